Background: an optimization exercise with open tools, aiming at small area. Do not read the settings as production practice. At most, simulation tests tie the RTL to the original design; equivalence was not proved. Runs are listed by start time; runs that overlapped did not see each other's results, and the first one shown may already differ from the original design. Some runs may be left out. An edit can pass the tests and still lose a function that they never use. The RTL of runs 6 to 11 was laid out without a check of its function. No driver is modelled on the clock port, so clocking that relies on it looks cheaper here than on a real chip.

### run.sh
#!/bin/bash
# synth_recipe.tcl (not shown) runs the flow's synth.tcl, then flattens the netlist and writes it again
# the make line also repeats each setting of config.mk as NAME=value (left out here)
make -C /OpenROAD-flow-scripts/flow DESIGN_CONFIG=/design/flow/config.mk WORK_HOME=/design/flow/orfs CLKGATE_MAP_FILE= SYNTH_SCRIPT=/design/flow/synth_recipe.tcl finish
### constraint.sdc
create_clock -name core_clock -period 10.0 [get_ports {clk}]
set_input_delay 2.0000 -clock core_clock [delete_from_list [all_inputs] [get_ports {clk}]]
set_output_delay 2.0000 -clock core_clock [all_outputs]
set_load 0.01 [all_outputs]
### config.mk
export PLATFORM = sky130hd
export DESIGN_NAME = top
export DESIGN_NICKNAME = top
export VERILOG_FILES = /design/flow/design.v
export SDC_FILE = /design/flow/constraint.sdc
export NUM_CORES = 4
export LEC_CHECK = 0
export CAP_MARGIN = 20
export CORE_MARGIN = 2
export CORE_UTILIZATION = 40
export SLEW_MARGIN = 20
### design.v
module pixel_clk(clk,reset,clkdiv4);
input clk, reset;
output clkdiv4;
reg [1:0] cnt;
assign clkdiv4=(cnt==2'd3);
always@(posedge clk or posedge reset)
begin
    if (reset) cnt<=2'd0;
    else 
     begin
        if (cnt==2'd3) cnt <= 2'd0;   
        else           cnt <= cnt+1;
     end
end
endmodule
module kbd_protocol (reset, clk, en, ps2clk, ps2data, scancode,flag);
  input        reset, clk, en, ps2clk, ps2data;
  output [7:0] scancode;
  output flag;
  reg    [7:0] scancode;
  reg    [7:0] ps2clksamples;  
  reg flag;
  always @(posedge clk or posedge reset)
    if (reset) ps2clksamples <= 8'd0;
      else if (en) ps2clksamples <= {ps2clksamples[7:0], ps2clk};
  wire fall_edge;  
  assign fall_edge = (ps2clksamples[7:4] == 4'hF) & (ps2clksamples[3:0] == 4'h0);
  reg    [9:0] shift;    
  reg    [3:0] cnt;      
  reg          f0;       
  always @(posedge clk or posedge reset)
  begin
    if (reset) 
      begin
        cnt    <= 4'd0;
        scancode <= 8'd0;
        shift    <= 10'd0;
        f0       <= 1'b0;
        flag<=0;
      end  
     else if (en) begin
     flag<=1'd0;
     if (fall_edge)
         begin
           if (cnt == 4'd10)  
             begin
               cnt <= 0;
               if ((shift[0] == 0) && (ps2data == 1) && (^shift[9:1]==1))  
                 begin
                   if (f0)  
                     begin
                       scancode <= shift[8:1];
                       f0 <= 0;
                       flag<=1;
                     end
                    else if (shift[8:1] == 8'hF0) f0 <= 1'b1;
                 end  
             end
            else
             begin
               shift <= {ps2data, shift[9:1]};  
               cnt <= cnt+1;
             end
         end
         end
     end
endmodule
module cnt25 (reset, clk, enable, clkdiv25);
input reset, clk, enable;
output clkdiv25;
reg [5:0] cnt;
assign clkdiv25 =(cnt==5'd24);
always @(posedge reset or posedge clk)
  if (reset) cnt <= 0;
   else if (enable) 
          if (clkdiv25) cnt <= 0;
            else cnt <= cnt + 1;
endmodule
module cnt64 (reset, clk, enable, clkdiv64);
input reset, clk, enable;
output clkdiv64;
reg [5:0] cnt;
assign clkdiv64 = (cnt==8'd63);
always @(posedge reset or posedge clk)
  if (reset) cnt <= 0;
   else if (enable)
       if(clkdiv64) cnt <= 0;
         else cnt <= cnt + 1;
endmodule
module cnt10 (reset, clk, enable, clkdiv10);
input reset, clk, enable;
output clkdiv10;
reg [3:0] cnt;
assign clkdiv10 = (cnt==8'd9);
always @(posedge reset or posedge clk)
  if (reset) cnt <= 0;
   else if (enable) 
        if(clkdiv10)cnt <=0;
           else cnt <= cnt + 1;
endmodule
module TenHertz(reset,clk,tenH_clk);
input clk, reset;
output tenH_clk;
wire clk10Hz;
wire first, second, third, fourth;
cnt25 i0 (reset, clk, 1'b1, first);
cnt25 i1 (reset, clk, first, second);
cnt25 i2 (reset, clk, first & second, third);
cnt10 i3 (reset,clk,first & second & third,fourth);
cnt64 i4 (reset, clk, first & second & third & fourth , clk10Hz);
assign tenH_clk = first & second & third & fourth & clk10Hz;
endmodule
module scancode_decoder(reset,clk,vga_clk,flag,scancode,start_address_out,char_enable,R,G,B);
input [7:0] scancode;
input reset,clk,vga_clk,flag;
output reg char_enable,R,G,B;
output reg [5:0] start_address_out;
always @(posedge clk or posedge reset ) 
begin 
if(reset)
   begin
    char_enable<=0;
     R<=0;
	  G<=0;
	  B<=0;	
   end
else	 begin
   if(vga_clk & flag)
     begin
      case(scancode)
        8'h2B: begin  
					start_address_out<=6'b000000; 
					char_enable<=1; 
					end
        8'h15: begin  
					start_address_out<=6'b010000; 
					char_enable<=1;
					end					
        8'h33: begin  
					start_address_out<=6'b100000; 
					char_enable<=1;
					end
        8'h22: begin  
					start_address_out<=6'b110000 ; 
					char_enable<=1;
					end
			8'h2d:begin
			        R<=1;
					  G<=0;
					  B<=0;
               end	
         8'h34:begin
			        R<=0;
			        G<=1;
					  B<=0;
               end	
	      8'h32:begin
			        R<=0;
					  G<=0;
			        B<=1;
               end	
			8'h44:begin
			        R<=0;
					  G<=0;
					  B<=0;
               end	
			8'h23:begin
			          R<=1;
					  G<=1;
					  B<=1;
               end			
			default : char_enable<=0;
     endcase
  end
  end
end
endmodule
module correct_line(no_line,display_area,starting_address,address_output);
input [5:0]starting_address;
input [3:0]no_line;
input display_area;
output [5:0]address_output;
assign address_output=(display_area) ? starting_address+no_line:0;
endmodule
module myRom(char_enable,address,data_out);
input [5:0] address;
input char_enable;
output [7:0] data_out;
assign data_out= (char_enable) ?(address==6'b000000) ? 8'b11111111 :
								(address==6'b000001) ? 8'b11111111 :		
								(address==6'b000010) ? 8'b11000000 :
								(address==6'b000011) ? 8'b11000000 :
								(address==6'b000100) ? 8'b11000000 :
								(address==6'b000101) ? 8'b11000000 :
					   		(address==6'b000110) ? 8'b11000000 :
								(address==6'b000111) ? 8'b11111111 :
								(address==6'b001000) ? 8'b11111111 :
								(address==6'b001001) ? 8'b11000000 :
								(address==6'b001010) ? 8'b11000000 :
								(address==6'b001011) ? 8'b11000000 :
								(address==6'b001100) ? 8'b11000000 :
								(address==6'b001101) ? 8'b11000000 :
								(address==6'b001110) ? 8'b11000000 :
								(address==6'b001111) ? 8'b11000000 :
								(address==6'b010000) ? 8'b00011000 :		
								(address==6'b010001) ? 8'b01100110 :
								(address==6'b010010) ? 8'b11000011 :
								(address==6'b010011) ? 8'b11000011 :
								(address==6'b010100) ? 8'b11000011 :
								(address==6'b010101) ? 8'b11000011 :
								(address==6'b010110) ? 8'b11000011 :
								(address==6'b010111) ? 8'b11000011 :
								(address==6'b011000) ? 8'b11000011 :
								(address==6'b011001) ? 8'b11000011 :
								(address==6'b011010) ? 8'b11000011 :
								(address==6'b011011) ? 8'b11000011 :
								(address==6'b011100) ? 8'b11000011 :
								(address==6'b011101) ? 8'b11000011 :
								(address==6'b011110) ? 8'b01100110 :
								(address==6'b011111) ? 8'b00011011:
								(address==6'b100000) ? 8'b11000011 :		
								(address==6'b100001) ? 8'b11000011 :
								(address==6'b100010) ? 8'b11000011 :
								(address==6'b100011) ? 8'b11000011 :
								(address==6'b100100) ? 8'b11000011 :
								(address==6'b100101) ? 8'b11000011 :
								(address==6'b100110) ? 8'b11000011 :
								(address==6'b100111) ? 8'b11111111 :
								(address==6'b101000) ? 8'b11111111 :
								(address==6'b101001) ? 8'b11000011 :
								(address==6'b101010) ? 8'b11000011 :
								(address==6'b101011) ? 8'b11000011 :
								(address==6'b101100) ? 8'b11000011 :
								(address==6'b101101) ? 8'b11000011 :
								(address==6'b101110) ? 8'b11000011 :
								(address==6'b101111) ? 8'b11000011 :
								(address==6'b110000) ? 8'b11000011 :		
								(address==6'b110001) ? 8'b11000011 :
								(address==6'b110010) ? 8'b11000011 :
								(address==6'b110011) ? 8'b01100110 :
								(address==6'b110100) ? 8'b01100110 :
								(address==6'b110101) ? 8'b01100110 :
								(address==6'b110110) ? 8'b00111000 :
								(address==6'b110111) ? 8'b00111000 :
								(address==6'b111000) ? 8'b00111000 :
								(address==6'b111001) ? 8'b00111000 :
								(address==6'b111010) ? 8'b01101100 :
								(address==6'b111011) ? 8'b01101100 :
								(address==6'b111100) ? 8'b01100110 :
								(address==6'b111101) ? 8'b11000011 :
								(address==6'b111110) ? 8'b11000011 : 
                             8'b11000011 : 
								8'b00000000; 
endmodule
module piso(reset,parallel_input,clk,vga_clk,display_area,serial_output);
input [7:0] parallel_input;
input clk,vga_clk,display_area,reset;
output reg serial_output;
reg [2:0]cnt;
always @(posedge clk or posedge reset)
begin
 if (reset)
	begin
		cnt<=3'd0;
		serial_output <= 0;
	end
	else if (!vga_clk) ;
	else if (display_area==0) 
    begin
    cnt<=0;
    serial_output <= 0;
    end
	else  
		begin 
          serial_output <= parallel_input[7-cnt];
        if (cnt==3'd7)
		    cnt<=0;
        else
		 cnt<=cnt+1;
		end
end
endmodule
module vgasync(clk,clk25,reset,hsync,vsync,display_area,line);
input clk,clk25,reset;
output hsync,vsync,display_area;
output[3:0] line;
wire hsync,vsync;
reg [9:0] pix_cnt;
reg [8:0] line_cnt;
parameter H_FRONT_PORCH = 16 ;
parameter H_SYNC_PULSE = 96 ;
parameter H_BACK_PORCH = 48 ;
parameter H_VISIBLE_PIXELS = 640 ;
parameter H_END=800;
parameter V_FRONT_PORCH = 12 ;
parameter V_SYNC_PULSE = 2 ;
parameter V_BACK_PORCH = 35 ;   
parameter V_VISIBLE_LINES = 400 ;
parameter V_END=449;
parameter H_LEFT_BORDER=475;
parameter H_RIGHT_BORDER=483;
parameter V_TOP_BORDER=241;
parameter V_BOTTOM_BORDER=256;
always @(posedge clk or posedge reset) 
begin
    if (reset)  
    begin
        pix_cnt<=10'd0;
        line_cnt<=9'd0;	  
    end
    else if (!clk25) ;
    else if (pix_cnt==H_END)  
         begin
          pix_cnt<=10'd0;
             if (line_cnt==V_END)
              line_cnt<=9'd0; 
             else
             line_cnt<=line_cnt+9'd1;  
         end
    else pix_cnt<=pix_cnt+10'd1;  
    end
assign hsync =(pix_cnt>H_FRONT_PORCH-1 && pix_cnt<H_FRONT_PORCH+H_SYNC_PULSE)? 0:1;
assign vsync =(line_cnt>V_FRONT_PORCH-1 && line_cnt<V_FRONT_PORCH+V_SYNC_PULSE)? 1:0; 
assign display_area=(pix_cnt>=H_LEFT_BORDER && pix_cnt<= H_RIGHT_BORDER && line_cnt>=V_TOP_BORDER && line_cnt<=V_BOTTOM_BORDER)? 1:0;
assign line[3:0]=(line_cnt>=V_TOP_BORDER ) ? (line_cnt - V_TOP_BORDER):0;
endmodule
module makeRGB(reset,clk,vga_clk,tenH_clk,display_area,serial_output,Radd,Gadd,Badd,R,G,B);
input reset,clk,vga_clk,tenH_clk,display_area;
input serial_output,Radd,Gadd,Badd;
output reg [2:0]  R,G,B;
reg b1,b2,b3;
always @(posedge clk or posedge reset) begin
 if(reset)
    begin 
     b1 <=0;
	  b2 <=0;
	  b3 <=0;	 
	 end	 
 else if(tenH_clk)
  begin
     b1 <=~b1;
	  b2 <=~b2;
	  b3 <=~b3;
	end  
 end 
always @(posedge clk or posedge reset)  
begin
if (reset)
    begin 
	   R <= 0;
	   G <= 0;
	   B <= 0;
    end
else if (!vga_clk) ;
else if (display_area & serial_output) 
    begin
	   if(Radd & Badd & Gadd)
	      begin 
            R<={b1,b2,b3};
            G<={b1,b2,b3};
            B<={b1,b2,b3};			
          end
		else if(Gadd)	
	     begin  
            R<=3'b000;
            G<=3'b111;
            B<=3'b000;
         end
		else if(Badd)
         begin  
            R<=3'b000;
            G<=3'b000;
            B<=3'b111;
         end
		else if(Radd)
		     begin 
			   R<=3'b111;
            G<=3'b000;
            B<=3'b000;
			  end			
		else
		   begin  
            R<=3'b111;
            G<=3'b111;
            B<=3'b111;
         end
	end
else	
        begin	  
			  R<=3'b000;
           G<=3'b000;
		     B<=3'b000;
			end
end	
endmodule
module make_pwm(reset,clk,clkdiv4,scancode,pwm);
input reset,clk,clkdiv4;
input [7:0] scancode;
output pwm;
reg [9:0]cnt;
reg [6:0]prsinoro;
wire [6:0]sinoro;
wire reset,clkdiv4,first,second,en_nxt;
cnt25 i0 (reset, clk, clkdiv4, first);
cnt25 i1 (reset, clk, clkdiv4 & first, second);
assign en_nxt = clkdiv4 & first & second;
 assign  sinoro = (scancode==8'h2B)?41: 
                  (scancode==8'h15)?51: 
                  (scancode==8'h33)?61: 
                  (scancode==8'h22)?81: 
                   prsinoro;
assign pwm=(cnt<sinoro)?1:0;
  always @(posedge clk or posedge reset) 
   begin
     if(reset) begin cnt <= 9'd0;  end
     else if(en_nxt)
        begin
         if(cnt==10'd800) begin 
            cnt<= 10'd0;
			  end
         else cnt<=cnt+10'd1;
        end
     end 
always @(posedge clk or posedge reset) 
     begin
     if(reset) begin prsinoro <= 41; end
     else if (clkdiv4)
   		prsinoro<=sinoro;	 
     end
endmodule
module top(reset,clk,ps2clk,ps2data,hsync,vsync, Rout, Gout, Bout,pwm);
input reset,clk;
input ps2clk,ps2data;
output hsync,vsync,pwm;
output [2:0]Rout,Gout,Bout;
wire [7:0]scancode,data_out;
wire clkdiv4,display_area,clk,reset,flag,char_enable;
wire [5:0] start_address_out,address_output;
wire serial_output,Radd,Gadd,Badd,tenH_clk;
wire [3:0]no_line;
pixel_clk pix (clk,reset,clkdiv4);
kbd_protocol       kbdp(reset,clk,clkdiv4, ps2clk, ps2data, scancode,flag);
TenHertz th (reset,clk,tenH_clk);
scancode_decoder kbddec(reset,clk,clkdiv4,flag,scancode,start_address_out,char_enable,Radd,Gadd,Badd); 
correct_line cl(no_line,display_area,start_address_out,address_output);
myRom       chr(char_enable,address_output,data_out);
piso         pss(reset,data_out,clk,clkdiv4,display_area,serial_output);
vgasync     syn(clk,clkdiv4,reset,hsync,vsync,display_area,no_line);
makeRGB     clr(reset,clk,clkdiv4,tenH_clk,display_area,serial_output,Radd,Gadd,Badd,Rout,Gout,Bout);
make_pwm   mpwm(reset,clk,clkdiv4,scancode,pwm);
endmodule
==> impl_results.md, run 1 <==
- CTS max path bufs: 2
- RD Place Congestion: 0.908
- Crit path launch type: flop
- Antenna viol nets, final: 0
- CTS H-tree lvls: 4
- Post-CTS sizing: 0
- Clock sinks: roughly 130
- Seq cells post-synth: roughly 130
- Slew Viols, Final: 0
- Vias in the first global route: 5192
- Top Metal Used: met4
- Final setup viols: 0
- Max-slew headroom: 33.2%
- Worst path required time: 8000 ps
- N_diodes: 0
- FF-to-FF End: pss.serial_output$_DFFE_PP0P_
- Syn Area/Cell: ~9.7 um^2
- Fin crit period: 5510 ps
- Remaining DRCs: 0
- Worst Setup SP: kbdp.scancode[1]$_DFFE_PP0P_
- Die ar.: around 19000 um^2
- Chip Height: 137 um
- Number of port buffers: 15
- Die width: 137 um
- Final Hold Fails: 0
- Synth unique cells: 69
- CP max FO: 8
- # rows: 48
- HPWL after DPL: about 9400 um
- Hold Path Class: flop to flop
- Root buffer cell: clkbuf_16
- Nets: approximately 800
- Critical Path AT: 3510 ps
- Final WL: 13700 um
- Remaining Overflow, GRT: 0
- Status: timing/DRC/antenna clean
- Setup Crit Path Kind: flop to output port
- CTS buffer count: 17
- Max Cap Viol: 0
- Fin Setup TNS: 0 ps
- Clk Latency, worst-skew pair: 420 ps
- Reg clk slew, reported paths: around 60 ps
- Core area: 17400 um^2
- Worst Setup End Kind: output port
- GR Util All Layers: 15.6%
- Number of flops mapped to enable cells by yosys: 2
- Critical Path End: pwm
- Global-route wire length before repair: 23800 um
- Yosys Warn Count: 10
- RSZ-0062 raised after global routing: no
- WL met1: 6330 um
- Iteration-0 DRC Markers: 278
- Async S/R FF share, synth: 98.5%
- Seq/Total Area, Yosys: a little under half
- Starting density of the core: 41.1%
- R2R cell count: 9
- Largest net degree at the start of global routing: 71
- Tcrit/Tclk final: 55.1%
- Total number of vias: 5342
- Syn Inst Count: around 730
- WL/cell: about 14 um
- Clock Skew: 9.81 ps
- Via/cell ratio: 5.45
- Top-Level Pins: 16
- Met3 WL: 449 um
- TritonCTS clock tree: yes
- Share of post-route cells with drive strength above 1: 10.9%
- Metal2 WL: between 6000 and 7000 um
- Fmax: 0.182 GHz
- Initial antenna violation count: 0
- Setup slack, reg-to-reg: 6480 ps
- Count of hold-fix buffers inserted at cts: 0
- Worst slew pin tran: 993 ps
- Syn Std Cell Area: 7130 um^2
- Area grow syn2layout: 13.8%
- Filler Cells Inserted: between 1500 and 2000
- R2r startpoint: syn.line_cnt[0]$_DFFE_PP0P_
- TritonRoute pass-1 iters: 5
- Postcts setup bufs: 0
- Post-synth top flop: dfrtp_1
## cell type report
type	instances	area [um^2]	area share, %
multi-input cells	527	3530	43.5
flip-flops and latches	132	3320	40.9
clock buffers	18	429	5.29
well taps	225	282	3.47
clock inverters	14	198	2.44
repair buffers	20	188	2.31
inverters	44	168	2.07
## metrics by stage
stage                     instances  hold slack, ps  setup slack, ps  cell area (um^2)  utilization [%]
after floorplan                 732             403             4540              7130                -
after global placement          948             422             5020              7480             43.1
after detailed placement        948             421             4940              7480             43.1
after CTS                       980             430             4480              8110             46.7
after global routing            980             446             4170              8110             46.7
final                           980             427             4490              8110             46.7
## cells in the mapped netlist (3+ instances only)
cell	number	area, um^2
buf_2	7	35.0
a31oi_1	11	68.8
and2_1	5	31.3
nor2b_1	11	68.8
or4b_1	3	30.0
o2111ai_1	3	26.3
xnor2_1	29	254
a21o_1	5	37.5
and3_1	11	68.8
nand2_1	62	233
dfrtp_1	127	3180
nand4_1	19	119
nor2_1	66	248
mux2i_1	6	60.1
dfstp_2	3	78.8
xor2_1	27	236
clkbuf_1	20	75.1
o21ai_0	47	235
or3_1	7	43.8
and4_1	6	52.6
inv_1	44	165
nand3b_1	3	22.5
mux2_2	25	282
o22ai_1	10	62.6
ha_1	31	388
nor3_1	7	35.0
nor3b_1	6	45.0
a21oi_1	15	75.1
or3b_2	3	26.3
nand3_1	36	180
a2111oi_0	4	35.0
nand4b_1	6	52.6
o211ai_1	5	37.5
o31ai_1	4	30.0
nor4_1	7	43.8
nand2b_1	10	62.6
## worst max-delay path, stage by stage, from the launching register on
cell	delay, ps
dfrtp_1	380
nor2b_1	420
nand3_1	180
nor2_1	230
o21ai_0	110
a21oi_1	140
a31oi_1	70
ha_1	330
a21o_1	160
a21oi_1	140
nor2_1	50
o21ai_0	140
o311a_1	200
clkdlybuf4s50_1	540
## registers in the layout, indices dropped and copies added (netlist names), 2 cells and up
register and count:
kbdp.shift 10, mpwm.cnt 10, syn.pix_cnt 10, syn.line_cnt 9, kbdp.ps2clksamples 8, kbdp.scancode 8
mpwm.prsinoro 7, mpwm.i0.cnt 6, mpwm.i1.cnt 6, th.i0.cnt 6, th.i1.cnt 6, th.i2.cnt 6
th.i4.cnt 6, kbdp.cnt 4, th.i3.cnt 4, clr.B 3, clr.G 3, clr.R 3
pss.cnt 3, kbddec.start_address_out 2, pix.cnt 2
## layout by cell type, fill, tap and decap left out, drive strengths merged, types with 13 or more instances in the layout
cell type        n
clkbuf          18
nand3           37
ha              31
xnor2           29
dfrtp          127
nand4           19
inv             48
clkdlybuf4s50   15
a21oi           15
o21ai           48
nor2            68
nand2           62
and3            13
mux2            25
xor2            27
## worst min path at each step
| stage | start | end | slack [ps] | depth (start not counted) |
|---|---|---|---|---|
| 6_report | pix.cnt[0]$_DFF_PP0_ | pix.cnt[0]$_DFF_PP0_ | 430 | 1 |
| 5_1_grt | pix.cnt[0]$_DFF_PP0_ | pix.cnt[0]$_DFF_PP0_ | 450 | 1 |
| 4_1_cts | pix.cnt[0]$_DFF_PP0_ | pix.cnt[0]$_DFF_PP0_ | 430 | 1 |
| 3_5_place_dp | pix.cnt[0]$_DFF_PP0_ | pix.cnt[0]$_DFF_PP0_ | 420 | 1 |
| 3_3_place_gp | pix.cnt[0]$_DFF_PP0_ | pix.cnt[0]$_DFF_PP0_ | 420 | 1 |
| 2_1_floorplan | pix.cnt[0]$_DFF_PP0_ | pix.cnt[0]$_DFF_PP0_ | 400 | 1 |
## per-layer routing
layer | GRT usage, % | vias to the layer above
met4 | 6.07 | 0
met3 | 3.53 | 16
met1 | 19.8 | 2638
met2 | 25.9 | 79
li1 | - | 2609
met5 | 0 | -
## cell families after synthesis
kind of cell    share of synthesized area, %
xor+xnor                                6.88
simple gates                            21.5
mux                                     4.79
flops                                   46.5
fa+ha+maj                               5.44
compound gates                          10.9
buf+inv                                 3.99
Power of run 1 is not shown: the default activity estimate is doubtful for this run.
==> run 2, diff against run 1 <==
==> design.v (replaced) <==
module top(reset,clk,ps2clk,ps2data,hsync,vsync, Rout, Gout, Bout,pwm);
input reset,clk;
input ps2clk,ps2data;
output hsync,vsync,pwm;
output [2:0] Rout,Gout,Bout;
reg [1:0] q;
wire tick = &q;
always @(posedge clk or posedge reset)
  if (reset) q <= 2'd0;
  else       q <= q + 2'd1;
reg [9:0]  p;
reg [11:0] k;
reg        b;
wire p_end = (p == 10'd624);
wire step  = tick & p_end;
wire k_end = (k == 12'd3999);
always @(posedge clk or posedge reset)
  if (reset) begin
    p <= 10'd0; k <= 12'd0; b <= 1'b0;
  end else if (tick) begin
    p <= p_end ? 10'd0 : p + 10'd1;
    if (p_end) begin
      k <= k_end ? 12'd0 : k + 12'd1;
      if (k_end) b <= ~b;
    end
  end
reg [9:0] h;
reg [8:0] v;
wire h_end = (h == 10'd800);
always @(posedge clk or posedge reset)
  if (reset) begin
    h <= 10'd0; v <= 9'd0;
  end else if (tick) begin
    if (h_end) begin
      h <= 10'd0;
      v <= (v == 9'd449) ? 9'd0 : v + 9'd1;
    end else
      h <= h + 10'd1;
  end
assign hsync = ~(h >= 10'd16 && h <= 10'd111);
assign vsync = (v == 9'd12 || v == 9'd13);
wire display = (h >= 10'd475 && h <= 10'd483 && v >= 9'd241 && v <= 9'd256);
reg [3:0] s;
wire fe = (s == 4'd8);
always @(posedge clk or posedge reset)
  if (reset) s <= 4'd0;
  else if (tick) begin
    if (ps2clk)
      s <= (s < 4'd4) ? s + 4'd1 : (s == 4'd4) ? 4'd4 : 4'd1;
    else
      s <= (s < 4'd4 || s == 4'd8) ? 4'd0 : s + 4'd1;
  end
reg [9:0] shift;    
reg [3:0] cnt;
reg       f0, flag;
reg [1:0] th;       
wire [7:0] d = shift[8:1];
wire stop_edge = tick & fe & (cnt == 4'd10);
wire good = (shift[0] == 1'b0) && ps2data && (^shift[9:1]);
wire key  = stop_edge & good & f0;
always @(posedge clk)
  if (tick & fe & (cnt != 4'd10)) shift <= {ps2data, shift[9:1]};
always @(posedge clk or posedge reset)
  if (reset) begin
    cnt <= 4'd0; f0 <= 1'b0; flag <= 1'b0; th <= 2'd0;
  end else if (tick) begin
    flag <= key;
    if (fe) cnt <= (cnt == 4'd10) ? 4'd0 : cnt + 4'd1;
    if (stop_edge & good) f0 <= ~f0 & (d == 8'hF0);
    if (key)
      case (d)
        8'h2B: th <= 2'd0;
        8'h15: th <= 2'd1;
        8'h33: th <= 2'd2;
        8'h22: th <= 2'd3;
        default: ;
      endcase
  end
reg       ce;
reg [1:0] ca;
reg       dr, dg, db;
always @(posedge clk or posedge reset)
  if (reset) begin
    ce <= 1'b0; ca <= 2'd0; dr <= 1'b0; dg <= 1'b0; db <= 1'b0;
  end else if (tick & flag) begin
    case (d)
      8'h2B: begin ca <= 2'd0; ce <= 1'b1; end
      8'h15: begin ca <= 2'd1; ce <= 1'b1; end
      8'h33: begin ca <= 2'd2; ce <= 1'b1; end
      8'h22: begin ca <= 2'd3; ce <= 1'b1; end
      8'h2D: begin dr <= 1'b1; dg <= 1'b0; db <= 1'b0; end
      8'h34: begin dr <= 1'b0; dg <= 1'b1; db <= 1'b0; end
      8'h32: begin dr <= 1'b0; dg <= 1'b0; db <= 1'b1; end
      8'h44: begin dr <= 1'b0; dg <= 1'b0; db <= 1'b0; end
      8'h23: begin dr <= 1'b1; dg <= 1'b1; db <= 1'b1; end
      default: ce <= 1'b0;
    endcase
  end
wire [3:0] row = v[3:0] - 4'd1;           
wire [2:0] col = h[2:0] - 3'd3;           
reg  [7:0] rd;
always @* begin
  case (ca)
    2'd0: rd = (row == 4'd0 || row == 4'd1 || row == 4'd7 || row == 4'd8) ? 8'hFF : 8'hC0;
    2'd1: case (row)
            4'd0:  rd = 8'h18;
            4'd1:  rd = 8'h66;
            4'd14: rd = 8'h66;
            4'd15: rd = 8'h1B;
            default: rd = 8'hC3;
          endcase
    2'd2: rd = (row == 4'd7 || row == 4'd8) ? 8'hFF : 8'hC3;
    default: case (row)
            4'd3, 4'd4, 4'd5, 4'd12: rd = 8'h66;
            4'd6, 4'd7, 4'd8, 4'd9:  rd = 8'h38;
            4'd10, 4'd11:            rd = 8'h6C;
            default:                 rd = 8'hC3;
          endcase
  endcase
end
wire pix = rd[3'd7 - col];
reg serial;                  
always @(posedge clk)
  if (tick) serial <= display & ce & pix;
reg ro, go, bo;
wire flash = dr & dg;
always @(posedge clk or posedge reset)
  if (reset) begin
    ro <= 1'b0; go <= 1'b0; bo <= 1'b0;
  end else if (tick) begin
    ro <= display & serial & (flash ? b : ~(dg | db));
    go <= display & serial & (flash ? b : ~(dr | db));
    bo <= display & serial & (flash ? b : ~(dr | dg));
  end
assign Rout = {3{ro}};
assign Gout = {3{go}};
assign Bout = {3{bo}};
reg [9:0] c;
always @(posedge clk or posedge reset)
  if (reset) c <= 10'd0;
  else if (step) c <= (c == 10'd800) ? 10'd0 : c + 10'd1;
reg [6:0] thv;
always @* case (th)
  2'd0: thv = 7'd41;
  2'd1: thv = 7'd51;
  2'd2: thv = 7'd61;
  default: thv = 7'd81;
endcase
assign pwm = (c < {3'd0, thv});
endmodule
==> run 2 against run 1 <==
Net effect: area after synthesis fell by 27%; first-iteration DRC count up 16%; highest routed layer unchanged; critical path depth decreased by 3; synthesized cell count down 23%; worst setup slack improved by 800 ps; routed wire length is 27% lower; still clean; critical endpoint unchanged.
==> impl_results.md, run 2 <==
- Status: timing/DRC/antenna clean
- Count of hold-fix buffers inserted at cts: 0 (unchanged)
- Vias in the first global route: 3761 (-28%)
- WL/cell: 13.6 um (-2.9%)
- RSZ-0062 raised after global routing: no
- RD Place Congestion: 0.860 (-5.3%)
- Commonest non-fill, non-tap cell in the layout: dfrtp_1
- Die ar.: 14000 um^2 (-26%)
- Slew Viols, Final: 0 (unchanged)
- Synth top cells by count: dfrtp_1, nand2_1, nor2_1
- Syn Area/Cell: 9.29 um^2 (-4.6%)
- Yosys Warn Count: 1 (-9)
- Largest register FFs: 12
- Nets: 605 (-22%)
- Worst Setup End Kind: output port
- Commonest cells after routing, fill and taps aside: dfrtp_1, nand2_1, nor2_1, ha_1, o21ai_0
- Simple-Gate Fraction of Synth Area: 21.7% (+0.21 points)
- Number of flops mapped to enable cells by yosys: 11 (+9)
- Seq/Total Area, Yosys: 42.3% (-4.3 points)
- Top post-synthesis cells by area: dfrtp_1, ha_1, edfxtp_1, nand2_1, o21ai_0
- Top-Level Pins: 16 (unchanged)
- Area grow syn2layout: 10.8%
- Fin Setup TNS: 0 ps (unchanged)
- # rows: 41 (-15%)
- Postcts setup bufs: 0 (unchanged)
- Final WL: 10100 um (-27%)
- Die width: 118 um (-14%)
- Iteration-0 DRC Markers: 322 (+16%)
- Remaining Overflow, GRT: 0 (unchanged)
- CTS buffer count: 9 (-8)
- TritonRoute pass-1 iters: 5 (unchanged)
- Clock sinks: 86 (-35%)
- Final setup viols: 0 (unchanged)
- Synth Area in Adders: 9.10% (+3.7 points)
- Share of the synthesized area in the top cell type: 35.9% (-8.7 points)
- N_diodes: 0 (unchanged)
- Most numerous cell in the Yosys netlist: dfrtp_1
- Antenna viol nets, final: 0 (unchanged)
- Worst path required time: 8000 ps (about the same)
- Syn Std Cell Area: 5220 um^2 (-27%)
- Max Cap Viol: 0 (unchanged)
- Clock Skew: 6.39 ps (-3.43 ps)
- R2R cell count: 11 (+2)
- Final Hold Fails: 0 (unchanged)
- Number of port buffers: 15 (unchanged)
- Critical Path End: pwm
- Seq cells post-synth: 86 (-35%)
- TritonCTS clock tree: yes
- Fmax: 0.213 GHz (+17%)
- Worst slew pin tran: 1010 ps (+12.5 ps)
- Worst Setup SP: th[1]$_DFFE_PP0P_
- Share of post-route cells with drive strength above 1: 6.16% (-4.7 points)
- Clk Latency, worst-skew pair: 350 ps (-70 ps)
- Tcrit/Tclk final: 47.0% (-8.0 points)
- FF-to-FF End: serial$_DFFE_PP_
- Largest family of logic cells by synthesized area: simple AND/OR/NAND/NOR gates
- Global-route wire length before repair: 17700 um (-26%)
- Starting density of the core: 41.2% (+0.16 points)
- Setup slack, reg-to-reg: 7040 ps (+560 ps)
- Critical Path AT: 2700 ps (-810 ps)
- Crit path launch type: flop
- HPWL after DPL: 7170 um (-24%)
- Largest Register: k
- CP max FO: 5 (-3)
- Post-CTS sizing: 0 (unchanged)
- Root buffer cell: clkbuf_16
- Largest net degree at the start of global routing: 76 (+7.0%)
- Reg clk slew, reported paths: 70 ps (about the same)
- Setup Crit Path Kind: flop to output port
- Synth Area in Compound Gates: 12.5% (+1.6 points)
- Largest area contributor in the netlist: dfrtp_1
- R2r startpoint: v[0]$_DFFE_PP0P_
- Fin crit period: 4700 ps (-802 ps)
- Synth unique cells: 60 (-13%)
- Syn Inst Count: 562 (-23%)
- CTS max path bufs: 2 (unchanged)
- Max-slew headroom: 32.5% (-0.71 points)
- Core area: 12700 um^2 (-27%)
- Total number of vias: 3980 (-25%)
- Xor/xnor share of the synthesized area: 6.35% (-0.53 points)
- Remaining DRCs: 0 (unchanged)
- Async S/R FF share, synth: 87.2% (-11 points)
- Via/cell ratio: 5.38 (-1.3%)
- Hold Path Class: flop to flop
- Post-synth top flop: dfrtp_1
- Chip Height: 118 um (-14%)
- Initial antenna violation count: 0 (unchanged)
- CTS H-tree lvls: 3 (-1)
- Post-synthesis mux area share: 2.85% (-1.9 points)
- GR Util All Layers: 15.3% (-0.34 points)
## run 2: cell count changes in the layout (fill, tap and decap cells not counted), sizes merged, moves of 11 or more
cell | previous run | this run
dfrtp | 127 | 75
inv | 48 | 34
mux2 | 25 | 5
nand3 | 37 | 22
nor2 | 68 | 46
xor2 | 27 | 16
## run 2: worst max-delay path, stage by stage (launching register included)
cell and delay, ps:
dfrtp_1 410, nand2b_1 160, ha_1 270, a21o_1 180, a21o_1 170, a21oi_1 140, nor2b_1 60, o21ai_0 180
nand2b_1 80, a21oi_1 160, clkdlybuf4s50_1 550
## run 2: how the worst min path moves through the flow
| stage | depth (start not counted) | start | endpoint |
|---|---|---|---|
| final | 1 | q[0]$_DFF_PP0_ | q[0]$_DFF_PP0_ |
| after CTS | 1 | q[0]$_DFF_PP0_ | q[0]$_DFF_PP0_ |
| after detailed placement | 1 | q[0]$_DFF_PP0_ | q[0]$_DFF_PP0_ |
| after global placement | 1 | q[0]$_DFF_PP0_ | q[0]$_DFF_PP0_ |
| after floorplan | 1 | q[0]$_DFF_PP0_ | q[0]$_DFF_PP0_ |
| after global routing | 1 | q[0]$_DFF_PP0_ | q[0]$_DFF_PP0_ |
## run 2: cell families (layout without fill, tap and decap cells)
kind of cell,Yosys count,after routing
AND/OR/NAND/NOR,223,223
buffers and inverters,61,67
flip-flops,86,86
AO/OA/AOI/OAI,104,104
multiplexers,13,13
adder cells (fa/ha/maj),38,38
XOR/XNOR,37,37
## run 2: metal layers
layer | track usage (%) | vias up | routed length (um)
li1 | - | 1997 | -
met3 | 3.57 | 14 | 335
met2 | 23.7 | 66 | 4500
met5 | 0 | - | 0
met1 | 21.0 | 1903 | 5080
met4 | 4.89 | 0 | 149
## run 2: final cells by class
cell class / instances / area [um^2]
fill: 1209 / 6890
multi-input combinational: 415 / 2740
sequential: 86 / 2210
clock buffer: 9 / 225
tap: 172 / 215
timing repair buffer: 18 / 173
inverter: 33 / 124
clock inverter: 7 / 97.6
## run 2: through the flow
stage	worst slack [ps]	hold slack (ps)	std cells	utilization [%]	area (um^2)
floorplan	6090	414	562	-	5220
global placement	5710	433	724	43.1	5460
detailed placement	5670	439	724	43.1	5460
CTS	5280	450	740	45.7	5780
global route	5110	469	740	45.7	5780
finish	5300	443	740	45.7	5780
Power of run 2 is not shown: the default activity estimate is doubtful for this run.
==> run 3, diff against run 2 <==
==> design.v (replaced) <==
module top(reset,clk,ps2clk,ps2data,hsync,vsync, Rout, Gout, Bout,pwm);
input reset,clk;
input ps2clk,ps2data;
output hsync,vsync,pwm;
output [2:0] Rout,Gout,Bout;
reg [1:0] q;
wire tick = &q;
always @(posedge clk or posedge reset)
  if (reset) q <= 2'd0;
  else       q <= q + 2'd1;
reg [9:0]  p;
reg [11:0] k;
reg        b;
wire       p_end = p[9] & p[6] & p[5] & p[4];           
wire       step  = tick & p_end;
wire [9:0] pn = p + {9'd0, tick};
wire [12:0] kn = {1'b0, k} + {12'd0, step};
wire       k_wrap = kn[12];
always @(posedge clk or posedge reset)
  if (reset) begin
    p <= 10'd0; k <= 12'd96; b <= 1'b0;
  end else begin
    p <= pn & ~({10{step}} & 10'b1001110001);
    k <= kn[11:0] | {5'd0, k_wrap, k_wrap, 5'd0};
    if (k_wrap) b <= ~b;
  end
reg [9:0] h;
reg [8:0] v;
wire h_end = h[9] & h[8] & h[5];                       
wire v_end = v[8] & v[7] & v[6] & v[0];                
wire hw = tick & h_end;
wire [9:0] hn = h + {9'd0, tick};
wire [8:0] vn = v + {8'd0, hw};
always @(posedge clk or posedge reset)
  if (reset) begin
    h <= 10'd0; v <= 9'd0;
  end else begin
    h <= hn & ~({10{hw}} & 10'b1100100001);
    v <= vn & ~({9{hw & v_end}} & 9'b111000010);
  end
assign hsync = ~(h >= 10'd16 && h <= 10'd111);
assign vsync = (v == 9'd12 || v == 9'd13);
wire display = (h >= 10'd475 && h <= 10'd483 && v >= 9'd241 && v <= 9'd256);
reg [3:0] s;
wire fe = s[3] & (s[2:0] == 3'd4);
always @(posedge clk or posedge reset)
  if (reset) s <= 4'd0;
  else if (tick) begin
    if (ps2clk)
      s <= s[3] ? 4'd1 : (s[2] ? 4'd4 : s + 4'd1);
    else
      s <= s[3] ? (s[2] ? 4'd0 : s + 4'd1) : (s[2] ? 4'b1001 : 4'd0);
  end
reg [8:0] sh;       
reg       par;      
reg [3:0] cnt;
reg       f0, flag;
reg [1:0] th;       
wire [7:0] d = sh[8:1];
wire fe_t   = tick & fe;
wire c10    = cnt[3] & cnt[1];                          
wire c0     = ~(cnt[3] | cnt[2] | cnt[1] | cnt[0]);
wire c_hi   = cnt[3] & (cnt[1] | cnt[0]);               
wire stop_edge = fe_t & c10;
wire good = ~sh[0] & ps2data & par;
wire key  = stop_edge & good & f0;
always @(posedge clk) begin
  if (fe_t & ~c_hi) sh <= {ps2data, sh[8:1]};
  if (fe_t & ~c10)  par <= ps2data ^ (par & ~c0);
end
always @(posedge clk or posedge reset)
  if (reset) begin
    cnt <= 4'd0; f0 <= 1'b0; flag <= 1'b0; th <= 2'd0;
  end else begin
    if (tick) flag <= key;
    if (fe_t) cnt <= c10 ? 4'd0 : cnt + 4'd1;
    if (stop_edge & good) f0 <= ~f0 & (d == 8'hF0);
    if (key)
      case (d)
        8'h2B: th <= 2'd0;
        8'h15: th <= 2'd1;
        8'h33: th <= 2'd2;
        8'h22: th <= 2'd3;
        default: ;
      endcase
  end
reg       ce;
reg [1:0] ca;
reg       dr, dg, db;
always @(posedge clk or posedge reset)
  if (reset) begin
    ce <= 1'b0; ca <= 2'd0; dr <= 1'b0; dg <= 1'b0; db <= 1'b0;
  end else if (tick & flag) begin
    case (d)
      8'h2B: begin ca <= 2'd0; ce <= 1'b1; end
      8'h15: begin ca <= 2'd1; ce <= 1'b1; end
      8'h33: begin ca <= 2'd2; ce <= 1'b1; end
      8'h22: begin ca <= 2'd3; ce <= 1'b1; end
      8'h2D: begin dr <= 1'b1; dg <= 1'b0; db <= 1'b0; end
      8'h34: begin dr <= 1'b0; dg <= 1'b1; db <= 1'b0; end
      8'h32: begin dr <= 1'b0; dg <= 1'b0; db <= 1'b1; end
      8'h44: begin dr <= 1'b0; dg <= 1'b0; db <= 1'b0; end
      8'h23: begin dr <= 1'b1; dg <= 1'b1; db <= 1'b1; end
      default: ce <= 1'b0;
    endcase
  end
reg pix;
always @* begin
  case ({ca, v[3:0], h[2:0]})
    9'd3, 9'd4, 9'd8, 9'd9, 9'd10, 9'd11, 9'd12, 9'd13,
    9'd14, 9'd15, 9'd16, 9'd17, 9'd18, 9'd19, 9'd20, 9'd21,
    9'd22, 9'd23, 9'd27, 9'd28, 9'd35, 9'd36, 9'd43, 9'd44,
    9'd51, 9'd52, 9'd59, 9'd60, 9'd64, 9'd65, 9'd66, 9'd67,
    9'd68, 9'd69, 9'd70, 9'd71, 9'd72, 9'd73, 9'd74, 9'd75,
    9'd76, 9'd77, 9'd78, 9'd79, 9'd83, 9'd84, 9'd91, 9'd92,
    9'd99, 9'd100, 9'd107, 9'd108, 9'd115, 9'd116, 9'd123, 9'd124,
    9'd129, 9'd130, 9'd134, 9'd135, 9'd142, 9'd143, 9'd144, 9'd145,
    9'd148, 9'd149, 9'd153, 9'd154, 9'd155, 9'd156, 9'd161, 9'd162,
    9'd163, 9'd164, 9'd169, 9'd170, 9'd171, 9'd172, 9'd177, 9'd178,
    9'd179, 9'd180, 9'd185, 9'd186, 9'd187, 9'd188, 9'd193, 9'd194,
    9'd195, 9'd196, 9'd201, 9'd202, 9'd203, 9'd204, 9'd209, 9'd210,
    9'd211, 9'd212, 9'd217, 9'd218, 9'd219, 9'd220, 9'd225, 9'd226,
    9'd227, 9'd228, 9'd233, 9'd234, 9'd235, 9'd236, 9'd241, 9'd242,
    9'd243, 9'd244, 9'd248, 9'd249, 9'd252, 9'd253, 9'd257, 9'd258,
    9'd259, 9'd260, 9'd265, 9'd266, 9'd267, 9'd268, 9'd273, 9'd274,
    9'd275, 9'd276, 9'd281, 9'd282, 9'd283, 9'd284, 9'd289, 9'd290,
    9'd291, 9'd292, 9'd297, 9'd298, 9'd299, 9'd300, 9'd305, 9'd306,
    9'd307, 9'd308, 9'd313, 9'd314, 9'd315, 9'd316, 9'd320, 9'd321,
    9'd322, 9'd323, 9'd324, 9'd325, 9'd326, 9'd327, 9'd328, 9'd329,
    9'd330, 9'd331, 9'd332, 9'd333, 9'd334, 9'd335, 9'd337, 9'd338,
    9'd339, 9'd340, 9'd345, 9'd346, 9'd347, 9'd348, 9'd353, 9'd354,
    9'd355, 9'd356, 9'd361, 9'd362, 9'd363, 9'd364, 9'd369, 9'd370,
    9'd371, 9'd372, 9'd377, 9'd378, 9'd379, 9'd380, 9'd385, 9'd386,
    9'd387, 9'd388, 9'd393, 9'd394, 9'd395, 9'd396, 9'd401, 9'd402,
    9'd403, 9'd404, 9'd409, 9'd410, 9'd411, 9'd412, 9'd416, 9'd417,
    9'd420, 9'd421, 9'd424, 9'd425, 9'd428, 9'd429, 9'd432, 9'd433,
    9'd436, 9'd437, 9'd445, 9'd446, 9'd447, 9'd453, 9'd454, 9'd455,
    9'd461, 9'd462, 9'd463, 9'd469, 9'd470, 9'd471, 9'd472, 9'd476,
    9'd477, 9'd479, 9'd480, 9'd484, 9'd485, 9'd487, 9'd488, 9'd489,
    9'd492, 9'd493, 9'd497, 9'd498, 9'd499, 9'd500, 9'd505, 9'd506,
    9'd507, 9'd508: pix = 1'b1;
    default: pix = 1'b0;
  endcase
end
reg serial;                  
always @(posedge clk)
  if (tick) serial <= display & ce & pix;
reg ro, go, bo;
wire flash = dr & dg;
always @(posedge clk or posedge reset)
  if (reset) begin
    ro <= 1'b0; go <= 1'b0; bo <= 1'b0;
  end else if (tick) begin
    ro <= display & serial & (flash ? b : ~(dg | db));
    go <= display & serial & (flash ? b : ~(dr | db));
    bo <= display & serial & (flash ? b : ~(dr | dg));
  end
assign Rout = {3{ro}};
assign Gout = {3{go}};
assign Bout = {3{bo}};
reg [9:0] c;
wire cw = step & c[9] & c[8] & c[5];                   
wire [9:0] cn = c + {9'd0, step};
always @(posedge clk or posedge reset)
  if (reset) c <= 10'd0;
  else c <= cn & ~({10{cw}} & 10'b1100100001);
wire [6:0] cl = c[6:0];
reg lt;
always @* case (th)
  2'd0: lt = cl < 7'd41;
  2'd1: lt = cl < 7'd51;
  2'd2: lt = cl < 7'd61;
  default: lt = cl < 7'd81;
endcase
assign pwm = ~(c[9] | c[8] | c[7]) & lt;
endmodule
==> flow/run.sh (new file) <==
#!/bin/bash
# Standard ORFS flow with smaller port buffers and a smaller clock tree.
set -euo pipefail
bash standard.sh synth > synth.log 2>&1
bash standard.sh \
  REMOVE_ABC_BUFFERS=1 \
  BUFFER_PORTS_ARGS="-buffer_cell sky130_fd_sc_hd__buf_1" \
  CTS_ARGS="-sink_clustering_enable -sink_clustering_size 30 -sink_clustering_max_diameter 100 -buf_list sky130_fd_sc_hd__clkbuf_8 -dont_use_dummy_load -repair_clock_nets" \
  finish > finish.log 2>&1
==> standard.sh (new file) <==
#!/bin/bash
# synth_recipe.tcl (not shown) runs the flow's synth.tcl, then flattens the netlist and writes it again
# the make line also repeats each setting of config.mk as NAME=value (left out here)
make -C /OpenROAD-flow-scripts/flow DESIGN_CONFIG=/design/flow/config.mk WORK_HOME=/design/flow/orfs CLKGATE_MAP_FILE= SYNTH_SCRIPT=/design/flow/synth_recipe.tcl "${@:-finish}"
removed: run.sh
==> run 3 against run 2 <==
Net effect: still clean; design area down 19%; critical path depth down 5; clock skew up 24 ps; maximum frequency up 25%; die area down 14%; via count down 21%; clock-buffer cell count unchanged; critical path type unchanged; largest cell class is now sequential cells.
==> impl_results.md, run 3 <==
- Status: timing/DRC/antenna clean
- Clock Skew: 29.9 ps (+23.5 ps)
- Max Cap Viol: 0 (unchanged)
- CP delay by family, top: compound AO/OA/AOI/OAI gates
- Initial antenna violation count: 0 (unchanged)
- RSZ-0062 raised after global routing: no
- Slowest stage cell, crit path: dfrtp_1
- Die width: 110 um (-7.2%)
- Worst Setup End Kind: output port
- Seq/Total Area, Yosys: 49.4% (+7.1 points)
- Top Metal Used: met4
- Number of cells on the critical path: 5 (-5)
- CP Buf/Inv Count: 1 (unchanged)
- Final setup viols: 0 (unchanged)
- Largest area contributor in the netlist: dfrtp_1
- N_diodes: 0 (unchanged)
- CTS max path bufs: 2 (unchanged)
- Iteration-0 DRC Markers: 106 (-67%)
- Setup slack, reg-to-reg: 7490 ps (+450 ps)
- Dpl cells: 568 (-22%)
- Vias in the first global route: 3001 (-20%)
- Multi-input logic area: 2040 um^2 (-26%)
- Most numerous cell in the Yosys netlist: dfrtp_1
- Share of post-route cells with drive strength above 1: 5.49% (-0.67 points)
- Post-CTS sizing: 0 (unchanged)
- Chip Height: 110 um (-7.2%)
- Largest net degree at the start of global routing: 76 (unchanged)
- Sequential cell area: 2210 um^2 (+0.11%)
- Hold Path Class: flop to flop
- Area grow syn2layout: 5.37%
- TritonRoute pass-1 iters: 4 (-1)
- Number of flops mapped to enable cells by yosys: 11 (unchanged)
- Slew Viols, Final: 0 (unchanged)
- Antenna viol nets, final: 0 (unchanged)
- Postcts setup bufs: 0 (unchanged)
- WL met1: 3880 um (-24%)
- Worst slew pin tran: 932 ps (-73.9 ps)
- Syn Area/Cell: 10.3 um^2 (+10%)
- Clock sinks: 86 (unchanged)
- FF-to-FF End: th[1]$_DFFE_PP0P_
- Async S/R FF share, synth: 87.2% (unchanged)
- R2R cell count: 6 (-5)
- TritonCTS clock tree: yes
- Count of hold-fix buffers inserted at cts: 0 (unchanged)
- Root buffer cell: clkbuf_8
- CTS H-tree lvls: 3 (unchanged)
- Share of the synthesized area in the top cell type: 40.8% (+4.9 points)
- Global-route wire length before repair: 13900 um (-21%)
- WL/cell: 13.9 um (+2.3%)
- Worst path required time: 8000 ps (about the same)
- Clk Latency, worst-skew pair: 350 ps (about the same)
- Fmax: 0.265 GHz (+25%)
- Largest Register: k
- Synth unique cells: 63 (+5.0%)
- Max-slew headroom: 37.9% (+5.4 points)
- Total number of vias: 3140 (-21%)
- Fin crit period: 3770 ps (-936 ps)
- Tcrit/Tclk final: 37.7% (-9.4 points)
- Starting density of the core: 41.1% (-0.13 points)
- Commonest cells after routing, fill and taps aside: dfrtp_1, nand2_1, nand3_1, nor2_1, inv_1
- Largest register FFs: 12 (unchanged)
- Synth top cells by count: dfrtp_1, nand2_1, nand3_1
- CP max stage delay: 460 ps (-90 ps)
- Remaining Overflow, GRT: 0 (unchanged)
- Filler Cells Inserted: 1020 (-16%)
- Syn Inst Count: 436 (-22%)
- HPWL after DPL: 5520 um (-23%)
- Reg clk slew, reported paths: 90 ps (+20 ps)
- Metal2 WL: 3810 um (-15%)
- Final non-filler cell total: 577 (-22%)
- Top post-synthesis cells by area: dfrtp_1, edfxtp_1, ha_1, xnor2_1, xor2_1
- Critical Path AT: 1770 ps (-930 ps)
- Yosys Warn Count: 1 (unchanged)
- Remaining DRCs: 0 (unchanged)
- Nets: 461 (-24%)
- R2r startpoint: q[0]$_DFF_PP0_
- Final Hold Fails: 0 (unchanged)
- # rows: 38 (-7.3%)
- Syn Std Cell Area: 4470 um^2 (-14%)
- Number of port buffers: 15 (unchanged)
- Fin Setup TNS: 0 ps (unchanged)
- CP max FO: 7 (+2)
- Commonest non-fill, non-tap cell in the layout: dfrtp_1
- Worst Setup SP: c[3]$_DFF_PP0_
- Via/cell ratio: 5.44 (+1.2%)
- Critical Path End: pwm
- Top-Level Pins: 16 (unchanged)
- Met3 WL: 263 um (-21%)
- Seq cells post-synth: 86 (unchanged)
- Core area: 10900 um^2 (-14%)
- CTS buffer count: 9 (unchanged)
- Setup Crit Path Kind: flop to output port
- Crit path launch type: flop
- Post-synth top flop: dfrtp_1
- Final WL: 8030 um (-20%)
- Die ar.: 12000 um^2 (-14%)
- Sequence of cells on the critical path: o41ai_1 -> nand4_1 -> o21ai_0 -> o311a_1 -> buf_1
- RD Place Congestion: 0.882 (+2.5%)
- GR Util All Layers: 14.7% (-0.59 points)
==> run 3: cell count changes in the layout (fill, tap and decap cells not counted), sizes merged, moves of 6 or more <==
cell / previous run / this run
ha: 38 / 18
buf: 3 / 17
mux2i: 7 / 1
clkdlybuf4s50: 15 / 0
nor2: 46 / 29
inv: 34 / 24
or3: 9 / 2
nand3: 22 / 29
nand2: 59 / 34
nand4: 25 / 9
and3: 13 / 6
a21oi: 17 / 10
o21ai: 39 / 17
==> run 3: final cells by class <==
| type | count | area share [%] |
|---|---|---|
| Inverter | 24 | 1.91 |
| Timing Repair Buffer | 17 | 1.51 |
| Tap cell | 140 | 3.72 |
| Clock buffer | 9 | 2.63 |
| Multi-Input combinational cell | 301 | 43.4 |
| Sequential cell | 86 | 46.9 |
==> run 3: routing by layer <==
| metal | vias up | track usage, % |
|---|---|---|
| met5 | - | 0 |
| met4 | 0 | 4.97 |
| met3 | 8 | 3.85 |
| met2 | 58 | 24.1 |
| met1 | 1517 | 18.9 |
| li1 | 1557 | - |
==> run 3: kinds of logic after synthesis <==
| group | synth area share (%) |
|---|---|
| xor gates and xnor gates | 8.22 |
| AOI/OAI and AO/OA | 12.1 |
| buffers and inverters | 4.92 |
| DFF | 49.4 |
| and+or+nand+nor | 18.9 |
| muxes | 1.48 |
| adders and majority gates | 5.04 |
==> run 3: worst min-delay path by stage <==
stage | startpoint | to | slack [ps] | cells after the start
after global routing | q[0]$_DFF_PP0_ | q[0]$_DFF_PP0_ | 460 | 1
after floorplan | q[0]$_DFF_PP0_ | q[0]$_DFF_PP0_ | 400 | 1
after global placement | q[0]$_DFF_PP0_ | q[0]$_DFF_PP0_ | 410 | 1
after CTS | q[0]$_DFF_PP0_ | q[0]$_DFF_PP0_ | 440 | 1
after detailed placement | q[0]$_DFF_PP0_ | q[0]$_DFF_PP0_ | 420 | 1
final | q[0]$_DFF_PP0_ | q[0]$_DFF_PP0_ | 430 | 1
==> run 3: through the flow <==
| step | hold WS, ps | utilization [%] | setup WS [ps] | instance area, um^2 |
|---|---|---|---|---|
| finish | 429 | 43.3 | 6230 | 4710 |
| global route | 461 | 43.3 | 6110 | 4710 |
| CTS | 436 | 43.3 | 6240 | 4710 |
| detailed placement | 422 | 42.2 | 6660 | 4590 |
| global placement | 415 | 42.2 | 6670 | 4590 |
| floorplan | 401 | - | 6090 | 4340 |
==> run 3: worst register-to-register path, stage by stage (launching register included) <==
cell,delay (ps)
dfrtp_1,360
ha_1,210
buf_4,280
nand4_1,350
nor4b_1,650
nand3_1,190
mux2_1,340
Power of run 3 is not shown: the default activity estimate is doubtful for this run.
==> run 4, diff against run 3 <==
--- a/flow/run.sh
+++ b/flow/run.sh
@@ -1,7 +1,20 @@
 #!/bin/bash
-# Standard ORFS flow with smaller port buffers and a smaller clock tree.
+# Standard synthesis, then an area re-mapping of its combinational logic
+# (proven equal before use), then the standard ORFS layout with small port
+# buffers and a small clock tree.
 set -euo pipefail
+R=orfs/results/sky130hd/top/base
+LIB=$FLOW_HOME/platforms/sky130hd/lib/sky130_fd_sc_hd__tt_025C_1v80.lib
 bash standard.sh synth > synth.log 2>&1
+cp $R/1_2_yosys.v std.v
+sed "s|@LIB@|$LIB|g" flow/reopt.ys > reopt_run.ys
+sed "s|@LIB@|$LIB|g" flow/equiv.ys > equiv_run.ys
+if yosys -q -l reopt.log reopt_run.ys > reopt_out.log 2>&1 && \
+   yosys -q -l equiv.log equiv_run.ys > equiv_out.log 2>&1; then
+  cp reopt.v $R/1_2_yosys.v
+  rm -f $R/1_synth.odb $R/1_synth.sdc
+  bash standard.sh synth > synth2.log 2>&1
+fi
 bash standard.sh \
   REMOVE_ABC_BUFFERS=1 \
   BUFFER_PORTS_ARGS="-buffer_cell sky130_fd_sc_hd__buf_1" \
==> flow/area.abc (new file) <==
strash
&get -n
&deepsyn -T 30
&dch -f
&nf -a -R 1000
&put
topo
==> flow/equiv.ys (new file) <==
# Prove the re-mapped netlist equal to the standard one, register by register.
read_liberty -ignore_miss_func @LIB@
read_verilog std.v
rename top gold
read_verilog reopt.v
rename top gate
hierarchy -check
rename -hide gold/w:_*_ gold/c:_*_ gate/w:_*_ gate/c:_*_
flatten gold gate
async2sync
opt_clean
equiv_make gold gate eq
hierarchy -top eq
equiv_simple -seq 1
equiv_induct
equiv_status -assert
==> flow/reopt.ys (new file) <==
# Re-map the combinational logic of the standard synthesis for area.
# Registers (and their names and cell types) are kept as they are.
read_liberty -ignore_miss_func @LIB@
read_verilog std.v
hierarchy -top top
blackbox sky130_fd_sc_hd__df* sky130_fd_sc_hd__edf*
flatten
opt -purge
abc -liberty @LIB@ -dont_use sky130_fd_sc_hd__lpflow_bleeder_1 -dont_use sky130_fd_sc_hd__lpflow_clkbufkapwr_1 -dont_use sky130_fd_sc_hd__lpflow_clkbufkapwr_16 -dont_use sky130_fd_sc_hd__lpflow_clkbufkapwr_2 -dont_use sky130_fd_sc_hd__lpflow_clkbufkapwr_4 -dont_use sky130_fd_sc_hd__lpflow_clkbufkapwr_8 -dont_use sky130_fd_sc_hd__lpflow_clkinvkapwr_1 -dont_use sky130_fd_sc_hd__lpflow_clkinvkapwr_16 -dont_use sky130_fd_sc_hd__lpflow_clkinvkapwr_2 -dont_use sky130_fd_sc_hd__lpflow_clkinvkapwr_4 -dont_use sky130_fd_sc_hd__lpflow_clkinvkapwr_8 -dont_use sky130_fd_sc_hd__lpflow_decapkapwr_12 -dont_use sky130_fd_sc_hd__lpflow_decapkapwr_3 -dont_use sky130_fd_sc_hd__lpflow_decapkapwr_4 -dont_use sky130_fd_sc_hd__lpflow_decapkapwr_6 -dont_use sky130_fd_sc_hd__lpflow_decapkapwr_8 -dont_use sky130_fd_sc_hd__lpflow_inputiso0n_1 -dont_use sky130_fd_sc_hd__lpflow_inputiso0p_1 -dont_use sky130_fd_sc_hd__lpflow_inputiso1n_1 -dont_use sky130_fd_sc_hd__lpflow_inputiso1p_1 -dont_use sky130_fd_sc_hd__lpflow_inputisolatch_1 -dont_use sky130_fd_sc_hd__lpflow_isobufsrc_1 -dont_use sky130_fd_sc_hd__lpflow_isobufsrc_16 -dont_use sky130_fd_sc_hd__lpflow_isobufsrc_2 -dont_use sky130_fd_sc_hd__lpflow_isobufsrc_4 -dont_use sky130_fd_sc_hd__lpflow_isobufsrc_8 -dont_use sky130_fd_sc_hd__lpflow_isobufsrckapwr_16 -dont_use sky130_fd_sc_hd__lpflow_lsbuf_lh_hl_isowell_tap_1 -dont_use sky130_fd_sc_hd__lpflow_lsbuf_lh_hl_isowell_tap_2 -dont_use sky130_fd_sc_hd__lpflow_lsbuf_lh_hl_isowell_tap_4 -dont_use sky130_fd_sc_hd__lpflow_lsbuf_lh_isowell_4 -dont_use sky130_fd_sc_hd__lpflow_lsbuf_lh_isowell_tap_1 -dont_use sky130_fd_sc_hd__lpflow_lsbuf_lh_isowell_tap_2 -dont_use sky130_fd_sc_hd__lpflow_lsbuf_lh_isowell_tap_4 -dont_use sky130_fd_sc_hd__probe_p_8 -dont_use sky130_fd_sc_hd__probec_p_8  -script flow/area.abc
opt_clean -purge
setundef -zero
splitnets
opt_clean -purge
hilomap -singleton -hicell sky130_fd_sc_hd__conb_1 HI -locell sky130_fd_sc_hd__conb_1 LO
insbuf -buf sky130_fd_sc_hd__buf_1 A X
opt_clean -purge
check -assert
stat -liberty @LIB@
select top
write_verilog -selected -noattr -nohex -nodec reopt.v
==> run 4 against run 3 <==
Net effect: non-clock buffer count stayed put; maximum frequency did not move; routed wire length unchanged; first-iteration DRC count stayed put; die area unchanged; register-to-register slack barely moved; clock skew stayed put; via count unchanged; synthesized cell count stayed put; hold slack is the same.
==> impl_results.md, run 4 <==
- Starting density of the core: 41.1% (unchanged)
- Tcrit/Tclk final: 37.7% (unchanged)
- N_diodes: 0 (unchanged)
- Iteration-0 DRC Markers: 106 (unchanged)
- CTS H-tree lvls: 3 (unchanged)
- Remaining Overflow, GRT: 0 (unchanged)
- RSZ-0062 raised after global routing: no
- Chip Height: 110 um (unchanged)
- CTS max path bufs: 2 (unchanged)
- Synth Area in Adders: 5.03% (unchanged)
- Top-Level Pins: 16 (unchanged)
- CP delay by family, top: compound AO/OA/AOI/OAI gates
- Final WL: 8030 um (unchanged)
- Finished layout cell area: 4710 um^2 (unchanged)
- Number of port buffers: 15 (unchanged)
- Critical Path AT: 1770 ps (about the same)
- Largest Register: k
- Reg clk slew, reported paths: 90 ps (about the same)
- Syn Std Cell Area: 4470 um^2 (unchanged)
- Fin crit period: 3770 ps (unchanged)
- Most numerous cell in the Yosys netlist: dfrtp_1
- Largest register FFs: 12 (unchanged)
- Worst path required time: 8000 ps (about the same)
- Via/cell ratio: 5.44 (unchanged)
- Clock sinks: 86 (unchanged)
- Synth Area in Compound Gates: 12.1% (unchanged)
- Xor/xnor share of the synthesized area: 8.22% (unchanged)
- CTS buffer count: 9 (unchanged)
- Antenna viol nets, final: 0 (unchanged)
- HPWL after DPL: 5520 um (unchanged)
- GR Util All Layers: 14.7% (unchanged)
- Status: timing/DRC/antenna clean
- Die ar.: 12000 um^2 (unchanged)
- Postcts setup bufs: 0 (unchanged)
- Synth unique cells: 63 (unchanged)
- Post-route setup slack: 6230 ps (unchanged)
- Nets: 461 (unchanged)
- Share of post-route cells with drive strength above 1: 5.49% (unchanged)
- Place WS: 6660 ps (unchanged)
- Initial antenna violation count: 0 (unchanged)
- Yosys Warn Count: 1 (unchanged)
- Remaining DRCs: 0 (unchanged)
- Core area: 10900 um^2 (unchanged)
- Root buffer cell: clkbuf_8
- Cell area after placement: 4590 um^2 (unchanged)
- CP max FO: 7 (unchanged)
- Post-synthesis mux area share: 1.48% (unchanged)
- Final Hold Fails: 0 (unchanged)
- Setup slack, reg-to-reg: 7490 ps (about the same)
- RD Place Congestion: 0.882 (unchanged)
- Syn Inst Count: 436 (unchanged)
- TritonRoute pass-1 iters: 4 (unchanged)
- Fmax: 0.265 GHz (unchanged)
- Area grow syn2layout: 5.37% (unchanged)
- Seq cells post-synth: 86 (unchanged)
- Post-CTS sizing: 0 (unchanged)
- Worst Setup End Kind: output port
- Syn Area/Cell: 10.3 um^2 (unchanged)
- Clk Latency, worst-skew pair: 350 ps (about the same)
- Clock Skew: 29.9 ps (unchanged)
- Largest net degree at the start of global routing: 76 (unchanged)
- Number of flops mapped to enable cells by yosys: 11 (unchanged)
- Share of the synthesized area in the top cell type: 40.8% (unchanged)
- Post-synth top flop: dfrtp_1
- Vias in the first global route: 3001 (unchanged)
- Crit path launch type: flop
- Max-slew headroom: 37.9% (unchanged)
- Sequence of cells on the critical path: o41ai_1 -> nand4_1 -> o21ai_0 -> o311a_1 -> buf_1
- CP max stage delay: 460 ps (about the same)
- Simple-Gate Fraction of Synth Area: 18.9% (unchanged)
- Hold Path Class: flop to flop
- Synth top cells by count: dfrtp_1, nand2_1, nand3_1
- Seq/Total Area, Yosys: 49.4% (unchanged)
- CP Buf/Inv Count: 1 (unchanged)
- Max Cap Viol: 0 (unchanged)
- # rows: 38 (unchanged)
- Total number of vias: 3140 (unchanged)
- Final setup viols: 0 (unchanged)
- Fin Setup TNS: 0 ps (unchanged)
- Commonest cells after routing, fill and taps aside: dfrtp_1, nand2_1, nand3_1, nor2_1, inv_1
- WL/cell: 13.9 um (unchanged)
- Worst slew pin tran: 932 ps (unchanged)
- Setup Crit Path Kind: flop to output port
- Commonest non-fill, non-tap cell in the layout: dfrtp_1
- Slew Viols, Final: 0 (unchanged)
- Global-route wire length before repair: 13900 um (unchanged)
- Largest family of logic cells by synthesized area: simple AND/OR/NAND/NOR gates
- Die width: 110 um (unchanged)
- Count of hold-fix buffers inserted at cts: 0 (unchanged)
- Largest area contributor in the netlist: dfrtp_1
- Top post-synthesis cells by area: dfrtp_1, edfxtp_1, ha_1, xnor2_1, xor2_1
- Async S/R FF share, synth: 87.2% (unchanged)
- Slowest stage cell, crit path: dfrtp_1
- TritonCTS clock tree: yes
run 4: cell counts in the layout (fill, tap and decap cells not counted):
No cell type changed its count.
run 4: cell type report:
cell class,count,area (um^2)
multi-input cells,301,2040
fillers,1020,6170
clock buffers,9,124
repair buffers,17,71.3
flip-flops and latches,86,2210
well taps,140,175
inverters,24,90.1
run 4: cell families (layout without fill, tap and decap cells):
logic type	after synthesis	in the layout
mux	6	6
fa+ha+maj	18	18
flops	86	86
xor+xnor	42	42
simple gates	159	159
compound gates	76	76
buf+inv	49	50
run 4: per-stage QoR:
stage / hold slack [ps] / utilization, % / instances
floorplan: 401 / - / 411
finish: 429 / 43.3 / 577
detailed placement: 422 / 42.2 / 568
CTS: 436 / 43.3 / 577
global placement: 415 / 42.2 / 568
global route: 461 / 43.3 / 577
run 4: worst reg2reg max path, cell delays in order, from the launching register on:
cell,delay (ps)
dfrtp_1,360
ha_1,210
buf_4,280
nand4_1,350
nor4b_1,650
nand3_1,190
mux2_1,340
run 4: worst paths after layout:
check	start	end	cells after the start
hold / removal	q[0]$_DFF_PP0_	q[0]$_DFF_PP0_	1
setup / recovery	c[3]$_DFF_PP0_	pwm	5
min in group asynchronous	reset	k[4]$_DFF_PP0_	3
hold reg to reg	q[0]$_DFF_PP0_	q[0]$_DFF_PP0_	1
max in group asynchronous	reset	s[2]$_DFFE_PP0N_	3
setup reg to reg	q[0]$_DFF_PP0_	th[1]$_DFFE_PP0P_	6
run 4: per-layer routing:
layer,vias up,GRT usage [%],routed length (um)
li1,1557,-,-
met1,1517,18.9,3880
met2,58,24.1,3810
met3,8,3.85,263
met4,0,4.97,81
met5,-,0,0
Power of run 4 is not shown: the default activity estimate is doubtful for this run.
==> run 5, diff against run 4 <==
--- a/flow/equiv.ys
+++ b/flow/equiv.ys
@@ -5,6 +5,7 @@
 read_verilog reopt.v
 rename top gate
 hierarchy -check
+check -assert gate
 rename -hide gold/w:_*_ gold/c:_*_ gate/w:_*_ gate/c:_*_
 flatten gold gate
 async2sync
--- a/flow/reopt.ys
+++ b/flow/reopt.ys
@@ -14,7 +14,6 @@
 hilomap -singleton -hicell sky130_fd_sc_hd__conb_1 HI -locell sky130_fd_sc_hd__conb_1 LO
 insbuf -buf sky130_fd_sc_hd__buf_1 A X
 opt_clean -purge
-check -assert
 stat -liberty @LIB@
 select top
 write_verilog -selected -noattr -nohex -nodec reopt.v
==> run 5 against run 4 <==
Net effect: sequential share of layout area up 6.2 points; worst setup slack better by 33 ps; via count fell by 14%; clock-buffer cell count did not move; synthesized cell count fell by 14%; register-to-register slack got worse by 610 ps; routed wire length decreased by 15%; non-clock buffer count rose by 1; core utilization is 1.5 points higher; first-iteration DRC count is 22% higher; critical path depth increased by 1.
==> impl_results.md, run 5 <==
- Fin Setup TNS: 0 ps (unchanged)
- Final WL: 6860 um (-15%)
- FF-to-FF End: th[1]$_DFFE_PP0P_
- Max Cap Viol: 0 (unchanged)
- Status: timing/DRC/antenna clean
- Crit path launch type: flop
- Remaining DRCs: 0 (unchanged)
- Reg clk slew, reported paths: 80 ps (about the same)
- Worst slew pin tran: 928 ps (-3.64 ps)
- Syn Inst Count: 376 (-14%)
- Clock sinks: 86 (unchanged)
- Share of post-route cells with drive strength above 1: 3.81% (-1.7 points)
- Vias in the first global route: 2554 (-15%)
- Worst Setup End Kind: output port
- Final hold slack: 469 ps (+39.8 ps)
- RD Place Congestion: 0.842 (-4.4%)
- Top-Level Pins: 16 (unchanged)
- R2R cell count: 9 (+3)
- Via/cell ratio: 5.19 (-4.6%)
- Core area: 9280 um^2 (-15%)
- Initial antenna violation count: 0 (unchanged)
- Largest register FFs: 12 (unchanged)
- Die width: 102 um (-7.2%)
- Largest Register: k
- Setup Crit Path Kind: flop to output port
- RSZ-0062 raised after global routing: no
- Critical Path End: pwm
- Setup slack, reg-to-reg: 6880 ps (-610 ps)
- Yosys Warn Count: 1 (unchanged)
- Number of port buffers: 15 (unchanged)
- Iteration-0 DRC Markers: 129 (+22%)
- Worst Setup SP: c[0]$_DFF_PP0_
- Total number of vias: 2714 (-14%)
- Area grow syn2layout: 8.63%
- # rows: 35 (-7.9%)
- Tcrit/Tclk final: 37.4% (-0.33 points)
- Starting density of the core: 41.2% (+0.16 points)
- TritonRoute pass-1 iters: 4 (unchanged)
- Max-slew headroom: 38.1% (+0.24 points)
- Antenna viol nets, final: 0 (unchanged)
- Slew Viols, Final: 0 (unchanged)
- Syn Std Cell Area: 3830 um^2 (-14%)
- CTS max path bufs: 2 (unchanged)
- Syn Area/Cell: 10.2 um^2 (-0.75%)
- Final Hold Fails: 0 (unchanged)
- Hold Path Class: flop to flop
- WL/cell: 13.1 um (-5.8%)
- Final setup viols: 0 (unchanged)
- Fin util: 44.8% (+1.5 points)
- TritonCTS clock tree: yes
- Global-route wire length before repair: 11900 um (-14%)
- Post-CTS sizing: 0 (unchanged)
- Cell area after placement: 4040 um^2 (-12%)
- Commonest cells after routing, fill and taps aside: dfrtp_1, nand2_1, nor2_1, a21oi_1, xnor2_1
- Largest net degree at the start of global routing: 76 (unchanged)
- Filler Cells Inserted: 907 (-11%)
- Fmax: 0.268 GHz (+0.89%)
- HPWL after DPL: 4760 um (-14%)
- Commonest non-fill, non-tap cell in the layout: dfrtp_1
- Chip Height: 102 um (-7.2%)
- GR Util All Layers: 14.6% (-0.058 points)
- Root buffer cell: clkbuf_8
- Clk Latency, worst-skew pair: 350 ps (about the same)
- CP max FO: 6 (-1)
- Critical Path AT: 1740 ps (-30 ps)
- Postcts setup bufs: 0 (unchanged)
- N_diodes: 0 (unchanged)
- Fin crit period: 3740 ps (-33.2 ps)
- Clock Skew: 20.2 ps (-9.72 ps)
- Die ar.: 10400 um^2 (-14%)
- Finished layout cell area: 4160 um^2 (-12%)
- Nets: 400 (-13%)
- CTS H-tree lvls: 3 (unchanged)
- Remaining Overflow, GRT: 0 (unchanged)
- Count of hold-fix buffers inserted at cts: 0 (unchanged)
- R2r startpoint: q[0]$_DFF_PP0_
- CTS buffer count: 9 (unchanged)
- Worst path required time: 8000 ps (about the same)
## run 5: worst min path at each step
stage	startpoint	to	slack [ps]	cells after the start
after global placement	p[3]$_DFF_PP0_	p[3]$_DFF_PP0_	450	1
after floorplan	p[3]$_DFF_PP0_	p[3]$_DFF_PP0_	440	1
after detailed placement	f0$_DFFE_PP0N_	f0$_DFFE_PP0N_	460	1
after CTS	f0$_DFFE_PP0N_	f0$_DFFE_PP0N_	470	1
final	f0$_DFFE_PP0N_	f0$_DFFE_PP0N_	470	1
after global routing	k[11]$_DFF_PP0_	k[11]$_DFF_PP0_	500	1
## run 5: area by class of cell
| type | count | area, um^2 | share of cell area [%] |
|---|---|---|---|
| multi-input cells | 265 | 1530 | 36.7 |
| repair buffers | 18 | 78.8 | 1.90 |
| flip-flops and latches | 86 | 2210 | 53.1 |
| inverters | 16 | 60.1 | 1.44 |
| well taps | 129 | 161 | 3.88 |
| clock buffers | 9 | 124 | 2.98 |
## run 5: critical path, cell delays in order, from the launching register on
cell	delay, ps
dfrtp_1	420
o21ai_0	170
nand2_1	80
o32ai_1	220
a31oi_1	130
nor4_1	170
buf_1	180
## run 5: stage by stage
step           std cells  worst slack, ps
3_3_place_gp         514             6670
6_report             523             6260
2_1_floorplan        367             6700
5_1_grt              523             6140
4_1_cts              523             6250
3_5_place_dp         514             6660
## run 5: routing by layer
| layer | track usage (%) | vias to the layer above | part of all wire (%) |
|---|---|---|---|
| met4 | 6.15 | 0 | 1.7 |
| met2 | 23.2 | 34 | 46 |
| met1 | 19.2 | 1290 | 49 |
| met5 | 0 | - | 0 |
| li1 | - | 1379 | - |
| met3 | 3.83 | 11 | 3.0 |
Power of run 5 is not shown: the default activity estimate is doubtful for this run.
==> run 6, diff against run 5 <==
==> design.v (replaced) <==
module top(reset,clk,ps2clk,ps2data,hsync,vsync, Rout, Gout, Bout,pwm);
input reset,clk;
input ps2clk,ps2data;
output hsync,vsync,pwm;
output [2:0] Rout,Gout,Bout;
reg [1:0] q;
wire tick = &q;
always @(posedge clk)
  if (reset) q <= 2'd0;
  else       q <= q + 2'd1;
reg [9:0]  p;
reg [11:0] k;
reg        b, bt;
wire       p_end = p[9] & p[6] & p[5] & p[4];           
wire       step  = tick & p_end;
wire [9:0] pn = p + {9'd0, tick};
wire [12:0] kn = {1'b0, k} + {12'd0, step};
wire       k_wrap = kn[12];
always @(posedge clk)
  if (reset) begin
    p <= 10'd0; k <= 12'd96; bt <= 1'b0;
  end else begin
    p <= pn & ~({10{step}} & 10'b1001110001);
    k <= kn[11:0] | {5'd0, k_wrap, k_wrap, 5'd0};
    if (tick) bt <= k_wrap;
  end
always @(posedge clk or posedge reset)
  if (reset) b <= 1'b0;
  else if (tick & bt) b <= ~b;
reg [9:0] h;
reg [8:0] v;
wire h_end = h[9] & h[8] & h[5];                       
wire v_end = v[8] & v[7] & v[6] & v[0];                
wire hw = tick & h_end;
wire [9:0] hn = h + {9'd0, tick};
wire [8:0] vn = v + {8'd0, hw};
always @(posedge clk or posedge reset)
  if (reset) begin
    h <= 10'd0; v <= 9'd0;
  end else begin
    h <= hn & ~({10{hw}} & 10'b1100100001);
    v <= vn & ~({9{hw & v_end}} & 9'b111000010);
  end
assign hsync = ~(h >= 10'd16 && h <= 10'd111);
assign vsync = (v == 9'd12 || v == 9'd13);
wire shown = (h >= 10'd477 && h <= 10'd484 && v >= 9'd241 && v <= 9'd256);
reg [3:0] s;
wire fe = s[3] & (s[2:0] == 3'd4);
always @(posedge clk)
  if (reset) s <= 4'd0;
  else if (tick) begin
    if (ps2clk)
      s <= s[3] ? 4'd1 : (s[2] ? 4'd4 : s + 4'd1);
    else
      s <= s[3] ? (s[2] ? 4'd0 : s + 4'd1) : (s[2] ? 4'b1001 : 4'd0);
  end
reg [8:0] sh;       
reg       par;      
reg [3:0] cnt;
reg [1:0] th;       
wire [7:0] d = sh[8:1];
wire fe_t   = tick & fe;
wire c10    = cnt[3] & cnt[1];                          
wire c0     = ~(cnt[3] | cnt[2] | cnt[1] | cnt[0]);
wire c_hi   = cnt[3] & (cnt[1] | cnt[0]);               
wire stop_edge = fe_t & c10;
wire good = ~sh[0] & ps2data & par;
localparam IDLE = 3'd0, ARMED = 3'd1, K1 = 3'd4, K2 = 3'd5, K3 = 3'd6;
reg [2:0] ks;
wire armed = (ks == ARMED);
wire key   = stop_edge & good & armed;
always @(posedge clk) begin
  if (fe_t & ~c_hi) sh <= {ps2data, sh[8:1]};
  if (fe_t & ~c10)  par <= ps2data ^ (par & ~c0);
end
always @(posedge clk)
  if (reset) begin
    cnt <= 4'd0; ks <= IDLE;
  end else begin
    if (fe_t) cnt <= c10 ? 4'd0 : cnt + 4'd1;
    if (tick) begin
      if (stop_edge & good)
        ks <= armed ? K1 : (d == 8'hF0) ? ARMED : IDLE;
      else case (ks)
        K1: ks <= K2;
        K2: ks <= K3;
        K3: ks <= IDLE;
        default: ;
      endcase
    end
  end
always @(posedge clk or posedge reset)
  if (reset) th <= 2'd0;
  else begin
    if (key)
      case (d)
        8'h2B: th <= 2'd0;
        8'h15: th <= 2'd1;
        8'h33: th <= 2'd2;
        8'h22: th <= 2'd3;
        default: ;
      endcase
  end
reg       ce;
reg [1:0] ca;       
reg       dr, dg, db;
always @(posedge clk or posedge reset)
  if (reset) begin
    dr <= 1'b0; dg <= 1'b0; db <= 1'b0;
  end else if (tick & (ks == K2)) begin
    case (d)
      8'h2D: begin dr <= 1'b1; dg <= 1'b0; db <= 1'b0; end
      8'h34: begin dr <= 1'b0; dg <= 1'b1; db <= 1'b0; end
      8'h32: begin dr <= 1'b0; dg <= 1'b0; db <= 1'b1; end
      8'h44: begin dr <= 1'b0; dg <= 1'b0; db <= 1'b0; end
      8'h23: begin dr <= 1'b1; dg <= 1'b1; db <= 1'b1; end
      default: ;
    endcase
  end
always @(posedge clk or posedge reset)
  if (reset) ce <= 1'b0;
  else if (tick & (ks == K3)) begin
    case (d)
      8'h2B, 8'h15, 8'h33, 8'h22: ce <= 1'b1;
      8'h2D, 8'h34, 8'h32, 8'h44, 8'h23: ;
      default: ce <= 1'b0;
    endcase
  end
always @(posedge clk)
  if (tick & (ks == K3))
    case (d)
      8'h2B: ca <= 2'd0;
      8'h15: ca <= 2'd1;
      8'h33: ca <= 2'd2;
      8'h22: ca <= 2'd3;
      default: ;
    endcase
reg pix;
always @* begin
  case ({ca, v[3:0], h[2:0]})
    9'd5, 9'd6, 9'd8, 9'd9, 9'd10, 9'd11, 9'd12, 9'd13,
    9'd14, 9'd15, 9'd16, 9'd17, 9'd18, 9'd19, 9'd20, 9'd21,
    9'd22, 9'd23, 9'd29, 9'd30, 9'd37, 9'd38, 9'd45, 9'd46,
    9'd53, 9'd54, 9'd61, 9'd62, 9'd64, 9'd65, 9'd66, 9'd67,
    9'd68, 9'd69, 9'd70, 9'd71, 9'd72, 9'd73, 9'd74, 9'd75,
    9'd76, 9'd77, 9'd78, 9'd79, 9'd85, 9'd86, 9'd93, 9'd94,
    9'd101, 9'd102, 9'd109, 9'd110, 9'd117, 9'd118, 9'd125, 9'd126,
    9'd128, 9'd129, 9'd131, 9'd132, 9'd136, 9'd137, 9'd146, 9'd147,
    9'd150, 9'd151, 9'd155, 9'd156, 9'd157, 9'd158, 9'd163, 9'd164,
    9'd165, 9'd166, 9'd171, 9'd172, 9'd173, 9'd174, 9'd179, 9'd180,
    9'd181, 9'd182, 9'd187, 9'd188, 9'd189, 9'd190, 9'd195, 9'd196,
    9'd197, 9'd198, 9'd203, 9'd204, 9'd205, 9'd206, 9'd211, 9'd212,
    9'd213, 9'd214, 9'd219, 9'd220, 9'd221, 9'd222, 9'd227, 9'd228,
    9'd229, 9'd230, 9'd235, 9'd236, 9'd237, 9'd238, 9'd243, 9'd244,
    9'd245, 9'd246, 9'd250, 9'd251, 9'd254, 9'd255, 9'd259, 9'd260,
    9'd261, 9'd262, 9'd267, 9'd268, 9'd269, 9'd270, 9'd275, 9'd276,
    9'd277, 9'd278, 9'd283, 9'd284, 9'd285, 9'd286, 9'd291, 9'd292,
    9'd293, 9'd294, 9'd299, 9'd300, 9'd301, 9'd302, 9'd307, 9'd308,
    9'd309, 9'd310, 9'd315, 9'd316, 9'd317, 9'd318, 9'd320, 9'd321,
    9'd322, 9'd323, 9'd324, 9'd325, 9'd326, 9'd327, 9'd328, 9'd329,
    9'd330, 9'd331, 9'd332, 9'd333, 9'd334, 9'd335, 9'd339, 9'd340,
    9'd341, 9'd342, 9'd347, 9'd348, 9'd349, 9'd350, 9'd355, 9'd356,
    9'd357, 9'd358, 9'd363, 9'd364, 9'd365, 9'd366, 9'd371, 9'd372,
    9'd373, 9'd374, 9'd379, 9'd380, 9'd381, 9'd382, 9'd387, 9'd388,
    9'd389, 9'd390, 9'd395, 9'd396, 9'd397, 9'd398, 9'd403, 9'd404,
    9'd405, 9'd406, 9'd411, 9'd412, 9'd413, 9'd414, 9'd418, 9'd419,
    9'd422, 9'd423, 9'd426, 9'd427, 9'd430, 9'd431, 9'd434, 9'd435,
    9'd438, 9'd439, 9'd440, 9'd441, 9'd447, 9'd448, 9'd449, 9'd455,
    9'd456, 9'd457, 9'd463, 9'd464, 9'd465, 9'd471, 9'd473, 9'd474,
    9'd478, 9'd479, 9'd481, 9'd482, 9'd486, 9'd487, 9'd490, 9'd491,
    9'd494, 9'd495, 9'd499, 9'd500, 9'd501, 9'd502, 9'd507, 9'd508,
    9'd509, 9'd510: pix = 1'b1;
    default: pix = 1'b0;
  endcase
end
wire lit   = shown & ce & pix;
wire flash = dr & dg;
assign Rout = {3{lit & (flash ? b : ~(dg | db))}};
assign Gout = {3{lit & (flash ? b : ~(dr | db))}};
assign Bout = {3{lit & (flash ? b : ~(dr | dg))}};
reg [9:0] c;
wire cw = step & c[9] & c[8] & c[5];                   
wire [9:0] cn = c + {9'd0, step};
always @(posedge clk or posedge reset)
  if (reset) c <= 10'd0;
  else c <= cn & ~({10{cw}} & 10'b1100100001);
wire [6:0] cl = c[6:0];
reg lt;
always @* case (th)
  2'd0: lt = cl < 7'd41;
  2'd1: lt = cl < 7'd51;
  2'd2: lt = cl < 7'd61;
  default: lt = cl < 7'd81;
endcase
assign pwm = ~(c[9] | c[8] | c[7]) & lt;
endmodule
--- a/flow/run.sh
+++ b/flow/run.sh
@@ -18,5 +18,5 @@
 bash standard.sh \
   REMOVE_ABC_BUFFERS=1 \
   BUFFER_PORTS_ARGS="-buffer_cell sky130_fd_sc_hd__buf_1" \
-  CTS_ARGS="-sink_clustering_enable -sink_clustering_size 30 -sink_clustering_max_diameter 100 -buf_list sky130_fd_sc_hd__clkbuf_8 -dont_use_dummy_load -repair_clock_nets" \
+  CTS_ARGS="-sink_clustering_enable -sink_clustering_size 12 -sink_clustering_max_diameter 50 -root_buf sky130_fd_sc_hd__clkbuf_16 -buf_list sky130_fd_sc_hd__clkbuf_4 -dont_use_dummy_load -repair_clock_nets" \
   finish > finish.log 2>&1
==> run 6 against run 5 <==
Net effect: routed wire length up 1.5%; clock skew down 13 ps; first-iteration DRC count down 15%; global-route usage up 0.24 points; area after synthesis down 3.8%; non-clock buffer count unchanged; via count up 6.7%; maximum frequency down 22%; die area down 3.7%; synthesized cell count up 4.5%.
==> impl_results.md, run 6 <==
- Status: timing/DRC/antenna clean
- Top-Level Pins: 16 (unchanged)
- Slowest stage cell, crit path: dfrtp_1
- Critical Path AT: 2770 ps (+1030 ps)
- Syn Inst Count: 393 (+4.5%)
- Post-CTS sizing: 0 (unchanged)
- Final Hold Fails: 0 (unchanged)
- Chip Height: 99.9 um (-1.9%)
- TritonRoute pass-1 iters: 4 (unchanged)
- Clock Skew: 7.58 ps (-12.6 ps)
- Yosys Warn Count: 1 (unchanged)
- Hold Path Class: flop to flop
- Sequence of cells on the critical path: or2_0 -> a32o_1 -> a2111oi_0 -> o31a_1 -> o21ai_0 -> o2111ai_1 -> or2_0 -> o21ai_0 -> buf_1
- Commonest non-fill, non-tap cell in the layout: nor2_1
- CTS buffer count: 9 (unchanged)
- CP max stage delay: 490 ps (+70 ps)
- Postcts setup bufs: 0 (unchanged)
- TritonCTS clock tree: yes
- CP max FO: 11 (+5)
- CTS H-tree lvls: 3 (unchanged)
- Root buffer cell: clkbuf_16
- # rows: 35 (unchanged)
- Remaining Overflow, GRT: 0 (unchanged)
- Max-slew headroom: 42.4% (+4.3 points)
- RD Place Congestion: 0.786 (-6.7%)
- Iteration-0 DRC Markers: 110 (-15%)
- Starting density of the core: 40.6% (-0.62 points)
- Antenna viol nets, final: 0 (unchanged)
- Number of port buffers: 15 (unchanged)
- Crit path launch type: flop
- Largest register FFs: 12 (unchanged)
- Slew Viols, Final: 0 (unchanged)
- Global-route wire length before repair: 12000 um (+0.58%)
- N_diodes: 0 (unchanged)
- Largest net degree at the start of global routing: 47 (-38%)
- Setup Crit Path Kind: flop to output port
- Count of hold-fix buffers inserted at cts: 0 (unchanged)
- Vias in the first global route: 2703 (+5.8%)
- Dpl cells: 516 (+0.39%)
- Largest Register: k
- R2R cell count: 11 (+2)
- Die ar.: 9990 um^2 (-3.7%)
- Area grow syn2layout: 11.4%
- Finished layout cell area: 4100 um^2 (-1.4%)
- Worst slew pin tran: 863 ps (-64.5 ps)
- Clock sinks: 84 (-2.3%)
- Cell area after placement: 3880 um^2 (-3.9%)
- Max Cap Viol: 0 (unchanged)
- Reg clk slew, reported paths: 60 ps (-20 ps)
- Die width: 99.9 um (-1.9%)
- HPWL after DPL: 4800 um (+0.86%)
- Final non-filler cell total: 525 (+0.38%)
- Via/cell ratio: 5.52 (+6.3%)
- Share of post-route cells with drive strength above 1: 2.90% (-0.91 points)
- Final WL: 6960 um (+1.5%)
- Tcrit/Tclk final: 47.7% (+10 points)
- Initial antenna violation count: 0 (unchanged)
- HP Start: q[0]$_SDFF_PP0_
- Fmax: 0.210 GHz (-22%)
- Hold path cells: 1 (unchanged)
- GR Util All Layers: 14.9% (+0.24 points)
- Syn Std Cell Area: 3680 um^2 (-3.8%)
- Worst Setup End Kind: output port
- Fin crit period: 4770 ps (+1040 ps)
- FF-to-FF End: k[11]$_SDFF_PP0_
- Remaining DRCs: 0 (unchanged)
- RSZ-0062 raised after global routing: no
- Total number of vias: 2896 (+6.7%)
- Nets: 420 (+5.0%)
- Fin Setup TNS: 0 ps (unchanged)
- WHS Endpoint: q[0]$_SDFF_PP0_
- Syn Area/Cell: 9.37 um^2 (-8.0%)
- Core area: 9060 um^2 (-2.4%)
- Filler Cells Inserted: 884 (-2.5%)
- Commonest cells after routing, fill and taps aside: nor2_1, a21oi_1, dfrtp_1, dfxtp_1
- Final setup viols: 0 (unchanged)
- WL/cell: 13.3 um (+1.1%)
- R2r startpoint: q[0]$_SDFF_PP0_
- Worst path required time: 8000 ps (about the same)
- Setup slack, reg-to-reg: 7050 ps (+170 ps)
- CTS max path bufs: 2 (unchanged)
- Clk Latency, worst-skew pair: 330 ps (-20 ps)
## run 6: layout make-up
cell class | count | area (um^2) | area share [%]
repair buffers | 18 | 78.8 | 1.92
clock buffers | 9 | 225 | 5.49
well taps | 111 | 139 | 3.39
multi-input cells | 291 | 1630 | 39.8
flip-flops and latches | 84 | 1980 | 48.3
inverters | 12 | 45.0 | 1.10
## run 6: worst max-delay path by stage
stage                        start  endpoint  slack (ps)  depth (start not counted)
floorplan           v[1]$_DFF_PP0_   Bout[0]        5570                          7
finish              v[1]$_DFF_PP0_   Bout[2]        5230                          9
global placement    v[1]$_DFF_PP0_   Gout[2]        5670                          9
detailed placement  v[1]$_DFF_PP0_   Bout[2]        5570                          9
CTS                 v[1]$_DFF_PP0_   Bout[2]        5210                          9
global route        v[1]$_DFF_PP0_   Bout[1]        4990                          9
## run 6: layer usage
layer | routed length [um] | part of all wire (%) | global-route usage (%)
met1 | 3450 | 50 | 19.2
met2 | 3140 | 45 | 23.8
met3 | 262 | 3.8 | 4.74
met4 | 108 | 1.6 | 5.06
met5 | 0 | 0 | 0
## run 6: worst max-delay path: cells and delay by family, from the launching register on
family / cells / cell delay, ps
AO/OA/AOI/OAI: 6 / 1260
flip-flops: 1 / 490
AND/OR/NAND/NOR: 2 / 530
buffers and inverters: 1 / 160
## run 6: metrics by stage
stage / hold WS [ps] / setup slack [ps] / util (%)
floorplan: 407 / 5570 / -
global placement: 418 / 5670 / 42.8
detailed placement: 437 / 5570 / 42.8
CTS: 454 / 5210 / 45.3
global route: 482 / 4990 / 45.3
finish: 447 / 5230 / 45.3
Power of run 6 is not shown: the default activity estimate is doubtful for this run.
==> run 7, diff against run 6 <==
--- a/flow/run.sh
+++ b/flow/run.sh
@@ -18,5 +18,5 @@
 bash standard.sh \
   REMOVE_ABC_BUFFERS=1 \
   BUFFER_PORTS_ARGS="-buffer_cell sky130_fd_sc_hd__buf_1" \
-  CTS_ARGS="-sink_clustering_enable -sink_clustering_size 12 -sink_clustering_max_diameter 50 -root_buf sky130_fd_sc_hd__clkbuf_16 -buf_list sky130_fd_sc_hd__clkbuf_4 -dont_use_dummy_load -repair_clock_nets" \
+  CTS_ARGS="-sink_clustering_enable -sink_clustering_size 30 -sink_clustering_max_diameter 100 -buf_list sky130_fd_sc_hd__clkbuf_8 -dont_use_dummy_load -repair_clock_nets" \
   finish > finish.log 2>&1
==> run 7 against run 6 <==
Net effect: critical path depth did not move; core utilization is 1.1 points lower; area after synthesis is the same; die area unchanged; non-clock buffer count unchanged; maximum frequency about the same; hold slack improved by 5.2 ps; design area is 2.5% lower; cell count did not move; first-iteration DRC count rose by 2.7%.
==> impl_results.md, run 7 <==
- CTS buffer count: 9 (unchanged)
- # rows: 35 (unchanged)
- Slowest stage cell, crit path: dfrtp_1
- Total number of vias: 2867 (-1.0%)
- TritonCTS clock tree: yes
- Chip Height: 99.9 um (unchanged)
- Reg clk slew, reported paths: 80 ps (+20 ps)
- CP max stage delay: 500 ps (about the same)
- Largest Register: k
- Clk Latency, worst-skew pair: 340 ps (about the same)
- Postcts setup bufs: 0 (unchanged)
- Final Hold Fails: 0 (unchanged)
- Clock sinks: 84 (unchanged)
- Dpl cells: 516 (unchanged)
- Commonest non-fill, non-tap cell in the layout: nor2_1
- Finished layout cell area: 4000 um^2 (-2.5%)
- Iteration-0 DRC Markers: 113 (+2.7%)
- Area grow syn2layout: 8.66%
- Die ar.: 9990 um^2 (unchanged)
- Die width: 99.9 um (unchanged)
- Root buffer cell: clkbuf_8
- Multi-input logic area: 1630 um^2 (unchanged)
- Tcrit/Tclk final: 47.7% (about the same)
- Global-route wire length before repair: 11900 um (-0.57%)
- WL/cell: 13.1 um (-0.85%)
- Largest net degree at the start of global routing: 47 (unchanged)
- Syn Std Cell Area: 3680 um^2 (unchanged)
- Yosys Warn Count: 1 (unchanged)
- Remaining Overflow, GRT: 0 (unchanged)
- Fmax: 0.210 GHz (about the same)
- Final non-filler cell total: 525 (unchanged)
- Worst path required time: 8000 ps (about the same)
- TritonRoute pass-1 iters: 4 (unchanged)
- Post-CTS sizing: 0 (unchanged)
- RD Place Congestion: 0.786 (unchanged)
- GR Util All Layers: 14.7% (-0.15 points)
- CP Buf/Inv Count: 1 (unchanged)
- CP delay by family, top: compound AO/OA/AOI/OAI gates
- CP max FO: 11 (unchanged)
- CTS H-tree lvls: 3 (unchanged)
- Sequence of cells on the critical path: or2_0 -> a32o_1 -> a2111oi_0 -> o31a_1 -> o21ai_0 -> o2111ai_1 -> or2_0 -> o21ai_0 -> buf_1
- Top-Level Pins: 16 (unchanged)
- Nets: 420 (unchanged)
- Critical Path AT: 2770 ps (about the same)
- Final WL: 6900 um (-0.85%)
- Hold Path Class: flop to flop
- Via/cell ratio: 5.46 (-1.0%)
- Vias in the first global route: 2690 (-0.48%)
- Syn Area/Cell: 9.37 um^2 (unchanged)
- Number of port buffers: 15 (unchanged)
- Starting density of the core: 40.6% (unchanged)
- Count of hold-fix buffers inserted at cts: 0 (unchanged)
- Final hold slack: 452 ps (+5.17 ps)
- Commonest cells after routing, fill and taps aside: nor2_1, a21oi_1, dfrtp_1, dfxtp_1
- Slew Viols, Final: 0 (unchanged)
- Worst slew pin tran: 867 ps (+4.03 ps)
- Share of post-route cells with drive strength above 1: 2.90% (unchanged)
- Initial antenna violation count: 0 (unchanged)
- CTS max path bufs: 2 (unchanged)
- Crit path launch type: flop
- Setup Crit Path Kind: flop to output port
- Final setup viols: 0 (unchanged)
- Remaining DRCs: 0 (unchanged)
- RSZ-0062 raised after global routing: no
- Max-slew headroom: 42.2% (-0.27 points)
- Fin Setup TNS: 0 ps (unchanged)
- Antenna viol nets, final: 0 (unchanged)
- Core area: 9060 um^2 (unchanged)
- Largest register FFs: 12 (unchanged)
- Fin crit period: 4770 ps (-2.06 ps)
- Max Cap Viol: 0 (unchanged)
- Cell area after placement: 3880 um^2 (unchanged)
- Worst Setup End Kind: output port
- Sequential cell area: 1980 um^2 (unchanged)
- HPWL after DPL: 4800 um (unchanged)
- N_diodes: 0 (unchanged)
- Clock Skew: 10.2 ps (+2.66 ps)
- Status: timing/DRC/antenna clean
- Syn Inst Count: 393 (unchanged)
- Filler Cells Inserted: 898 (+1.6%)
==> run 7: final timing paths <==
check / from / to / slack [ps] / depth (start not counted)
min: q[0]$_SDFF_PP0_ / q[0]$_SDFF_PP0_ / 450 / 1
max in group asynchronous: reset / ce$_DFFE_PP0P_ / 7610 / 4
max reg2reg: q[0]$_SDFF_PP0_ / k[11]$_SDFF_PP0_ / 7050 / 11
min in group asynchronous: reset / h[8]$_DFF_PP0_ / 2010 / 4
min reg2reg: q[0]$_SDFF_PP0_ / q[0]$_SDFF_PP0_ / 450 / 1
max: v[1]$_DFF_PP0_ / Bout[2] / 5230 / 9
==> run 7: per-stage QoR <==
stage,worst slack (ps),utilization (%)
finish,5230,44.1
global route,4990,44.1
CTS,5210,44.1
detailed placement,5570,42.8
global placement,5670,42.8
floorplan,5570,-
==> run 7: area by class of cell <==
| type | instances | share of cell area (%) |
|---|---|---|
| Tap cell | 111 | 3.47 |
| Multi-Input combinational cell | 291 | 40.8 |
| Inverter | 12 | 1.13 |
| Clock buffer | 9 | 3.10 |
| Timing Repair Buffer | 18 | 1.97 |
| Sequential cell | 84 | 49.5 |
==> run 7: metal layers <==
metal	up-vias	GRT usage, %	wire (um)
met5	-	0	0
met4	0	4.11	69
met3	8	4.74	247
met2	39	23.9	3140
met1	1359	19.0	3440
li1	1461	-	-
Power of run 7 is not shown: the default activity estimate is doubtful for this run.
==> run 8, diff against run 7 <==
--- a/flow/run.sh
+++ b/flow/run.sh
@@ -18,5 +18,5 @@
 bash standard.sh \
   REMOVE_ABC_BUFFERS=1 \
   BUFFER_PORTS_ARGS="-buffer_cell sky130_fd_sc_hd__buf_1" \
-  CTS_ARGS="-sink_clustering_enable -sink_clustering_size 30 -sink_clustering_max_diameter 100 -buf_list sky130_fd_sc_hd__clkbuf_8 -dont_use_dummy_load -repair_clock_nets" \
+  CTS_ARGS="-sink_clustering_enable -sink_clustering_size 45 -sink_clustering_max_diameter 200 -buf_list sky130_fd_sc_hd__clkbuf_16 -dont_use_dummy_load -repair_clock_nets" \
   finish > finish.log 2>&1
==> run 8 against run 7 <==
Net effect: synthesized cell count did not move; via count increased by 1.0%; clock-buffer cell count is the same; cell count stayed put; die area unchanged; flip-flop and latch count stayed put; largest cell class unchanged; highest routed layer unchanged.
==> impl_results.md, run 8 <==
- Largest register FFs: 12 (unchanged)
- Postcts setup bufs: 0 (unchanged)
- Final WL: 6960 um (+0.85%)
- Nets: 420 (unchanged)
- R2r startpoint: q[0]$_SDFF_PP0_
- Worst Setup SP: v[1]$_DFF_PP0_
- Post-CTS sizing: 0 (unchanged)
- Top-Level Pins: 16 (unchanged)
- Commonest cells after routing, fill and taps aside: nor2_1, a21oi_1, dfrtp_1, dfxtp_1
- Via/cell ratio: 5.52 (+1.0%)
- Chip Height: 99.9 um (unchanged)
- Crit path launch type: flop
- Number of port buffers: 15 (unchanged)
- WL/cell: 13.3 um (+0.85%)
- Slowest stage cell, crit path: dfrtp_1
- Worst Setup End Kind: output port
- RD Place Congestion: 0.786 (unchanged)
- Clk Latency, worst-skew pair: 330 ps (about the same)
- Total number of vias: 2896 (+1.0%)
- Setup slack, reg-to-reg: 7050 ps (about the same)
- Commonest non-fill, non-tap cell in the layout: nor2_1
- N_diodes: 0 (unchanged)
- Clock sinks: 84 (unchanged)
- CTS max path bufs: 2 (unchanged)
- Max-slew headroom: 42.4% (+0.27 points)
- TritonRoute pass-1 iters: 4 (unchanged)
- Iteration-0 DRC Markers: 110 (-2.7%)
- Syn Std Cell Area: 3680 um^2 (unchanged)
- Vias in the first global route: 2703 (+0.48%)
- Count of hold-fix buffers inserted at cts: 0 (unchanged)
- Die width: 99.9 um (unchanged)
- Syn Area/Cell: 9.37 um^2 (unchanged)
- Starting density of the core: 40.6% (unchanged)
- Reg clk slew, reported paths: 60 ps (-20 ps)
- Fin crit period: 4770 ps (+2.06 ps)
- Largest Register: k
- R2R cell count: 11 (unchanged)
- Remaining Overflow, GRT: 0 (unchanged)
- CP max FO: 11 (unchanged)
- Antenna viol nets, final: 0 (unchanged)
- Yosys Warn Count: 1 (unchanged)
- # rows: 35 (unchanged)
- Final Hold Fails: 0 (unchanged)
- Setup Crit Path Kind: flop to output port
- Hold Path Class: flop to flop
- Slew Viols, Final: 0 (unchanged)
- CTS H-tree lvls: 3 (unchanged)
- RSZ-0062 raised after global routing: no
- TritonCTS clock tree: yes
- Syn Inst Count: 393 (unchanged)
- Die ar.: 9990 um^2 (unchanged)
- CP delay by family, top: compound AO/OA/AOI/OAI gates
- Clock Skew: 7.58 ps (-2.66 ps)
- Fmax: 0.210 GHz (about the same)
- Share of post-route cells with drive strength above 1: 2.90% (unchanged)
- CP max stage delay: 490 ps (about the same)
- Root buffer cell: clkbuf_16
- Status: timing/DRC/antenna clean
- Max Cap Viol: 0 (unchanged)
- Initial antenna violation count: 0 (unchanged)
- Worst slew pin tran: 863 ps (-4.03 ps)
- Final setup viols: 0 (unchanged)
- Area grow syn2layout: 11.4%
- Fin Setup TNS: 0 ps (unchanged)
- CTS buffer count: 9 (unchanged)
- FF-to-FF End: k[11]$_SDFF_PP0_
- Number of cells on the critical path: 9 (unchanged)
- Tcrit/Tclk final: 47.7% (about the same)
- CP Buf/Inv Count: 1 (unchanged)
- Global-route wire length before repair: 12000 um (+0.58%)
- Worst path required time: 8000 ps (about the same)
- Sequence of cells on the critical path: or2_0 -> a32o_1 -> a2111oi_0 -> o31a_1 -> o21ai_0 -> o2111ai_1 -> or2_0 -> o21ai_0 -> buf_1
- HPWL after DPL: 4800 um (unchanged)
- Critical Path AT: 2770 ps (about the same)
- Remaining DRCs: 0 (unchanged)
- Core area: 9060 um^2 (unchanged)
- GR Util All Layers: 14.9% (+0.15 points)
- Critical Path End: Bout[2]
- Largest net degree at the start of global routing: 47 (unchanged)
-- run 8: layout make-up --
class	instances	area [um^2]
Inverter	12	45.0
Timing Repair Buffer	18	78.8
Multi-Input combinational cell	291	1630
Clock buffer	9	225
Sequential cell	84	1980
Fill cell	884	4960
Tap cell	111	139
-- run 8: worst reg2reg max path, cell delays in order, from the launching register on --
cell     delay [ps]
dfxtp_1         370
and2_0          220
nand3_1         110
nor2_1          420
and3_1          300
and3_1          250
and3_1          250
and3_1          220
and3_1          210
and2_0          240
a21oi_1         130
o21a_1          120
-- run 8: worst min-delay path by stage --
stage,cells after the start,end,from
2_1_floorplan,1,q[0]$_SDFF_PP0_,q[0]$_SDFF_PP0_
5_1_grt,1,p[8]$_SDFF_PP0_,p[8]$_SDFF_PP0_
6_report,1,q[0]$_SDFF_PP0_,q[0]$_SDFF_PP0_
3_3_place_gp,1,q[0]$_SDFF_PP0_,q[0]$_SDFF_PP0_
3_5_place_dp,1,q[0]$_SDFF_PP0_,q[0]$_SDFF_PP0_
4_1_cts,1,q[0]$_SDFF_PP0_,q[0]$_SDFF_PP0_
-- run 8: stage by stage --
step           util, %  hold WS, ps  cells  worst slack, ps  area, um^2
4_1_cts           45.3          454    525             5210        4100
5_1_grt           45.3          482    525             4990        4100
3_3_place_gp      42.8          418    516             5670        3880
2_1_floorplan        -          407    387             5570        3660
6_report          45.3          447    525             5230        4100
3_5_place_dp      42.8          437    516             5570        3880
-- run 8: layer usage --
metal | global-route usage, % | vias up | share of wire, %
met1 | 19.2 | 1383 | 50
met2 | 23.8 | 43 | 45
met4 | 5.06 | 0 | 1.6
li1 | - | 1461 | -
met3 | 4.74 | 9 | 3.8
met5 | 0 | - | 0
Power of run 8 is not shown: the default activity estimate is doubtful for this run.
==> run 9, diff against run 8 <==
--- a/design.v
+++ b/design.v
@@ -57,37 +57,30 @@
 reg [8:0] sh;       
 reg       par;      
 reg [3:0] cnt;
+reg       f0;       
 reg [1:0] th;       
 wire [7:0] d = sh[8:1];
 wire fe_t   = tick & fe;
 wire c10    = cnt[3] & cnt[1];                          
 wire c0     = ~(cnt[3] | cnt[2] | cnt[1] | cnt[0]);
 wire c_hi   = cnt[3] & (cnt[1] | cnt[0]);               
+wire kk     = cnt[3] & (cnt[2] | (cnt[1] & cnt[0]));   
+wire k2     = cnt[3] & cnt[2] & ~cnt[0];                
+wire k3     = cnt[3] & cnt[2] & cnt[0];                 
 wire stop_edge = fe_t & c10;
 wire good = ~sh[0] & ps2data & par;
-localparam IDLE = 3'd0, ARMED = 3'd1, K1 = 3'd4, K2 = 3'd5, K3 = 3'd6;
-reg [2:0] ks;
-wire armed = (ks == ARMED);
-wire key   = stop_edge & good & armed;
+wire key  = stop_edge & good & f0;
 always @(posedge clk) begin
   if (fe_t & ~c_hi) sh <= {ps2data, sh[8:1]};
   if (fe_t & ~c10)  par <= ps2data ^ (par & ~c0);
 end
 always @(posedge clk)
   if (reset) begin
-    cnt <= 4'd0; ks <= IDLE;
+    cnt <= 4'd0; f0 <= 1'b0;
   end else begin
-    if (fe_t) cnt <= c10 ? 4'd0 : cnt + 4'd1;
-    if (tick) begin
-      if (stop_edge & good)
-        ks <= armed ? K1 : (d == 8'hF0) ? ARMED : IDLE;
-      else case (ks)
-        K1: ks <= K2;
-        K2: ks <= K3;
-        K3: ks <= IDLE;
-        default: ;
-      endcase
-    end
+    if (tick & kk)   cnt <= k3 ? 4'd0 : cnt + 4'd1;
+    else if (fe_t)   cnt <= c10 ? (key ? 4'd11 : 4'd0) : cnt + 4'd1;
+    if (stop_edge & good) f0 <= ~f0 & (d == 8'hF0);
   end
 always @(posedge clk or posedge reset)
   if (reset) th <= 2'd0;
@@ -107,7 +100,7 @@
 always @(posedge clk or posedge reset)
   if (reset) begin
     dr <= 1'b0; dg <= 1'b0; db <= 1'b0;
-  end else if (tick & (ks == K2)) begin
+  end else if (tick & k2) begin
     case (d)
       8'h2D: begin dr <= 1'b1; dg <= 1'b0; db <= 1'b0; end
       8'h34: begin dr <= 1'b0; dg <= 1'b1; db <= 1'b0; end
@@ -119,7 +112,7 @@
   end
 always @(posedge clk or posedge reset)
   if (reset) ce <= 1'b0;
-  else if (tick & (ks == K3)) begin
+  else if (tick & k3) begin
     case (d)
       8'h2B, 8'h15, 8'h33, 8'h22: ce <= 1'b1;
       8'h2D, 8'h34, 8'h32, 8'h44, 8'h23: ;
@@ -127,7 +120,7 @@
     endcase
   end
 always @(posedge clk)
-  if (tick & (ks == K3))
+  if (tick & k3)
     case (d)
       8'h2B: ca <= 2'd0;
       8'h15: ca <= 2'd1;
--- a/flow/run.sh
+++ b/flow/run.sh
@@ -16,7 +16,7 @@
   bash standard.sh synth > synth2.log 2>&1
 fi
 bash standard.sh \
-  REMOVE_ABC_BUFFERS=1 \
+  REMOVE_ABC_BUFFERS=1 CORE_UTILIZATION=70 CAP_MARGIN=0 SLEW_MARGIN=0 \
   BUFFER_PORTS_ARGS="-buffer_cell sky130_fd_sc_hd__buf_1" \
-  CTS_ARGS="-sink_clustering_enable -sink_clustering_size 45 -sink_clustering_max_diameter 200 -buf_list sky130_fd_sc_hd__clkbuf_16 -dont_use_dummy_load -repair_clock_nets" \
+  CTS_ARGS="-sink_clustering_enable -sink_clustering_size 40 -sink_clustering_max_diameter 300 -root_buf sky130_fd_sc_hd__clkbuf_4 -buf_list sky130_fd_sc_hd__clkbuf_8 -dont_use_dummy_load" \
   finish > finish.log 2>&1
==> run 9 against run 8 <==
Net effect: still clean; design area shrank 7.2%; synthesized cell count shrank 3.3%; flip-flop and latch count shrank 2; maximum frequency grew 4.3%; critical path type unchanged.
==> impl_results.md, run 9 <==
- Slew Viols, Final: 0 (unchanged)
- Chip Height: 75.7 um (-24%)
- RD Place Congestion: 0.845 (+7.5%)
- Dpl cells: 461 (-11%)
- Top-Level Pins: 16 (unchanged)
- Finished layout cell area: 3810 um^2 (-7.2%)
- GR Util All Layers: 25.0% (+10 points)
- Final Hold Fails: 0 (unchanged)
- Largest Register: k
- Root buffer cell: clkbuf_4
- CTS H-tree lvls: 3 (unchanged)
- Post-CTS sizing: 0 (unchanged)
- Global-route wire length before repair: 10900 um (-9.4%)
- Number of port buffers: 15 (unchanged)
- Share of post-route cells with drive strength above 1: 2.75% (-0.15 points)
- Starting density of the core: 71.4% (+31 points)
- Critical Path AT: 2580 ps (-190 ps)
- Fin util: 75.5% (+30 points)
- Total number of vias: 2822 (-2.6%)
- Largest register FFs: 12 (unchanged)
- Area grow syn2layout: 5.66%
- Max-slew headroom: 49.1% (+6.7 points)
- WL/cell: 13.7 um (+3.5%)
- CTS buffer count: 9 (unchanged)
- CTS max path bufs: 2 (unchanged)
- Yosys Warn Count: 1 (unchanged)
- TritonRoute pass-1 iters: 4 (unchanged)
- Final setup viols: 0 (unchanged)
- Fin crit period: 4580 ps (-195 ps)
- RSZ-0062 raised after global routing: no
- Max Cap Viol: 0 (unchanged)
- Worst Setup End Kind: output port
- # rows: 26 (-26%)
- Nets: 406 (-3.3%)
- Largest net degree at the start of global routing: 50 (+6.4%)
- Commonest non-fill, non-tap cell in the layout: nor2_1
- HPWL after DPL: 4630 um (-3.6%)
- Syn Inst Count: 380 (-3.3%)
- Clock sinks: 82 (-2.4%)
- Postcts setup bufs: 0 (unchanged)
- Hold Path Class: flop to flop
- Via/cell ratio: 6.00 (+8.8%)
- Setup Crit Path Kind: flop to output port
- Die ar.: 5740 um^2 (-43%)
- Syn Area/Cell: 9.48 um^2 (+1.2%)
- Tcrit/Tclk final: 45.8% (-2.0 points)
- Clk Latency, worst-skew pair: 420 ps (+90 ps)
- Core area: 5040 um^2 (-44%)
- Initial antenna violation count: 0 (unchanged)
- Reg clk slew, reported paths: 90 ps (+30 ps)
- Final WL: 6450 um (-7.3%)
- N_diodes: 0 (unchanged)
- Remaining DRCs: 0 (unchanged)
- Die width: 75.7 um (-24%)
- Filler Cells Inserted: 386 (-56%)
- Remaining Overflow, GRT: 0 (unchanged)
- Antenna viol nets, final: 0 (unchanged)
- Cell area after placement: 3740 um^2 (-3.6%)
- Worst path required time: 8000 ps (about the same)
- Final non-filler cell total: 470 (-10%)
- Count of hold-fix buffers inserted at cts: 0 (unchanged)
- Fin Setup TNS: 0 ps (unchanged)
- CP max FO: 6 (-5)
- Clock Skew: 24.1 ps (+16.5 ps)
- TritonCTS clock tree: yes
- Fmax: 0.219 GHz (+4.3%)
- Commonest cells after routing, fill and taps aside: nor2_1, dfrtp_1, dfxtp_1, a21oi_1, nand2_1
- Crit path launch type: flop
- Vias in the first global route: 2572 (-4.8%)
- Worst slew pin tran: 753 ps (-110 ps)
- Iteration-0 DRC Markers: 147 (+34%)
- Status: timing/DRC/antenna clean
- Syn Std Cell Area: 3600 um^2 (-2.2%)
==> run 9: final timing paths <==
| check | startpoint | end | slack (ps) | cells after the start |
|---|---|---|---|---|
| worst max register to register | q[0]$_SDFF_PP0_ | k[11]$_SDFF_PP0_ | 7150 | 10 |
| worst min register to register | q[0]$_SDFF_PP0_ | q[0]$_SDFF_PP0_ | 470 | 1 |
| worst min-delay path | q[0]$_SDFF_PP0_ | q[0]$_SDFF_PP0_ | 470 | 1 |
| max in group asynchronous | reset | v[1]$_DFF_PP0_ | 7560 | 3 |
| min in group asynchronous | reset | c[2]$_DFF_PP0_ | 2030 | 3 |
| worst max-delay path | v[1]$_DFF_PP0_ | Gout[1] | 5420 | 10 |
==> run 9: cell type report <==
cell class / count / area [um^2] / area share [%]
multi-input cells: 283 / 1600 / 42.1
well taps: 70 / 87.6 / 2.30
clock buffers: 9 / 67.6 / 1.78
flip-flops and latches: 82 / 1940 / 51.0
inverters: 9 / 33.8 / 0.888
repair buffers: 17 / 71.3 / 1.87
==> run 9: worst max-delay path, cell delays in order, from the launching register on <==
cell and delay, ps:
dfrtp_1 430, clkinv_1 130, o21ai_0 310, and3_1 210
o31a_1 110, a211oi_1 60, nor4_1 280, nand2_1 100
a21o_1 170, a21oi_1 200, buf_1 180
==> run 9: per-stage QoR <==
stage	setup slack (ps)	hold slack, ps
final	5420	469
after global routing	5090	497
after CTS	5410	475
after detailed placement	5830	452
after global placement	5900	447
after floorplan	5930	430
==> run 9: layer usage <==
metal / share of wire (%) / vias to the layer above / track usage [%] / wire (um)
met5: 0 / - / 0 / 0
li1: - / 1430 / - / -
met3: 2.8 / 13 / 3.17 / 178
met1: 47 / 1335 / 32.3 / 3030
met4: 1.7 / 0 / 10.7 / 108
met2: 49 / 44 / 42.3 / 3130
Power of run 9 is not shown: the default activity estimate is doubtful for this run.
==> run 10, diff against run 9 <==
--- a/flow/run.sh
+++ b/flow/run.sh
@@ -18,5 +18,5 @@
 bash standard.sh \
   REMOVE_ABC_BUFFERS=1 CORE_UTILIZATION=70 CAP_MARGIN=0 SLEW_MARGIN=0 \
   BUFFER_PORTS_ARGS="-buffer_cell sky130_fd_sc_hd__buf_1" \
-  CTS_ARGS="-sink_clustering_enable -sink_clustering_size 40 -sink_clustering_max_diameter 300 -root_buf sky130_fd_sc_hd__clkbuf_4 -buf_list sky130_fd_sc_hd__clkbuf_8 -dont_use_dummy_load" \
+  CTS_ARGS="-sink_clustering_enable -sink_clustering_size 30 -sink_clustering_max_diameter 100 -buf_list sky130_fd_sc_hd__clkbuf_8 -dont_use_dummy_load -repair_clock_nets" \
   finish > finish.log 2>&1
==> run 10 against run 9 <==
Net effect: still clean on timing, DRC and antenna; clock skew decreased by 9.0 ps; global-route usage rose by 0.40 points; cell count unchanged.
==> impl_results.md, run 10 <==
- Clock sinks: 82 (unchanged)
- Remaining DRCs: 0 (unchanged)
- Setup Crit Path Kind: flop to output port
- Sequence of cells on the critical path: clkinv_1 -> o21ai_0 -> and3_1 -> o31a_1 -> a211oi_1 -> nor4_1 -> nand2_1 -> a21o_1 -> a21oi_1 -> buf_1
- Remaining Overflow, GRT: 0 (unchanged)
- Syn Area/Cell: 9.48 um^2 (unchanged)
- Worst Setup SP: v[1]$_DFF_PP0_
- Largest register FFs: 12 (unchanged)
- CTS max path bufs: 2 (unchanged)
- Fmax: 0.222 GHz (+1.5%)
- CTS H-tree lvls: 3 (unchanged)
- TritonRoute pass-1 iters: 4 (unchanged)
- Max-slew headroom: 49.5% (+0.37 points)
- Tcrit/Tclk final: 45.1% (-0.66 points)
- Slew Viols, Final: 0 (unchanged)
- CP max stage delay: 430 ps (about the same)
- Clk Latency, worst-skew pair: 350 ps (-70 ps)
- R2r startpoint: q[0]$_SDFF_PP0_
- Root buffer cell: clkbuf_8
- Iteration-0 DRC Markers: 195 (+33%)
- Commonest non-fill, non-tap cell in the layout: nor2_1
- HP Start: q[0]$_SDFF_PP0_
- Final hold slack: 461 ps (-7.84 ps)
- Number of port buffers: 15 (unchanged)
- Antenna viol nets, final: 0 (unchanged)
- CP max FO: 6 (unchanged)
- Crit path launch type: flop
- Status: timing/DRC/antenna clean
- Area grow syn2layout: 7.22%
- Chip Height: 75.7 um (unchanged)
- Count of hold-fix buffers inserted at cts: 0 (unchanged)
- Starting density of the core: 71.4% (unchanged)
- GR Util All Layers: 25.4% (+0.40 points)
- Largest net degree at the start of global routing: 50 (unchanged)
- Final Hold Fails: 0 (unchanged)
- Final setup viols: 0 (unchanged)
- RD Place Congestion: 0.845 (unchanged)
- Worst Setup End Kind: output port
- Core area: 5040 um^2 (unchanged)
- Die ar.: 5740 um^2 (unchanged)
- # rows: 26 (unchanged)
- Worst path required time: 8000 ps (about the same)
- Top-Level Pins: 16 (unchanged)
- CP delay by family, top: compound AO/OA/AOI/OAI gates
- Nets: 406 (unchanged)
- TritonCTS clock tree: yes
- Worst slew pin tran: 748 ps (-5.42 ps)
- Syn Inst Count: 380 (unchanged)
- Total number of vias: 2812 (-0.35%)
- Post-CTS sizing: 0 (unchanged)
- Fin Setup TNS: 0 ps (unchanged)
- Max Cap Viol: 0 (unchanged)
- Hold Path Class: flop to flop
- Reg clk slew, reported paths: 60 ps (-30 ps)
- Commonest cells after routing, fill and taps aside: nor2_1, dfrtp_1, dfxtp_1, a21oi_1, nand2_1
- Post-route setup slack: 5490 ps (+66.2 ps)
- Cell area after placement: 3740 um^2 (unchanged)
- Largest Register: k
- Initial antenna violation count: 0 (unchanged)
- CTS buffer count: 9 (unchanged)
- Vias in the first global route: 2593 (+0.82%)
- Via/cell ratio: 5.98 (-0.35%)
- Global-route wire length before repair: 11000 um (+0.70%)
- Final WL: 6540 um (+1.3%)
- N_diodes: 0 (unchanged)
- Clock Skew: 15.1 ps (-8.99 ps)
- Yosys Warn Count: 1 (unchanged)
- Die width: 75.7 um (unchanged)
- CP Buf/Inv Count: 2 (unchanged)
- HPWL after DPL: 4630 um (unchanged)
- Place WS: 5830 ps (unchanged)
- Critical Path AT: 2510 ps (-70 ps)
- Fin crit period: 4510 ps (-66.2 ps)
- Finished layout cell area: 3860 um^2 (+1.5%)
- WL/cell: 13.9 um (+1.3%)
- Slowest stage cell, crit path: dfrtp_1
- RSZ-0062 raised after global routing: no
- Share of post-route cells with drive strength above 1: 2.75% (unchanged)
- Postcts setup bufs: 0 (unchanged)
- Syn Std Cell Area: 3600 um^2 (unchanged)
==> run 10: cell count changes in the layout (fill, tap and decap cells not counted) <==
cell,before,now
clkbuf_4,9,0
clkbuf_8,0,9
==> run 10: worst register-to-register path, stage by stage, from the launching register on <==
cell and delay (ps):
dfxtp_1 370, nand2_1 210, nor2_1 420, and3_1 280, and3_1 250, and3_1 250
and3_1 220, and3_1 210, and2_0 230, a21oi_1 140, o21a_1 150
==> run 10: final timing paths <==
| path | end | depth (start not counted) | slack [ps] |
|---|---|---|---|
| setup / recovery | Gout[1] | 10 | 5490 |
| hold / removal | q[0]$_SDFF_PP0_ | 1 | 460 |
| setup reg to reg | k[11]$_SDFF_PP0_ | 10 | 7160 |
| hold reg to reg | q[0]$_SDFF_PP0_ | 1 | 460 |
| max in group asynchronous | v[1]$_DFF_PP0_ | 3 | 7480 |
| min in group asynchronous | c[2]$_DFF_PP0_ | 3 | 2120 |
==> run 10: layout make-up <==
| type | instances | area [um^2] |
|---|---|---|
| sequential | 82 | 1940 |
| multi-input combinational | 283 | 1600 |
| fill | 373 | 1180 |
| clock buffer | 9 | 124 |
| tap | 70 | 87.6 |
| timing repair buffer | 17 | 71.3 |
| inverter | 9 | 33.8 |
==> run 10: metal layers <==
metal | vias to the layer above | track usage, % | part of all wire (%)
li1 | 1419 | - | -
met1 | 1341 | 32.0 | 47
met2 | 41 | 43.2 | 49
met3 | 11 | 3.17 | 2.6
met4 | 0 | 12.5 | 2.0
met5 | - | 0 | 0
==> run 10: through the flow <==
| stage | cells | utilization (%) |
|---|---|---|
| floorplan | 374 | - |
| global placement | 461 | 74.1 |
| detailed placement | 461 | 74.1 |
| CTS | 470 | 76.6 |
| global route | 470 | 76.6 |
| finish | 470 | 76.6 |
Power of run 10 is not shown: the default activity estimate is doubtful for this run.
==> run 11, diff against run 10 <==
--- a/flow/run.sh
+++ b/flow/run.sh
@@ -18,5 +18,5 @@
 bash standard.sh \
   REMOVE_ABC_BUFFERS=1 CORE_UTILIZATION=70 CAP_MARGIN=0 SLEW_MARGIN=0 \
   BUFFER_PORTS_ARGS="-buffer_cell sky130_fd_sc_hd__buf_1" \
-  CTS_ARGS="-sink_clustering_enable -sink_clustering_size 30 -sink_clustering_max_diameter 100 -buf_list sky130_fd_sc_hd__clkbuf_8 -dont_use_dummy_load -repair_clock_nets" \
+  CTS_ARGS="-sink_clustering_enable -sink_clustering_size 40 -sink_clustering_max_diameter 300 -root_buf sky130_fd_sc_hd__clkbuf_8 -buf_list sky130_fd_sc_hd__clkbuf_8 -dont_use_dummy_load" \
   finish > finish.log 2>&1
==> run 11 against run 10 <==
Net effect: synthesized cell count up 1.6%; register-to-register slack improved by 20 ps; die area rose by 0.49%; still clean on timing, DRC and antenna; non-clock buffer count fell by 1; sequential share of layout area is 0.15 points lower; flip-flop and latch count is the same; critical path depth shrank 3; clock skew up 2.1 ps; largest cell class unchanged; highest routed layer unchanged; maximum frequency down 2.7%; via count shrank 0.60%; first-iteration DRC count shrank 2.1%.
==> impl_results.md, run 11 <==
- Status: timing/DRC/antenna clean
- Area grow syn2layout: 6.98%
- Antenna viol nets, final: 0 (unchanged)
- Hold Path Class: flop to flop
- Worst path required time: 8000 ps (about the same)
- Max Cap Viol: 0 (unchanged)
- Vias in the first global route: 2508 (-3.3%)
- Worst Setup End Kind: output port
- Chip Height: 75.9 um (+0.24%)
- Top Metal Used: met4
- Largest register FFs: 12 (unchanged)
- Fin crit period: 4640 ps (+125 ps)
- TritonRoute pass-1 iters: 4 (unchanged)
- Initial antenna violation count: 0 (unchanged)
- Clock sinks: 82 (unchanged)
- TritonCTS clock tree: yes
- Top-Level Pins: 16 (unchanged)
- Syn Area/Cell: 9.38 um^2 (-1.0%)
- Fin util: 76.8% (+0.22 points)
- Die width: 75.9 um (+0.24%)
- Fin Setup TNS: 0 ps (unchanged)
- RD Place Congestion: 0.867 (+2.7%)
- Remaining Overflow, GRT: 0 (unchanged)
- WL met1: 3130 um (+2.8%)
- Post-CTS sizing: 0 (unchanged)
- Remaining DRCs: 0 (unchanged)
- Yosys Warn Count: 1 (unchanged)
- Core area: 5040 um^2 (unchanged)
- Setup Crit Path Kind: flop to output port
- Fmax: 0.216 GHz (-2.7%)
- Via/cell ratio: 5.88 (-1.7%)
- Root buffer cell: clkbuf_8
- Clock Skew: 17.3 ps (+2.13 ps)
- Crit path launch type: flop
- Final hold slack: 463 ps (+1.78 ps)
- Final setup viols: 0 (unchanged)
- Slew Viols, Final: 0 (unchanged)
- Number of port buffers: 15 (unchanged)
- WL/cell: 13.7 um (-1.7%)
- Nets: 411 (+1.2%)
- GR Util All Layers: 23.4% (-2.0 points)
- CTS buffer count: 9 (unchanged)
- Reg clk slew, reported paths: 70 ps (about the same)
- Clk Latency, worst-skew pair: 350 ps (about the same)
- Postcts setup bufs: 0 (unchanged)
- CTS H-tree lvls: 3 (unchanged)
- HPWL after DPL: 4570 um (-1.2%)
- Met3 WL: 193 um (+16%)
- Iteration-0 DRC Markers: 191 (-2.1%)
- Tcrit/Tclk final: 46.4% (+1.3 points)
- Final Hold Fails: 0 (unchanged)
- Critical Path AT: 2640 ps (+130 ps)
- Count of hold-fix buffers inserted at cts: 0 (unchanged)
- Syn Std Cell Area: 3620 um^2 (+0.52%)
- Die ar.: 5760 um^2 (+0.49%)
- Max-slew headroom: 21.4% (-28 points)
- Final WL: 6490 um (-0.69%)
- CTS max path bufs: 2 (unchanged)
- N_diodes: 0 (unchanged)
- Global-route wire length before repair: 11000 um (+0.37%)
- Share of post-route cells with drive strength above 1: 2.47% (-0.28 points)
- # rows: 26 (unchanged)
- Commonest non-fill, non-tap cell in the layout: nor2_1
- Total number of vias: 2795 (-0.60%)
- RSZ-0062 raised after global routing: no
- Syn Inst Count: 386 (+1.6%)
- Commonest cells after routing, fill and taps aside: nor2_1, a21oi_1, dfrtp_1, dfxtp_1, o21ai_0
- Largest net degree at the start of global routing: 48 (-4.0%)
- Largest Register: k
- Starting density of the core: 71.8% (+0.37 points)
- Metal2 WL: 3060 um (-4.2%)
- Worst slew pin tran: 1170 ps (+421 ps)
- CP max FO: 11 (+5)
[run 11: layout make-up]
cell class | instances | area (um^2)
clock buffers | 9 | 124
fillers | 364 | 1170
inverters | 8 | 30.0
multi-input cells | 290 | 1630
flip-flops and latches | 82 | 1940
well taps | 70 | 87.6
repair buffers | 16 | 63.8
[run 11: path summary, 6_finish.rpt]
| kind | endpoint | startpoint | slack [ps] | cells past startpoint |
|---|---|---|---|---|
| max in group asynchronous | v[6]$_DFF_PP0_ | reset | 7560 | 3 |
| worst min-delay path | q[0]$_SDFF_PP0_ | q[0]$_SDFF_PP0_ | 460 | 1 |
| min in group asynchronous | db$_DFFE_PP0P_ | reset | 2040 | 3 |
| worst min register to register | q[0]$_SDFF_PP0_ | q[0]$_SDFF_PP0_ | 460 | 1 |
| worst max register to register | sh[4]$_DFFE_PP_ | q[0]$_SDFF_PP0_ | 7180 | 5 |
| worst max-delay path | Bout[0] | h[1]$_DFF_PP0_ | 5360 | 7 |
[run 11: metal layers]
layer | track usage, % | vias to the layer above
met5 | 0 | -
met4 | 10.2 | 0
met3 | 4.29 | 11
met2 | 37.9 | 44
met1 | 31.2 | 1302
li1 | - | 1438
[run 11: critical path: stages, from the launching register on]
cell       delay [ps]
dfrtp_1           490
o21ai_0           400
nor2_1             70
a2111oi_0         570
o211ai_1          220
a21o_1            210
a21oi_1           170
buf_1             170
[run 11: metrics by stage]
stage / cells / cell area [um^2] / setup WS, ps
detailed placement: 466 / 3750 / 5740
global route: 475 / 3870 / 5050
floorplan: 380 / 3600 / 5890
finish: 475 / 3870 / 5360
CTS: 475 / 3870 / 5380
global placement: 466 / 3750 / 5790
Power of run 11 is not shown: the default activity estimate is doubtful for this run.
==> run 12, diff against run 11 <==
--- a/design.v
+++ b/design.v
@@ -24,7 +24,7 @@
     k <= kn[11:0] | {5'd0, k_wrap, k_wrap, 5'd0};
     if (tick) bt <= k_wrap;
   end
-always @(posedge clk or posedge reset)
+always @(posedge clk)
   if (reset) b <= 1'b0;
   else if (tick & bt) b <= ~b;
 reg [9:0] h;
@@ -34,15 +34,15 @@
 wire hw = tick & h_end;
 wire [9:0] hn = h + {9'd0, tick};
 wire [8:0] vn = v + {8'd0, hw};
-always @(posedge clk or posedge reset)
+always @(posedge clk)
   if (reset) begin
     h <= 10'd0; v <= 9'd0;
   end else begin
     h <= hn & ~({10{hw}} & 10'b1100100001);
     v <= vn & ~({9{hw & v_end}} & 9'b111000010);
   end
-assign hsync = ~(h >= 10'd16 && h <= 10'd111);
-assign vsync = (v == 9'd12 || v == 9'd13);
+assign hsync = ~(h >= 10'd16 && h <= 10'd111) | reset;
+assign vsync = (v == 9'd12 || v == 9'd13) & ~reset;
 wire shown = (h >= 10'd477 && h <= 10'd484 && v >= 9'd241 && v <= 9'd256);
 reg [3:0] s;
 wire fe = s[3] & (s[2:0] == 3'd4);
@@ -82,7 +82,7 @@
     else if (fe_t)   cnt <= c10 ? (key ? 4'd11 : 4'd0) : cnt + 4'd1;
     if (stop_edge & good) f0 <= ~f0 & (d == 8'hF0);
   end
-always @(posedge clk or posedge reset)
+always @(posedge clk)
   if (reset) th <= 2'd0;
   else begin
     if (key)
@@ -97,7 +97,7 @@
 reg       ce;
 reg [1:0] ca;       
 reg       dr, dg, db;
-always @(posedge clk or posedge reset)
+always @(posedge clk)
   if (reset) begin
     dr <= 1'b0; dg <= 1'b0; db <= 1'b0;
   end else if (tick & k2) begin
@@ -110,7 +110,7 @@
       default: ;
     endcase
   end
-always @(posedge clk or posedge reset)
+always @(posedge clk)
   if (reset) ce <= 1'b0;
   else if (tick & k3) begin
     case (d)
@@ -166,7 +166,7 @@
     default: pix = 1'b0;
   endcase
 end
-wire lit   = shown & ce & pix;
+wire lit   = shown & ce & pix & ~reset;
 wire flash = dr & dg;
 assign Rout = {3{lit & (flash ? b : ~(dg | db))}};
 assign Gout = {3{lit & (flash ? b : ~(dr | db))}};
@@ -174,7 +174,7 @@
 reg [9:0] c;
 wire cw = step & c[9] & c[8] & c[5];                   
 wire [9:0] cn = c + {9'd0, step};
-always @(posedge clk or posedge reset)
+always @(posedge clk)
   if (reset) c <= 10'd0;
   else c <= cn & ~({10{cw}} & 10'b1100100001);
 wire [6:0] cl = c[6:0];
@@ -185,5 +185,5 @@
   2'd2: lt = cl < 7'd61;
   default: lt = cl < 7'd81;
 endcase
-assign pwm = ~(c[9] | c[8] | c[7]) & lt;
+assign pwm = (~(c[9] | c[8] | c[7]) & lt) | reset;
 endmodule
--- a/flow/run.sh
+++ b/flow/run.sh
@@ -18,5 +18,5 @@
 bash standard.sh \
   REMOVE_ABC_BUFFERS=1 CORE_UTILIZATION=70 CAP_MARGIN=0 SLEW_MARGIN=0 \
   BUFFER_PORTS_ARGS="-buffer_cell sky130_fd_sc_hd__buf_1" \
-  CTS_ARGS="-sink_clustering_enable -sink_clustering_size 40 -sink_clustering_max_diameter 300 -root_buf sky130_fd_sc_hd__clkbuf_8 -buf_list sky130_fd_sc_hd__clkbuf_8 -dont_use_dummy_load" \
+  CTS_ARGS="-sink_clustering_enable -sink_clustering_size 12 -sink_clustering_max_diameter 60 -root_buf sky130_fd_sc_hd__clkbuf_8 -buf_list sky130_fd_sc_hd__clkbuf_4 -sink_clustering_buffer sky130_fd_sc_hd__clkbuf_4 -dont_use_dummy_load" \
   finish > finish.log 2>&1
==> run 12 against run 11 <==
Net effect: still clean; critical path depth grew 2; routed wire length rose by 3.7%; worst setup slack worse by 1300 ps; design area down 3.3%; clock-buffer cell count unchanged; critical path type is now input port to output port.
==> impl_results.md, run 12 <==
- Status: timing/DRC/antenna clean
- Worst path required time: 8000 ps (about the same)
- CTS max path bufs: 2 (unchanged)
- Clk Latency, worst-skew pair: 350 ps (about the same)
- Vias in the first global route: 2756 (+9.9%)
- Crit path launch type: input port
- Nets: 435 (+5.8%)
- TritonRoute pass-1 iters: 6 (+2)
- Total number of vias: 2993 (+7.1%)
- Hold Path Class: flop to flop
- Slowest stage cell, crit path: nor4_1
- N_diodes: 0 (unchanged)
- Filler Cells Inserted: 350 (-3.8%)
- RSZ-0062 raised after global routing: no
- Syn Std Cell Area: 3490 um^2 (-3.5%)
- Area grow syn2layout: 7.16%
- CP max stage delay: 370 ps (-200 ps)
- Die width: 74.7 um (-1.7%)
- Largest Register: k
- Commonest non-fill, non-tap cell in the layout: dfxtp_1
- Remaining Overflow, GRT: 0 (unchanged)
- Clock Skew: 29.2 ps (+11.9 ps)
- Syn Area/Cell: 8.52 um^2 (-9.1%)
- Commonest cells after routing, fill and taps aside: dfxtp_1, nor2_1, nor3_1, a21oi_1, nand2_1
- Syn Inst Count: 410 (+6.2%)
- Yosys Warn Count: 1 (unchanged)
- Via/cell ratio: 6.03 (+2.6%)
- Core area: 4750 um^2 (-5.7%)
- Largest register FFs: 12 (unchanged)
- Die ar.: 5570 um^2 (-3.3%)
- Place WS: 4060 ps (-1680 ps)
- Max Cap Viol: 0 (unchanged)
- HPWL after DPL: 4730 um (+3.4%)
- Final WL: 6730 um (+3.7%)
- Final Hold Fails: 0 (unchanged)
- Reg clk slew, reported paths: 60 ps (about the same)
- Largest net degree at the start of global routing: 58 (+21%)
- Share of post-route cells with drive strength above 1: 2.56% (+0.095 points)
- Fin crit period: 5950 ps (+1310 ps)
- Tcrit/Tclk final: 59.5% (+13 points)
- Root buffer cell: clkbuf_8
- CTS buffer count: 9 (unchanged)
- Postcts setup bufs: 0 (unchanged)
- Final hold slack: 450 ps (-12.7 ps)
- Worst slew pin tran: 754 ps (-415 ps)
- Iteration-0 DRC Markers: 278 (+46%)
- Clock sinks: 82 (unchanged)
- Slew Viols, Final: 0 (unchanged)
- Global-route wire length before repair: 11400 um (+4.0%)
- Antenna viol nets, final: 0 (unchanged)
- Max-slew headroom: 49.7% (+28 points)
- Remaining DRCs: 0 (unchanged)
- CP max FO: 57 (+46)
- Number of port buffers: 15 (unchanged)
- Post-CTS sizing: 0 (unchanged)
- Initial antenna violation count: 0 (unchanged)
- Top-Level Pins: 16 (unchanged)
- Starting density of the core: 73.5% (+1.7 points)
- Count of hold-fix buffers inserted at cts: 0 (unchanged)
- Worst Setup End Kind: output port
- # rows: 25 (-3.8%)
- Setup Crit Path Kind: input port to output port
- Final setup viols: 0 (unchanged)
- Chip Height: 74.7 um (-1.7%)
- RD Place Congestion: 0.902 (+3.9%)
- Critical Path AT: 3950 ps (+1310 ps)
- Post-route setup slack: 4050 ps (-1310 ps)
- Fin Setup TNS: 0 ps (unchanged)
- WL/cell: 13.6 um (-0.68%)
- GR Util All Layers: 26.8% (+3.4 points)
- TritonCTS clock tree: yes
- CTS H-tree lvls: 3 (unchanged)
- Sequence of cells on the critical path: clkbuf_2 -> buf_4 -> nor4_1 -> o211ai_1 -> a221o_1 -> a31oi_1 -> nand2b_1 -> o21ai_0 -> buf_1
- Fmax: 0.168 GHz (-22%)
## run 12: changes by cell type in the layout (fill, tap and decap cells not counted), sizes merged, moves of 7 or more
cell and change:
dfrtp -36, dfxtp +36, nand2 +10, nor2 +11, nor3 +20, o21a +8
xor2 -7
## run 12: final timing paths
check,slack [ps],start,end,cells past startpoint
hold reg to reg,450,q[0]$_SDFF_PP0_,q[0]$_SDFF_PP0_,1
hold / removal,450,q[0]$_SDFF_PP0_,q[0]$_SDFF_PP0_,1
setup / recovery,4050,reset,Rout[1],9
setup reg to reg,7020,q[0]$_SDFF_PP0_,k[11]$_SDFF_PP0_,10
## run 12: area by class of cell
type                       instances  area, um^2  share of cell area [%]
clock buffer                       9         124                    3.31
inverter                           5        18.8                   0.501
multi-input combinational        317        1690                    45.2
sequential                        82        1760                    47.0
tap                               67        83.8                    2.24
timing repair buffer              16        65.1                    1.74
## run 12: worst max-delay path: cells and delay by family
family	cells	cell delay (ps)
AO/OA/AOI/OAI	4	910
buffers and inverters	3	560
AND/OR/NAND/NOR	2	470
## run 12: layer usage
metal	track usage, %	vias to the layer above	part of all wire [%]
li1	-	1524	-
met1	34.6	1373	46
met2	42.7	80	48
met3	6.02	16	4.1
met4	13.7	0	2.0
met5	0	-	0
## run 12: per-stage QoR
stage	instance area, um^2	utilization [%]	cells
2_1_floorplan	3470	-	404
3_3_place_gp	3620	76.2	487
3_5_place_dp	3620	76.2	487
4_1_cts	3740	78.8	496
5_1_grt	3740	78.8	496
6_report	3740	78.8	496
Power of run 12 is not shown: the default activity estimate is doubtful for this run.
==> run 13, diff against run 12 <==
--- a/flow/run.sh
+++ b/flow/run.sh
@@ -18,5 +18,5 @@
 bash standard.sh \
   REMOVE_ABC_BUFFERS=1 CORE_UTILIZATION=70 CAP_MARGIN=0 SLEW_MARGIN=0 \
   BUFFER_PORTS_ARGS="-buffer_cell sky130_fd_sc_hd__buf_1" \
-  CTS_ARGS="-sink_clustering_enable -sink_clustering_size 12 -sink_clustering_max_diameter 60 -root_buf sky130_fd_sc_hd__clkbuf_8 -buf_list sky130_fd_sc_hd__clkbuf_4 -sink_clustering_buffer sky130_fd_sc_hd__clkbuf_4 -dont_use_dummy_load" \
+  CTS_ARGS="-sink_clustering_enable -sink_clustering_size 40 -sink_clustering_max_diameter 300 -root_buf sky130_fd_sc_hd__clkbuf_8 -buf_list sky130_fd_sc_hd__clkbuf_4 -dont_use_dummy_load" \
   finish > finish.log 2>&1
==> run 13 against run 12 <==
Net effect: highest routed layer unchanged; flip-flop and latch count unchanged; register-to-register slack got worse by 140 ps; hold slack gained 12 ps; synthesized cell count rose by 0.24%; largest cell class unchanged; die area rose by 1.3%; critical path depth up 1; clock skew decreased by 15 ps; global-route usage decreased by 2.4 points; via count fell by 2.1%.
==> impl_results.md, run 13 <==
- Largest register FFs: 12 (unchanged)
- Sequential cell area: 1760 um^2 (unchanged)
- Yosys Warn Count: 1 (unchanged)
- Final setup viols: 0 (unchanged)
- Commonest non-fill, non-tap cell in the layout: dfxtp_1
- Filler Cells Inserted: 351 (+0.29%)
- Clock Skew: 14.5 ps (-14.6 ps)
- Sequence of cells on the critical path: clkbuf_2 -> buf_4 -> nor4bb_1 -> nand3_1 -> a2111o_1 -> a311oi_1 -> a21boi_0 -> a21boi_0 -> a22o_1 -> buf_1
- Final Hold Fails: 0 (unchanged)
- R2r startpoint: sh[1]$_DFFE_PP_
- Commonest cells after routing, fill and taps aside: dfxtp_1, nor2_1, nor3_1, a21oi_1, nand2_1
- Clock sinks: 82 (unchanged)
- N_diodes: 0 (unchanged)
- Multi-input logic area: 1730 um^2 (+2.0%)
- Hold path cells: 1 (unchanged)
- Worst Setup SP: reset
- Chip Height: 75.1 um (+0.66%)
- # rows: 25 (unchanged)
- Metal2 WL: 3000 um (-6.7%)
- WHS Endpoint: q[0]$_SDFF_PP0_
- Syn Inst Count: 411 (+0.24%)
- Most Frequent Cell on Critical Path: a21boi_0
- Iteration-0 DRC Markers: 195 (-30%)
- CTS H-tree lvls: 3 (unchanged)
- Finished layout cell area: 3790 um^2 (+1.3%)
- Hold Path Class: flop to flop
- TritonCTS clock tree: yes
- Status: timing/DRC/antenna clean
- Fin Setup TNS: 0 ps (unchanged)
- CTS max path bufs: 2 (unchanged)
- Die ar.: 5650 um^2 (+1.3%)
- Largest Register: k
- Met3 WL: 238 um (-13%)
- Fmax: 0.155 GHz (-8.0%)
- Count of hold-fix buffers inserted at cts: 0 (unchanged)
- HP Start: q[0]$_SDFF_PP0_
- Slowest stage cell, crit path: a21boi_0
- Total number of vias: 2930 (-2.1%)
- Max Cap Viol: 0 (unchanged)
- Fin crit period: 6460 ps (+516 ps)
- Vias in the first global route: 2475 (-10%)
- Remaining Overflow, GRT: 0 (unchanged)
- HPWL after DPL: 4550 um (-3.9%)
- Initial antenna violation count: 0 (unchanged)
- Area grow syn2layout: 7.06% (about the same)
- Core area: 4820 um^2 (+1.3%)
- Post-CTS sizing: 0 (unchanged)
- Syn Area/Cell: 8.62 um^2 (+1.1%)
- Top-Level Pins: 16 (unchanged)
- Nets: 436 (+0.23%)
- Tcrit/Tclk final: 64.6% (+5.2 points)
- Cell area after placement: 3670 um^2 (+1.3%)
- Die width: 75.1 um (+0.66%)
- Setup Crit Path Kind: input port to output port
- Final WL: 6470 um (-3.8%)
- Slew Viols, Final: 0 (unchanged)
- Worst Setup End Kind: output port
- Crit path launch type: input port
- TritonRoute pass-1 iters: 4 (-2)
- CP max FO: 57 (unchanged)
- FF-to-FF End: ca[0]$_DFFE_PP_
- RSZ-0062 raised after global routing: no
- Max-slew headroom: 41.1% (-8.7 points)
- R2R cell count: 7 (-3)
- Worst slew pin tran: 862 ps (+108 ps)
- Largest net degree at the start of global routing: 58 (unchanged)
- Root buffer cell: clkbuf_8
- Critical Path AT: 4460 ps (+510 ps)
- WL met1: 3120 um (+0.55%)
- Clk Latency, worst-skew pair: 340 ps (about the same)
- Via/cell ratio: 5.90 (-2.3%)
- Reg clk slew, reported paths: 70 ps (about the same)
- Remaining DRCs: 0 (unchanged)
- GR Util All Layers: 24.4% (-2.4 points)
- CTS buffer count: 9 (unchanged)
- Postcts setup bufs: 0 (unchanged)
- WL/cell: 13.0 um (-4.0%)
- CP max stage delay: 370 ps (about the same)
- Global-route wire length before repair: 10600 um (-7.1%)
- Share of post-route cells with drive strength above 1: 2.56% (-0.0060 points)
- Setup slack, reg-to-reg: 6880 ps (-140 ps)
- Syn Std Cell Area: 3540 um^2 (+1.4%)
- RD Place Congestion: 0.871 (-3.4%)
- Number of port buffers: 15 (unchanged)
- Worst path required time: 8000 ps (about the same)
- Top Metal Used: met4
- Antenna viol nets, final: 0 (unchanged)
- Starting density of the core: 73.6% (about the same)
-- run 13: cell types whose count changed in the layout (fill, tap and decap cells not counted), sizes merged, moves of 4 or more --
cell | previous run | this run
clkinv | 5 | 9
a211oi | 5 | 1
and3 | 22 | 18
nor2 | 58 | 51
a21boi | 0 | 5
-- run 13: routing by layer --
metal / track usage (%) / vias up
li1: - / 1541
met1: 31.8 / 1319
met2: 40.0 / 59
met3: 4.55 / 11
met4: 10.3 / 0
met5: 0 / -
-- run 13: stage by stage --
stage / worst slack [ps] / instances / utilization [%] / hold slack [ps]
floorplan: 3640 / 405 / - / 407
global placement: 3610 / 488 / 76.2 / 420
detailed placement: 3510 / 488 / 76.2 / 442
CTS: 3520 / 497 / 78.8 / 467
global route: 3240 / 497 / 78.8 / 492
finish: 3540 / 497 / 78.8 / 462
-- run 13: critical path, delay by kind of cell --
family,cells,cell delay [ps]
compound gates,5,1470
buf+inv,3,540
simple gates,2,450
-- run 13: final cells by class --
cell class	instances	area share, %
Clock buffer	9	3.27
Inverter	9	0.891
Multi-Input combinational cell	314	45.5
Sequential cell	82	46.4
Tap cell	67	2.21
Timing Repair Buffer	16	1.72
-- run 13: worst max path at each step --
| stage | endpoint | slack (ps) | depth (start not counted) |
|---|---|---|---|
| floorplan | Rout[0] | 3640 | 7 |
| global placement | Rout[0] | 3610 | 10 |
| detailed placement | Rout[1] | 3510 | 10 |
| CTS | Rout[1] | 3520 | 10 |
| global route | Rout[0] | 3240 | 10 |
| finish | Rout[1] | 3540 | 10 |
Power of run 13 is not shown: the default activity estimate is doubtful for this run.
==> run 14, diff against run 13 <==
==> flow/run.sh (replaced) <==
#!/bin/bash
# Standard synthesis; its combinational logic re-mapped for area with a few
# seeds of ABC's deepsyn, each proven equal to the standard netlist register by
# register, the smallest kept; then the standard ORFS layout with small port
# buffers and a small clock tree.
set -euo pipefail
R=orfs/results/sky130hd/top/base
LIB=$FLOW_HOME/platforms/sky130hd/lib/sky130_fd_sc_hd__tt_025C_1v80.lib
bash standard.sh synth > synth.log 2>&1
cp $R/1_2_yosys.v std.v
for S in 0 1 2 3; do
  (
    mkdir -p reopt_$S
    cd reopt_$S
    ln -sf ../std.v std.v
    sed "s|@SEED@|$S|" ../flow/area.abc > area_run.abc
    sed "s|@LIB@|$LIB|g" ../flow/reopt.ys > reopt_run.ys
    sed "s|@LIB@|$LIB|g" ../flow/equiv.ys > equiv_run.ys
    if yosys -q -l reopt.log reopt_run.ys > reopt_out.log 2>&1 && \
       yosys -q -l equiv.log equiv_run.ys > equiv_out.log 2>&1; then
      grep "Chip area" reopt.log | tail -1 | awk '{print $NF}' > area.txt
    fi
  ) &
done
wait
best=""; besta=""
for S in 0 1 2 3; do
  if [[ -f reopt_$S/area.txt ]]; then
    a=$(cat reopt_$S/area.txt)
    if [[ -z "$besta" ]] || python3 -c "import sys; sys.exit(0 if $a < $besta else 1)"; then best=$S; besta=$a; fi
  fi
done
echo "reopt areas: $(cat reopt_*/area.txt 2>/dev/null | tr '\n' ' ') best seed: ${best:-none}" > reopt_choice.log
if [[ -n "$best" ]]; then
  cp reopt_$best/reopt.v $R/1_2_yosys.v
  rm -f $R/1_synth.odb $R/1_synth.sdc
  bash standard.sh synth > synth2.log 2>&1
fi
bash standard.sh \
  REMOVE_ABC_BUFFERS=1 CORE_UTILIZATION=70 CAP_MARGIN=0 SLEW_MARGIN=0 \
  BUFFER_PORTS_ARGS="-buffer_cell sky130_fd_sc_hd__buf_1" \
  CTS_ARGS="-sink_clustering_enable -sink_clustering_size 40 -sink_clustering_max_diameter 300 -root_buf sky130_fd_sc_hd__clkbuf_8 -buf_list sky130_fd_sc_hd__clkbuf_4 -dont_use_dummy_load" \
  finish > finish.log 2>&1
==> flow/area.abc (replaced) <==
strash
&get -n
&deepsyn -T 40 -S @SEED@
&dch -f
&nf -a -R 1000
&put
topo
==> flow/reopt.ys (replaced) <==
# Re-map the combinational logic of the standard synthesis for area.
# Registers (and their names and cell types) are kept as they are.
read_liberty -ignore_miss_func @LIB@
read_verilog std.v
hierarchy -top top
blackbox sky130_fd_sc_hd__df* sky130_fd_sc_hd__edf*
flatten
opt -purge
abc -liberty @LIB@ -dont_use sky130_fd_sc_hd__lpflow_bleeder_1 -dont_use sky130_fd_sc_hd__lpflow_clkbufkapwr_1 -dont_use sky130_fd_sc_hd__lpflow_clkbufkapwr_16 -dont_use sky130_fd_sc_hd__lpflow_clkbufkapwr_2 -dont_use sky130_fd_sc_hd__lpflow_clkbufkapwr_4 -dont_use sky130_fd_sc_hd__lpflow_clkbufkapwr_8 -dont_use sky130_fd_sc_hd__lpflow_clkinvkapwr_1 -dont_use sky130_fd_sc_hd__lpflow_clkinvkapwr_16 -dont_use sky130_fd_sc_hd__lpflow_clkinvkapwr_2 -dont_use sky130_fd_sc_hd__lpflow_clkinvkapwr_4 -dont_use sky130_fd_sc_hd__lpflow_clkinvkapwr_8 -dont_use sky130_fd_sc_hd__lpflow_decapkapwr_12 -dont_use sky130_fd_sc_hd__lpflow_decapkapwr_3 -dont_use sky130_fd_sc_hd__lpflow_decapkapwr_4 -dont_use sky130_fd_sc_hd__lpflow_decapkapwr_6 -dont_use sky130_fd_sc_hd__lpflow_decapkapwr_8 -dont_use sky130_fd_sc_hd__lpflow_inputiso0n_1 -dont_use sky130_fd_sc_hd__lpflow_inputiso0p_1 -dont_use sky130_fd_sc_hd__lpflow_inputiso1n_1 -dont_use sky130_fd_sc_hd__lpflow_inputiso1p_1 -dont_use sky130_fd_sc_hd__lpflow_inputisolatch_1 -dont_use sky130_fd_sc_hd__lpflow_isobufsrc_1 -dont_use sky130_fd_sc_hd__lpflow_isobufsrc_16 -dont_use sky130_fd_sc_hd__lpflow_isobufsrc_2 -dont_use sky130_fd_sc_hd__lpflow_isobufsrc_4 -dont_use sky130_fd_sc_hd__lpflow_isobufsrc_8 -dont_use sky130_fd_sc_hd__lpflow_isobufsrckapwr_16 -dont_use sky130_fd_sc_hd__lpflow_lsbuf_lh_hl_isowell_tap_1 -dont_use sky130_fd_sc_hd__lpflow_lsbuf_lh_hl_isowell_tap_2 -dont_use sky130_fd_sc_hd__lpflow_lsbuf_lh_hl_isowell_tap_4 -dont_use sky130_fd_sc_hd__lpflow_lsbuf_lh_isowell_4 -dont_use sky130_fd_sc_hd__lpflow_lsbuf_lh_isowell_tap_1 -dont_use sky130_fd_sc_hd__lpflow_lsbuf_lh_isowell_tap_2 -dont_use sky130_fd_sc_hd__lpflow_lsbuf_lh_isowell_tap_4 -dont_use sky130_fd_sc_hd__probe_p_8 -dont_use sky130_fd_sc_hd__probec_p_8  -script area_run.abc
opt_clean -purge
setundef -zero
splitnets
opt_clean -purge
hilomap -singleton -hicell sky130_fd_sc_hd__conb_1 HI -locell sky130_fd_sc_hd__conb_1 LO
insbuf -buf sky130_fd_sc_hd__buf_1 A X
opt_clean -purge
stat -liberty @LIB@
select top
write_verilog -selected -noattr -nohex -nodec reopt.v
==> run 14 against run 13 <==
Net effect: still clean; worst setup slack improved by 520 ps; area after synthesis decreased by 1.4%; synthesized cell count decreased by 0.24%.
==> impl_results.md, run 14 <==
- Status: timing/DRC/antenna clean
- Number of cells on the critical path: 9 (-1)
- Yosys Warn Count: 1 (unchanged)
- Starting density of the core: 73.5% (about the same)
- Tcrit/Tclk final: 59.5% (-5.2 points)
- Max-slew headroom: 49.7% (+8.7 points)
- Final hold slack: 450 ps (-11.9 ps)
- GR Util All Layers: 26.8% (+2.4 points)
- Worst path required time: 8000 ps (about the same)
- Remaining Overflow, GRT: 0 (unchanged)
- N_diodes: 0 (unchanged)
- HPWL after DPL: 4730 um (+4.1%)
- Die ar.: 5570 um^2 (-1.3%)
- CTS max path bufs: 2 (unchanged)
- Global-route wire length before repair: 11400 um (+7.6%)
- Clock Skew: 29.2 ps (+14.6 ps)
- Crit path launch type: input port
- Antenna viol nets, final: 0 (unchanged)
- Largest register FFs: 12 (unchanged)
- Iteration-0 DRC Markers: 278 (+43%)
- Syn Std Cell Area: 3490 um^2 (-1.4%)
- Total number of vias: 2993 (+2.2%)
- # rows: 25 (unchanged)
- Count of hold-fix buffers inserted at cts: 0 (unchanged)
- Slew Viols, Final: 0 (unchanged)
- R2R cell count: 10 (+3)
- Core area: 4750 um^2 (-1.3%)
- WL/cell: 13.6 um (+4.2%)
- Clk Latency, worst-skew pair: 350 ps (about the same)
- Post-CTS sizing: 0 (unchanged)
- Syn Area/Cell: 8.52 um^2 (-1.1%)
- Slowest stage cell, crit path: nor4_1
- Share of post-route cells with drive strength above 1: 2.56% (+0.0060 points)
- Postcts setup bufs: 0 (unchanged)
- Initial antenna violation count: 0 (unchanged)
- TritonCTS clock tree: yes
- Fmax: 0.168 GHz (+8.7%)
- CP delay by family, top: compound AO/OA/AOI/OAI gates
- Hold Path Class: flop to flop
- Max Cap Viol: 0 (unchanged)
- Remaining DRCs: 0 (unchanged)
- Worst Setup End Kind: output port
- Final Hold Fails: 0 (unchanged)
- Fin crit period: 5950 ps (-516 ps)
- Commonest non-fill, non-tap cell in the layout: dfxtp_1
- Fin Setup TNS: 0 ps (unchanged)
- Number of port buffers: 15 (unchanged)
- Top-Level Pins: 16 (unchanged)
- Largest net degree at the start of global routing: 58 (unchanged)
- Root buffer cell: clkbuf_8
- Fin util: 78.8% (about the same)
- Nets: 435 (-0.23%)
- RD Place Congestion: 0.902 (+3.5%)
- CTS buffer count: 9 (unchanged)
- CTS H-tree lvls: 3 (unchanged)
- Worst slew pin tran: 754 ps (-108 ps)
- Area grow syn2layout: 7.16% (about the same)
- CP Buf/Inv Count: 3 (unchanged)
- Commonest cells after routing, fill and taps aside: dfxtp_1, nor2_1, nor3_1, a21oi_1, nand2_1
- Clock sinks: 82 (unchanged)
- Hold path cells: 1 (unchanged)
- Setup Crit Path Kind: input port to output port
- Reg clk slew, reported paths: 60 ps (about the same)
- Sequence of cells on the critical path: clkbuf_2 -> buf_4 -> nor4_1 -> o211ai_1 -> a221o_1 -> a31oi_1 -> nand2b_1 -> o21ai_0 -> buf_1
- Final WL: 6730 um (+4.0%)
- Vias in the first global route: 2756 (+11%)
- Via/cell ratio: 6.03 (+2.4%)
- CP max stage delay: 370 ps (about the same)
- CP max FO: 57 (unchanged)
- Critical Path AT: 3950 ps (-510 ps)
- Largest Register: k
- TritonRoute pass-1 iters: 6 (+2)
- Final setup viols: 0 (unchanged)
- Chip Height: 74.7 um (-0.65%)
- RSZ-0062 raised after global routing: no
- Die width: 74.7 um (-0.65%)
- Syn Inst Count: 410 (-0.24%)
==> run 14: through the flow <==
stage	area (um^2)	instances	worst slack (ps)
2_1_floorplan	3470	404	4400
3_3_place_gp	3620	487	4180
3_5_place_dp	3620	487	4060
4_1_cts	3740	496	4050
5_1_grt	3740	496	3810
6_report	3740	496	4050
==> run 14: layer usage <==
layer | vias to the layer above | global-route usage [%] | part of all wire [%]
li1 | 1524 | - | -
met1 | 1373 | 34.6 | 46
met2 | 80 | 42.7 | 48
met3 | 16 | 6.02 | 4.1
met4 | 0 | 13.7 | 2.0
met5 | - | 0 | 0
==> run 14: cell type report <==
type,count,area (um^2)
inverter,5,18.8
multi-input combinational,317,1690
timing repair buffer,16,65.1
tap,67,83.8
sequential,82,1760
fill,350,1010
clock buffer,9,124
==> run 14: final timing paths <==
check	startpoint	endpoint	slack, ps
setup / recovery	reset	Rout[1]	4050
hold / removal	q[0]$_SDFF_PP0_	q[0]$_SDFF_PP0_	450
hold reg to reg	q[0]$_SDFF_PP0_	q[0]$_SDFF_PP0_	450
setup reg to reg	q[0]$_SDFF_PP0_	k[11]$_SDFF_PP0_	7020
Power of run 14 is not shown: the default activity estimate is doubtful for this run.
==> run 15, diff against run 14 <==
--- a/flow/run.sh
+++ b/flow/run.sh
@@ -2,7 +2,8 @@
 # Standard synthesis; its combinational logic re-mapped for area with a few
 # seeds of ABC's deepsyn, each proven equal to the standard netlist register by
 # register, the smallest kept; then the standard ORFS layout with small port
-# buffers and a small clock tree.
+# buffers and a small clock tree, each clock buffer then
+# downsized where the clock slew allows.
 set -euo pipefail
 R=orfs/results/sky130hd/top/base
 LIB=$FLOW_HOME/platforms/sky130hd/lib/sky130_fd_sc_hd__tt_025C_1v80.lib
@@ -12,7 +13,7 @@
   (
     mkdir -p reopt_$S
     cd reopt_$S
-    ln -sf ../std.v std.v
+    cp ../std.v std.v
     sed "s|@SEED@|$S|" ../flow/area.abc > area_run.abc
     sed "s|@LIB@|$LIB|g" ../flow/reopt.ys > reopt_run.ys
     sed "s|@LIB@|$LIB|g" ../flow/equiv.ys > equiv_run.ys
@@ -37,7 +38,7 @@
   bash standard.sh synth > synth2.log 2>&1
 fi
 bash standard.sh \
-  REMOVE_ABC_BUFFERS=1 CORE_UTILIZATION=70 CAP_MARGIN=0 SLEW_MARGIN=0 \
+  REMOVE_ABC_BUFFERS=1 CORE_UTILIZATION=70 CAP_MARGIN=0 SLEW_MARGIN=0 POST_CTS_TCL=$PWD/flow/post_cts.tcl \
   BUFFER_PORTS_ARGS="-buffer_cell sky130_fd_sc_hd__buf_1" \
   CTS_ARGS="-sink_clustering_enable -sink_clustering_size 40 -sink_clustering_max_diameter 300 -root_buf sky130_fd_sc_hd__clkbuf_8 -buf_list sky130_fd_sc_hd__clkbuf_4 -dont_use_dummy_load" \
   finish > finish.log 2>&1
==> flow/post_cts.tcl (new file) <==
# After clock tree synthesis: give each clock buffer the smallest of clkbuf_2
# and clkbuf_4 that keeps every flip-flop clock pin's slew under 100 ps
# (placement estimate), then legalize the placement again.
set smaller {sky130_fd_sc_hd__clkbuf_2 sky130_fd_sc_hd__clkbuf_4}
set limit 0.100
proc max_clk_slew {} {
  estimate_parasitics -placement
  set m 0.0
  foreach p [all_registers -clock_pins] {
    set s [get_property $p slew_max]
    if {$s > $m} { set m $s }
  }
  return $m
}
puts "clock slew before sizing: [max_clk_slew]"
# leaves first, root last
set bufs [lsort -decreasing [lmap c [get_cells clkbuf_*] {get_full_name $c}]]
foreach name $bufs {
  set c [get_cells $name]
  set old [get_property $c ref_name]
  set done 0
  foreach small $smaller {
    if {$old eq $small} { set done 1; break }
    replace_cell $name $small
    set s [max_clk_slew]
    if {$s <= $limit} {
      puts "resize $name to $small ($s)"
      set done 1
      break
    }
  }
  if {!$done} {
    replace_cell $name $old
    puts "keep $name as $old"
  }
}
puts "clock slew after sizing: [max_clk_slew]"
detailed_placement
check_placement -verbose
==> run 15 against run 14 <==
Net effect: area after synthesis increased by 0.21%; critical path depth decreased by 1; core utilization decreased by 1.0 points; first-iteration DRC count decreased by 27%; hold slack improved by 30 ps; flip-flop and latch count unchanged; global-route usage decreased by 0.43 points; synthesized cell count increased by 0.49%.
==> impl_results.md, run 15 <==
- Status: timing/DRC/antenna clean
- Syn Std Cell Area: 3500 um^2 (+0.21%)
- # rows: 25 (unchanged)
- GR Util All Layers: 26.4% (-0.43 points)
- Fmax: 0.170 GHz (+0.99%)
- Syn Area/Cell: 8.50 um^2 (-0.27%)
- Largest net degree at the start of global routing: 59 (+1.7%)
- Final Hold Fails: 0 (unchanged)
- Tcrit/Tclk final: 58.9% (-0.58 points)
- Filler Cells Inserted: 360 (+2.9%)
- HPWL after DPL: 4570 um (-3.5%)
- Clock sinks: 82 (unchanged)
- Setup Crit Path Kind: input port to output port
- Final WL: 6800 um (+1.1%)
- Die ar.: 5580 um^2 (+0.20%)
- RSZ-0062 raised after global routing: no
- Die width: 74.7 um (+0.10%)
- Multi-input logic area: 1680 um^2 (-0.44%)
- TritonRoute pass-1 iters: 4 (-2)
- Reg clk slew, reported paths: 70 ps (about the same)
- Commonest cells after routing, fill and taps aside: dfxtp_1, nor2_1, nor3_1, a21oi_1, nand2_1
- Critical Path AT: 3890 ps (-60 ps)
- WL/cell: 13.7 um (+0.68%)
- Remaining Overflow, GRT: 0 (unchanged)
- Worst Setup End Kind: output port
- Iteration-0 DRC Markers: 203 (-27%)
- Slew Viols, Final: 0 (unchanged)
- Sequential cell area: 1760 um^2 (unchanged)
- Nets: 437 (+0.46%)
- Area grow syn2layout: 6.25%
- Max-slew headroom: 46.5% (-3.2 points)
- Clk Latency, worst-skew pair: 360 ps (about the same)
- Fin crit period: 5890 ps (-58.4 ps)
- Final setup viols: 0 (unchanged)
- Core area: 4790 um^2 (+0.66%)
- Worst slew pin tran: 802 ps (+48.3 ps)
- RD Place Congestion: 0.917 (+1.7%)
- Sequence of cells on the critical path: clkbuf_2 -> buf_4 -> or3_1 -> nor3_1 -> o2111ai_1 -> or2_0 -> o21ai_0 -> buf_1
- CP max FO: 58 (+1.8%)
- Final non-filler cell total: 498 (+0.40%)
- TritonCTS clock tree: yes
- Number of port buffers: 15 (unchanged)
- Clock Skew: 32.9 ps (+3.75 ps)
- Top-Level Pins: 16 (unchanged)
- Chip Height: 74.7 um (+0.10%)
- Slowest stage cell, crit path: or3_1
- Commonest non-fill, non-tap cell in the layout: dfxtp_1
- Largest register FFs: 12 (unchanged)
- Via/cell ratio: 6.06 (+0.46%)
- Share of post-route cells with drive strength above 1: 2.55% (-0.012 points)
- Hold Path Class: flop to flop
- Syn Inst Count: 412 (+0.49%)
- Global-route wire length before repair: 11400 um (-0.25%)
- N_diodes: 0 (unchanged)
- Dpl cells: 489 (+0.41%)
- Crit path launch type: input port
- Initial antenna violation count: 0 (unchanged)
- Max Cap Viol: 0 (unchanged)
- Remaining DRCs: 0 (unchanged)
- Largest Register: k
- Vias in the first global route: 2642 (-4.1%)
- Total number of vias: 3019 (+0.87%)
- Fin Setup TNS: 0 ps (unchanged)
- Antenna viol nets, final: 0 (unchanged)
- CP max stage delay: 440 ps (+70 ps)
- Yosys Warn Count: 1 (unchanged)
- Worst path required time: 8000 ps (about the same)
- Starting density of the core: 73.2% (-0.32 points)
-- run 15: routing by layer --
| metal | wire [um] | vias up | share of wire, % | GRT usage (%) |
|---|---|---|---|---|
| met1 | 3240 | 1397 | 48 | 34.6 |
| met3 | 227 | 14 | 3.3 | 4.15 |
| li1 | - | 1546 | - | - |
| met2 | 3200 | 62 | 47 | 42.5 |
| met4 | 131 | 0 | 1.9 | 13.5 |
| met5 | 0 | - | 0 | 0 |
-- run 15: layout make-up --
type | count | area share (%)
clock buffer | 9 | 2.49
sequential | 82 | 47.3
multi-input combinational | 315 | 45.3
tap | 67 | 2.25
timing repair buffer | 16 | 1.75
inverter | 9 | 0.908
-- run 15: stage by stage --
| stage | hold WS, ps | cell area (um^2) | util (%) | setup WS, ps |
|---|---|---|---|---|
| finish | 480 | 3720 | 77.8 | 4110 |
| global route | 507 | 3720 | 77.8 | 3940 |
| detailed placement | 440 | 3630 | 75.8 | 4110 |
| global placement | 416 | 3630 | 75.8 | 4230 |
| floorplan | 407 | 3480 | - | 4450 |
-- run 15: path summary, 6_finish.rpt --
path / from / endpoint / slack [ps] / cells after the start
setup / recovery: reset / Rout[1] / 4110 / 8
hold / removal: dg$_SDFFE_PP0P_ / dg$_SDFFE_PP0P_ / 480 / 2
hold reg to reg: dg$_SDFFE_PP0P_ / dg$_SDFFE_PP0P_ / 480 / 2
setup reg to reg: q[0]$_SDFF_PP0_ / k[11]$_SDFF_PP0_ / 7010 / 10
-- run 15: critical path: cells and delay by family --
| kind | cells | cell delay [ps] |
|---|---|---|
| compound gates | 2 | 440 |
| buf+inv | 3 | 570 |
| simple gates | 3 | 860 |
Power of run 15 is not shown: the default activity estimate is doubtful for this run.
==> run 16, diff against run 15 <==
--- a/flow/run.sh
+++ b/flow/run.sh
@@ -1,6 +1,6 @@
 #!/bin/bash
 # Standard synthesis; its combinational logic re-mapped for area with a few
-# seeds of ABC's deepsyn, each proven equal to the standard netlist register by
+# seeds of ABC's deepsyn (each run to a fixed count of steps without gain), each proven equal to the standard netlist register by
 # register, the smallest kept; then the standard ORFS layout with small port
 # buffers and a small clock tree, each clock buffer then
 # downsized where the clock slew allows.
==> flow/area.abc (replaced) <==
strash
&get -n
&deepsyn -J 300 -T 900 -S @SEED@
&dch -f
&nf -a -R 1000
&put
topo
--- a/flow/equiv.ys
+++ b/flow/equiv.ys
@@ -6,6 +6,7 @@
 rename top gate
 hierarchy -check
 check -assert gate
+select -assert-none gate/t:$*
 rename -hide gold/w:_*_ gold/c:_*_ gate/w:_*_ gate/c:_*_
 flatten gold gate
 async2sync
==> run 16 against run 15 <==
Net effect: register-to-register slack improved by 50 ps; still clean on timing, DRC and antenna; critical path depth increased by 1; flip-flop and latch count did not move; maximum frequency is 3.6% higher; first-iteration DRC count is 16% higher; worst setup slack improved by 210 ps; clock-buffer cell count did not move; design area shrank 0.30%; global-route usage fell by 2.4 points; sequential share of layout area increased by 0.14 points; cell count fell by 2.8%.
==> impl_results.md, run 16 <==
- CP delay by family, top: simple AND/OR/NAND/NOR gates
- Syn Inst Count: 398 (-3.4%)
- Slew Viols, Final: 0 (unchanged)
- Chip Height: 74.6 um (-0.15%)
- # rows: 25 (unchanged)
- Yosys Warn Count: 1 (unchanged)
- Fin util: 78.0% (+0.27 points)
- Fin Setup TNS: 0 ps (unchanged)
- N_diodes: 0 (unchanged)
- TritonCTS clock tree: yes
- CP max stage delay: 340 ps (-100 ps)
- WL/cell: 13.1 um (-4.2%)
- Clock Skew: 28.2 ps (-4.77 ps)
- Sequence of cells on the critical path: clkbuf_2 -> buf_4 -> nor4_1 -> nand4_1 -> a21o_1 -> a21oi_1 -> nand2_1 -> o31ai_1 -> buf_1
- Worst slew pin tran: 864 ps (+62.3 ps)
- Remaining DRCs: 0 (unchanged)
- Filler Cells Inserted: 333 (-7.5%)
- Largest register FFs: 12 (unchanged)
- Starting density of the core: 73.4% (+0.24 points)
- CP Buf/Inv Count: 3 (unchanged)
- CP max FO: 56 (-3.4%)
- Via/cell ratio: 6.01 (-0.82%)
- Max-slew headroom: 41.9% (-4.7 points)
- Final WL: 6330 um (-6.9%)
- Status: timing/DRC/antenna clean
- Largest net degree at the start of global routing: 57 (-3.4%)
- Vias in the first global route: 2422 (-8.3%)
- Commonest non-fill, non-tap cell in the layout: dfxtp_1
- Largest Register: k
- Die width: 74.6 um (-0.15%)
- Die ar.: 5570 um^2 (-0.29%)
- Clock sinks: 82 (unchanged)
- Syn Std Cell Area: 3490 um^2 (-0.32%)
- Nets: 423 (-3.2%)
- Worst path required time: 8000 ps (about the same)
- Clk Latency, worst-skew pair: 410 ps (+50 ps)
- Hold Path Class: flop to flop
- Critical Path AT: 3680 ps (-210 ps)
- Initial antenna violation count: 0 (unchanged)
- Remaining Overflow, GRT: 0 (unchanged)
- RD Place Congestion: 0.880 (-4.1%)
- Top-Level Pins: 16 (unchanged)
- Syn Area/Cell: 8.77 um^2 (+3.2%)
- Setup Crit Path Kind: input port to output port
- HPWL after DPL: 4310 um (-5.7%)
- GR Util All Layers: 24.0% (-2.4 points)
- Iteration-0 DRC Markers: 235 (+16%)
- Global-route wire length before repair: 10300 um (-9.9%)
- Antenna viol nets, final: 0 (unchanged)
- Share of post-route cells with drive strength above 1: 2.64% (+0.086 points)
- Crit path launch type: input port
- Max Cap Viol: 0 (unchanged)
- Worst Setup End Kind: output port
- Final Hold Fails: 0 (unchanged)
- Fin crit period: 5680 ps (-207 ps)
- Fmax: 0.176 GHz (+3.6%)
- Total number of vias: 2910 (-3.6%)
- Tcrit/Tclk final: 56.8% (-2.1 points)
- Slowest stage cell, crit path: nor4_1
- TritonRoute pass-1 iters: 5 (+1)
- Area grow syn2layout: 6.27% (about the same)
- Final setup viols: 0 (unchanged)
- Commonest cells after routing, fill and taps aside: dfxtp_1, nor2_1, a21oi_1, nor3_1, nand2_1
- RSZ-0062 raised after global routing: no
- Core area: 4750 um^2 (-0.65%)
- Number of port buffers: 15 (unchanged)
- Reg clk slew, reported paths: 80 ps (about the same)
-- run 16: layout make-up --
type                            instances  area, um^2  area share [%]
Tap cell                               67        83.8            2.26
Sequential cell                        82        1760            47.5
Clock buffer                            9        92.6            2.50
Inverter                                9        33.8           0.911
Multi-Input combinational cell        301        1670            45.1
Timing Repair Buffer                   16        65.1            1.75
-- run 16: through the flow --
step	cells	hold WS, ps	setup WS (ps)	area (um^2)
6_report	484	447	4320	3710
2_1_floorplan	392	407	4560	3470
5_1_grt	484	478	4140	3710
3_3_place_gp	475	416	4400	3620
3_5_place_dp	475	432	4320	3620
-- run 16: worst paths after layout --
check	from	endpoint	slack (ps)	cells past startpoint
worst min-delay path	q[0]$_SDFF_PP0_	q[0]$_SDFF_PP0_	450	1
worst min register to register	q[0]$_SDFF_PP0_	q[0]$_SDFF_PP0_	450	1
worst max-delay path	reset	Rout[2]	4320	9
worst max register to register	q[0]$_SDFF_PP0_	k[11]$_SDFF_PP0_	7060	10
-- run 16: per-layer routing --
layer,wire (um),track usage [%],vias to the layer above
met4,129,11.5,0
met5,0,0,-
met2,2820,38.0,54
met3,217,6.16,13
met1,3170,30.9,1333
li1,-,-,1510
-- run 16: worst register-to-register path, cell delays in order (launching register included) --
cell and delay, ps:
dfxtp_1 370, nand2_1 220, nor2_1 520, and3_1 290, and3_1 250, and3_1 250, and3_1 230, and3_1 220
and2_0 240, a21oi_1 130, o21a_1 140
Power of run 16 is not shown: the default activity estimate is doubtful for this run.
==> run 17, diff against run 16 <==
--- a/design.v
+++ b/design.v
@@ -10,7 +10,7 @@
   else       q <= q + 2'd1;
 reg [9:0]  p;
 reg [11:0] k;
-reg        b, bt;
+reg        b;
 wire       p_end = p[9] & p[6] & p[5] & p[4];           
 wire       step  = tick & p_end;
 wire [9:0] pn = p + {9'd0, tick};
@@ -18,15 +18,14 @@
 wire       k_wrap = kn[12];
 always @(posedge clk)
   if (reset) begin
-    p <= 10'd0; k <= 12'd96; bt <= 1'b0;
+    p <= 10'd0; k <= 12'd96;
   end else begin
     p <= pn & ~({10{step}} & 10'b1001110001);
     k <= kn[11:0] | {5'd0, k_wrap, k_wrap, 5'd0};
-    if (tick) bt <= k_wrap;
   end
 always @(posedge clk)
   if (reset) b <= 1'b0;
-  else if (tick & bt) b <= ~b;
+  else if (k_wrap) b <= ~b;
 reg [9:0] h;
 reg [8:0] v;
 wire h_end = h[9] & h[8] & h[5];                       
--- a/flow/run.sh
+++ b/flow/run.sh
@@ -38,7 +38,7 @@
   bash standard.sh synth > synth2.log 2>&1
 fi
 bash standard.sh \
-  REMOVE_ABC_BUFFERS=1 CORE_UTILIZATION=70 CAP_MARGIN=0 SLEW_MARGIN=0 POST_CTS_TCL=$PWD/flow/post_cts.tcl \
+  REMOVE_ABC_BUFFERS=1 CORE_UTILIZATION=80 CAP_MARGIN=0 SLEW_MARGIN=0 POST_CTS_TCL=$PWD/flow/post_cts.tcl \
   BUFFER_PORTS_ARGS="-buffer_cell sky130_fd_sc_hd__buf_1" \
   CTS_ARGS="-sink_clustering_enable -sink_clustering_size 40 -sink_clustering_max_diameter 300 -root_buf sky130_fd_sc_hd__clkbuf_8 -buf_list sky130_fd_sc_hd__clkbuf_4 -dont_use_dummy_load" \
   finish > finish.log 2>&1
==> run 17 against run 16 <==
Net effect: still clean; first-iteration DRC count grew 15%; hold slack gained 48 ps; core utilization grew 11 points; register-to-register slack lost 170 ps; via count grew 6.4%.
==> impl_results.md, run 17 <==
- Status: timing/DRC/antenna clean
- Nets: 413 (-2.4%)
- Number of port buffers: 15 (unchanged)
- Largest net degree at the start of global routing: 42 (-26%)
- Die width: 69.7 um (-6.7%)
- Fin crit period: 6250 ps (+570 ps)
- Commonest non-fill, non-tap cell in the layout: dfxtp_1
- CP Buf/Inv Count: 3 (unchanged)
- Commonest cells after routing, fill and taps aside: dfxtp_1, nor2_1, a21oi_1, nor3_1, nand2_1
- GR Util All Layers: 32.6% (+8.6 points)
- Share of post-route cells with drive strength above 1: 2.70% (+0.065 points)
- Max-slew headroom: 54.1% (+12 points)
- Global-route wire length before repair: 12700 um (+24%)
- Worst slew pin tran: 682 ps (-182 ps)
- Syn Std Cell Area: 3450 um^2 (-1.2%)
- CP delay by family, top: compound AO/OA/AOI/OAI gates
- Sequence of cells on the critical path: clkbuf_2 -> buf_4 -> a311o_1 -> or4_1 -> a21oi_1 -> nand4_1 -> a21o_1 -> a21oi_1 -> buf_1
- RD Place Congestion: 0.941 (+7.0%)
- Fin Setup TNS: 0 ps (unchanged)
- Final WL: 7670 um (+21%)
- N_diodes: 0 (unchanged)
- Clock Skew: 31.6 ps (+3.44 ps)
- Worst path required time: 8000 ps (about the same)
- Critical Path AT: 4250 ps (+570 ps)
- Total number of vias: 3097 (+6.4%)
- TritonRoute pass-1 iters: 6 (+1)
- Multi-input logic area: 1660 um^2 (-0.90%)
- Sequential cell area: 1740 um^2 (-1.1%)
- Filler Cells Inserted: 206 (-38%)
- Final setup viols: 0 (unchanged)
- Hold Path Class: flop to flop
- Largest Register: k
- Chip Height: 69.7 um (-6.7%)
- Tcrit/Tclk final: 62.5% (+5.7 points)
- Remaining DRCs: 0 (unchanged)
- Final Hold Fails: 0 (unchanged)
- Vias in the first global route: 2891 (+19%)
- TritonCTS clock tree: yes
- Initial antenna violation count: 0 (unchanged)
- Slew Viols, Final: 0 (unchanged)
- Die ar.: 4850 um^2 (-13%)
- Worst Setup End Kind: output port
- Slowest stage cell, crit path: or4_1
- Remaining Overflow, GRT: 0 (unchanged)
- Setup Crit Path Kind: input port to output port
- HPWL after DPL: 5110 um (+19%)
- Antenna viol nets, final: 0 (unchanged)
- Clock sinks: 81 (-1.2%)
- Most Frequent Cell on Critical Path: a21oi_1
- RSZ-0062 raised after global routing: no
- CP max FO: 41 (-27%)
- Fmax: 0.160 GHz (-9.1%)
- Crit path launch type: input port
- Yosys Warn Count: 1 (unchanged)
- Clk Latency, worst-skew pair: 370 ps (-40 ps)
- Iteration-0 DRC Markers: 270 (+15%)
- Reg clk slew, reported paths: 80 ps (about the same)
- Via/cell ratio: 6.78 (+13%)
- WL/cell: 16.8 um (+28%)
- Top-Level Pins: 16 (unchanged)
- Syn Inst Count: 388 (-2.5%)
- Largest register FFs: 12 (unchanged)
- # rows: 23 (-8.0%)
- Core area: 4090 um^2 (-14%)
- CP max stage delay: 520 ps (+180 ps)
- Max Cap Viol: 0 (unchanged)
- Area grow syn2layout: 5.91%
- Syn Area/Cell: 8.89 um^2 (+1.3%)
- Starting density of the core: 84.4% (+11 points)
[run 17: path summary, 6_finish.rpt]
path / slack, ps / cells after the start / startpoint / to
setup / recovery: 3750 / 9 / reset / Gout[0]
setup reg to reg: 6890 / 10 / q[0]$_SDFF_PP0_ / k[11]$_SDFF_PP0_
hold / removal: 490 / 2 / p[9]$_SDFF_PP0_ / p[9]$_SDFF_PP0_
hold reg to reg: 490 / 2 / p[9]$_SDFF_PP0_ / p[9]$_SDFF_PP0_
[run 17: through the flow]
stage | hold WS, ps | utilization (%) | std cells | area, um^2 | worst slack (ps)
final | 494 | 89.4 | 457 | 3650 | 3750
after floorplan | 415 | - | 382 | 3430 | 4300
after global placement | 431 | 87.0 | 448 | 3550 | 3900
after detailed placement | 468 | 87.0 | 448 | 3550 | 3790
after global routing | 519 | 89.4 | 457 | 3650 | 3640
[run 17: cell type report]
cell class	instances	share of cell area, %
flip-flops and latches	81	47.7
multi-input cells	294	45.4
clock buffers	9	2.71
well taps	50	1.71
repair buffers	16	1.78
inverters	7	0.719
[run 17: layer usage]
metal	vias up	share of wire, %	track usage, %	routed length, um
met3	28	5.9	7.70	455
met4	0	3.0	16.2	229
met1	1458	41	38.9	3140
met2	130	50	55.2	3850
met5	-	0	0	0
li1	1481	-	-	-
[run 17: worst register-to-register path, delay by kind of cell, from the launching register on]
kind	cells	cell delay, ps
simple gates	8	2320
flops	1	410
compound gates	2	290
Power of run 17 is not shown: the default activity estimate is doubtful for this run.
==> run 18, diff against run 17 <==
--- a/flow/run.sh
+++ b/flow/run.sh
@@ -38,7 +38,7 @@
   bash standard.sh synth > synth2.log 2>&1
 fi
 bash standard.sh \
-  REMOVE_ABC_BUFFERS=1 CORE_UTILIZATION=80 CAP_MARGIN=0 SLEW_MARGIN=0 POST_CTS_TCL=$PWD/flow/post_cts.tcl \
+  REMOVE_ABC_BUFFERS=1 CORE_UTILIZATION=90 CAP_MARGIN=0 SLEW_MARGIN=0 POST_CTS_TCL=$PWD/flow/post_cts.tcl \
   BUFFER_PORTS_ARGS="-buffer_cell sky130_fd_sc_hd__buf_1" \
   CTS_ARGS="-sink_clustering_enable -sink_clustering_size 40 -sink_clustering_max_diameter 300 -root_buf sky130_fd_sc_hd__clkbuf_8 -buf_list sky130_fd_sc_hd__clkbuf_4 -dont_use_dummy_load" \
   finish > finish.log 2>&1
==> run 18 against run 17 <==
Net effect: the run now fails in 3_1_place_gp_skip_io; area after synthesis unchanged; synthesized cell count stayed put.
==> impl_results.md, run 18 <==
- Die width: 65.9 um (-5.4%)
- # rows: 22 (-4.3%)
- Syn Std Cell Area: 3450 um^2 (unchanged)
- Syn Area/Cell: 8.89 um^2 (unchanged)
- Status: stopped before the end
- Exit stage: 3_1_place_gp_skip_io
- Chip Height: 65.9 um (-5.4%)
- Starting density of the core: 94.2% (+9.8 points)
- Syn Inst Count: 388 (unchanged)
- Yosys Warn Count: 1 (unchanged)
- Err: [ERROR GPL-0301] Utilization 107.533 % exceeds 100%.
==> run 19, diff against run 18 <==
--- a/flow/run.sh
+++ b/flow/run.sh
@@ -9,7 +9,7 @@
 LIB=$FLOW_HOME/platforms/sky130hd/lib/sky130_fd_sc_hd__tt_025C_1v80.lib
 bash standard.sh synth > synth.log 2>&1
 cp $R/1_2_yosys.v std.v
-for S in 0 1 2 3; do
+for S in 0 1 2 3 4 5 6 7; do
   (
     mkdir -p reopt_$S
     cd reopt_$S
@@ -25,7 +25,7 @@
 done
 wait
 best=""; besta=""
-for S in 0 1 2 3; do
+for S in 0 1 2 3 4 5 6 7; do
   if [[ -f reopt_$S/area.txt ]]; then
     a=$(cat reopt_$S/area.txt)
     if [[ -z "$besta" ]] || python3 -c "import sys; sys.exit(0 if $a < $besta else 1)"; then best=$S; besta=$a; fi
@@ -38,7 +38,7 @@
   bash standard.sh synth > synth2.log 2>&1
 fi
 bash standard.sh \
-  REMOVE_ABC_BUFFERS=1 CORE_UTILIZATION=90 CAP_MARGIN=0 SLEW_MARGIN=0 POST_CTS_TCL=$PWD/flow/post_cts.tcl \
+  REMOVE_ABC_BUFFERS=1 CORE_UTILIZATION=85 CAP_MARGIN=0 SLEW_MARGIN=0 POST_CTS_TCL=$PWD/flow/post_cts.tcl \
   BUFFER_PORTS_ARGS="-buffer_cell sky130_fd_sc_hd__buf_1" \
   CTS_ARGS="-sink_clustering_enable -sink_clustering_size 40 -sink_clustering_max_diameter 300 -root_buf sky130_fd_sc_hd__clkbuf_8 -buf_list sky130_fd_sc_hd__clkbuf_4 -dont_use_dummy_load" \
   finish > finish.log 2>&1
==> run 19 against run 18 <==
Net effect: the run fails in 3_3_place_gp; area after synthesis unchanged; synthesized cell count unchanged.
==> impl_results.md, run 19 <==
- Exit stage: 3_3_place_gp
- Top-Level Pins: 16
- Syn Inst Count: 388 (unchanged)
- Status: stopped before the end
- Err: [ERROR GPL-0301] Utilization 101.201 % exceeds 100%.
- Number of port buffers: 15
- # rows: 23 (+4.5%)
- Starting density of the core: 87.5% (-6.7 points)
- Die width: 67.7 um (+2.7%)
- Yosys Warn Count: 1 (unchanged)
- Chip Height: 67.7 um (+2.7%)
- Syn Std Cell Area: 3450 um^2 (unchanged)
- Syn Area/Cell: 8.89 um^2 (unchanged)
==> run 20, diff against run 19 <==
--- a/flow/run.sh
+++ b/flow/run.sh
@@ -9,7 +9,7 @@
 LIB=$FLOW_HOME/platforms/sky130hd/lib/sky130_fd_sc_hd__tt_025C_1v80.lib
 bash standard.sh synth > synth.log 2>&1
 cp $R/1_2_yosys.v std.v
-for S in 0 1 2 3 4 5 6 7; do
+for S in 0 1 2 3; do
   (
     mkdir -p reopt_$S
     cd reopt_$S
@@ -25,7 +25,7 @@
 done
 wait
 best=""; besta=""
-for S in 0 1 2 3 4 5 6 7; do
+for S in 0 1 2 3; do
   if [[ -f reopt_$S/area.txt ]]; then
     a=$(cat reopt_$S/area.txt)
     if [[ -z "$besta" ]] || python3 -c "import sys; sys.exit(0 if $a < $besta else 1)"; then best=$S; besta=$a; fi
@@ -38,7 +38,7 @@
   bash standard.sh synth > synth2.log 2>&1
 fi
 bash standard.sh \
-  REMOVE_ABC_BUFFERS=1 CORE_UTILIZATION=85 CAP_MARGIN=0 SLEW_MARGIN=0 POST_CTS_TCL=$PWD/flow/post_cts.tcl \
+  REMOVE_ABC_BUFFERS=1 CORE_UTILIZATION=80 CAP_MARGIN=0 SLEW_MARGIN=0 POST_CTS_TCL=$PWD/flow/post_cts.tcl \
   BUFFER_PORTS_ARGS="-buffer_cell sky130_fd_sc_hd__buf_1" \
   CTS_ARGS="-sink_clustering_enable -sink_clustering_size 40 -sink_clustering_max_diameter 300 -root_buf sky130_fd_sc_hd__clkbuf_8 -buf_list sky130_fd_sc_hd__clkbuf_4 -dont_use_dummy_load" \
   finish > finish.log 2>&1
--- a/flow/post_cts.tcl
+++ b/flow/post_cts.tcl
@@ -1,8 +1,8 @@
 # After clock tree synthesis: give each clock buffer the smallest of clkbuf_2
-# and clkbuf_4 that keeps every flip-flop clock pin's slew under 100 ps
+# and clkbuf_4 that keeps every flip-flop clock pin's slew under 106 ps
 # (placement estimate), then legalize the placement again.
 set smaller {sky130_fd_sc_hd__clkbuf_2 sky130_fd_sc_hd__clkbuf_4}
-set limit 0.100
+set limit 0.106
 proc max_clk_slew {} {
   estimate_parasitics -placement
   set m 0.0
==> run 20 against run 19 <==
Net effect: now clean on timing, DRC and antenna; area after synthesis unchanged; synthesized cell count unchanged.
==> impl_results.md, run 20 <==
- RSZ-0062 raised after global routing: no
- Largest register FFs: 12
- Final hold slack: 494 ps
- Crit path launch type: input port
- Critical Path End: Gout[0]
- Core area: about 4100 um^2
- Die width: 69.7 um (+2.9%)
- Chip Height: 69.7 um (+2.9%)
- Remaining DRCs: 0
- Final non-filler cell total: around 460
- Fin Setup TNS: 0 ps
- # rows: 23 (unchanged)
- Clock sinks: 81
- TritonCTS clock tree: yes
- Via/cell ratio: 6.77
- RD Place Congestion: 0.941
- Final setup viols: 0
- Worst Setup SP: reset
- GR Util All Layers: around a third
- Die ar.: just under 5000 um^2
- Global-route wire length before repair: 12700 um
- Hold path cells: 2
- Final WL: 7670 um
- Share of post-route cells with drive strength above 1: 2.70%
- Iteration-0 DRC Markers: roughly 310
- Fmax: approximately 0.16 GHz
- Top-Level Pins: 16 (unchanged)
- Syn Inst Count: 388 (unchanged)
- FF-to-FF End: k[11]$_SDFF_PP0_
- Met1 Usage GRT: around two fifths
- Number of port buffers: 15 (unchanged)
- Syn Area/Cell: 8.89 um^2 (unchanged)
- Slew Viols, Final: 0
- Hold Path Class: flop to flop
- Global route hottest layer: met2
- Remaining Overflow, GRT: 0
- CP max FO: just over 40
- Met3 Use GR: 8.14%
- Worst Setup End Kind: output port
- Clock Skew: 31.3 ps
- Yosys Warn Count: 1 (unchanged)
- Tcrit/Tclk final: 62.5%
- WL/cell: 16.8 um
- Commonest non-fill, non-tap cell in the layout: dfxtp_1
- Critical Path AT: 4250 ps
- R2R cell count: 10
- HPWL after DPL: roughly 5100 um
- Largest net degree at the start of global routing: 42
- Met2 Use GR: 54.9%
- Status: timing/DRC/antenna clean
- Total number of vias: 3094
- Max-slew headroom: 54.0%
- Dpl cells: 448
- Setup slack, reg-to-reg: 6910 ps
- Initial antenna violation count: 0
- Clk Latency, worst-skew pair: 530 ps
- Nets: 413
- Worst path required time: ~8000 ps
- Syn Std Cell Area: 3450 um^2 (unchanged)
- Antenna viol nets, final: 0
- Max Cap Viol: 0
- Starting density of the core: 84.4% (-3.1 points)
- Commonest cells after routing, fill and taps aside: dfxtp_1, nor2_1, a21oi_1, nor3_1, nand2_1
- Area grow syn2layout: 5.48%
- Vias in the first global route: 2896
- R2r startpoint: q[0]$_SDFF_PP0_
- Largest Register: k
- Fin crit period: 6250 ps
- Worst slew pin tran: 684 ps
- N_diodes: 0
- Reg clk slew, reported paths: around 80 ps
- Final Hold Fails: 0
- Setup Crit Path Kind: input port to output port
- TritonRoute pass-1 iters: 6
run 20: worst min-delay path by stage:
stage,startpoint,endpoint,slack (ps)
detailed placement,q[0]$_SDFF_PP0_,q[0]$_SDFF_PP0_,470
global route,p[3]$_SDFF_PP0_,p[3]$_SDFF_PP0_,520
finish,p[9]$_SDFF_PP0_,p[9]$_SDFF_PP0_,490
floorplan,q[0]$_SDFF_PP0_,q[0]$_SDFF_PP0_,410
global placement,q[0]$_SDFF_PP0_,q[0]$_SDFF_PP0_,430
run 20: critical path, cell delays in order:
cell	delay [ps]
clkbuf_2	90
buf_4	260
a311o_1	380
or4_1	520
a21oi_1	190
nand4_1	200
a21o_1	220
a21oi_1	190
buf_1	180
run 20: area by class of cell:
| cell class | instances | area (um^2) |
|---|---|---|
| sequential | 81 | 1740 |
| timing repair buffer | 16 | 65.1 |
| inverter | 7 | 26.3 |
| clock buffer | 9 | 83.8 |
| multi-input combinational | 294 | 1660 |
| tap | 50 | 62.6 |
| fill | 210 | 449 |
run 20: metal layers:
layer,routed length (um),share of wire [%],vias to the layer above
li1,-,-,1483
met1,3180,41,1444
met2,3800,50,141
met3,462,6.0,26
met4,229,3.0,0
met5,0,0,-
run 20: metrics by stage:
stage / setup WS, ps / instance area (um^2) / util, %
global route: 3640 / 3640 / 89.0
detailed placement: 3790 / 3550 / 87.0
finish: 3750 / 3640 / 89.0
floorplan: 4300 / 3430 / -
global placement: 3900 / 3550 / 87.0
Power of run 20 is not shown: the default activity estimate is doubtful for this run.
==> run 21, diff against run 20 <==
--- a/flow/run.sh
+++ b/flow/run.sh
@@ -38,7 +38,7 @@
   bash standard.sh synth > synth2.log 2>&1
 fi
 bash standard.sh \
-  REMOVE_ABC_BUFFERS=1 CORE_UTILIZATION=80 CAP_MARGIN=0 SLEW_MARGIN=0 POST_CTS_TCL=$PWD/flow/post_cts.tcl \
+  REMOVE_ABC_BUFFERS=1 CORE_UTILIZATION=82 CAP_MARGIN=0 SLEW_MARGIN=0 POST_CTS_TCL=$PWD/flow/post_cts.tcl \
   BUFFER_PORTS_ARGS="-buffer_cell sky130_fd_sc_hd__buf_1" \
   CTS_ARGS="-sink_clustering_enable -sink_clustering_size 40 -sink_clustering_max_diameter 300 -root_buf sky130_fd_sc_hd__clkbuf_8 -buf_list sky130_fd_sc_hd__clkbuf_4 -dont_use_dummy_load" \
   finish > finish.log 2>&1
--- a/flow/post_cts.tcl
+++ b/flow/post_cts.tcl
@@ -1,8 +1,8 @@
 # After clock tree synthesis: give each clock buffer the smallest of clkbuf_2
-# and clkbuf_4 that keeps every flip-flop clock pin's slew under 106 ps
+# and clkbuf_4 that keeps every flip-flop clock pin's slew under 100 ps
 # (placement estimate), then legalize the placement again.
 set smaller {sky130_fd_sc_hd__clkbuf_2 sky130_fd_sc_hd__clkbuf_4}
-set limit 0.106
+set limit 0.100
 proc max_clk_slew {} {
   estimate_parasitics -placement
   set m 0.0
==> run 21 against run 20 <==
Net effect: still clean; first-iteration DRC count increased by 20%; flip-flop and latch count unchanged; sequential share of layout area stayed put.
==> impl_results.md, run 21 <==
- # rows: 23 (unchanged)
- Final setup viols: 0 (unchanged)
- Reg clk slew, reported paths: 90 ps (about the same)
- TritonCTS clock tree: yes
- Max Cap Viol: 0 (unchanged)
- Hold Path Class: flop to flop
- Die ar.: 4740 um^2 (-2.3%)
- HPWL after DPL: 4990 um (-2.2%)
- Yosys Warn Count: 1 (unchanged)
- RSZ-0062 raised after global routing: no
- Antenna viol nets, final: 0 (unchanged)
- Syn Inst Count: 388 (unchanged)
- Slew Viols, Final: 0 (unchanged)
- Core area: 4030 um^2 (-1.4%)
- Largest net degree at the start of global routing: 42 (unchanged)
- Share of post-route cells with drive strength above 1: 2.70% (unchanged)
- Largest Register: k
- Iteration-0 DRC Markers: 374 (+20%)
- Largest register FFs: 12 (unchanged)
- WL/cell: 17.1 um (+2.1%)
- Via/cell ratio: 6.82 (+0.78%)
- Commonest non-fill, non-tap cell in the layout: dfxtp_1
- Clock Skew: 38.2 ps (+6.92 ps)
- Multi-input logic area: 1660 um^2 (unchanged)
- Crit path launch type: input port
- Fin Setup TNS: 0 ps (unchanged)
- Top-Level Pins: 16 (unchanged)
- Fin crit period: 6240 ps (-9.07 ps)
- Initial antenna violation count: 0 (unchanged)
- Worst Setup End Kind: output port
- Syn Std Cell Area: 3450 um^2 (unchanged)
- CP max FO: 41 (unchanged)
- RD Place Congestion: 0.936 (-0.61%)
- Remaining Overflow, GRT: 0 (unchanged)
- Total number of vias: 3118 (+0.78%)
- Chip Height: 68.8 um (-1.2%)
- Worst path required time: 8000 ps (about the same)
- GR Util All Layers: 36.0% (+3.3 points)
- Remaining DRCs: 0 (unchanged)
- Nets: 413 (unchanged)
- Starting density of the core: 85.6% (+1.2 points)
- Clock sinks: 81 (unchanged)
- Fmax: 0.160 GHz (+0.15%)
- Sequential cell area: 1740 um^2 (unchanged)
- Global-route wire length before repair: 12400 um (-2.1%)
- Tcrit/Tclk final: 62.4% (-0.091 points)
- Final non-filler cell total: 457 (unchanged)
- Vias in the first global route: 2809 (-3.0%)
- Area grow syn2layout: 5.48% (unchanged)
- Critical Path AT: 4240 ps (about the same)
- Number of port buffers: 15 (unchanged)
- Clk Latency, worst-skew pair: 540 ps (about the same)
- Status: timing/DRC/antenna clean
- Max-slew headroom: 49.6% (-4.4 points)
- Setup Crit Path Kind: input port to output port
- Final WL: 7830 um (+2.1%)
- Worst slew pin tran: 746 ps (+62.2 ps)
- Syn Area/Cell: 8.89 um^2 (unchanged)
- Dpl cells: 448 (unchanged)
- Filler Cells Inserted: 189 (-10%)
- TritonRoute pass-1 iters: 5 (-1)
- N_diodes: 0 (unchanged)
- Final Hold Fails: 0 (unchanged)
- Die width: 68.8 um (-1.2%)
- Commonest cells after routing, fill and taps aside: dfxtp_1, nor2_1, a21oi_1, nor3_1, nand2_1
[run 21: worst paths after layout]
kind / startpoint / to / slack (ps) / cells after the start
setup / recovery: reset / Bout[2] / 3760 / 9
hold / removal: q[0]$_SDFF_PP0_ / q[0]$_SDFF_PP0_ / 490 / 1
setup reg to reg: q[0]$_SDFF_PP0_ / k[11]$_SDFF_PP0_ / 7000 / 10
hold reg to reg: q[0]$_SDFF_PP0_ / q[0]$_SDFF_PP0_ / 490 / 1
[run 21: layout make-up]
type | count | share of cell area [%]
Clock buffer | 9 | 2.30
Inverter | 7 | 0.722
Multi-Input combinational cell | 294 | 45.6
Sequential cell | 81 | 47.9
Tap cell | 50 | 1.72
Timing Repair Buffer | 16 | 1.79
[run 21: routing by layer]
metal | GRT usage, % | vias to the layer above | part of all wire [%]
met5 | 0 | - | 0
met1 | 43.0 | 1457 | 42
met4 | 14.7 | 0 | 2.1
met2 | 62.7 | 157 | 50
met3 | 7.95 | 26 | 5.7
li1 | - | 1478 | -
[run 21: critical path, cell delays in order]
cell and delay, ps:
clkbuf_2 80, buf_4 250, a311o_1 380, or4_1 520, a21oi_1 200, nand4_1 190
a21o_1 210, a21oi_1 190, buf_1 200
[run 21: metrics by stage]
stage | util (%) | hold WS, ps | cell area, um^2 | setup WS [ps]
2_1_floorplan | - | 415 | 3430 | 4300
3_3_place_gp | 88.2 | 443 | 3550 | 3890
3_5_place_dp | 88.2 | 442 | 3550 | 3810
5_1_grt | 90.3 | 519 | 3640 | 3640
6_report | 90.3 | 488 | 3640 | 3760
Power of run 21 is not shown: the default activity estimate is doubtful for this run.
==> run 22, diff against run 21 <==
--- a/flow/post_cts.tcl
+++ b/flow/post_cts.tcl
@@ -1,8 +1,8 @@
 # After clock tree synthesis: give each clock buffer the smallest of clkbuf_2
-# and clkbuf_4 that keeps every flip-flop clock pin's slew under 100 ps
+# and clkbuf_4 that keeps every flip-flop clock pin's slew under 106 ps
 # (placement estimate), then legalize the placement again.
 set smaller {sky130_fd_sc_hd__clkbuf_2 sky130_fd_sc_hd__clkbuf_4}
-set limit 0.100
+set limit 0.106
 proc max_clk_slew {} {
   estimate_parasitics -placement
   set m 0.0
==> run 22 against run 21 <==
Net effect: register-to-register slack hardly changed; design area shrank 0.17%; clock skew shrank 3.8 ps; sequential share of layout area grew 0.083 points; flip-flop and latch count is the same.
==> impl_results.md, run 22 <==
- Area grow syn2layout: 5.30%
- Status: timing/DRC/antenna clean
- Antenna viol nets, final: 0 (unchanged)
- RD Place Congestion: 0.936 (unchanged)
- Yosys Warn Count: 1 (unchanged)
- Core area: 4030 um^2 (unchanged)
- Final Hold Fails: 0 (unchanged)
- Largest net degree at the start of global routing: 42 (unchanged)
- Largest Register: k
- Worst Setup End Kind: output port
- Fin crit period: 6230 ps (-10.4 ps)
- Setup slack, reg-to-reg: 7000 ps (about the same)
- Fmax: 0.160 GHz (+0.17%)
- Hold Path Class: flop to flop
- Syn Area/Cell: 8.89 um^2 (unchanged)
- Critical Path AT: 4230 ps (about the same)
- Reg clk slew, reported paths: 90 ps (about the same)
- Chip Height: 68.8 um (unchanged)
- Crit path launch type: input port
- Worst path required time: 8000 ps (about the same)
- Setup Crit Path Kind: input port to output port
- Tcrit/Tclk final: 62.3% (-0.10 points)
- Final setup viols: 0 (unchanged)
- N_diodes: 0 (unchanged)
- Starting density of the core: 85.6% (unchanged)
- Nets: 413 (unchanged)
- Commonest non-fill, non-tap cell in the layout: dfxtp_1
- CP max FO: 41 (unchanged)
- Share of post-route cells with drive strength above 1: 2.70% (unchanged)
- FF-to-FF End: k[11]$_SDFF_PP0_
- Slew Viols, Final: 0 (unchanged)
- Remaining DRCs: 0 (unchanged)
- Largest register FFs: 12 (unchanged)
- WL/cell: 17.2 um (+0.57%)
- Top-Level Pins: 16 (unchanged)
- R2R cell count: 10 (unchanged)
- R2r startpoint: q[0]$_SDFF_PP0_
- Sequence of cells on the critical path: clkbuf_2 -> buf_4 -> a311o_1 -> or4_1 -> a21oi_1 -> nand4_1 -> a21o_1 -> a21oi_1 -> buf_1
- Final WL: 7870 um (+0.57%)
- Number of cells on the critical path: 9 (unchanged)
- Commonest cells after routing, fill and taps aside: dfxtp_1, nor2_1, a21oi_1, nor3_1, nand2_1
- Critical Path End: Bout[2]
- CP delay by family, top: compound AO/OA/AOI/OAI gates
- CP Buf/Inv Count: 3 (unchanged)
- Slowest stage cell, crit path: or4_1
- Die width: 68.8 um (unchanged)
- Initial antenna violation count: 0 (unchanged)
- Clock sinks: 81 (unchanged)
- Vias in the first global route: 2812 (+0.11%)
- Hold path cells: 1 (unchanged)
- Fin Setup TNS: 0 ps (unchanged)
- Remaining Overflow, GRT: 0 (unchanged)
- Filler Cells Inserted: 191 (+1.1%)
- Iteration-0 DRC Markers: 351 (-6.1%)
- Syn Std Cell Area: 3450 um^2 (unchanged)
- Syn Inst Count: 388 (unchanged)
- Multi-input logic area: 1660 um^2 (unchanged)
- Number of port buffers: 15 (unchanged)
- CP max stage delay: 520 ps (about the same)
- # rows: 23 (unchanged)
- Sequential cell area: 1740 um^2 (unchanged)
- Worst Setup SP: reset
- Clk Latency, worst-skew pair: 530 ps (about the same)
- TritonRoute pass-1 iters: 7 (+2)
- TritonCTS clock tree: yes
- GR Util All Layers: 36.0% (unchanged)
- HPWL after DPL: 4990 um (unchanged)
- Max Cap Viol: 0 (unchanged)
- Max-slew headroom: 48.7% (-0.94 points)
- Total number of vias: 3113 (-0.16%)
- Via/cell ratio: 6.81 (-0.16%)
- Die ar.: 4740 um^2 (unchanged)
- Global-route wire length before repair: 12400 um (about the same)
- Clock Skew: 34.4 ps (-3.82 ps)
- Worst slew pin tran: 760 ps (+14.0 ps)
- RSZ-0062 raised after global routing: no
- Final hold slack: 488 ps (+0.158 ps)
- Most Frequent Cell on Critical Path: a21oi_1
==> run 22: how the worst min path moves through the flow <==
stage | from | to | slack, ps
finish | q[0]$_SDFF_PP0_ | q[0]$_SDFF_PP0_ | 490
global route | q[0]$_SDFF_PP0_ | q[0]$_SDFF_PP0_ | 520
detailed placement | q[0]$_SDFF_PP0_ | q[0]$_SDFF_PP0_ | 440
global placement | q[0]$_SDFF_PP0_ | q[0]$_SDFF_PP0_ | 440
floorplan | q[0]$_SDFF_PP0_ | q[0]$_SDFF_PP0_ | 410
==> run 22: layer usage <==
metal / vias to the layer above / part of all wire [%] / global-route usage, %
met5: - / 0 / 0
met1: 1462 / 42 / 43.0
met2: 154 / 50 / 62.7
met3: 23 / 6.0 / 7.95
li1: 1474 / - / -
met4: 0 / 2.3 / 14.7
==> run 22: layout make-up <==
type / instances / share of cell area (%)
Multi-Input combinational cell: 294 / 45.7
Timing Repair Buffer: 16 / 1.79
Sequential cell: 81 / 48.0
Inverter: 7 / 0.724
Clock buffer: 9 / 2.14
Tap cell: 50 / 1.72
==> run 22: stage by stage <==
stage | instances | cell area, um^2 | worst slack [ps] | utilization [%]
global placement | 448 | 3550 | 3890 | 88.2
finish | 457 | 3630 | 3770 | 90.1
floorplan | 382 | 3430 | 4300 | -
global route | 457 | 3630 | 3640 | 90.1
detailed placement | 448 | 3550 | 3810 | 88.2
Power of run 22 is not shown: the default activity estimate is doubtful for this run.

re-timing with driven ports:
The flow's constraints put no driver on any port. The routed layouts listed below were extracted and timed again, unchanged, in two steps. Step 1: set_driving_cell puts a clkbuf_16 on clk and a buf_2 on each other input, an assumption about the parent block. Step 2 also shifts input and output timing later by t, the mid clock arrival at the registers, as if the neighbouring blocks saw the same clock. Slacks: no drivers / after step 1 / after step 2; pairs: no drivers / after step 1.
run	t, ns	setup WS [ns]	worst register clock-pin slew, ns	worst data-port slew with drivers (ns)
run 1	0.458	4.493 / 4.453 / 4.911	0.06 / 0.06	0.04
run 2	0.379	5.295 / 5.261 / 5.639	0.07 / 0.07	0.04
run 3	0.367	6.231 / 6.201 / 6.568	0.09 / 0.09	0.03
run 4	0.367	6.231 / 6.201 / 6.568	0.09 / 0.09	0.03
run 5	0.375	6.265 / 6.231 / 6.606	0.08 / 0.08	0.03
run 6	0.358	5.228 / 5.195 / 5.553	0.06 / 0.06	0.04
run 7	0.362	5.230 / 5.201 / 5.563	0.08 / 0.08	0.04
run 8	0.358	5.228 / 5.195 / 5.553	0.06 / 0.06	0.04
run 9	0.433	5.423 / 5.395 / 5.829	0.12 / 0.12	0.03
run 10	0.371	5.490 / 5.460 / 5.831	0.08 / 0.08	0.03
run 11	0.363	5.364 / 5.337 / 5.700	0.08 / 0.08	0.03
run 12	0.366	4.052 / 4.028 / 4.028	0.09 / 0.09	0.03
run 13	0.362	3.536 / 3.514 / 3.514	0.08 / 0.08	0.03
run 14	0.366	4.052 / 4.028 / 4.028	0.09 / 0.09	0.03
run 15	0.370	4.110 / 4.083 / 4.083	0.11 / 0.11	0.03
run 16	0.430	4.317 / 4.296 / 4.296	0.10 / 0.10	0.03
run 17	0.382	3.747 / 3.715 / 3.715	0.10 / 0.10	0.04
run 20	0.546	3.746 / 3.716 / 3.716	0.11 / 0.11	0.04
run 21	0.543	3.755 / 3.733 / 3.733	0.11 / 0.11	0.04
run 22	0.540	3.766 / 3.743 / 3.743	0.11 / 0.11	0.04
After both steps setup and hold are still met in every run listed. The setup slack of run 17, which loses most, moves by -0.032 ns with the drivers and by -0.032 ns with both steps.
